Context: an optimization exercise on an open-source flow, tuned for small area. The choices shown serve that exercise and are no tape-out recipe. Where RTL was checked, it was by simulation tests only, not by an equivalence proof against the original. The runs stand in the order in which they began. Some may have run side by side, so a run need not build on the results above it, and the first need not be the original design. Some runs may be left out. An edit can pass the tests and still lose a function that they never use. The RTL of runs 3 and 5 to 7 was laid out without a check of its function. Power and IR drop assume default switching activity.

==> flow/design.v <==
module VGA(clk, rst, VGA_HS, VGA_VS ,VGA_R, VGA_G, VGA_B,VGA_BLANK_N,VGA_CLOCK, player, result_in, result,  state);
	input 				clk, rst;
	input		[1:0]		state;  
	input 	[1:0]  	player;  
	input 	[1:0] 	result;  
	input 	[17:0] 	result_in;  
	output 				VGA_HS, VGA_VS;
	output 				VGA_BLANK_N, VGA_CLOCK;
	output reg [7:0] 	VGA_R, VGA_G, VGA_B;
	reg 					clk25M;
	reg 					VGA_HS, VGA_VS;
	reg		[10:0] 	counterHS;
	reg		[9:0] 	counterVS;
	reg 		[2:0] 	valid;
	reg 		[12:0] 	X, Y;
	reg 	[23:0]	color[0:5];
	parameter H_FRONT = 16;
	parameter H_SYNC  = 96;
	parameter H_BACK  = 48;
	parameter H_ACT   = 640;
	parameter H_BLANK = H_FRONT + H_SYNC + H_BACK;
	parameter H_TOTAL = H_FRONT + H_SYNC + H_BACK + H_ACT;
	parameter V_FRONT = 11;
	parameter V_SYNC  = 2;
	parameter V_BACK  = 32;
	parameter V_ACT   = 480;
	parameter V_BLANK = V_FRONT + V_SYNC + V_BACK;
	parameter V_TOTAL = V_FRONT + V_SYNC + V_BACK + V_ACT;
	assign VGA_BLANK_N = ~((counterHS<H_BLANK)||(counterVS<V_BLANK));
	assign VGA_CLOCK = ~clk25M;
	always@(posedge clk)
		if(!rst)
			clk25M <= 1'b0;
		else
			clk25M <= ~clk25M;
	wire pix_en = ~clk25M;
	always@(posedge clk)	begin
		if(!rst) begin
			counterHS <= 0;
			VGA_HS <= 1'b1;
			X <= 0;
		end
		else if(pix_en) begin
			if(counterHS == H_TOTAL) 
				counterHS <= 0;
			else 
				counterHS <= counterHS + 1'b1;
			if(counterHS == H_FRONT-1)
				VGA_HS <= 1'b0;
			if(counterHS == H_FRONT + H_SYNC -1)
				VGA_HS <= 1'b1;
			if(counterHS >= H_BLANK)
				X <= counterHS-H_BLANK;
			else
				X <= 0;	
		end
	end
	always@(posedge clk)
	begin
		if(!rst) begin
			counterVS <= 0;
			VGA_VS <= 1'b1;
			Y <= 0;
		end
		else if(pix_en) begin
			if(counterVS == V_TOTAL) 
				counterVS <= 0;
			else if(counterHS == H_TOTAL) 
				counterVS <= counterVS + 1'b1;
			if(counterVS == V_FRONT-1)
				VGA_VS <= 1'b0;
			if(counterVS == V_FRONT + V_SYNC -1)
				VGA_VS <= 1'b1;
			if(counterVS >= V_BLANK)
				Y <= counterVS-V_BLANK;
			else
				Y <= 0;
		end
	end
	always@(posedge clk) begin
		if (!rst) begin
			{VGA_R,VGA_G,VGA_B} <= 0 ;
		end else if(pix_en) begin
			if(state == 0)begin
				{VGA_R,VGA_G,VGA_B} <= 24'h64A682;  
				if( ((X - 270) * (X - 270)  + (Y - 240) * (Y - 240)) <= 1600)
					{VGA_R,VGA_G,VGA_B}<=  color[3]; 
				if( ((X - 270) * (X - 270)  + (Y - 240) * (Y - 240)) <= 400)
					{VGA_R,VGA_G,VGA_B}<=  24'h64A682;
				if( ((X < 413 && X > 323)  && (Y < 280 && Y > 200))	 && ( (X - Y >= 115) && (X - Y <= 145)  ) )
					{VGA_R,VGA_G,VGA_B} <=  color[3];
				if( ((X < 413 && X > 323)  && (Y < 280 && Y > 200))	 && ( (X + Y >= 595) && (X + Y <= 625)  ) )
					{VGA_R,VGA_G,VGA_B} <=  color[3];
			end
			else if(state == 1)begin
				if(( X <= 218 && X >= 208) || (X >= 421 && X <=431))
					{VGA_R,VGA_G,VGA_B} <= color[0];
				else if(( Y >= 155 && Y <= 165) || (Y <= 325 && Y >= 315))
					{VGA_R,VGA_G,VGA_B} <= color[0];
				else
					{VGA_R,VGA_G,VGA_B}<= color[3];
				if(result_in[1:0] == 2'b01)begin
					if( ((X - 107) * (X - 107)  + (Y - 80) * (Y - 80)) <= 1600)
						{VGA_R,VGA_G,VGA_B}<=  color[1];
					if( ((X - 107) * (X - 107)  + (Y - 80) * (Y - 80)) <= 900)
						{VGA_R,VGA_G,VGA_B}<=  color[3];
				end else if(result_in[1:0] == 2'b10)begin
					if( ((X < 150 && X > 60)  && (Y < 120 && Y > 40)) && ( ( (X - Y >= 22) && (X - Y <= 32)  )  || ( (X + Y >= 182) && (X + Y <= 192) )) )
						{VGA_R,VGA_G,VGA_B} <=  color[2];
				end
				if(result_in[3:2] == 2'b01)begin
					if( ((X - 320) * (X - 320)  + (Y - 80) * (Y - 80)) <= 1600)
						{VGA_R,VGA_G,VGA_B}<=  color[1];
					if( ((X - 320) * (X - 320)  + (Y - 80) * (Y - 80)) <= 900)
						{VGA_R,VGA_G,VGA_B}<=  color[3];
				end else if(result_in[3:2] == 2'b10)begin
					if( ((X < 363 && X > 273)  && (Y < 120 && Y > 40))	 && ( ((X - Y >= 235) && (X - Y <= 245) ) ||  ( (X + Y >= 395) && (X + Y <= 405)  ) ) )
						{VGA_R,VGA_G,VGA_B} <=  color[2];
				end
				if(result_in[5:4] == 2'b01)begin
					if( ((X - 533) * (X - 533)  + (Y - 80) * (Y - 80)) <= 1600)
						{VGA_R,VGA_G,VGA_B}<=  color[1];
					if( ((X - 533) * (X - 533)  + (Y - 80) * (Y - 80)) <= 900)
						{VGA_R,VGA_G,VGA_B}<=  color[3];
				end else if(result_in[5:4] == 2'b10)begin
					if( ((X < 576 && X > 486)  && (Y < 120 && Y > 40))	 && ( (X - Y >= 448) && (X - Y <= 458)  ) )
						{VGA_R,VGA_G,VGA_B} <=  color[2];
					if( ((X < 576 && X > 486)  && (Y < 120 && Y > 40))	 && ( (X + Y >= 608) && (X + Y <= 618)  ) )
						{VGA_R,VGA_G,VGA_B} <=  color[2];
				end
				if(result_in[7:6] == 2'b01)begin
					if( ((X - 107) * (X - 107)  + (Y - 240) * (Y - 240)) <= 1600)
						{VGA_R,VGA_G,VGA_B}<=  color[1];
					if( ((X - 107) * (X - 107)  + (Y - 240) * (Y - 240)) <= 900)
						{VGA_R,VGA_G,VGA_B}<=  color[3];
				end else if(result_in[7:6] == 2'b10)begin
					if( ((X < 150 && X > 60)  && (Y < 280 && Y > 200))	 && ( (X - Y >= -138) && (X - Y <= -128)  ) )
						{VGA_R,VGA_G,VGA_B} <=  color[2];
					if( ((X < 150 && X > 60)  && (Y < 280 && Y > 200))	 && ( (X + Y >= 342) && (X + Y <= 352)  ) )
						{VGA_R,VGA_G,VGA_B} <=  color[2];
				end
				if(result_in[9:8] == 2'b01)begin
					if( ((X - 320) * (X - 320)  + (Y - 240) * (Y - 240)) <= 1600)
						{VGA_R,VGA_G,VGA_B}<=  color[1];
					if( ((X - 320) * (X - 320)  + (Y - 240) * (Y - 240)) <= 900)
						{VGA_R,VGA_G,VGA_B}<=  color[3];
				end else if(result_in[9:8] == 2'b10)begin
					if( ((X < 363 && X > 273)  && (Y < 280 && Y > 200))	 && ( (X - Y >= 75) && (X - Y <= 85)  ) )
						{VGA_R,VGA_G,VGA_B} <=  color[2];
					if( ((X < 363 && X > 273)  && (Y < 280 && Y > 200))	 && ( (X + Y >= 555) && (X + Y <= 565)  ) )
						{VGA_R,VGA_G,VGA_B} <=  color[2];
				end
				if(result_in[11:10] == 2'b01)begin
					if( ((X - 533) * (X - 533)  + (Y - 240) * (Y - 240)) <= 1600)
						{VGA_R,VGA_G,VGA_B}<=  color[1];
					if( ((X - 533) * (X - 533)  + (Y - 240) * (Y - 240)) <= 900)
						{VGA_R,VGA_G,VGA_B}<=  color[3];
				end else if(result_in[11:10] == 2'b10)begin
					if( ((X < 576 && X > 486)  && (Y < 280 && Y > 200))	 && ( (X - Y >= 288) && (X - Y <= 298)  ) )
						{VGA_R,VGA_G,VGA_B} <=  color[2];
					if( ((X < 576 && X > 486)  && (Y < 280 && Y > 200))	 && ( (X + Y >= 768) && (X + Y <= 778)  ) )
						{VGA_R,VGA_G,VGA_B} <=  color[2];
				end
				if(result_in[13:12] == 2'b01)begin
					if( ((X - 107) * (X - 107)  + (Y - 400) * (Y - 400)) <= 1600)
						{VGA_R,VGA_G,VGA_B}<=  color[1];
					if( ((X - 107) * (X - 107)  + (Y - 400) * (Y - 400)) <= 900)
						{VGA_R,VGA_G,VGA_B}<=  color[3];
				end else if(result_in[13:12] == 2'b10)begin
					if( ((X < 150 && X > 60)  && (Y < 440 && Y > 360))	 && ( (X - Y >= -298) && (X - Y <= -288)  ) )
						{VGA_R,VGA_G,VGA_B} <=  color[2];
					if( ((X < 150 && X > 60)  && (Y < 440 && Y > 360))	 && ( (X + Y >= 502) && (X + Y <= 512)  ) )
						{VGA_R,VGA_G,VGA_B} <=  color[2];
				end
				if(result_in[15:14] == 2'b01)begin
					if( ((X - 320) * (X - 320)  + (Y - 400) * (Y - 400)) <= 1600)
						{VGA_R,VGA_G,VGA_B}<=  color[1];
					if( ((X - 320) * (X - 320)  + (Y - 400) * (Y - 400)) <= 900)
						{VGA_R,VGA_G,VGA_B}<=  color[3];
				end else if(result_in[15:14] == 2'b10)begin
					if( ((X < 363 && X > 273)  && (Y < 440 && Y > 360))	 && ( (X - Y >= -85) && (X - Y <= -75)  ) )
						{VGA_R,VGA_G,VGA_B} <=  color[2];
					if( ((X < 363 && X > 273)  && (Y < 440 && Y > 360))	 && ( (X + Y >= 715) && (X + Y <= 725)  ) )
						{VGA_R,VGA_G,VGA_B} <=  color[2];
				end
				if(result_in[17:16] == 2'b01)begin
					if( ((X - 533) * (X - 533)  + (Y - 400) * (Y - 400)) <= 1600)
						{VGA_R,VGA_G,VGA_B}<=  color[1];
					if( ((X - 533) * (X - 533)  + (Y - 400) * (Y - 400)) <= 900)
						{VGA_R,VGA_G,VGA_B}<=  color[3];
				end else if(result_in[17:16] == 2'b10)begin
					if( ((X < 576 && X > 486)  && (Y < 440 && Y > 360))	 && ( (X - Y >= 128) && (X - Y <= 138)  ) )
						{VGA_R,VGA_G,VGA_B} <=  color[2];
					if( ((X < 576 && X > 486)  && (Y < 440 && Y > 360))	 && ( (X + Y >= 928) && (X + Y <= 938)  ) )
						{VGA_R,VGA_G,VGA_B} <=  color[2];
				end
			end
			else if(state == 2)begin	
				if(result == 2'b01)
					{VGA_R,VGA_G,VGA_B}<= color[1];
				else if(result == 2'b10)
					{VGA_R,VGA_G,VGA_B}<= color[2];
				else if (result == 2'b00)
					{VGA_R,VGA_G,VGA_B}<= color[0];
			end		
		end
	end
	always@(posedge clk)begin
		if(!rst)begin
			color[0]<=24'h000000;
			color[1]<=24'h000000;
			color[2]<=24'h000000;
			color[3]<=24'h000000;
		end else begin
			color[0]<=24'hCACACA;	 
			color[1]<=24'h2E77AE;  	 
			color[2]<=24'hCA1F3D;	 
			color[3]<=24'hFFFFFF;	 
		end
	end
endmodule
==> flow/run.sh <==
#!/bin/bash
# synth_recipe.tcl (not shown) runs the flow's synth.tcl, then flattens the netlist and writes it again
# the make line also repeats each setting of config.mk as NAME=value (left out here)
make -C /OpenROAD-flow-scripts/flow DESIGN_CONFIG=/design/flow/config.mk WORK_HOME=/design/flow/orfs CLKGATE_MAP_FILE= SYNTH_SCRIPT=/design/flow/synth_recipe.tcl finish
==> flow/config.mk <==
export PLATFORM = sky130hd
export DESIGN_NAME = VGA
export DESIGN_NICKNAME = VGA
export VERILOG_FILES = /design/flow/design.v
export SDC_FILE = /design/flow/constraint.sdc
export NUM_CORES = 4
export LEC_CHECK = 0
export CAP_MARGIN = 20
export CORE_MARGIN = 2
export CORE_UTILIZATION = 40
export SLEW_MARGIN = 20
==> flow/constraint.sdc <==
create_clock -name core_clock -period 20.0 [get_ports {clk}]
set_input_delay 4.0000 -clock core_clock [delete_from_list [all_inputs] [get_ports {clk}]]
set_output_delay 4.0000 -clock core_clock [all_outputs]
set_load 0.01 [all_outputs]
==> results of run 1 <==
## synthesized netlist by cell type, types with 14 or more instances
cell       instances  area, sq um
o31a_1            15          131
nand2_1          572         2150
clkbuf_1         131          492
dfxtp_1           61         1220
a21boi_0          31          233
or3_1             55          344
mux2i_1           32          320
ha_1             710         8880
and2_1            75          469
or2_2             41          257
a311oi_1          14          123
nor3b_1           18          135
a21o_1           134         1010
xnor2_1          308         2700
o21ai_0          275         1380
clkinv_1          29          109
nor2_1           700         2630
buf_1             22         82.6
o21a_1            82          616
a211oi_1          53          398
nand4_1           53          332
o22ai_1           18          113
nand2b_1          96          601
nor2b_1           71          444
o211ai_1          39          293
a21oi_1          375         1880
or4_1             15          113
nor3_1           157          786
a2111oi_0         24          210
xor2_1            89          780
o2111ai_1         25          219
nand3_1          129          646
o21ai_1           18         90.1
and3_1            61          382
a211o_1           17          149
a31o_2            19          166
o31ai_1           26          195
inv_1           1591         5970
a31oi_1           54          338
o21bai_1          43          323
nor4_1            54          338
fa_1            1269        25400
## layout make-up
cell class	instances	area, sq um
fillers	16600	94400
inverters	1626	6100
clock inverters	7	80.1
multi-input cells	6038	58200
well taps	2189	2740
diodes	3	7.51
clock buffers	9	225
repair buffers	170	1400
flip-flops and latches	61	1220
## layer usage
layer	GRT usage	wire length [um]
met1	0.356	95200
met4	0.109	10900
met5	0	41
met2	0.424	99500
met3	0.0275	12900
## logic make-up (layout without fill, tap and decap cells)
kind of cell | Yosys count | in the layout | share of synthesized area
AO/OA/AOI/OAI | 1428 | 1428 | 0.143
XOR/XNOR | 400 | 400 | 0.0536
adder cells (fa/ha/maj) | 1982 | 1982 | 0.520
buffers and inverters | 1791 | 1812 | 0.102
flip-flops | 61 | 61 | 0.0185
multiplexers | 44 | 44 | 0.00690
other | 2 | 19 | 0.000114
AND/OR/NAND/NOR | 2168 | 2168 | 0.155
## stage by stage
step | worst slack, ns | cells
5_1_grt | 2.84 | 10100
6_report | 3.85 | 10100
2_1_floorplan | 6.42 | 7890
3_3_place_gp | 4.04 | 10100
3_5_place_dp | 3.91 | 10100
4_1_cts | 3.88 | 10100
## how the worst max path moves through the flow
| stage | from | to | slack, ns |
|---|---|---|---|
| final | Y[7]$_SDFFE_PN0N_ | VGA_R[5]$_SDFFE_PN0P_ | 3.85 |
| after global routing | Y[7]$_SDFFE_PN0N_ | VGA_R[5]$_SDFFE_PN0P_ | 2.84 |
| after CTS | Y[7]$_SDFFE_PN0N_ | VGA_R[5]$_SDFFE_PN0P_ | 3.88 |
| after detailed placement | Y[7]$_SDFFE_PN0N_ | VGA_R[5]$_SDFFE_PN0P_ | 3.91 |
| after global placement | Y[7]$_SDFFE_PN0N_ | VGA_R[5]$_SDFFE_PN0P_ | 4.04 |
| after floorplan | Y[4]$_SDFFE_PN0N_ | VGA_R[5]$_SDFFE_PN0P_ | 6.42 |
## cell usage in the layout (no fill, tap or decap), types with 55 or more instances in the layout
cell,n
and2_1,75
nand3_1,129
and3_1,61
nand2b_1,96
a21o_1,134
xor2_1,86
dfxtp_1,58
a21oi_1,373
fa_1,1269
inv_1,1591
xnor2_1,294
nor3_1,155
o21ai_0,275
nand2_1,572
nor2b_1,71
ha_1,708
o21a_1,82
buf_4,118
or3_1,55
nor2_1,698
## sequential cells by signal (all words and copies together) (netlist names), 3 cells and up
signal	count
VGA_B	3
VGA_G	6
VGA_R	4
X	12
Y	11
counterHS	11
counterVS	10
## worst max-delay path, delay by kind of cell, from the launching register on
kind / cells / cell delay (ns)
AND/OR/NAND/NOR: 9 / 2.09
flip-flops: 1 / 0.66
buffers and inverters: 8 / 1.02
XOR/XNOR: 6 / 2.08
adder cells (fa/ha/maj): 13 / 5.94
AO/OA/AOI/OAI: 17 / 4.18
==> summary.txt, run 1 <==
Synth cell types=between 100 and 150; Setup CP Type=reg2reg; max_cap viols=0; Post-CTS Setup Inserts=0; CP max-delay cell=dfxtp_1; Tot GR Track Use=0.261; Design Area, Final=70,000 sq um; Worst Tran Pin Value=around 1.3 ns; via density per instance=approximately 5.5; TritonCTS clock tree=yes; fin crit period=~16 ns; largest net degree at the start of global routing=48; Resize count post-CTS=0; asr flop ratio synth=0; H-tree Lvls=3; DRC violations left=0; I/O Buffers=51; setup TNS=0 ns; GPL Wtd Cong=between 0.9 and 1; core box area=164,000 sq um; Horiz. Die Dim=approximately 410 um; vias in the first global route=57,300; CTS root buffer=clkbuf_16; Post-Syn Instances=7,876; placed cell areas=between 60,000 and 70,000 sq um; Starting DRT DRC Count=~3,800; Worst Hold Class=reg2reg; Sink Count=61; Initial Util=0.401; share of layout cells above drive strength 1=0.0362; Layout Utilization=0.426; io pins=54; Die ar.=about 170,000 sq um; CTS Buffer Depth=2; hold path start=VGA_VS$_SDFFE_PN1P_; final-stage net count=approximately 10,000; worst skew pair latency=around 0.35 ns; Yosys warnings=2; mapped cell area=approximately 66,000 sq um; global-route wire length before repair=338,000 um; DP HPWL=188,000 um; outcome=complete, no violations; RSZ-0062 raised after global routing=false; clock transition at the registers of the reported paths=0.07 ns; Fin. Hold Viols=0; Slew Limit Fails=0; Main synth FF type=dfxtp_1; CP max FO=13; hold path cells=2; CP max stage delay=0.66 ns; Synth-to-Final Area Change=6.09%; sequential share of the synthesized area=0.0185; Die Y=between 400 and 500 um; Relative slew margins=0.118; fmax=between 60 and 70 MHz; flop2flop setup slack=~3.8 ns; R2R cell count=53; Synth Area per Inst=roughly 8.4 sq um; cts hold-fix bufs=0; Core Rows=between 100 and 150; WL final=between 200,000 and 250,000 um; EDFF count, synth=0; Startpoint Class=flip-flop; Synth Register Bits=approximately 60; Worst Path Required=approximately 20 ns; # setup viols final=0; FF-to-FF End=VGA_R[5]$_SDFFE_PN0P_; crit path DAT=around 16 ns; Setup Skew=about 0.012 ns; routed len/inst=21.6 um; vias=55,600; DRT antenna net count=0; DRT Pass-1 Iters=6; Crit. End Element=flip-flop; r2r startpoint=Y[7]$_SDFFE_PN0N_; cts bufs inserted=9; Top cell by count, worst path=fa_1; Worst Hold End=VGA_VS$_SDFFE_PN1P_; Hold Slack=around 0.54 ns; Tcrit/Tclk final=0.808; initial antenna violation count=11; gr ovfl total=0
Power of run 1 is left out: the tool's default activity adds up to more than one toggle a clock period on the data nets, which glitch-free logic cannot reach.
==> run 2, diff against run 1 <==
==> flow/design.v (replaced) <==
module VGA(clk, rst, VGA_HS, VGA_VS ,VGA_R, VGA_G, VGA_B,VGA_BLANK_N,VGA_CLOCK, player, result_in, result,  state);
	input 				clk, rst;
	input		[1:0]		state;
	input 	[1:0]  	player;
	input 	[1:0] 	result;
	input 	[17:0] 	result_in;
	output 				VGA_HS, VGA_VS;
	output 				VGA_BLANK_N, VGA_CLOCK;
	output  [7:0] 	VGA_R, VGA_G, VGA_B;
	localparam [2:0] C_Z = 3'd0, C_BG = 3'd1, C_GR = 3'd2, C_BL = 3'd3, C_RD = 3'd4, C_WH = 3'd5;
	reg			clk25M;
	reg	[9:0]	H;
	reg	[9:0]	V;
	reg			loaded;
	reg	[2:0]	code;
	function [5:0] n40;
		input [5:0] b;
		case (b)
			6'd0: n40 = 6'd41;
			6'd1: n40 = 6'd40;
			6'd2: n40 = 6'd40;
			6'd3: n40 = 6'd40;
			6'd4: n40 = 6'd40;
			6'd5: n40 = 6'd40;
			6'd6: n40 = 6'd40;
			6'd7: n40 = 6'd40;
			6'd8: n40 = 6'd40;
			6'd9: n40 = 6'd39;
			6'd10: n40 = 6'd39;
			6'd11: n40 = 6'd39;
			6'd12: n40 = 6'd39;
			6'd13: n40 = 6'd38;
			6'd14: n40 = 6'd38;
			6'd15: n40 = 6'd38;
			6'd16: n40 = 6'd37;
			6'd17: n40 = 6'd37;
			6'd18: n40 = 6'd36;
			6'd19: n40 = 6'd36;
			6'd20: n40 = 6'd35;
			6'd21: n40 = 6'd35;
			6'd22: n40 = 6'd34;
			6'd23: n40 = 6'd33;
			6'd24: n40 = 6'd33;
			6'd25: n40 = 6'd32;
			6'd26: n40 = 6'd31;
			6'd27: n40 = 6'd30;
			6'd28: n40 = 6'd29;
			6'd29: n40 = 6'd28;
			6'd30: n40 = 6'd27;
			6'd31: n40 = 6'd26;
			6'd32: n40 = 6'd25;
			6'd33: n40 = 6'd23;
			6'd34: n40 = 6'd22;
			6'd35: n40 = 6'd20;
			6'd36: n40 = 6'd18;
			6'd37: n40 = 6'd16;
			6'd38: n40 = 6'd13;
			6'd39: n40 = 6'd9;
			6'd40: n40 = 6'd1;
			default: n40 = 6'd0;
		endcase
	endfunction
	function [5:0] n30;
		input [5:0] b;
		case (b)
			6'd0: n30 = 6'd31;
			6'd1: n30 = 6'd30;
			6'd2: n30 = 6'd30;
			6'd3: n30 = 6'd30;
			6'd4: n30 = 6'd30;
			6'd5: n30 = 6'd30;
			6'd6: n30 = 6'd30;
			6'd7: n30 = 6'd30;
			6'd8: n30 = 6'd29;
			6'd9: n30 = 6'd29;
			6'd10: n30 = 6'd29;
			6'd11: n30 = 6'd28;
			6'd12: n30 = 6'd28;
			6'd13: n30 = 6'd28;
			6'd14: n30 = 6'd27;
			6'd15: n30 = 6'd26;
			6'd16: n30 = 6'd26;
			6'd17: n30 = 6'd25;
			6'd18: n30 = 6'd25;
			6'd19: n30 = 6'd24;
			6'd20: n30 = 6'd23;
			6'd21: n30 = 6'd22;
			6'd22: n30 = 6'd21;
			6'd23: n30 = 6'd20;
			6'd24: n30 = 6'd19;
			6'd25: n30 = 6'd17;
			6'd26: n30 = 6'd15;
			6'd27: n30 = 6'd14;
			6'd28: n30 = 6'd11;
			6'd29: n30 = 6'd8;
			6'd30: n30 = 6'd1;
			default: n30 = 6'd0;
		endcase
	endfunction
	function [5:0] n20;
		input [5:0] b;
		case (b)
			6'd0: n20 = 6'd21;
			6'd1: n20 = 6'd20;
			6'd2: n20 = 6'd20;
			6'd3: n20 = 6'd20;
			6'd4: n20 = 6'd20;
			6'd5: n20 = 6'd20;
			6'd6: n20 = 6'd20;
			6'd7: n20 = 6'd19;
			6'd8: n20 = 6'd19;
			6'd9: n20 = 6'd18;
			6'd10: n20 = 6'd18;
			6'd11: n20 = 6'd17;
			6'd12: n20 = 6'd17;
			6'd13: n20 = 6'd16;
			6'd14: n20 = 6'd15;
			6'd15: n20 = 6'd14;
			6'd16: n20 = 6'd13;
			6'd17: n20 = 6'd11;
			6'd18: n20 = 6'd9;
			6'd19: n20 = 6'd7;
			6'd20: n20 = 6'd1;
			default: n20 = 6'd0;
		endcase
	endfunction
	wire pix_en = ~clk25M;
	wire hend = (H == 10'd800);
	wire h0 = (H == 10'd0);
	always @(posedge clk) begin
		if (!rst) begin
			clk25M <= 1'b0;
			H <= 10'd0;
			V <= 10'd0;
			loaded <= 1'b0;
		end else begin
			clk25M <= ~clk25M;
			loaded <= 1'b1;
			if (pix_en) begin
				H <= hend ? 10'd0 : H + 10'd1;
				if (V == 10'd525) V <= 10'd0;
				else if (hend) V <= V + 10'd1;
			end
		end
	end
	assign VGA_CLOCK = ~clk25M;
	assign VGA_HS = ~(H >= 10'd16 && H <= 10'd111);
	assign VGA_VS = ~((!h0 && (V == 10'd10 || V == 10'd11)) || (h0 && (V == 10'd11 || V == 10'd12)));
	assign VGA_BLANK_N = (H >= 10'd160) && (V >= 10'd45);
	wire vline = (H >= 10'd369 && H <= 10'd379) || (H >= 10'd582 && H <= 10'd592);
	wire hline_n = (V >= 10'd200 && V <= 10'd210) || (V >= 10'd360 && V <= 10'd370);
	wire hline_0 = (V >= 10'd201 && V <= 10'd211) || (V >= 10'd361 && V <= 10'd371);
	wire hline = h0 ? hline_0 : hline_n;
	wire col0 = (H >= 10'd222 && H <= 10'd310);
	wire col1 = (H >= 10'd435 && H <= 10'd523);
	wire col2 = (H >= 10'd648 && H <= 10'd736);
	wire sring = (H >= 10'd391 && H <= 10'd471);
	wire scross = (H >= 10'd485 && H <= 10'd573);
	wire row0 = (V >= 10'd85 && V <= 10'd165);
	wire row1 = (V >= 10'd245 && V <= 10'd325);
	wire row2 = (V >= 10'd405 && V <= 10'd485);
	reg [9:0] hc;
	always @* begin
		if (state[0] == 1'b0) hc = sring ? 10'd431 : 10'd531;
		else hc = col0 ? 10'd268 : col1 ? 10'd481 : 10'd694;
	end
	wire [9:0] vc = row0 ? 10'd125 : row1 ? 10'd285 : 10'd445;
	wire [9:0] ud = H - hc;
	wire [9:0] vd = V - vc;
	wire [7:0] u = ud[7:0];
	wire [7:0] v = vd[7:0];
	wire [7:0] au = u[7] ? -u : u;
	wire [7:0] av = v[7] ? -v : v;
	wire [5:0] a = au[5:0];
	wire [5:0] b = av[5:0];
	wire in_o = (au[7:6] == 2'b00) && (a < n40(b));
	wire in_i30 = (a < n30(b));
	wire in_i20 = (a < n20(b));
	wire [6:0] d = {1'b0, a} - {1'b0, b};
	wire [6:0] ad = d[6] ? -d : d;
	wire vbox = (av <= 8'd39);
	wire ubox = u[7] ? (au <= 8'd46) : (au <= 8'd42);
	wire cr5 = vbox && ubox && (ad <= 7'd5);
	wire cr15 = vbox && ubox && (ad <= 7'd15);
	reg [1:0] cellv;
	always @* begin
		case ({row2, row1, row0, col2, col1, col0})
			6'b001001: cellv = result_in[1:0];
			6'b001010: cellv = result_in[3:2];
			6'b001100: cellv = result_in[5:4];
			6'b010001: cellv = result_in[7:6];
			6'b010010: cellv = result_in[9:8];
			6'b010100: cellv = result_in[11:10];
			6'b100001: cellv = result_in[13:12];
			6'b100010: cellv = result_in[15:14];
			6'b100100: cellv = result_in[17:16];
			default: cellv = 2'b00;
		endcase
	end
	reg [2:0] nxt;
	always @* begin
		nxt = code;
		if (state == 2'd0) begin
			nxt = C_BG;
			if (row1 && sring && in_o && !in_i20) nxt = loaded ? C_WH : C_Z;
			if (row1 && scross && cr15) nxt = loaded ? C_WH : C_Z;
		end else if (state == 2'd1) begin
			if (vline || hline) nxt = loaded ? C_GR : C_Z;
			else nxt = loaded ? C_WH : C_Z;
			if (cellv == 2'b01 && in_o && !in_i30) nxt = loaded ? C_BL : C_Z;
			if (cellv == 2'b10 && cr5) nxt = loaded ? C_RD : C_Z;
		end else if (state == 2'd2) begin
			if (result == 2'b01) nxt = loaded ? C_BL : C_Z;
			else if (result == 2'b10) nxt = loaded ? C_RD : C_Z;
			else if (result == 2'b00) nxt = loaded ? C_GR : C_Z;
		end
	end
	always @(posedge clk) begin
		if (!rst) code <= C_Z;
		else if (pix_en) code <= nxt;
	end
	reg [23:0] rgb;
	always @* begin
		case (code)
			C_BG: rgb = 24'h64A682;
			C_GR: rgb = 24'hCACACA;
			C_BL: rgb = 24'h2E77AE;
			C_RD: rgb = 24'hCA1F3D;
			C_WH: rgb = 24'hFFFFFF;
			default: rgb = 24'h000000;
		endcase
	end
	assign {VGA_R, VGA_G, VGA_B} = rgb;
endmodule
==> run 2 against run 1 <==
  * Still clean
  * Clock-buffer cell count decreased by 6
  * Routed wire length decreased by 94%
  * Global-route usage decreased by 5.0 points
  * Critical endpoint is now code[0]$_SDFFE_PN0P_
==> summary.txt, run 2 <==
outcome=complete, no violations; Tcrit/Tclk final=0.492; hold path cells=1; Synth Area per Inst=around 7.0 sq um; Yosys warnings=1; Resize count post-CTS=0; Synth cell types=between 80 and 90; RSZ-0062 raised after global routing=false; Setup Skew=0.00830 ns; asr flop ratio synth=0; GR Util met2=0.380; TritonCTS clock tree=yes; gr busiest metal=met2; GPL Wtd Cong=between 0.9 and 1; gr ovfl total=0; Starting DRT DRC Count=between 400 and 500; Pwr per Cell Area=about 38 nW/um^2; dpl cells=just over 800; H-tree Lvls=1; Main synth FF type=dfxtp_1; Die ar.=12,400 sq um; commonest non-fill, non-tap cell in the layout=nand2_1; Layout fillers=roughly 1,200; vias=between 4,000 and 5,000; met3 GRT Util=0.0208; Initial Util=0.407; Synth area leader=ha_1; Horiz. Die Dim=between 100 and 150 um; final-stage net count=751; cts bufs inserted=3; global-route wire length before repair=between 20,000 and 25,000 um; max_cap viols=0; initial antenna violation count=0; vias in the first global route=about 4,700; r2r startpoint=V[0]$_SDFFE_PN0P_; Sink Count=25; setup TNS=0 ns; DP HPWL=between 10,000 and 15,000 um; mapped cell area=between 4000 and 5000 sq um; Synth area leaders=ha_1 (14%), dfxtp_1 (11%), nand2_1 (6.2%); Startpoint Class=input port; DRT antenna net count=0; Worst Hold End=clk25M$_SDFF_PN0_; CP max FO=11; # setup viols final=0; R2R cell count=27; post-route non-filler standard cell count=around 810; antenna diode count=0; Setup CP Type=in2reg; Synth-to-Final Area Change=12.1%; Post-CTS Setup Inserts=0; Commonest cells post-synth=nand2_1 (76), nor2_1 (63), ha_1 (51); largest net degree at the start of global routing=17; via density per instance=roughly 6.1; DRT Pass-1 Iters=5; EDFF count, synth=0; Synth Register Bits=25; io pins=54; CTS Buffer Depth=2; Relative slew margins=0.436; core box area=11,300 sq um; share of layout cells above drive strength 1=0.0477; hold path start=clk25M$_SDFF_PN0_; routed len/inst=approximately 16 um; Slew Limit Fails=0; Core Rows=39; I/O Buffers=51; Fin. Hold Viols=0; FF-to-FF End=code[0]$_SDFFE_PN0P_; most common cell in the netlist=nand2_1; fin crit period=roughly 10 ns; flop2flop setup slack=12.43 ns; CTS root buffer=clkbuf_16; sequential share of the synthesized area=0.109; Worst Path Required=between 20 and 25 ns; Largest regs=H x10, V x10, code x3; Leak Pwr=between 1.5 and 2 nW; share of the synthesized area in the top cell type=0.139; Post-Syn Instances=approximately 660; Worst Tran Pin Value=~0.85 ns; fmax=102 MHz; DRC violations left=0; Die Y=~110 um; Tot GR Track Use=0.212; Crit. End Element=flip-flop; clock transition at the registers of the reported paths=0.07 ns; worst skew pair latency=~0.26 ns; Worst IR Drop VDD=between 0.03 and 0.04 mV; WL final=roughly 13,000 um; crit path DAT=9.97 ns; met1 Use GR=0.279; leading cell types in the layout, fill and taps excluded=nand2_1 (76), nor2_1 (63), ha_1 (51), clkdlybuf4s50_1 (51), o21ai_0 (44); cts hold-fix bufs=0; Worst Hold Class=reg2reg
run 2: cell types whose count changed after synthesis, sizes merged, moves of 287 or more:
cell | previous run | this run
a21oi | 379 | 39
fa | 1269 | 2
ha | 710 | 51
inv | 1597 | 34
nand2 | 572 | 77
nor2 | 701 | 64
xnor2 | 308 | 21
run 2: stage by stage:
step                      power (W)  hold WS [ns]  worst slack, ns  utilization  cell area (sq um)
after global routing       0.000211         0.555             9.63        0.456               5160
after floorplan            0.000120         0.476            11.46            -               4610
after global placement     0.000147         0.510             10.0        0.449               5080
after CTS                  0.000195         0.531            10.19        0.456               5160
final                      0.000195         0.528            10.17        0.456               5160
after detailed placement   0.000150         0.522             9.95        0.449               5080
run 2: how the worst max path moves through the flow:
stage | endpoint | start | slack [ns] | cells after the start
3_3_place_gp | code[0]$_SDFFE_PN0P_ | state[0] | 10.0 | 25
2_1_floorplan | code[0]$_SDFFE_PN0P_ | state[0] | 11.46 | 24
3_5_place_dp | code[0]$_SDFFE_PN0P_ | state[0] | 9.95 | 25
4_1_cts | code[0]$_SDFFE_PN0P_ | state[0] | 10.19 | 25
6_report | code[0]$_SDFFE_PN0P_ | state[0] | 10.17 | 25
5_1_grt | code[0]$_SDFFE_PN0P_ | state[0] | 9.63 | 25
run 2: logic make-up after synthesis:
| logic type | Yosys count | synth area share |
|---|---|---|
| AO/OA/AOI/OAI | 190 | 0.281 |
| buffers and inverters | 77 | 0.0785 |
| flip-flops | 25 | 0.109 |
| AND/OR/NAND/NOR | 262 | 0.287 |
| XOR/XNOR | 40 | 0.0777 |
| multiplexers | 8 | 0.0177 |
| adder cells (fa/ha/maj) | 54 | 0.149 |
run 2: critical path, cell delays in order:
cell             delay [ns]
clkdlybuf4s50_1        0.63
inv_1                  0.18
and2_1                 0.19
a21oi_1                0.12
ha_1                   0.32
a21o_1                 0.20
nand2_1                0.06
o211ai_1               0.14
o31ai_1                0.27
xor2_1                 0.68
mux2i_1                0.44
inv_1                  0.19
ha_1                   0.30
nor2b_1                0.12
o21a_1                 0.18
nor2_1                 0.11
xnor2_1                0.14
or4b_2                 0.68
a21oi_1                0.14
mux2i_1                0.12
nor4_1                 0.16
and3_1                 0.21
nand4_1                0.16
o2111ai_1              0.14
o21ai_1                0.08
run 2: cell type report:
cell class | count | area [sq um] | share of cell area
Multi-Input combinational cell | 554 | 3740 | 0.725
Clock buffer | 3 | 75.1 | 0.0145
Inverter | 35 | 136 | 0.0264
Sequential cell | 25 | 500 | 0.0969
Timing Repair Buffer | 53 | 526 | 0.102
Tap cell | 143 | 179 | 0.0346
Clock inverter | 1 | 5.00 | 0.000969
run 2: power by group:
group	switching [W]	internal, W	total, W
sequential	0.00000357	0.0000512	0.0000547
clock	0.0000186	0.0000270	0.0000456
combinational	0.0000516	0.0000427	0.0000943
total	0.0000738	0.000121	0.000195
run 2: routing by layer:
| layer | wire length [um] | vias up |
|---|---|---|
| met5 | 0 | - |
| met4 | 206 | 0 |
| met3 | 837 | 18 |
| met2 | 6410 | 197 |
| met1 | 5920 | 2327 |
| li1 | - | 2421 |
==> run 3, diff against run 2 <==
--- a/flow/design.v
+++ b/flow/design.v
@@ -9,8 +9,10 @@
 	output  [7:0] 	VGA_R, VGA_G, VGA_B;
 	localparam [2:0] C_Z = 3'd0, C_BG = 3'd1, C_GR = 3'd2, C_BL = 3'd3, C_RD = 3'd4, C_WH = 3'd5;
 	reg			clk25M;
-	reg	[9:0]	H;
-	reg	[9:0]	V;
+	reg	[1:0]	hs;		 
+	reg	[7:0]	ho;		 
+	reg	[1:0]	vs;		 
+	reg	[7:0]	vo;		 
 	reg			loaded;
 	reg	[2:0]	code;
 	function [5:0] n40;
@@ -125,75 +127,80 @@
 		endcase
 	endfunction
 	wire pix_en = ~clk25M;
-	wire hend = (H == 10'd800);
-	wire h0 = (H == 10'd0);
+	wire hend = (hs == 2'd0) ? (ho == 8'd195) : (hs == 2'd3) ? (ho == 8'd234) : (ho == 8'd240);
+	wire lend = (hs == 2'd3) && (ho == 8'd234);
+	wire vend = (vs == 2'd0) ? (vo == 8'd126) : (vo == 8'd224);
+	wire vwrap = (vs == 2'd3) && (vo == 8'd208);
+	wire h0 = (hs == 2'd0) && (ho == 8'd28);
 	always @(posedge clk) begin
 		if (!rst) begin
 			clk25M <= 1'b0;
-			H <= 10'd0;
-			V <= 10'd0;
+			hs <= 2'd0;
+			ho <= 8'd28;
+			vs <= 2'd0;
+			vo <= 8'd65;
 			loaded <= 1'b0;
 		end else begin
 			clk25M <= ~clk25M;
 			loaded <= 1'b1;
 			if (pix_en) begin
-				H <= hend ? 10'd0 : H + 10'd1;
-				if (V == 10'd525) V <= 10'd0;
-				else if (hend) V <= V + 10'd1;
+				if (hend) begin
+					hs <= hs + 2'd1;
+					ho <= 8'd28;
+				end else
+					ho <= ho + 8'd1;
+				if (vwrap) begin
+					vs <= 2'd0;
+					vo <= 8'd65;
+				end else if (lend) begin
+					if (vend) begin
+						vs <= vs + 2'd1;
+						vo <= 8'd65;
+					end else
+						vo <= vo + 8'd1;
+				end
 			end
 		end
 	end
 	assign VGA_CLOCK = ~clk25M;
-	assign VGA_HS = ~(H >= 10'd16 && H <= 10'd111);
-	assign VGA_VS = ~((!h0 && (V == 10'd10 || V == 10'd11)) || (h0 && (V == 10'd11 || V == 10'd12)));
-	assign VGA_BLANK_N = (H >= 10'd160) && (V >= 10'd45);
-	wire vline = (H >= 10'd369 && H <= 10'd379) || (H >= 10'd582 && H <= 10'd592);
-	wire hline_n = (V >= 10'd200 && V <= 10'd210) || (V >= 10'd360 && V <= 10'd370);
-	wire hline_0 = (V >= 10'd201 && V <= 10'd211) || (V >= 10'd361 && V <= 10'd371);
-	wire hline = h0 ? hline_0 : hline_n;
-	wire col0 = (H >= 10'd222 && H <= 10'd310);
-	wire col1 = (H >= 10'd435 && H <= 10'd523);
-	wire col2 = (H >= 10'd648 && H <= 10'd736);
-	wire sring = (H >= 10'd391 && H <= 10'd471);
-	wire scross = (H >= 10'd485 && H <= 10'd573);
-	wire row0 = (V >= 10'd85 && V <= 10'd165);
-	wire row1 = (V >= 10'd245 && V <= 10'd325);
-	wire row2 = (V >= 10'd405 && V <= 10'd485);
-	reg [9:0] hc;
-	always @* begin
-		if (state[0] == 1'b0) hc = sring ? 10'd431 : 10'd531;
-		else hc = col0 ? 10'd268 : col1 ? 10'd481 : 10'd694;
-	end
-	wire [9:0] vc = row0 ? 10'd125 : row1 ? 10'd285 : 10'd445;
-	wire [9:0] ud = H - hc;
-	wire [9:0] vd = V - vc;
-	wire [7:0] u = ud[7:0];
-	wire [7:0] v = vd[7:0];
-	wire [7:0] au = u[7] ? -u : u;
-	wire [7:0] av = v[7] ? -v : v;
-	wire [5:0] a = au[5:0];
-	wire [5:0] b = av[5:0];
-	wire in_o = (au[7:6] == 2'b00) && (a < n40(b));
-	wire in_i30 = (a < n30(b));
-	wire in_i20 = (a < n20(b));
-	wire [6:0] d = {1'b0, a} - {1'b0, b};
-	wire [6:0] ad = d[6] ? -d : d;
-	wire vbox = (av <= 8'd39);
-	wire ubox = u[7] ? (au <= 8'd46) : (au <= 8'd42);
-	wire cr5 = vbox && ubox && (ad <= 7'd5);
-	wire cr15 = vbox && ubox && (ad <= 7'd15);
+	assign VGA_HS = ~((hs == 2'd0) && ho >= 8'd44 && ho <= 8'd139);
+	assign VGA_VS = ~((vs == 2'd0) && (h0 ? (vo == 8'd76 || vo == 8'd77) : (vo == 8'd75 || vo == 8'd76)));
+	assign VGA_BLANK_N = (hs != 2'd0 || ho >= 8'd188) && (vs != 2'd0 || vo >= 8'd110);
+	wire hmid = (hs == 2'd1) || (hs == 2'd2);
+	wire vmid = (vs == 2'd1) || (vs == 2'd2);
+	wire vline = hmid && ho >= 8'd229 && ho <= 8'd239;
+	wire hline = vmid && (h0 ? (vo >= 8'd204 && vo <= 8'd214) : (vo >= 8'd203 && vo <= 8'd213));
+	wire colr = (hs != 2'd0) && ho >= 8'd82 && ho <= 8'd170;
+	wire rowr = (vs != 2'd0) && vo >= 8'd88 && vo <= 8'd168;
+	wire vbox = (vs != 2'd0) && vo >= 8'd89 && vo <= 8'd167;
+	wire sring = (hs == 2'd2) && (vs == 2'd2) && rowr && ho >= 8'd38 && ho <= 8'd118;
+	wire scross = (hs == 2'd2) && ho >= 8'd132 && ho <= 8'd220;
+	wire [7:0] un = 8'd128 - ho;
+	wire [7:0] vn = 8'd128 - vo;
+	wire [6:0] a = ho[7] ? ho[6:0] : un[6:0];
+	wire [6:0] b = vo[7] ? vo[6:0] : vn[6:0];
+	wire [6:0] g = a - 7'd50;
+	wire [6:0] gn = 7'd50 - a;
+	wire [5:0] h = g[6] ? gn[5:0] : g[5:0];
+	wire st0 = (state == 2'd0);
+	wire [5:0] m = st0 ? h : a[5:0];
+	wire r_out = m < n40(b[5:0]);
+	wire r_in = m < (st0 ? n20(b[5:0]) : n30(b[5:0]));
+	wire ring = r_out && !r_in;
+	wire [6:0] df = {1'b0, m} - {1'b0, b[5:0]};
+	wire crs = st0 ? ($signed(df) >= -7'sd15 && $signed(df) <= 7'sd15) : ($signed(df) >= -7'sd5 && $signed(df) <= 7'sd5);
 	reg [1:0] cellv;
 	always @* begin
-		case ({row2, row1, row0, col2, col1, col0})
-			6'b001001: cellv = result_in[1:0];
-			6'b001010: cellv = result_in[3:2];
-			6'b001100: cellv = result_in[5:4];
-			6'b010001: cellv = result_in[7:6];
-			6'b010010: cellv = result_in[9:8];
-			6'b010100: cellv = result_in[11:10];
-			6'b100001: cellv = result_in[13:12];
-			6'b100010: cellv = result_in[15:14];
-			6'b100100: cellv = result_in[17:16];
+		case ({vs, hs})
+			4'b0101: cellv = result_in[1:0];
+			4'b0110: cellv = result_in[3:2];
+			4'b0111: cellv = result_in[5:4];
+			4'b1001: cellv = result_in[7:6];
+			4'b1010: cellv = result_in[9:8];
+			4'b1011: cellv = result_in[11:10];
+			4'b1101: cellv = result_in[13:12];
+			4'b1110: cellv = result_in[15:14];
+			4'b1111: cellv = result_in[17:16];
 			default: cellv = 2'b00;
 		endcase
 	end
@@ -202,13 +209,13 @@
 		nxt = code;
 		if (state == 2'd0) begin
 			nxt = C_BG;
-			if (row1 && sring && in_o && !in_i20) nxt = loaded ? C_WH : C_Z;
-			if (row1 && scross && cr15) nxt = loaded ? C_WH : C_Z;
+			if (sring && ring) nxt = loaded ? C_WH : C_Z;
+			if ((vs == 2'd2) && scross && vbox && crs) nxt = loaded ? C_WH : C_Z;
 		end else if (state == 2'd1) begin
 			if (vline || hline) nxt = loaded ? C_GR : C_Z;
 			else nxt = loaded ? C_WH : C_Z;
-			if (cellv == 2'b01 && in_o && !in_i30) nxt = loaded ? C_BL : C_Z;
-			if (cellv == 2'b10 && cr5) nxt = loaded ? C_RD : C_Z;
+			if (cellv == 2'b01 && colr && rowr && ring) nxt = loaded ? C_BL : C_Z;
+			if (cellv == 2'b10 && colr && vbox && crs) nxt = loaded ? C_RD : C_Z;
 		end else if (state == 2'd2) begin
 			if (result == 2'b01) nxt = loaded ? C_BL : C_Z;
 			else if (result == 2'b10) nxt = loaded ? C_RD : C_Z;
==> flow/flow/run.sh (new file) <==
#!/bin/bash
# Layout flow: the standard synthesis, then the combinational cells of its netlist are
# re-optimised for area with ABC (flip-flops kept as they are, same cells and names), then
# the standard layout from floorplan on, with minimum-size port buffers.
set -euo pipefail
W=$(pwd)
R=$W/orfs/results/$FLOW_PLATFORM/VGA/base
LIB=$FLOW_HOME/platforms/$FLOW_PLATFORM/lib/sky130_fd_sc_hd__tt_025C_1v80.lib
YOSYS=$FLOW_HOME/../tools/install/yosys/bin/yosys
[ -x "$YOSYS" ] || YOSYS=yosys

bash standard.sh synth > $W/1_standard_synth.log 2>&1
cp $R/1_2_yosys.v $W/standard_synth.v

cat > $W/resynth.abc <<EOC
strash
&get -n
&deepsyn -T 60
&put
dch -f
map -a
topo
EOC
cat > $W/resynth.ys <<EOC
read_liberty -ignore_miss_func $LIB
read_verilog $W/standard_synth.v
hierarchy -top $FLOW_TOP
setattr -mod -set blackbox 1 sky130_fd_sc_hd__dfxtp_1
flatten
delete t:\\\$scopeinfo
opt_clean -purge
abc -script $W/resynth.abc -liberty $LIB -dont_use *probe* -dont_use *lpflow* -dont_use *clkbuf* -dont_use *dly* -dont_use *clkinv*
opt_clean -purge
hilomap -singleton -hicell sky130_fd_sc_hd__conb_1 HI -locell sky130_fd_sc_hd__conb_1 LO
stat -liberty $LIB
write_verilog -noattr -nohex -nodec $W/resynth.v
EOC
$YOSYS -l $W/2_resynth.log $W/resynth.ys > /dev/null 2>&1
cp $W/resynth.v $R/1_2_yosys.v
rm -f $R/1_synth.odb $R/1_synth.sdc

bash standard.sh "BUFFER_PORTS_ARGS=-buffer_cell sky130_fd_sc_hd__buf_1" finish > $W/3_standard_layout.log 2>&1
==> flow/standard.sh (new file) <==
#!/bin/bash
# synth_recipe.tcl (not shown) runs the flow's synth.tcl, then flattens the netlist and writes it again
# the make line also repeats each setting of config.mk as NAME=value (left out here)
make -C /OpenROAD-flow-scripts/flow DESIGN_CONFIG=/design/flow/config.mk WORK_HOME=/design/flow/orfs CLKGATE_MAP_FILE= SYNTH_SCRIPT=/design/flow/synth_recipe.tcl "${@:-finish}"
--- a/flow/config.mk
+++ b/flow/config.mk
@@ -5,7 +5,9 @@
 export SDC_FILE = /design/flow/constraint.sdc
 export NUM_CORES = 4
 export LEC_CHECK = 0
+export ABC_AREA = 1
 export CAP_MARGIN = 20
 export CORE_MARGIN = 2
 export CORE_UTILIZATION = 40
+export CTS_BUF_LIST = sky130_fd_sc_hd__clkbuf_4 sky130_fd_sc_hd__clkbuf_8
 export SLEW_MARGIN = 20
removed: flow/run.sh
==> run 3 against run 2 <==
  * Cell area fell by 42%
  * Maximum frequency rose by 26%
  * Combinational power fell by 56%
  * Critical path depth fell by 8
  * Clock-buffer cell count did not move
  * Clock power fell by 33%
  * Global-route usage rose by 0.82 points
  * Area after synthesis fell by 42%
  * Non-clock buffer count fell by 2
  * Register-to-register slack improved by 2.5 ns
  * Worst setup slack improved by 2.0 ns
  * Critical path type unchanged
  * Highest routed layer unchanged
==> summary.txt, run 3 <==
Post-Syn Instances=488; Crit. End Element=flip-flop; CTS root buffer=clkbuf_8; vias in the first global route=2,984; Yosys warnings=1; crit path DAT=roughly 8 ns; Slew Limit Fails=0; initial antenna violation count=0; met3 GRT Util=0.0173; DRT antenna net count=0; largest net degree at the start of global routing=15; Tot GR Track Use=0.220; Starting DRT DRC Count=around 200; Setup Skew=between 0.015 and 0.02 ns; Worst Hold Class=reg2reg; met1 Use GR=0.306; H-tree Lvls=1; Largest regs=ho x8, vo x8, code x3; WL final=7980 um; mapped cell area=between 2000 and 3000 sq um; placed cell areas=2970 sq um; global-route wire length before repair=13,600 um; DRT Pass-1 Iters=5; Relative slew margins=0.523; fin crit period=between 7 and 8 ns; core box area=between 6000 and 7000 sq um; GR Util met2=0.362; Die Y=between 80 and 90 um; gr busiest metal=met2; antenna diode count=0; RSZ-0062 raised after global routing=false; share of layout cells above drive strength 1=0.0147; Tcrit/Tclk final=0.391; final-stage net count=570; cts bufs inserted=3; Die ar.=about 7400 sq um; via density per instance=roughly 5.5; # setup viols final=0; gr ovfl total=0; Pwr per Cell Area=between 40 and 50 nW/um^2; commonest non-fill, non-tap cell in the layout=nor2_1; clock transition at the registers of the reported paths=0.10 ns; cts hold-fix bufs=0; TritonCTS clock tree=yes; GPL Wtd Cong=0.971; fmax=roughly 130 MHz; io pins=54; Horiz. Die Dim=around 86 um; Fin. Hold Viols=0; Synth-to-Final Area Change=12.5%; Resize count post-CTS=0; Worst Path Required=a little over 20 ns; routed len/inst=between 10 and 15 um; Startpoint Class=input port; vias=around 3,400; Initial Util=0.417; Synth Area per Inst=~5.5 sq um; CP max FO=10; I/O Buffers=between 50 and 60; Power Total=about 0.00013 W; Design Area, Final=about 3000 sq um; setup TNS=0 ns; Sink Count=25; leading cell types in the layout, fill and taps excluded=nor2_1 (98), nand2_1 (87), inv_1 (84); DRC violations left=0; Setup CP Type=in2reg; Post-CTS Setup Inserts=0; Layout Utilization=0.469; worst skew pair latency=0.28 ns; DP HPWL=between 6000 and 7000 um; CTS Buffer Depth=2; max_cap viols=0; outcome=complete, no violations; Worst IR Drop VDD=between 0.02 and 0.025 mV; Leak Pwr=around 1.4 nW; Core Rows=29; Worst Tran Pin Value=a little over 0.7 ns
run 3: path summary, 6_finish.rpt:
| path | to | cells past startpoint | slack [ns] | startpoint |
|---|---|---|---|---|
| setup / recovery | code[2]$_SDFFE_PN0P_ | 17 | 12.17 | state[0] |
| setup reg to reg | code[2]$_SDFFE_PN0P_ | 30 | 14.97 | ho[0]$_SDFFE_PN0N_ |
| hold reg to reg | clk25M$_SDFF_PN0_ | 1 | 0.45 | clk25M$_SDFF_PN0_ |
| hold / removal | clk25M$_SDFF_PN0_ | 1 | 0.45 | clk25M$_SDFF_PN0_ |
run 3: through the flow:
step	setup slack, ns	instances	hold WS (ns)
after global routing	11.87	620	0.481
after CTS	12.24	620	0.454
after detailed placement	11.96	616	0.432
after global placement	11.96	616	0.424
final	12.17	620	0.453
after floorplan	13.18	488	0.414
run 3: worst max-delay path: stages:
cell      delay [ns]
buf_1           0.12
nor2_1          0.53
inv_1           0.37
a21oi_1         0.19
o21ai_0         0.13
or2_2           0.30
nand2_1         0.07
xor2_1          0.37
xor2_1          0.25
nor2_1          0.08
a21oi_1         0.14
xor2_1          0.11
o41ai_1         0.60
nand2_1         0.09
o21ai_0         0.28
nand3_1         0.11
a221oi_1        0.25
run 3: cell type report:
class                           instances  area, sq um
Tap cell                               77         96.3
Inverter                               84          315
Clock buffer                            3         41.3
Multi-Input combinational cell        379         1860
Fill cell                             680         3410
Sequential cell                        25          500
Clock inverter                          1         5.00
Timing Repair Buffer                   51          191
run 3: per-layer routing:
| metal | share of wire | routed length, um | vias to the layer above |
|---|---|---|---|
| li1 | - | - | 1752 |
| met1 | 0.48 | 3820 | 1502 |
| met2 | 0.44 | 3480 | 155 |
| met3 | 0.063 | 506 | 19 |
| met4 | 0.021 | 166 | 0 |
| met5 | 0 | 0 | - |
run 3: where the power goes:
group | switching [W] | internal, W
Sequential | 0.00000169 | 0.0000512
Clock | 0.0000167 | 0.0000140
Combinational | 0.0000275 | 0.0000140
Total | 0.0000459 | 0.0000791
==> run 4, diff against run 3 <==
--- a/flow/design.v
+++ b/flow/design.v
@@ -15,115 +15,115 @@
 	reg	[7:0]	vo;		 
 	reg			loaded;
 	reg	[2:0]	code;
-	function [5:0] n40;
-		input [5:0] b;
-		case (b)
-			6'd0: n40 = 6'd41;
-			6'd1: n40 = 6'd40;
-			6'd2: n40 = 6'd40;
-			6'd3: n40 = 6'd40;
-			6'd4: n40 = 6'd40;
-			6'd5: n40 = 6'd40;
-			6'd6: n40 = 6'd40;
-			6'd7: n40 = 6'd40;
-			6'd8: n40 = 6'd40;
-			6'd9: n40 = 6'd39;
-			6'd10: n40 = 6'd39;
-			6'd11: n40 = 6'd39;
-			6'd12: n40 = 6'd39;
-			6'd13: n40 = 6'd38;
-			6'd14: n40 = 6'd38;
-			6'd15: n40 = 6'd38;
-			6'd16: n40 = 6'd37;
-			6'd17: n40 = 6'd37;
-			6'd18: n40 = 6'd36;
-			6'd19: n40 = 6'd36;
-			6'd20: n40 = 6'd35;
-			6'd21: n40 = 6'd35;
-			6'd22: n40 = 6'd34;
-			6'd23: n40 = 6'd33;
-			6'd24: n40 = 6'd33;
-			6'd25: n40 = 6'd32;
-			6'd26: n40 = 6'd31;
-			6'd27: n40 = 6'd30;
-			6'd28: n40 = 6'd29;
-			6'd29: n40 = 6'd28;
-			6'd30: n40 = 6'd27;
-			6'd31: n40 = 6'd26;
-			6'd32: n40 = 6'd25;
-			6'd33: n40 = 6'd23;
-			6'd34: n40 = 6'd22;
-			6'd35: n40 = 6'd20;
-			6'd36: n40 = 6'd18;
-			6'd37: n40 = 6'd16;
-			6'd38: n40 = 6'd13;
-			6'd39: n40 = 6'd9;
-			6'd40: n40 = 6'd1;
-			default: n40 = 6'd0;
+	function [5:0] t40;
+		input [5:0] p;
+		case (p)
+			6'd0: t40 = 6'd63;
+			6'd1: t40 = 6'd63;
+			6'd2: t40 = 6'd63;
+			6'd3: t40 = 6'd63;
+			6'd4: t40 = 6'd63;
+			6'd5: t40 = 6'd63;
+			6'd6: t40 = 6'd63;
+			6'd7: t40 = 6'd63;
+			6'd8: t40 = 6'd63;
+			6'd9: t40 = 6'd63;
+			6'd10: t40 = 6'd63;
+			6'd11: t40 = 6'd63;
+			6'd12: t40 = 6'd63;
+			6'd13: t40 = 6'd63;
+			6'd14: t40 = 6'd63;
+			6'd15: t40 = 6'd63;
+			6'd16: t40 = 6'd63;
+			6'd17: t40 = 6'd63;
+			6'd18: t40 = 6'd63;
+			6'd19: t40 = 6'd63;
+			6'd20: t40 = 6'd63;
+			6'd21: t40 = 6'd63;
+			6'd22: t40 = 6'd63;
+			6'd23: t40 = 6'd63;
+			6'd24: t40 = 6'd63;
+			6'd25: t40 = 6'd63;
+			6'd26: t40 = 6'd63;
+			6'd27: t40 = 6'd63;
+			6'd28: t40 = 6'd63;
+			6'd29: t40 = 6'd28;
+			6'd30: t40 = 6'd27;
+			6'd31: t40 = 6'd26;
+			6'd32: t40 = 6'd25;
+			6'd33: t40 = 6'd23;
+			6'd34: t40 = 6'd22;
+			6'd35: t40 = 6'd20;
+			6'd36: t40 = 6'd18;
+			6'd37: t40 = 6'd16;
+			6'd38: t40 = 6'd13;
+			6'd39: t40 = 6'd9;
+			6'd40: t40 = 6'd1;
+			default: t40 = 6'd0;
 		endcase
 	endfunction
-	function [5:0] n30;
-		input [5:0] b;
-		case (b)
-			6'd0: n30 = 6'd31;
-			6'd1: n30 = 6'd30;
-			6'd2: n30 = 6'd30;
-			6'd3: n30 = 6'd30;
-			6'd4: n30 = 6'd30;
-			6'd5: n30 = 6'd30;
-			6'd6: n30 = 6'd30;
-			6'd7: n30 = 6'd30;
-			6'd8: n30 = 6'd29;
-			6'd9: n30 = 6'd29;
-			6'd10: n30 = 6'd29;
-			6'd11: n30 = 6'd28;
-			6'd12: n30 = 6'd28;
-			6'd13: n30 = 6'd28;
-			6'd14: n30 = 6'd27;
-			6'd15: n30 = 6'd26;
-			6'd16: n30 = 6'd26;
-			6'd17: n30 = 6'd25;
-			6'd18: n30 = 6'd25;
-			6'd19: n30 = 6'd24;
-			6'd20: n30 = 6'd23;
-			6'd21: n30 = 6'd22;
-			6'd22: n30 = 6'd21;
-			6'd23: n30 = 6'd20;
-			6'd24: n30 = 6'd19;
-			6'd25: n30 = 6'd17;
-			6'd26: n30 = 6'd15;
-			6'd27: n30 = 6'd14;
-			6'd28: n30 = 6'd11;
-			6'd29: n30 = 6'd8;
-			6'd30: n30 = 6'd1;
-			default: n30 = 6'd0;
+	function [5:0] t30;
+		input [5:0] p;
+		case (p)
+			6'd0: t30 = 6'd63;
+			6'd1: t30 = 6'd63;
+			6'd2: t30 = 6'd63;
+			6'd3: t30 = 6'd63;
+			6'd4: t30 = 6'd63;
+			6'd5: t30 = 6'd63;
+			6'd6: t30 = 6'd63;
+			6'd7: t30 = 6'd63;
+			6'd8: t30 = 6'd63;
+			6'd9: t30 = 6'd63;
+			6'd10: t30 = 6'd63;
+			6'd11: t30 = 6'd63;
+			6'd12: t30 = 6'd63;
+			6'd13: t30 = 6'd63;
+			6'd14: t30 = 6'd63;
+			6'd15: t30 = 6'd63;
+			6'd16: t30 = 6'd63;
+			6'd17: t30 = 6'd63;
+			6'd18: t30 = 6'd63;
+			6'd19: t30 = 6'd63;
+			6'd20: t30 = 6'd63;
+			6'd21: t30 = 6'd63;
+			6'd22: t30 = 6'd21;
+			6'd23: t30 = 6'd20;
+			6'd24: t30 = 6'd19;
+			6'd25: t30 = 6'd17;
+			6'd26: t30 = 6'd15;
+			6'd27: t30 = 6'd14;
+			6'd28: t30 = 6'd11;
+			6'd29: t30 = 6'd8;
+			6'd30: t30 = 6'd1;
+			default: t30 = 6'd0;
 		endcase
 	endfunction
-	function [5:0] n20;
-		input [5:0] b;
-		case (b)
-			6'd0: n20 = 6'd21;
-			6'd1: n20 = 6'd20;
-			6'd2: n20 = 6'd20;
-			6'd3: n20 = 6'd20;
-			6'd4: n20 = 6'd20;
-			6'd5: n20 = 6'd20;
-			6'd6: n20 = 6'd20;
-			6'd7: n20 = 6'd19;
-			6'd8: n20 = 6'd19;
-			6'd9: n20 = 6'd18;
-			6'd10: n20 = 6'd18;
-			6'd11: n20 = 6'd17;
-			6'd12: n20 = 6'd17;
-			6'd13: n20 = 6'd16;
-			6'd14: n20 = 6'd15;
-			6'd15: n20 = 6'd14;
-			6'd16: n20 = 6'd13;
-			6'd17: n20 = 6'd11;
-			6'd18: n20 = 6'd9;
-			6'd19: n20 = 6'd7;
-			6'd20: n20 = 6'd1;
-			default: n20 = 6'd0;
+	function [5:0] t20;
+		input [5:0] p;
+		case (p)
+			6'd0: t20 = 6'd63;
+			6'd1: t20 = 6'd63;
+			6'd2: t20 = 6'd63;
+			6'd3: t20 = 6'd63;
+			6'd4: t20 = 6'd63;
+			6'd5: t20 = 6'd63;
+			6'd6: t20 = 6'd63;
+			6'd7: t20 = 6'd63;
+			6'd8: t20 = 6'd63;
+			6'd9: t20 = 6'd63;
+			6'd10: t20 = 6'd63;
+			6'd11: t20 = 6'd63;
+			6'd12: t20 = 6'd63;
+			6'd13: t20 = 6'd63;
+			6'd14: t20 = 6'd63;
+			6'd15: t20 = 6'd14;
+			6'd16: t20 = 6'd13;
+			6'd17: t20 = 6'd11;
+			6'd18: t20 = 6'd9;
+			6'd19: t20 = 6'd7;
+			6'd20: t20 = 6'd1;
+			default: t20 = 6'd0;
 		endcase
 	endfunction
 	wire pix_en = ~clk25M;
@@ -175,20 +175,21 @@
 	wire vbox = (vs != 2'd0) && vo >= 8'd89 && vo <= 8'd167;
 	wire sring = (hs == 2'd2) && (vs == 2'd2) && rowr && ho >= 8'd38 && ho <= 8'd118;
 	wire scross = (hs == 2'd2) && ho >= 8'd132 && ho <= 8'd220;
-	wire [7:0] un = 8'd128 - ho;
+	wire st0 = (state == 2'd0);
+	wire [7:0] hc = st0 ? (ho[7] ? 8'd178 : 8'd78) : 8'd128;
+	wire [7:0] du = ho - hc;
+	wire [7:0] dn = hc - ho;
+	wire [6:0] a = du[7] ? dn[6:0] : du[6:0];
 	wire [7:0] vn = 8'd128 - vo;
-	wire [6:0] a = ho[7] ? ho[6:0] : un[6:0];
 	wire [6:0] b = vo[7] ? vo[6:0] : vn[6:0];
-	wire [6:0] g = a - 7'd50;
-	wire [6:0] gn = 7'd50 - a;
-	wire [5:0] h = g[6] ? gn[5:0] : g[5:0];
-	wire st0 = (state == 2'd0);
-	wire [5:0] m = st0 ? h : a[5:0];
-	wire r_out = m < n40(b[5:0]);
-	wire r_in = m < (st0 ? n20(b[5:0]) : n30(b[5:0]));
+	wire [5:0] m = a[5:0];
+	wire [6:0] df = {1'b0, m} - {1'b0, b[5:0]};
+	wire [5:0] p = df[6] ? b[5:0] : m;
+	wire [5:0] q = df[6] ? m : b[5:0];
+	wire r_out = q < t40(p);
+	wire r_in = q < (st0 ? t20(p) : t30(p));
 	wire ring = r_out && !r_in;
-	wire [6:0] df = {1'b0, m} - {1'b0, b[5:0]};
-	wire crs = st0 ? ($signed(df) >= -7'sd15 && $signed(df) <= 7'sd15) : ($signed(df) >= -7'sd5 && $signed(df) <= 7'sd5);
+	wire crs = df[6] ? (df >= (st0 ? 7'd113 : 7'd123)) : (df <= (st0 ? 7'd15 : 7'd5));
 	reg [1:0] cellv;
 	always @* begin
 		case ({vs, hs})
--- a/flow/flow/run.sh
+++ b/flow/flow/run.sh
@@ -15,10 +15,10 @@
 cat > $W/resynth.abc <<EOC
 strash
 &get -n
-&deepsyn -T 60
+&deepsyn -T 30
 &put
 dch -f
-map -a
+amap
 topo
 EOC
 cat > $W/resynth.ys <<EOC
==> run 4 against run 3 <==
  * Still clean
  * Total power rose by 69%
  * Flip-flop and latch count unchanged
  * Worst hold slack better by 0.026 ns
  * Sequential share of layout area is 1.2 points higher
  * Worst setup slack got worse by 2.8 ns
  * Routed wire length is 4.6% lower
  * Highest routed layer unchanged
==> summary.txt, run 4 <==
outcome=complete, no violations; fin crit period=roughly 11 ns; Post-Syn Instances=approximately 430; clock transition at the registers of the reported paths=0.09 ns; Setup Skew=~0.0046 ns; DRC violations left=0; WL final=about 7600 um; Final WS setup=between 9 and 10 ns; CP max-delay cell=o32ai_1; Worst IR Drop VDD=just under 0.04 mV; R2R cell count=39; placed cell areas=roughly 2800 sq um; Horiz. Die Dim=82.6 um; # setup viols final=0; capture point of the worst path=code[0]$_SDFFE_PN0P_; global-route wire length before repair=11,600 um; Fin. Hold Viols=0; FF-to-FF End=code[0]$_SDFFE_PN0P_; CP delay by family, top=compound AO/OA/AOI/OAI gates; Tot GR Track Use=0.217; Leak Pwr=~1.1 nW; Startpoint Class=input port; Largest regs=ho x8, vo x8, code x3; final-stage net count=approximately 510; Core Rows=28; CP max FO=14; Top cell by count, worst path=nor2_1; Synth Area per Inst=5.80 sq um; DRT Pass-1 Iters=5; largest net degree at the start of global routing=15; fmax=~94 MHz; Layout Utilization=0.472; leading cell types in the layout, fill and taps excluded=nor2_1 (101), inv_1 (66), nand2_1 (55); flop2flop setup slack=between 10 and 15 ns; Die Y=a little over 80 um; Worst Hold Class=reg2reg; crit path DAT=roughly 11 ns; WP depth=37; vias in the first global route=2,614; setup TNS=0 ns; Relative slew margins=0.462; TritonCTS clock tree=yes; gr ovfl total=0; max_cap viols=0; r2r startpoint=ho[7]$_SDFFE_PN0N_; Sink Count=25; Slew Limit Fails=0; io pins=54; worst slack, placed=slightly above 9 ns; CP max stage delay=0.73 ns; DRT antenna net count=0; mapped cell area=about 2500 sq um; Synth-to-Final Area Change=13.8%; worst setup path startpoint=state[0]; Starting DRT DRC Count=~380; via density per instance=5.87; commonest non-fill, non-tap cell in the layout=nor2_1; initial antenna violation count=0; Setup CP Type=in2reg; CTS root buffer=clkbuf_8; Post-CTS Setup Inserts=0; Die ar.=6820 sq um; I/O Buffers=51; GPL Wtd Cong=just under 1; RSZ-0062 raised after global routing=false; Tcrit/Tclk final=0.530; Design Area, Final=between 2000 and 3000 sq um; vias=about 3,300; cts hold-fix bufs=0; worst skew pair latency=approximately 0.27 ns; share of layout cells above drive strength 1=0.0104; Yosys warnings=1; DP HPWL=6120 um; cts bufs inserted=3; Initial Util=0.415; routed len/inst=roughly 14 um; Resize count post-CTS=0; core box area=5960 sq um; sum of buffers and inverters on the critical path=4; CTS Buffer Depth=2; Pwr per Cell Area=~75 nW/um^2; Worst Path Required=just over 20 ns; Worst Tran Pin Value=a little over 0.8 ns; H-tree Lvls=1; antenna diode count=0; Crit. End Element=flip-flop
-- run 4: area by class of cell --
| cell class | instances | area, sq um |
|---|---|---|
| fill | 633 | 3140 |
| multi-input combinational | 335 | 1720 |
| inverter | 66 | 248 |
| tap | 75 | 93.8 |
| timing repair buffer | 52 | 199 |
| sequential | 25 | 500 |
| clock buffer | 4 | 48.8 |
-- run 4: how the worst min path moves through the flow --
stage | cells after the start | start | endpoint | slack (ns)
2_1_floorplan | 1 | clk25M$_SDFF_PN0_ | clk25M$_SDFF_PN0_ | 0.42
3_3_place_gp | 1 | vs[0]$_SDFFE_PN0P_ | vs[0]$_SDFFE_PN0P_ | 0.46
3_5_place_dp | 1 | vs[0]$_SDFFE_PN0P_ | vs[0]$_SDFFE_PN0P_ | 0.47
4_1_cts | 1 | vs[0]$_SDFFE_PN0P_ | vs[0]$_SDFFE_PN0P_ | 0.48
5_1_grt | 1 | vs[0]$_SDFFE_PN0P_ | vs[0]$_SDFFE_PN0P_ | 0.50
6_report | 1 | vs[0]$_SDFFE_PN0P_ | vs[0]$_SDFFE_PN0P_ | 0.48
-- run 4: where the power goes --
part	leakage, nW	internal (W)	switching, W
sequential	0.204	0.0000537	0.00000715
clock	0.0262	0.0000156	0.0000161
combinational	0.910	0.0000394	0.0000791
total	1.14	0.000109	0.000102
-- run 4: per-layer routing --
| metal | wire (um) | vias up | track usage |
|---|---|---|---|
| li1 | - | 1625 | - |
| met1 | 3530 | 1462 | 0.299 |
| met2 | 3240 | 168 | 0.350 |
| met3 | 713 | 12 | 0.0391 |
| met4 | 121 | 0 | 0.0541 |
| met5 | 0 | - | 0 |
-- run 4: metrics by stage --
stage                     cells  power [W]  hold WS, ns
after floorplan             426   0.000149        0.422
after CTS                   557   0.000210        0.483
after global placement      553   0.000175        0.463
after detailed placement    553   0.000177        0.471
after global routing        557   0.000231        0.497
final                       557   0.000211        0.479
==> run 5, diff against run 4 <==
--- a/flow/design.v
+++ b/flow/design.v
@@ -170,11 +170,6 @@
 	wire vmid = (vs == 2'd1) || (vs == 2'd2);
 	wire vline = hmid && ho >= 8'd229 && ho <= 8'd239;
 	wire hline = vmid && (h0 ? (vo >= 8'd204 && vo <= 8'd214) : (vo >= 8'd203 && vo <= 8'd213));
-	wire colr = (hs != 2'd0) && ho >= 8'd82 && ho <= 8'd170;
-	wire rowr = (vs != 2'd0) && vo >= 8'd88 && vo <= 8'd168;
-	wire vbox = (vs != 2'd0) && vo >= 8'd89 && vo <= 8'd167;
-	wire sring = (hs == 2'd2) && (vs == 2'd2) && rowr && ho >= 8'd38 && ho <= 8'd118;
-	wire scross = (hs == 2'd2) && ho >= 8'd132 && ho <= 8'd220;
 	wire st0 = (state == 2'd0);
 	wire [7:0] hc = st0 ? (ho[7] ? 8'd178 : 8'd78) : 8'd128;
 	wire [7:0] du = ho - hc;
@@ -189,6 +184,9 @@
 	wire r_out = q < t40(p);
 	wire r_in = q < (st0 ? t20(p) : t30(p));
 	wire ring = r_out && !r_in;
+	wire inr = !a[6] && !b[6];
+	wire ubox = du[7] ? (m <= 6'd46) : (m <= 6'd42);
+	wire vbox = (b[5:0] <= 6'd39);
 	wire crs = df[6] ? (df >= (st0 ? 7'd113 : 7'd123)) : (df <= (st0 ? 7'd15 : 7'd5));
 	reg [1:0] cellv;
 	always @* begin
@@ -210,13 +208,12 @@
 		nxt = code;
 		if (state == 2'd0) begin
 			nxt = C_BG;
-			if (sring && ring) nxt = loaded ? C_WH : C_Z;
-			if ((vs == 2'd2) && scross && vbox && crs) nxt = loaded ? C_WH : C_Z;
+			if ((hs == 2'd2) && (vs == 2'd2) && inr && (ho[7] ? (ubox && vbox && crs) : ring)) nxt = loaded ? C_WH : C_Z;
 		end else if (state == 2'd1) begin
 			if (vline || hline) nxt = loaded ? C_GR : C_Z;
 			else nxt = loaded ? C_WH : C_Z;
-			if (cellv == 2'b01 && colr && rowr && ring) nxt = loaded ? C_BL : C_Z;
-			if (cellv == 2'b10 && colr && vbox && crs) nxt = loaded ? C_RD : C_Z;
+			if (cellv == 2'b01 && inr && ring) nxt = loaded ? C_BL : C_Z;
+			if (cellv == 2'b10 && inr && ubox && vbox && crs) nxt = loaded ? C_RD : C_Z;
 		end else if (state == 2'd2) begin
 			if (result == 2'b01) nxt = loaded ? C_BL : C_Z;
 			else if (result == 2'b10) nxt = loaded ? C_RD : C_Z;
==> flow/flow/run.sh (replaced) <==
#!/bin/bash
# Layout flow: the standard synthesis; then the combinational cells of its netlist are
# re-optimised for area with ABC (several seeds, the smallest result kept), leaving the
# flip-flops as they are (same cells, same names); then the standard layout from
# floorplan on, with minimum-size port buffers.
set -euo pipefail
W=$(pwd)
R=$W/orfs/results/$FLOW_PLATFORM/VGA/base
LIB=$FLOW_HOME/platforms/$FLOW_PLATFORM/lib/sky130_fd_sc_hd__tt_025C_1v80.lib
YOSYS=$FLOW_HOME/../tools/install/yosys/bin/yosys
[ -x "$YOSYS" ] || YOSYS=yosys
NJ=${NUM_CORES:-4}

bash standard.sh synth > $W/1_standard_synth.log 2>&1
cp $R/1_2_yosys.v $W/standard_synth.v

mkdir -p $W/resynth
run_one() {
  local tag=$1 opt=$2 map=$3
  local d=$W/resynth/$tag
  mkdir -p $d
  printf 'strash\n&get -n\n&deepsyn %s\n&put\n%s\ntopo\n' "$opt" "$map" > $d/script.abc
  cat > $d/resynth.ys <<EOC
read_liberty -ignore_miss_func $LIB
read_verilog $W/standard_synth.v
hierarchy -top $FLOW_TOP
setattr -mod -set blackbox 1 sky130_fd_sc_hd__dfxtp_1
flatten
delete t:\\\$scopeinfo
opt_clean -purge
abc -script $d/script.abc -liberty $LIB -dont_use *probe* -dont_use *lpflow* -dont_use *clkbuf* -dont_use *dly* -dont_use *clkinv*
opt_clean -purge
hilomap -singleton -hicell sky130_fd_sc_hd__conb_1 HI -locell sky130_fd_sc_hd__conb_1 LO
tee -o $d/stat.txt stat -liberty $LIB
write_verilog -noattr -nohex -nodec $d/out.v
EOC
  timeout 900 $YOSYS -l $d/yosys.log $d/resynth.ys > /dev/null 2>&1 || true
}
i=0
for s in 0 7 13 21; do
  for map in "dch -f; amap" "dch -f; map -a; amap"; do
    run_one r$i "-S $s -T 15" "$map" &
    i=$((i+1))
    if (( i % NJ == 0 )); then wait; fi
  done
done
wait
best=""; bestA=""
for d in $W/resynth/r*; do
  [ -s $d/out.v ] || continue
  a=$(awk '/Chip area/ {print $NF}' $d/stat.txt | tail -1)
  [ -n "$a" ] || continue
  echo "$(basename $d) $a" >> $W/2_resynth_areas.txt
  if [ -z "$best" ] || awk -v a=$a -v b=$bestA 'BEGIN{exit !(a<b)}'; then best=$d; bestA=$a; fi
done
echo "kept $best ($bestA)" >> $W/2_resynth_areas.txt
cp $best/out.v $R/1_2_yosys.v
rm -f $R/1_synth.odb $R/1_synth.sdc

bash standard.sh "BUFFER_PORTS_ARGS=-buffer_cell sky130_fd_sc_hd__buf_1" finish > $W/3_standard_layout.log 2>&1
--- a/flow/config.mk
+++ b/flow/config.mk
@@ -9,5 +9,5 @@
 export CAP_MARGIN = 20
 export CORE_MARGIN = 2
 export CORE_UTILIZATION = 40
-export CTS_BUF_LIST = sky130_fd_sc_hd__clkbuf_4 sky130_fd_sc_hd__clkbuf_8
+export CTS_BUF_LIST = sky130_fd_sc_hd__clkbuf_8
 export SLEW_MARGIN = 20
==> run 5 against run 4 <==
  * Synthesized cell count decreased by 2.6%
  * Worst setup slack worse by 2.5 ns
  * Die area is 0.77% lower
  * Non-clock buffer count shrank 1
  * First-iteration DRC count is 43% lower
  * Register-to-register slack got worse by 1.3 ns
  * Still clean on timing, DRC and antenna
  * Critical endpoint is now code[2]$_SDFFE_PN0P_
  * Clock skew increased by 0.011 ns
  * Routed wire length shrank 1.8%
  * Combinational power down 47%
  * Largest cell class unchanged
  * Total power is 30% lower
==> summary.txt, run 5 <==
cts hold-fix bufs=0; R2R cell count=35; RSZ-0062 raised after global routing=false; Setup CP Type=in2reg; Die ar.=6770 sq um; outcome=complete, no violations; CTS Buffer Depth=2; Yosys warnings=1; largest net degree at the start of global routing=17; Leak Pwr=about 1.1 nW; Fin. Hold Viols=0; gr ovfl total=0; Largest regs=ho x8, vo x8, code x3; Crit. End Element=flip-flop; antenna diode count=0; DRT Pass-1 Iters=5; WL final=approximately 7500 um; routed len/inst=about 14 um; Synth-to-Final Area Change=13.7%; Slew Limit Fails=0; CP max FO=11; Final WS setup=just under 7 ns; final-stage net count=approximately 500; vias in the first global route=about 2,600; Sink Count=25; initial antenna violation count=0; Core Rows=28; max_cap viols=0; mapped cell area=2450 sq um; leading cell types in the layout, fill and taps excluded=nor2_1 (84), inv_1 (69), buf_1 (51); fmax=~76 MHz; r2r startpoint=ho[7]$_SDFFE_PN0N_; setup TNS=0 ns; CTS root buffer=clkbuf_8; clock transition at the registers of the reported paths=around 0.11 ns; crit path DAT=13.28 ns; Starting DRT DRC Count=217; Resize count post-CTS=0; I/O Buffers=51; Tcrit/Tclk final=0.655; Tot GR Track Use=0.222; # setup viols final=0; Die Y=around 80 um; FF-to-FF End=code[2]$_SDFFE_PN0P_; worst skew pair latency=about 0.28 ns; H-tree Lvls=1; worst slack, placed=between 6 and 7 ns; Synth Area per Inst=between 5 and 6 sq um; commonest non-fill, non-tap cell in the layout=nor2_1; global-route wire length before repair=11,800 um; Post-Syn Instances=a little over 400; Horiz. Die Dim=82.3 um; DRC violations left=0; hold path cells=1; DP HPWL=~6000 um; Worst Hold End=hs[0]$_SDFFE_PN0P_; Initial Util=0.414; Worst Tran Pin Value=approximately 1.0 ns; share of layout cells above drive strength 1=0.00851; Post-CTS Setup Inserts=0; io pins=54; via density per instance=~5.6; GPL Wtd Cong=0.862; TritonCTS clock tree=yes; vias=just over 3,000; core box area=5920 sq um; Hold Slack=0.545 ns; Setup Skew=0.0156 ns; hold path start=hs[0]$_SDFFE_PN0P_; CP max stage delay=~0.8 ns; Top cell by count, worst path=o21ai_0; CP max-delay cell=o21ai_0; Worst IR Drop VDD=~0.035 mV; fin crit period=between 10 and 15 ns; Worst Path Required=a little over 20 ns; Startpoint Class=input port; flop2flop setup slack=roughly 11 ns; Worst Hold Class=reg2reg; Pwr per Cell Area=roughly 53 nW/um^2; cts bufs inserted=3; Relative slew margins=0.318; DRT antenna net count=0
[run 5: area by class of cell]
class                   count  area (sq um)
multi-input cells         321          1690
well taps                  75          93.8
inverters                  69           259
clock inverters             1          8.76
repair buffers             51           191
clock buffers               3          41.3
flip-flops and latches     25           500
fillers                   630          3140
[run 5: how the worst max path moves through the flow]
stage	startpoint	depth (start not counted)	to	slack (ns)
floorplan	state[0]	36	code[2]$_SDFFE_PN0P_	9.24
global placement	state[0]	37	code[2]$_SDFFE_PN0P_	7.02
detailed placement	state[0]	37	code[2]$_SDFFE_PN0P_	6.80
CTS	state[0]	37	code[2]$_SDFFE_PN0P_	7.10
global route	state[0]	40	code[2]$_SDFFE_PN0P_	6.07
finish	state[0]	37	code[2]$_SDFFE_PN0P_	6.89
[run 5: critical path: cells and delay by family]
kind                   cells  cell delay (ns)
AOI/OAI and AO/OA         20             5.74
buffers and inverters      7             1.63
and+or+nand+nor           10             1.93
[run 5: routing by layer]
metal  GRT usage  wire (um)
met3      0.0283        257
met4      0.0433         59
met1       0.302       3540
met5           0          0
met2       0.375       3620
[run 5: power breakdown]
group	leakage [nW]	switching, W	internal (W)
Sequential	0.204	0.00000212	0.0000513
Combinational	0.826	0.0000420	0.0000205
Clock	0.0261	0.0000179	0.0000146
Total	1.06	0.0000621	0.0000865
[run 5: stage by stage]
step           area, sq um  utilization  cells  power (W)
2_1_floorplan         2450            -    415  0.0000997
3_3_place_gp          2740        0.462    541   0.000115
3_5_place_dp          2740        0.462    541   0.000115
4_1_cts               2790        0.470    545   0.000148
5_1_grt               2790        0.470    545   0.000159
6_report              2790        0.470    545   0.000149
==> run 6, diff against run 5 <==
--- a/flow/design.v
+++ b/flow/design.v
@@ -127,18 +127,18 @@
 		endcase
 	endfunction
 	wire pix_en = ~clk25M;
-	wire hend = (hs == 2'd0) ? (ho == 8'd195) : (hs == 2'd3) ? (ho == 8'd234) : (ho == 8'd240);
-	wire lend = (hs == 2'd3) && (ho == 8'd234);
-	wire vend = (vs == 2'd0) ? (vo == 8'd126) : (vo == 8'd224);
-	wire vwrap = (vs == 2'd3) && (vo == 8'd208);
-	wire h0 = (hs == 2'd0) && (ho == 8'd28);
+	wire hend = (hs == 2'd0) ? (&{ho[7], ho[5], ho[3:0]}) : (hs == 2'd3) ? (&{ho[7:5], ho[3], ho[1]}) : (&ho[7:4]);
+	wire lend = (hs == 2'd3) && (&{ho[7:5], ho[3], ho[1]});
+	wire vend = (vs == 2'd0) ? (&{vo[5], vo[3:2]}) : (&vo[7:5]);
+	wire vwrap = (vs == 2'd3) && (&{vo[7:6], vo[4]});
+	wire h0 = (hs == 2'd0) && (ho[7:5] == 3'd0) && (ho[3:0] == 4'd0);
 	always @(posedge clk) begin
 		if (!rst) begin
 			clk25M <= 1'b0;
 			hs <= 2'd0;
-			ho <= 8'd28;
+			ho <= 8'd16;
 			vs <= 2'd0;
-			vo <= 8'd65;
+			vo <= 8'd0;
 			loaded <= 1'b0;
 		end else begin
 			clk25M <= ~clk25M;
@@ -146,16 +146,16 @@
 			if (pix_en) begin
 				if (hend) begin
 					hs <= hs + 2'd1;
-					ho <= 8'd28;
+					ho <= (hs == 2'd3) ? 8'd16 : (hs == 2'd0) ? 8'd20 : 8'd28;
 				end else
 					ho <= ho + 8'd1;
 				if (vwrap) begin
 					vs <= 2'd0;
-					vo <= 8'd65;
+					vo <= 8'd0;
 				end else if (lend) begin
 					if (vend) begin
 						vs <= vs + 2'd1;
-						vo <= 8'd65;
+						vo <= (vs == 2'd0) ? 8'd48 : 8'd65;
 					end else
 						vo <= vo + 8'd1;
 				end
@@ -163,20 +163,20 @@
 		end
 	end
 	assign VGA_CLOCK = ~clk25M;
-	assign VGA_HS = ~((hs == 2'd0) && ho >= 8'd44 && ho <= 8'd139);
-	assign VGA_VS = ~((vs == 2'd0) && (h0 ? (vo == 8'd76 || vo == 8'd77) : (vo == 8'd75 || vo == 8'd76)));
-	assign VGA_BLANK_N = (hs != 2'd0 || ho >= 8'd188) && (vs != 2'd0 || vo >= 8'd110);
+	assign VGA_HS = ~((hs == 2'd0) && !ho[7] && (ho[6:5] != 2'd0));
+	assign VGA_VS = ~((vs == 2'd0) && (h0 ? (vo == 8'd11 || vo == 8'd12) : (vo == 8'd10 || vo == 8'd11)));
+	assign VGA_BLANK_N = (hs != 2'd0) && (vs != 2'd0);
 	wire hmid = (hs == 2'd1) || (hs == 2'd2);
 	wire vmid = (vs == 2'd1) || (vs == 2'd2);
-	wire vline = hmid && ho >= 8'd229 && ho <= 8'd239;
+	wire vline = hmid && ho >= 8'd229 && !(&ho[7:4]);
 	wire hline = vmid && (h0 ? (vo >= 8'd204 && vo <= 8'd214) : (vo >= 8'd203 && vo <= 8'd213));
 	wire st0 = (state == 2'd0);
 	wire [7:0] hc = st0 ? (ho[7] ? 8'd178 : 8'd78) : 8'd128;
 	wire [7:0] du = ho - hc;
-	wire [7:0] dn = hc - ho;
-	wire [6:0] a = du[7] ? dn[6:0] : du[6:0];
-	wire [7:0] vn = 8'd128 - vo;
-	wire [6:0] b = vo[7] ? vo[6:0] : vn[6:0];
+	wire [7:0] dx = du ^ {8{du[7]}};
+	wire [6:0] a = dx[6:0] + du[7];
+	wire [6:0] vx = vo[6:0] ^ {7{~vo[7]}};
+	wire [6:0] b = vx + !vo[7];
 	wire [5:0] m = a[5:0];
 	wire [6:0] df = {1'b0, m} - {1'b0, b[5:0]};
 	wire [5:0] p = df[6] ? b[5:0] : m;
==> run 6 against run 5 <==
  * Utilization decreased by 0.25 points
  * Final cell count increased by 0.73%
  * Die area fell by 2.1%
  * Routed wire length decreased by 7.0%
  * Combinational power grew 11%
  * Maximum frequency grew 19%
  * Critical path depth increased by 2
  * Critical path type unchanged
  * Critical endpoint is now code[0]$_SDFFE_PN0P_
==> summary.txt, run 6 <==
Synth-to-Final Area Change=14.3%; Die Y=around 81 um; crit path DAT=roughly 11 ns; Pwr per Cell Area=roughly 56 nW/um^2; met2 WL=about 3300 um; commonest non-fill, non-tap cell in the layout=nor2_1; RSZ-0062 raised after global routing=false; leading cell types in the layout, fill and taps excluded=nor2_1 (102), inv_1 (68), buf_1 (51); Resize count post-CTS=0; global-route wire length before repair=~11,000 um; fraction of power spent switching nets=0.421; Post-CTS Setup Inserts=0; Sink Count=25; vias in the first global route=between 2,000 and 3,000; WL final=approximately 6900 um; via density per instance=approximately 5.4; gr ovfl total=0; Worst Tran Pin Value=0.770 ns; initial antenna violation count=0; Yosys warnings=1; CTS Buffer Depth=2; GPL Wtd Cong=0.942; core box area=5850 sq um; cts bufs inserted=3; combinational share of power=0.450; TritonCTS clock tree=yes; Post-Route M1 WL=between 3000 and 4000 um; cts hold-fix bufs=0; Initial Util=0.409; Core Rows=28; Final WS setup=between 8 and 9 ns; Tot GR Track Use=0.213; largest net degree at the start of global routing=17; H-tree Lvls=1; CTS root buffer=clkbuf_8; io pins=54; Leak Pwr=around 1.0 nW; Worst IR Drop VDD=around 0.043 mV; Tcrit/Tclk final=0.553; sequential share of power=0.340; Synth Area per Inst=approximately 5.7 sq um; Slew Limit Fails=0; Setup Skew=roughly 0.0034 ns; worst slack, placed=around 9 ns; DRC violations left=0; outcome=complete, no violations; share of layout cells above drive strength 1=0.0105; max_cap viols=0; routed len/inst=about 13 um; sum of buffers and inverters on the critical path=5; Routed met3 length=between 150 and 200 um; antenna diode count=0; clock transition at the registers of the reported paths=approximately 0.10 ns; Setup CP Type=in2reg; P_int=approximately 0.000089 W; CP max stage delay=0.66 ns; setup TNS=0 ns; DRT Pass-1 Iters=5; mapped cell area=2390 sq um; clock power share=0.210; DP HPWL=~5700 um; CP max-delay cell=o22ai_1; Die ar.=about 6600 sq um; CP max FO=13; DRT antenna net count=0; flop2flop setup slack=12.45 ns; Fin. Hold Viols=0; Starting DRT DRC Count=~180; Largest regs=ho x8, vo x8, code x3; Crit. End Element=flip-flop; DR top layer=met4; Worst Path Required=between 20 and 25 ns; Top cell by count, worst path=nor2_1; Relative slew margins=0.473; Post-Syn Instances=between 400 and 500; CP delay by family, top=compound AO/OA/AOI/OAI gates; I/O Buffers=51; vias=2,985; # setup viols final=0; worst skew pair latency=0.28 ns; final-stage net count=between 500 and 600; fmax=90.4 MHz; Startpoint Class=input port; Horiz. Die Dim=a little over 80 um; Worst Hold Class=reg2reg; fin crit period=around 11 ns; total net switching power=0.0000648 W
-- run 6: final timing paths --
kind | startpoint | endpoint | cells after the start
worst min register to register | vs[1]$_SDFFE_PN0P_ | vs[1]$_SDFFE_PN0P_ | 1
worst max-delay path | state[1] | code[0]$_SDFFE_PN0P_ | 39
worst min-delay path | vs[1]$_SDFFE_PN0P_ | vs[1]$_SDFFE_PN0P_ | 1
worst max register to register | ho[7]$_SDFFE_PN0N_ | code[0]$_SDFFE_PN0P_ | 39
-- run 6: area by class of cell --
class	count	area [sq um]
well taps	75	93.8
fillers	637	3110
multi-input cells	325	1640
clock inverters	1	8.76
inverters	68	255
repair buffers	52	199
clock buffers	3	41.3
flip-flops and latches	25	500
-- run 6: power by group through the flow --
stage	clock, W	sequential [W]	combinational [W]
after global routing	0.0000350	0.0000525	0.0000791
after global placement	0	0.0000535	0.0000672
after CTS	0.0000333	0.0000523	0.0000686
after floorplan	0	0.0000531	0.0000517
final	0.0000323	0.0000523	0.0000692
after detailed placement	0	0.0000535	0.0000682
-- run 6: metal layers --
layer	global-route usage	vias up
met5	0	-
met4	0.0203	0
li1	-	1579
met3	0.0278	4
met1	0.295	1353
met2	0.365	49
-- run 6: through the flow --
step / area [sq um] / util / hold WS [ns] / power (W) / cells
after floorplan: 2390 / - / 0.455 / 0.000105 / 418
after global placement: 2690 / 0.459 / 0.472 / 0.000121 / 545
after detailed placement: 2690 / 0.459 / 0.486 / 0.000122 / 545
after CTS: 2740 / 0.468 / 0.511 / 0.000154 / 549
after global routing: 2740 / 0.468 / 0.537 / 0.000167 / 549
final: 2740 / 0.468 / 0.497 / 0.000154 / 549
-- run 6: worst register-to-register path: cells and delay by family (launching register included) --
kind	cells	cell delay, ns
AOI/OAI and AO/OA	17	3.46
buffers and inverters	3	0.58
DFF	1	0.54
and+or+nand+nor	19	2.85
==> run 7, diff against run 6 <==
--- a/flow/flow/run.sh
+++ b/flow/flow/run.sh
@@ -57,4 +57,4 @@
 cp $best/out.v $R/1_2_yosys.v
 rm -f $R/1_synth.odb $R/1_synth.sdc
 
-bash standard.sh "BUFFER_PORTS_ARGS=-buffer_cell sky130_fd_sc_hd__buf_1" finish > $W/3_standard_layout.log 2>&1
+bash standard.sh "BUFFER_PORTS_ARGS=-buffer_cell sky130_fd_sc_hd__buf_1" "CTS_ARGS=-repair_clock_nets -buf_list sky130_fd_sc_hd__clkbuf_8 -dont_use_dummy_load" finish > $W/3_standard_layout.log 2>&1
==> run 7 against run 6 <==
  * Still clean on timing, DRC and antenna
  * Routed wire length up 0.39%
  * Clock skew up 0.019 ns
  * Worst setup slack worse by 0.075 ns
  * Critical path type unchanged
==> summary.txt, run 7 <==
max_cap viols=0; clock transition at the registers of the reported paths=0.10 ns; vias in the first global route=2,535; Synth-to-Final Area Change=13.9%; worst skew pair latency=roughly 0.28 ns; Setup CP Type=in2reg; Worst Hold Class=reg2reg; share of layout cells above drive strength 1=0.00846; gr ovfl total=0; initial antenna violation count=0; leading cell types in the layout, fill and taps excluded=nor2_1 (102), inv_1 (68), buf_1 (51); Horiz. Die Dim=a little over 80 um; outcome=complete, no violations; Initial Util=0.409; Synth Area per Inst=~5.7 sq um; Worst Tran Pin Value=approximately 0.77 ns; worst setup path startpoint=state[1]; CTS root buffer=clkbuf_8; Die ar.=6620 sq um; io pins=54; fmax=89.8 MHz; Worst IR Drop VDD=around 0.042 mV; # setup viols final=0; mapped cell area=~2400 sq um; core box area=~6000 sq um; DRT Pass-1 Iters=7; cts bufs inserted=3; DP HPWL=5680 um; Starting DRT DRC Count=167; Relative slew margins=0.476; GPL Wtd Cong=between 0.9 and 1; Largest regs=ho x8, vo x8, code x3; hold path start=vs[1]$_SDFFE_PN0P_; Worst Path Required=around 20 ns; antenna diode count=0; DRT antenna net count=0; Setup Skew=between 0.02 and 0.025 ns; WL final=roughly 7000 um; H-tree Lvls=1; Post-Syn Instances=around 420; Yosys warnings=1; Core Rows=28; Tot GR Track Use=0.213; Die Y=~80 um; Power Total=0.000150 W; I/O Buffers=51; post-route non-filler standard cell count=between 500 and 600; Crit. End Element=flip-flop; dpl cells=~550; Leak Pwr=about 1.0 nW; Startpoint Class=input port; final-stage net count=roughly 500; Sink Count=25; CP max FO=13; crit path DAT=11.28 ns; Top cell by count, worst path=nor2_1; CP max-delay cell=o22ai_1; commonest non-fill, non-tap cell in the layout=nor2_1; r2r startpoint=ho[7]$_SDFFE_PN0N_; Resize count post-CTS=0; Fin. Hold Viols=0; Post-CTS Setup Inserts=0; fin crit period=around 11 ns; DRC violations left=0; TritonCTS clock tree=yes; largest net degree at the start of global routing=17; Tcrit/Tclk final=0.557; flop2flop setup slack=~12 ns; CTS Buffer Depth=2; routed len/inst=roughly 13 um; vias=just under 3,000; Pwr per Cell Area=about 55 nW/um^2; via density per instance=around 5.4; CP max stage delay=0.66 ns; cts hold-fix bufs=0; Slew Limit Fails=0; global-route wire length before repair=between 10,000 and 15,000 um; setup TNS=0 ns; RSZ-0062 raised after global routing=false
## run 7: final timing paths
kind | depth (start not counted) | to
setup / recovery | 39 | code[0]$_SDFFE_PN0P_
hold / removal | 1 | vs[1]$_SDFFE_PN0P_
setup reg to reg | 39 | code[0]$_SDFFE_PN0P_
hold reg to reg | 1 | vs[1]$_SDFFE_PN0P_
## run 7: worst max-delay path: cells and delay by family
| family | cells | cell delay, ns |
|---|---|---|
| AO/OA/AOI/OAI | 16 | 3.57 |
| buffers and inverters | 5 | 1.11 |
| AND/OR/NAND/NOR | 18 | 2.57 |
## run 7: report_power, final
group          leakage, nW  internal, W  switching [W]  total [W]
Sequential           0.203    0.0000510     0.00000128  0.0000523
Combinational        0.810    0.0000235      0.0000459  0.0000694
Clock               0.0216    0.0000135      0.0000153  0.0000288
Total                 1.03    0.0000879      0.0000625   0.000150
## run 7: layout make-up
type / instances / area [sq um]
sequential: 25 / 500
clock buffer: 3 / 41.3
fill: 637 / 3120
tap: 75 / 93.8
multi-input combinational: 325 / 1640
inverter: 68 / 255
timing repair buffer: 52 / 199
## run 7: metrics by stage
| stage | utilization | hold WS (ns) | cell area [sq um] | worst slack [ns] |
|---|---|---|---|---|
| floorplan | - | 0.455 | 2390 | 10.09 |
| global placement | 0.459 | 0.472 | 2690 | 8.76 |
| detailed placement | 0.459 | 0.486 | 2690 | 8.76 |
| CTS | 0.466 | 0.511 | 2730 | 9.01 |
| global route | 0.466 | 0.537 | 2730 | 7.86 |
| finish | 0.466 | 0.497 | 2730 | 8.86 |
## run 7: routing by layer
metal  part of all wire  wire, um  track usage  vias up
met2               0.48      3360        0.365       48
met5                  0         0            0        -
li1                   -         -            -     1578
met3              0.026       179       0.0278        2
met4             0.0010         7       0.0203        0
met1               0.49      3430        0.294     1348
==> run 8, diff against run 7 <==
--- a/flow/design.v
+++ b/flow/design.v
@@ -8,7 +8,7 @@
 	output 				VGA_BLANK_N, VGA_CLOCK;
 	output  [7:0] 	VGA_R, VGA_G, VGA_B;
 	localparam [2:0] C_Z = 3'd0, C_BG = 3'd1, C_GR = 3'd2, C_BL = 3'd3, C_RD = 3'd4, C_WH = 3'd5;
-	reg			clk25M;
+	reg			pclk;		 
 	reg	[1:0]	hs;		 
 	reg	[7:0]	ho;		 
 	reg	[1:0]	vs;		 
@@ -126,7 +126,7 @@
 			default: t20 = 6'd0;
 		endcase
 	endfunction
-	wire pix_en = ~clk25M;
+	wire pix_en = pclk;
 	wire hend = (hs == 2'd0) ? (&{ho[7], ho[5], ho[3:0]}) : (hs == 2'd3) ? (&{ho[7:5], ho[3], ho[1]}) : (&ho[7:4]);
 	wire lend = (hs == 2'd3) && (&{ho[7:5], ho[3], ho[1]});
 	wire vend = (vs == 2'd0) ? (&{vo[5], vo[3:2]}) : (&vo[7:5]);
@@ -134,14 +134,14 @@
 	wire h0 = (hs == 2'd0) && (ho[7:5] == 3'd0) && (ho[3:0] == 4'd0);
 	always @(posedge clk) begin
 		if (!rst) begin
-			clk25M <= 1'b0;
+			pclk <= 1'b1;
 			hs <= 2'd0;
 			ho <= 8'd16;
 			vs <= 2'd0;
 			vo <= 8'd0;
 			loaded <= 1'b0;
 		end else begin
-			clk25M <= ~clk25M;
+			pclk <= ~pclk;
 			loaded <= 1'b1;
 			if (pix_en) begin
 				if (hend) begin
@@ -162,7 +162,7 @@
 			end
 		end
 	end
-	assign VGA_CLOCK = ~clk25M;
+	assign VGA_CLOCK = pclk;
 	assign VGA_HS = ~((hs == 2'd0) && !ho[7] && (ho[6:5] != 2'd0));
 	assign VGA_VS = ~((vs == 2'd0) && (h0 ? (vo == 8'd11 || vo == 8'd12) : (vo == 8'd10 || vo == 8'd11)));
 	assign VGA_BLANK_N = (hs != 2'd0) && (vs != 2'd0);
==> flow/flow/run.sh (replaced) <==
#!/bin/bash
# Layout flow: the standard synthesis; then the combinational cells of its netlist are
# re-optimised for area with ABC (a few seeds in parallel, the smallest result kept), leaving the
# flip-flops as they are (same cells, same names); then the standard layout from floorplan
# on, with minimum-size port buffers and no dummy clock load.
set -euo pipefail
W=$(pwd)
R=$W/orfs/results/$FLOW_PLATFORM/VGA/base
LIB=$FLOW_HOME/platforms/$FLOW_PLATFORM/lib/sky130_fd_sc_hd__tt_025C_1v80.lib
YOSYS=$FLOW_HOME/../tools/install/yosys/bin/yosys
[ -x "$YOSYS" ] || YOSYS=yosys

bash standard.sh synth > $W/1_standard_synth.log 2>&1
cp $R/1_2_yosys.v $W/standard_synth.v

mkdir -p $W/resynth
run_one() {
  local tag=$1 opt=$2
  local d=$W/resynth/$tag
  mkdir -p $d
  printf 'strash\n&get -n\n&deepsyn %s\n&put\ndch -f\namap\ntopo\n' "$opt" > $d/script.abc
  cat > $d/resynth.ys <<EOC
read_liberty -ignore_miss_func $LIB
read_verilog $W/standard_synth.v
hierarchy -top $FLOW_TOP
setattr -mod -set blackbox 1 sky130_fd_sc_hd__dfxtp_1
flatten
delete t:\\\$scopeinfo
opt_clean -purge
abc -script $d/script.abc -liberty $LIB -dont_use *probe* -dont_use *lpflow* -dont_use *clkbuf* -dont_use *dly* -dont_use *clkinv*
opt_clean -purge
hilomap -singleton -hicell sky130_fd_sc_hd__conb_1 HI -locell sky130_fd_sc_hd__conb_1 LO
tee -o $d/stat.txt stat -liberty $LIB
write_verilog -noattr -nohex -nodec $d/out.v
EOC
  timeout 1200 $YOSYS -l $W/2_resynth_$tag.log $d/resynth.ys > /dev/null 2>&1 || true
}
run_one r0 "-I 4 -T 60 -S 0" &
run_one r1 "-I 4 -T 60 -S 7" &
run_one r2 "-I 4 -T 60 -S 13" &
run_one r3 "-I 4 -T 60 -S 21" &
wait
best=""; bestA=""
for d in $W/resynth/r*; do
  [ -s $d/out.v ] || continue
  a=$(awk '/Chip area/ {print $NF}' $d/stat.txt | tail -1)
  [ -n "$a" ] || continue
  echo "$(basename $d) $a" >> $W/2_resynth_areas.txt
  if [ -z "$best" ] || awk -v a=$a -v b=$bestA 'BEGIN{exit !(a<b)}'; then best=$d; bestA=$a; fi
done
echo "kept $best ($bestA)" >> $W/2_resynth_areas.txt
cp $best/out.v $R/1_2_yosys.v
rm -f $R/1_synth.odb $R/1_synth.sdc

bash standard.sh "BUFFER_PORTS_ARGS=-buffer_cell sky130_fd_sc_hd__buf_1" \
  "CTS_ARGS=-sink_clustering_enable -repair_clock_nets -buf_list sky130_fd_sc_hd__clkbuf_8 -dont_use_dummy_load" \
  finish > $W/3_standard_layout.log 2>&1
==> run 8 against run 7 <==
  * Routed wire length increased by 0.72%
  * Register-to-register slack got worse by 0.05 ns
  * Total power is 7.7% higher
  * Utilization up 1.0 points
  * First-iteration DRC count shrank 3.0%
  * Worst setup slack got worse by 0.093 ns
  * Clock-buffer cell count is the same
  * Synthesized cell count shrank 4.5%
==> summary.txt, run 8 <==
core box area=5570 sq um; final-stage net count=around 480; Post-CTS Setup Inserts=0; fin crit period=between 10 and 15 ns; Top cell by count, worst path=nor2_1; Sink Count=25; DP HPWL=about 5700 um; Tot GR Track Use=0.223; cts hold-fix bufs=0; # setup viols final=0; DRT Pass-1 Iters=6; DRT antenna net count=0; FF-to-FF End=code[0]$_SDFFE_PN0P_; placed cell areas=between 2000 and 3000 sq um; Setup Skew=between 0.009 and 0.01 ns; Largest regs=ho x8, vo x8, code x3; CP max FO=10; hold path cells=1; Relative slew margins=0.465; H-tree Lvls=1; crit path DAT=between 10 and 15 ns; Tcrit/Tclk final=0.561; Die Y=80.4 um; RSZ-0062 raised after global routing=false; vias=2,900; via density per instance=roughly 5.5; mapped cell area=roughly 2300 sq um; initial antenna violation count=0; sum of buffers and inverters on the critical path=7; Worst Hold Class=reg2reg; Starting DRT DRC Count=around 160; outcome=complete, no violations; Crit. End Element=flip-flop; routed len/inst=approximately 13 um; Synth-to-Final Area Change=13.8%; Synth Area per Inst=about 5.8 sq um; io pins=54; CP delay by family, top=compound AO/OA/AOI/OAI gates; Pwr per Cell Area=61.0 nW/um^2; Resize count post-CTS=0; WL final=7020 um; TritonCTS clock tree=yes; cts bufs inserted=3; Horiz. Die Dim=about 80 um; flop2flop setup slack=roughly 12 ns; DRC violations left=0; Post-Syn Instances=approximately 400; Design Area, Final=approximately 2700 sq um; leading cell types in the layout, fill and taps excluded=nor2_1 (100), inv_1 (69), buf_1 (51); CP max-delay cell=nor2_1; Worst Tran Pin Value=about 0.80 ns; Core Rows=27; CP max stage delay=between 0.4 and 0.5 ns; Leak Pwr=around 1.1 nW; Initial Util=0.419; gr ovfl total=0; hold path start=hs[0]$_SDFFE_PN0P_; capture point of the worst path=code[0]$_SDFFE_PN0P_; r2r startpoint=ho[2]$_SDFFE_PN0P_; Slew Limit Fails=0; Worst Path Required=roughly 20 ns; largest net degree at the start of global routing=15; Layout fillers=between 600 and 700; Fin. Hold Viols=0; I/O Buffers=between 50 and 60; antenna diode count=0; max_cap viols=0; WP depth=39; fmax=between 80 and 90 MHz; worst skew pair latency=0.27 ns; Yosys warnings=1; setup TNS=0 ns; commonest non-fill, non-tap cell in the layout=nor2_1; Worst IR Drop VDD=about 0.032 mV; Setup CP Type=in2reg; vias in the first global route=about 2,600; Startpoint Class=input port; worst setup path startpoint=state[0]; CTS root buffer=clkbuf_8; global-route wire length before repair=~12,000 um; Hold Slack=between 0.5 and 0.6 ns; GPL Wtd Cong=approximately 0.92; Die ar.=between 6000 and 7000 sq um; R2R cell count=40; share of layout cells above drive strength 1=0.00662; clock transition at the registers of the reported paths=~0.09 ns; CTS Buffer Depth=2
run 8: how the worst min path moves through the flow:
stage,to,slack [ns]
after detailed placement,code[1]$_SDFFE_PN0P_,0.50
final,hs[0]$_SDFFE_PN0P_,0.52
after global routing,code[1]$_SDFFE_PN0P_,0.54
after floorplan,code[0]$_SDFFE_PN0P_,0.46
after CTS,hs[0]$_SDFFE_PN0P_,0.52
after global placement,hs[0]$_SDFFE_PN0P_,0.49
run 8: area by class of cell:
type,count,area (sq um),share of cell area
flip-flops and latches,25,500,0.188
well taps,72,90.1,0.0339
clock buffers,3,41.3,0.0155
repair buffers,51,191,0.0721
inverters,69,259,0.0975
multi-input cells,305,1570,0.593
run 8: power breakdown:
part | switching (W) | total, W | leakage (nW) | internal, W
clock | 0.0000156 | 0.0000291 | 0.0216 | 0.0000135
sequential | 0.00000207 | 0.0000538 | 0.204 | 0.0000517
combinational | 0.0000533 | 0.0000792 | 0.832 | 0.0000258
total | 0.0000710 | 0.000162 | 1.06 | 0.0000910
run 8: per-stage QoR:
stage | instances | utilization | total power (W) | setup slack (ns)
floorplan | 399 | - | 0.000112 | 10.62
global placement | 522 | 0.469 | 0.000132 | 8.71
detailed placement | 522 | 0.469 | 0.000132 | 8.73
CTS | 525 | 0.477 | 0.000161 | 8.96
global route | 525 | 0.477 | 0.000174 | 7.99
finish | 525 | 0.477 | 0.000162 | 8.77
run 8: metal layers:
| layer | up-vias | track usage | share of wire |
|---|---|---|---|
| met3 | 8 | 0.0191 | 0.039 |
| li1 | 1505 | - | - |
| met2 | 78 | 0.384 | 0.46 |
| met1 | 1309 | 0.297 | 0.49 |
| met5 | - | 0 | 0 |
| met4 | 0 | 0.0627 | 0.014 |
==> run 9, diff against run 8 <==
--- a/flow/flow/run.sh
+++ b/flow/flow/run.sh
@@ -35,10 +35,10 @@
 EOC
   timeout 1200 $YOSYS -l $W/2_resynth_$tag.log $d/resynth.ys > /dev/null 2>&1 || true
 }
-run_one r0 "-I 4 -T 60 -S 0" &
-run_one r1 "-I 4 -T 60 -S 7" &
-run_one r2 "-I 4 -T 60 -S 13" &
-run_one r3 "-I 4 -T 60 -S 21" &
+run_one r0 "-T 10 -S 0" &
+run_one r1 "-T 10 -S 7" &
+run_one r2 "-T 10 -S 13" &
+run_one r3 "-T 10 -S 21" &
 wait
 best=""; bestA=""
 for d in $W/resynth/r*; do
@@ -53,5 +53,5 @@
 rm -f $R/1_synth.odb $R/1_synth.sdc
 
 bash standard.sh "BUFFER_PORTS_ARGS=-buffer_cell sky130_fd_sc_hd__buf_1" \
-  "CTS_ARGS=-sink_clustering_enable -repair_clock_nets -buf_list sky130_fd_sc_hd__clkbuf_8 -dont_use_dummy_load" \
+  "CTS_ARGS=-sink_clustering_enable -sink_clustering_size 30 -sink_clustering_max_diameter 500 -repair_clock_nets -buf_list sky130_fd_sc_hd__clkbuf_8 -dont_use_dummy_load" \
   finish > $W/3_standard_layout.log 2>&1
==> run 9 against run 8 <==
  * Still clean
  * Cell area is 2.0% higher
  * Via count hardly changed
  * Non-clock buffer count is 1 higher
  * Die area is 1.7% higher
  * Clock-buffer cell count stayed put
  * Maximum frequency is 1.3% lower
  * Combinational power is 31% lower
  * Routed wire length is 4.1% lower
  * Register-to-register slack better by 0.39 ns
  * Critical path depth is 2 lower
  * Utilization is 1.1 points lower
  * Critical path type unchanged
  * Critical endpoint is now code[2]$_SDFFE_PN0P_
==> summary.txt, run 9 <==
CP max FO=11; r2r startpoint=ho[7]$_SDFFE_PN0P_; GPL Wtd Cong=0.900; fmax=just under 90 MHz; Core Rows=28; cts hold-fix bufs=0; Tot GR Track Use=0.211; WP depth=37; flop2flop setup slack=12.74 ns; io pins=54; Fin. Hold Viols=0; gr ovfl total=0; # setup viols final=0; Post-Route M1 WL=approximately 3300 um; Starting DRT DRC Count=about 180; CP delay by family, top=compound AO/OA/AOI/OAI gates; Post-CTS Setup Inserts=0; Die Y=81.1 um; crit path DAT=around 12 ns; Setup CP Type=in2reg; leading cell types in the layout, fill and taps excluded=nor2_1 (81), inv_1 (66), buf_1 (51); DRC violations left=0; outcome=complete, no violations; Relative slew margins=0.544; DR top layer=met4; placed cell areas=2670 sq um; Resize count post-CTS=0; DRT antenna net count=0; Design Area, Final=between 2000 and 3000 sq um; Worst Hold Class=reg2reg; Crit. End Element=flip-flop; worst setup path startpoint=state[0]; core box area=~5800 sq um; Initial Util=0.409; vias in the first global route=2,471; setup TNS=0 ns; global-route wire length before repair=about 11,000 um; Horiz. Die Dim=between 80 and 90 um; CTS root buffer=clkbuf_8; clock transition at the registers of the reported paths=around 0.090 ns; vias=2,901; Leak Pwr=~1.0 nW; largest net degree at the start of global routing=15; via density per instance=5.38; met2 WL=~3100 um; Yosys warnings=1; Setup Skew=approximately 0.015 ns; TritonCTS clock tree=yes; Tcrit/Tclk final=0.569; post-route non-filler standard cell count=about 540; fin crit period=around 11 ns; Power Total=between 0.0001 and 0.00015 W; Startpoint Class=input port; CP max-delay cell=nor2_1; R2R cell count=37; routed len/inst=approximately 12 um; mapped cell area=2380 sq um; final-stage net count=roughly 490; commonest non-fill, non-tap cell in the layout=nor2_1; FF-to-FF End=code[2]$_SDFFE_PN0P_; RSZ-0062 raised after global routing=false; CTS Buffer Depth=2; WL final=between 6000 and 7000 um; Sink Count=25; Layout fillers=~660; sum of buffers and inverters on the critical path=8; Pwr per Cell Area=roughly 50 nW/um^2; share of layout cells above drive strength 1=0.00862; DP HPWL=~5600 um; Die ar.=approximately 6600 sq um; I/O Buffers=51; Post-Syn Instances=409; capture point of the worst path=code[2]$_SDFFE_PN0P_; dpl cells=536; Slew Limit Fails=0; Worst Tran Pin Value=a little under 0.7 ns; Worst IR Drop VDD=0.0279 mV; Routed met3 length=approximately 260 um; Worst Path Required=between 20 and 25 ns; cts bufs inserted=3; DRT Pass-1 Iters=5; H-tree Lvls=1; antenna diode count=0; Synth-to-Final Area Change=14.1%; Synth Area per Inst=just under 6 sq um; max_cap viols=0; CP max stage delay=0.58 ns; worst skew pair latency=about 0.27 ns; initial antenna violation count=0; Largest regs=ho x8, vo x8, code x3; Layout Utilization=0.466
-- run 9: changes by cell type in the layout (fill, tap and decap cells not counted), sizes merged, moves of 3 or more --
cell    delta
or2        +3
a221oi     -5
inv        -3
or3        +5
nand2     +10
nor2      -19
a22oi      +5
o22ai      +9
a21oi      +5
o221ai     -6
o32ai      -4
o21a       -5
o21ai     +12
-- run 9: layer usage --
layer | up-vias | global-route usage
li1 | 1551 | -
met5 | - | 0
met2 | 63 | 0.355
met3 | 5 | 0.0267
met1 | 1282 | 0.297
met4 | 0 | 0.0288
-- run 9: worst min path at each step --
stage / slack, ns / depth (start not counted) / end / startpoint
2_1_floorplan: 0.44 / 1 / vs[1]$_SDFFE_PN0P_ / vs[1]$_SDFFE_PN0P_
5_1_grt: 0.47 / 1 / pclk$_SDFF_PN1_ / pclk$_SDFF_PN1_
4_1_cts: 0.45 / 1 / pclk$_SDFF_PN1_ / pclk$_SDFF_PN1_
3_5_place_dp: 0.43 / 1 / pclk$_SDFF_PN1_ / pclk$_SDFF_PN1_
6_report: 0.46 / 1 / pclk$_SDFF_PN1_ / pclk$_SDFF_PN1_
3_3_place_gp: 0.44 / 1 / pclk$_SDFF_PN1_ / pclk$_SDFF_PN1_
-- run 9: area by class of cell --
cell class	count	area, sq um	area share
clock buffer	3	41.3	0.0152
inverter	66	248	0.0914
multi-input combinational	318	1630	0.601
sequential	25	500	0.185
tap	75	93.8	0.0346
timing repair buffer	52	199	0.0734
-- run 9: through the flow --
stage               worst slack (ns)  hold WS, ns
floorplan                       9.72        0.444
finish                          8.63        0.457
global route                    7.70        0.472
CTS                             8.72        0.451
global placement                8.40        0.437
detailed placement              8.45        0.433
-- run 9: worst reg2reg max path, delay by kind of cell (launching register included) --
| family | cells | cell delay [ns] |
|---|---|---|
| AO/OA/AOI/OAI | 15 | 3.36 |
| buffers and inverters | 7 | 0.96 |
| flip-flops | 1 | 0.47 |
| AND/OR/NAND/NOR | 15 | 2.41 |
-- run 9: report_power, final --
| group | leakage, nW | switching, W | internal [W] |
|---|---|---|---|
| registers | 0.203 | 0.00000116 | 0.0000509 |
| clock network | 0.0216 | 0.0000157 | 0.0000135 |
| logic | 0.776 | 0.0000349 | 0.0000198 |
==> run 10, diff against run 9 <==
--- a/flow/flow/run.sh
+++ b/flow/flow/run.sh
@@ -53,5 +53,5 @@
 rm -f $R/1_synth.odb $R/1_synth.sdc
 
 bash standard.sh "BUFFER_PORTS_ARGS=-buffer_cell sky130_fd_sc_hd__buf_1" \
-  "CTS_ARGS=-sink_clustering_enable -sink_clustering_size 30 -sink_clustering_max_diameter 500 -repair_clock_nets -buf_list sky130_fd_sc_hd__clkbuf_8 -dont_use_dummy_load" \
+  "CTS_ARGS=-repair_clock_nets -buf_list sky130_fd_sc_hd__clkbuf_16 -root_buf sky130_fd_sc_hd__clkbuf_16 -dont_use_dummy_load" \
   finish > $W/3_standard_layout.log 2>&1
==> run 10 against run 9 <==
  * Critical path depth is the same
  * Synthesized cell count unchanged
  * Non-clock buffer count stayed put
  * Flip-flop and latch count unchanged
  * Area after synthesis stayed put
  * Utilization up 0.58 points
  * Register-to-register slack lost 0.02 ns
  * Die area unchanged
  * Worst setup slack got worse by 0.010 ns
  * First-iteration DRC count is 14% higher
  * Critical endpoint unchanged
  * Largest power group unchanged
==> summary.txt, run 10 <==
outcome=complete, no violations; mapped cell area=between 2000 and 2500 sq um; Largest regs=ho x8, vo x8, code x3; global-route wire length before repair=about 11,000 um; GPL Wtd Cong=0.900; share of layout cells above drive strength 1=0.00862; CP max stage delay=between 0.5 and 0.6 ns; final-stage net count=about 490; Fin. Hold Viols=0; Tot GR Track Use=0.214; Starting DRT DRC Count=~200; TritonCTS clock tree=yes; # setup viols final=0; DRT antenna net count=0; flop2flop setup slack=12.72 ns; fin crit period=~11 ns; Initial Util=0.409; Synth-to-Final Area Change=15.5%; worst skew pair latency=~0.26 ns; CTS root buffer=clkbuf_16; Worst Tran Pin Value=approximately 0.66 ns; DRT Pass-1 Iters=5; Resize count post-CTS=0; CTS Buffer Depth=2; Worst Hold End=pclk$_SDFF_PN1_; Worst Path Required=20.17 ns; Synth Area per Inst=5.81 sq um; I/O Buffers=a little over 50; cts bufs inserted=3; Layout Utilization=0.472; Yosys warnings=1; Horiz. Die Dim=81.1 um; initial antenna violation count=0; R2R cell count=37; Crit. End Element=flip-flop; antenna diode count=0; Worst Hold Class=reg2reg; Relative slew margins=0.560; r2r startpoint=ho[7]$_SDFFE_PN0P_; io pins=54; DRC violations left=0; core box area=5820 sq um; Leak Pwr=~1 nW; leading cell types in the layout, fill and taps excluded=nor2_1 (81), inv_1 (66), buf_1 (51); Post-Syn Instances=409; crit path DAT=roughly 12 ns; Die Y=a little over 80 um; Sink Count=25; hold path cells=1; Pwr per Cell Area=between 50 and 60 nW/um^2; largest net degree at the start of global routing=15; Tcrit/Tclk final=0.569; Post-CTS Setup Inserts=0; gr ovfl total=0; clock transition at the registers of the reported paths=roughly 0.070 ns; Core Rows=28; fmax=~90 MHz; CP max FO=11; via density per instance=approximately 5.4; routed len/inst=between 10 and 15 um; setup TNS=0 ns; cts hold-fix bufs=0; vias in the first global route=~2,500; Layout fillers=655; CP delay by family, top=compound AO/OA/AOI/OAI gates; Setup CP Type=in2reg; DP HPWL=around 5600 um; RSZ-0062 raised after global routing=false; max_cap viols=0; Worst IR Drop VDD=approximately 0.026 mV; commonest non-fill, non-tap cell in the layout=nor2_1; CP max-delay cell=nor2_1; sum of buffers and inverters on the critical path=8; Die ar.=approximately 6600 sq um; Setup Skew=0.00835 ns; vias=2,911; H-tree Lvls=1; FF-to-FF End=code[2]$_SDFFE_PN0P_; Startpoint Class=input port; WL final=slightly below 7000 um; hold path start=pclk$_SDFF_PN1_; Slew Limit Fails=0
## run 10: layout make-up
type,count,area [sq um],share of cell area
clock buffers,3,75.1,0.0274
inverters,66,248,0.0903
multi-input cells,318,1630,0.593
flip-flops and latches,25,500,0.182
well taps,75,93.8,0.0342
repair buffers,52,199,0.0725
## run 10: power by group
part / internal [W] / switching, W
combinational: 0.0000198 / 0.0000348
sequential: 0.0000509 / 0.00000115
clock: 0.0000265 / 0.0000170
total: 0.0000972 / 0.0000530
## run 10: per-layer routing
layer  track usage  vias up  routed length (um)
met1         0.297     1301                3330
li1              -     1553                   -
met4        0.0288        0                  25
met2         0.362       55                3130
met5             0        -                   0
met3        0.0267        2                 259
## run 10: how the worst max path moves through the flow
stage	startpoint	end	slack (ns)	cells past startpoint
after floorplan	state[0]	code[2]$_SDFFE_PN0P_	9.72	37
after global placement	state[0]	code[2]$_SDFFE_PN0P_	8.40	37
after detailed placement	state[0]	code[0]$_SDFFE_PN0P_	8.45	38
after CTS	state[0]	code[2]$_SDFFE_PN0P_	8.70	37
after global routing	state[0]	code[2]$_SDFFE_PN0P_	7.68	37
final	state[0]	code[2]$_SDFFE_PN0P_	8.62	37
## run 10: stage by stage
step	setup slack, ns	instances	total power [W]	hold WS, ns	cell area, sq um
6_report	8.62	539	0.000150	0.452	2740
5_1_grt	7.68	539	0.000160	0.466	2740
4_1_cts	8.70	539	0.000150	0.446	2740
3_5_place_dp	8.45	536	0.000107	0.433	2670
3_3_place_gp	8.40	536	0.000107	0.437	2670
2_1_floorplan	9.72	409	0.0000936	0.444	2380
==> run 11, diff against run 10 <==
--- a/flow/design.v
+++ b/flow/design.v
@@ -129,8 +129,8 @@
 	wire pix_en = pclk;
 	wire hend = (hs == 2'd0) ? (&{ho[7], ho[5], ho[3:0]}) : (hs == 2'd3) ? (&{ho[7:5], ho[3], ho[1]}) : (&ho[7:4]);
 	wire lend = (hs == 2'd3) && (&{ho[7:5], ho[3], ho[1]});
-	wire vend = (vs == 2'd0) ? (&{vo[5], vo[3:2]}) : (&vo[7:5]);
-	wire vwrap = (vs == 2'd3) && (&{vo[7:6], vo[4]});
+	wire vend = (vs == 2'd0) ? (&vo[5:2]) : (&{vo[7], vo[4:0]});
+	wire vwrap = (vs == 2'd3) && (&{vo[7], vo[4]});
 	wire h0 = (hs == 2'd0) && (ho[7:5] == 3'd0) && (ho[3:0] == 4'd0);
 	always @(posedge clk) begin
 		if (!rst) begin
@@ -155,7 +155,7 @@
 				end else if (lend) begin
 					if (vend) begin
 						vs <= vs + 2'd1;
-						vo <= (vs == 2'd0) ? 8'd48 : 8'd65;
+						vo <= 8'd0;
 					end else
 						vo <= vo + 8'd1;
 				end
@@ -165,18 +165,19 @@
 	assign VGA_CLOCK = pclk;
 	assign VGA_HS = ~((hs == 2'd0) && !ho[7] && (ho[6:5] != 2'd0));
 	assign VGA_VS = ~((vs == 2'd0) && (h0 ? (vo == 8'd11 || vo == 8'd12) : (vo == 8'd10 || vo == 8'd11)));
-	assign VGA_BLANK_N = (hs != 2'd0) && (vs != 2'd0);
+	assign VGA_BLANK_N = (hs != 2'd0) && (vs != 2'd0 || vo >= 8'd45);
 	wire hmid = (hs == 2'd1) || (hs == 2'd2);
 	wire vmid = (vs == 2'd1) || (vs == 2'd2);
 	wire vline = hmid && ho >= 8'd229 && !(&ho[7:4]);
-	wire hline = vmid && (h0 ? (vo >= 8'd204 && vo <= 8'd214) : (vo >= 8'd203 && vo <= 8'd213));
+	wire hline = vmid && (h0 ? (vo >= 8'd140 && vo <= 8'd150) : (vo >= 8'd139 && vo <= 8'd149));
 	wire st0 = (state == 2'd0);
 	wire [7:0] hc = st0 ? (ho[7] ? 8'd178 : 8'd78) : 8'd128;
 	wire [7:0] du = ho - hc;
 	wire [7:0] dx = du ^ {8{du[7]}};
 	wire [6:0] a = dx[6:0] + du[7];
-	wire [6:0] vx = vo[6:0] ^ {7{~vo[7]}};
-	wire [6:0] b = vx + !vo[7];
+	wire vneg = (vo[7:6] == 2'b00);
+	wire [6:0] vx = {1'b0, vo[5:0] ^ {6{vneg}}} + vneg;
+	wire [6:0] b = {vx[6] | vo[7], vx[5:0]};
 	wire [5:0] m = a[5:0];
 	wire [6:0] df = {1'b0, m} - {1'b0, b[5:0]};
 	wire [5:0] p = df[6] ? b[5:0] : m;
--- a/flow/flow/run.sh
+++ b/flow/flow/run.sh
@@ -15,10 +15,10 @@
 
 mkdir -p $W/resynth
 run_one() {
-  local tag=$1 opt=$2
+  local tag=$1 pre=$2 opt=$3
   local d=$W/resynth/$tag
   mkdir -p $d
-  printf 'strash\n&get -n\n&deepsyn %s\n&put\ndch -f\namap\ntopo\n' "$opt" > $d/script.abc
+  printf 'strash\n%s\n&get -n\n&deepsyn %s\n&put\ndch -f\namap\ntopo\n' "$pre" "$opt" > $d/script.abc
   cat > $d/resynth.ys <<EOC
 read_liberty -ignore_miss_func $LIB
 read_verilog $W/standard_synth.v
@@ -35,10 +35,16 @@
 EOC
   timeout 1200 $YOSYS -l $W/2_resynth_$tag.log $d/resynth.ys > /dev/null 2>&1 || true
 }
-run_one r0 "-T 10 -S 0" &
-run_one r1 "-T 10 -S 7" &
-run_one r2 "-T 10 -S 13" &
-run_one r3 "-T 10 -S 21" &
+# two rounds of four ABC runs (different seeds and starting structures)
+run_one r0 "balance" "-I 4 -T 60 -S 0" &
+run_one r1 "balance" "-I 4 -T 60 -S 7" &
+run_one r2 "balance" "-I 4 -T 60 -S 13" &
+run_one r3 "balance" "-I 4 -T 60 -S 21" &
+wait
+run_one r4 "dc2" "-I 4 -T 60 -S 0" &
+run_one r5 "dc2" "-I 4 -T 60 -S 7" &
+run_one r6 "dc2" "-I 4 -T 60 -S 13" &
+run_one r7 "dc2" "-I 4 -T 60 -S 21" &
 wait
 best=""; bestA=""
 for d in $W/resynth/r*; do
@@ -53,5 +59,5 @@
 rm -f $R/1_synth.odb $R/1_synth.sdc
 
 bash standard.sh "BUFFER_PORTS_ARGS=-buffer_cell sky130_fd_sc_hd__buf_1" \
-  "CTS_ARGS=-repair_clock_nets -buf_list sky130_fd_sc_hd__clkbuf_16 -root_buf sky130_fd_sc_hd__clkbuf_16 -dont_use_dummy_load" \
+  "CTS_ARGS=-sink_clustering_enable -repair_clock_nets -buf_list sky130_fd_sc_hd__clkbuf_8 -dont_use_dummy_load" \
   finish > $W/3_standard_layout.log 2>&1
==> run 11 against run 10 <==
  * Still clean
  * Utilization up 0.38 points
  * Worst hold slack improved by 0.038 ns
  * Register-to-register slack lost 0.74 ns
  * Die area is 1.9% lower
  * Total power is 8.2% lower
  * Largest power group is now registers
==> summary.txt, run 11 <==
core box area=5570 sq um; gr ovfl total=0; CTS root buffer=clkbuf_8; Multi-input gate area=between 1500 and 2000 sq um; worst setup path startpoint=state[0]; Largest regs=ho x8, vo x8, code x3; crit path DAT=11.03 ns; routed len/inst=13.5 um; cts bufs inserted=3; WL final=7020 um; Initial Util=0.418; antenna diode count=0; leading cell types in the layout, fill and taps excluded=nor2_1 (99), inv_1 (61), buf_1 (51); Power Total=0.000138 W; largest net degree at the start of global routing=16; CTS Buffer Depth=2; H-tree Lvls=1; hold path cells=1; Post-Route M1 WL=approximately 3300 um; FF-to-FF End=code[0]$_SDFFE_PN0P_; worst skew pair latency=0.27 ns; DP HPWL=between 5000 and 6000 um; Setup CP Type=in2reg; DR top layer=met4; R2R cell count=37; Top cell by count, worst path=o21ai_0; Starting DRT DRC Count=225; DRT antenna net count=0; flop2flop setup slack=about 12 ns; GPL Wtd Cong=a little over 0.9; DRT Pass-1 Iters=5; mapped cell area=2330 sq um; setup TNS=0 ns; Worst Hold End=pclk$_SDFF_PN1_; initial antenna violation count=0; via density per instance=approximately 5.7; Relative slew margins=0.505; Resize count post-CTS=0; Worst IR Drop VDD=about 0.023 mV; Sink Count=25; Die Y=about 80 um; Tot GR Track Use=0.223; share of layout cells above drive strength 1=0.00668; Horiz. Die Dim=between 80 and 90 um; CP max stage delay=approximately 0.6 ns; Slew Limit Fails=0; Tcrit/Tclk final=0.544; Core Rows=27; fmax=roughly 92 MHz; final-stage net count=477; Yosys warnings=1; dpl cells=518; RSZ-0062 raised after global routing=false; Post-CTS Setup Inserts=0; Pwr per Cell Area=just over 50 nW/um^2; Layout fillers=601; met2 WL=roughly 3100 um; # setup viols final=0; outcome=complete, no violations; post-route non-filler standard cell count=521; Worst Tran Pin Value=0.742 ns; CP max-delay cell=a21oi_1; io pins=between 50 and 60; Setup Skew=around 0.024 ns; Worst Hold Class=reg2reg; DRC violations left=0; Synth Area per Inst=about 5.9 sq um; Crit. End Element=flip-flop; global-route wire length before repair=11,700 um; hold path start=pclk$_SDFF_PN1_; Post-Syn Instances=approximately 400; commonest non-fill, non-tap cell in the layout=nor2_1; Startpoint Class=input port; Die ar.=6450 sq um; Worst Path Required=between 20 and 25 ns; CP max FO=11; fin crit period=between 10 and 15 ns; Layout Utilization=0.476; Routed met3 length=approximately 530 um; max_cap viols=0; r2r startpoint=ho[7]$_SDFFE_PN0P_; vias in the first global route=around 2,600; Storage cell area=around 500 sq um; Fin. Hold Viols=0; TritonCTS clock tree=yes; I/O Buffers=between 50 and 60; clock transition at the registers of the reported paths=0.10 ns; Synth-to-Final Area Change=13.9%; vias=a little under 3,000; cts hold-fix bufs=0; Leak Pwr=between 1 and 1.5 nW
## run 11: power by group
group | switching, W | internal, W
registers | 0.00000329 | 0.0000517
clock network | 0.0000151 | 0.0000135
logic | 0.0000353 | 0.0000189
total | 0.0000536 | 0.0000841
## run 11: stage by stage
step                hold WS, ns  setup slack [ns]  cell area [sq um]
floorplan                 0.440             10.53               2330
global placement          0.458              9.11               2610
detailed placement        0.457              9.08               2610
CTS                       0.492              9.36               2650
global route              0.495              8.20               2650
finish                    0.491              9.12               2650
## run 11: area by class of cell
type | instances | area share
Timing Repair Buffer | 51 | 0.0722
Multi-Input combinational cell | 309 | 0.603
Tap cell | 72 | 0.0340
Inverter | 61 | 0.0864
Sequential cell | 25 | 0.189
Clock buffer | 3 | 0.0156
## run 11: worst max path at each step
stage,to,depth (start not counted)
3_3_place_gp,code[0]$_SDFFE_PN0P_,38
2_1_floorplan,code[2]$_SDFFE_PN0P_,35
5_1_grt,code[0]$_SDFFE_PN0P_,36
3_5_place_dp,code[0]$_SDFFE_PN0P_,38
4_1_cts,code[2]$_SDFFE_PN0P_,35
6_report,code[0]$_SDFFE_PN0P_,36
## run 11: per-layer routing
metal	track usage	vias up
li1	-	1522
met1	0.311	1325
met2	0.367	128
met3	0.0213	10
met4	0.0576	0
met5	0	-
## run 11: worst max-delay path, delay by kind of cell
kind	cells	cell delay, ns
AND/OR/NAND/NOR	9	1.25
AO/OA/AOI/OAI	20	4.69
buffers and inverters	7	1.08
==> run 12, diff against run 11 <==
--- a/flow/flow/run.sh
+++ b/flow/flow/run.sh
@@ -18,7 +18,7 @@
   local tag=$1 pre=$2 opt=$3
   local d=$W/resynth/$tag
   mkdir -p $d
-  printf 'strash\n%s\n&get -n\n&deepsyn %s\n&put\ndch -f\namap\ntopo\n' "$pre" "$opt" > $d/script.abc
+  printf 'strash\n%s\n&get -n\n&deepsyn %s\n&put\ndch -f\namap -F 100\ntopo\n' "$pre" "$opt" > $d/script.abc
   cat > $d/resynth.ys <<EOC
 read_liberty -ignore_miss_func $LIB
 read_verilog $W/standard_synth.v
==> run 12 against run 11 <==
  * Final cell count fell by 5.6%
  * Maximum frequency shrank 5.0%
  * Clock-buffer cell count did not move
  * Combinational power is 6.6% higher
  * Critical endpoint is now code[2]$_SDFFE_PN0P_
  * Largest cell class unchanged
==> summary.txt, run 12 <==
GPL Wtd Cong=0.999; GR Util met2=0.358; CTS root buffer=clkbuf_8; max_cap viols=0; initial antenna violation count=0; gr busiest metal=met2; Die ar.=6320 sq um; Fin. Hold Viols=0; outcome=complete, no violations; fmax=between 80 and 90 MHz; CP max stage delay=0.81 ns; met1 Use GR=0.315; DRT Pass-1 Iters=5; flop2flop setup slack=around 11 ns; CP max FO=10; CP max-delay cell=o21ai_0; H-tree Lvls=1; largest net degree at the start of global routing=15; WL final=about 7000 um; clock transition at the registers of the reported paths=around 0.090 ns; DP HPWL=5610 um; worst skew pair latency=0.27 ns; vias=around 3,000; Starting DRT DRC Count=roughly 250; R2R cell count=38; io pins=54; TritonCTS clock tree=yes; Resize count post-CTS=0; Worst Hold Class=reg2reg; mapped cell area=between 2000 and 2500 sq um; Die Y=79.5 um; Largest regs=ho x8, vo x8, code x3; DRC violations left=0; Final WS setup=8.55 ns; fin crit period=approximately 11 ns; worst slack, placed=8.56 ns; vias in the first global route=2,493; leading cell types in the layout, fill and taps excluded=nor2_1 (69), inv_1 (62), buf_1 (51); Yosys warnings=1; capture point of the worst path=code[2]$_SDFFE_PN0P_; crit path DAT=~12 ns; commonest non-fill, non-tap cell in the layout=nor2_1; RSZ-0062 raised after global routing=false; Worst IR Drop VDD=0.0298 mV; Initial Util=0.414; Pwr per Cell Area=between 50 and 60 nW/um^2; Top cell by count, worst path=nor2_1; Crit. End Element=flip-flop; Design Area, Final=~2600 sq um; CP delay by family, top=compound AO/OA/AOI/OAI gates; dpl cells=~490; # setup viols final=0; antenna diode count=0; global-route wire length before repair=between 10,000 and 15,000 um; routed len/inst=14.2 um; core box area=5510 sq um; WP depth=39; setup TNS=0 ns; cts bufs inserted=3; Core Rows=27; Leak Pwr=roughly 0.97 nW; Hold Slack=0.522 ns; DRT antenna net count=0; r2r startpoint=ho[7]$_SDFFE_PN0P_; via density per instance=a little under 6; Synth Area per Inst=6.23 sq um; gr ovfl total=0; CTS Buffer Depth=2; met3 GRT Util=0.0373; Setup CP Type=in2reg; Startpoint Class=input port; Tcrit/Tclk final=0.572; Layout fillers=600; Worst Path Required=between 20 and 25 ns; hold path cells=2; Post-CTS Setup Inserts=0; placed cell areas=approximately 2600 sq um; Tot GR Track Use=0.224; sum of buffers and inverters on the critical path=7; Relative slew margins=0.295; Post-Syn Instances=366; FF-to-FF End=code[2]$_SDFFE_PN0P_; post-route non-filler standard cell count=about 490; Sink Count=25; Setup Skew=between 0.015 and 0.02 ns; Horiz. Die Dim=between 70 and 80 um; final-stage net count=approximately 450; worst setup path startpoint=state[0]; Synth-to-Final Area Change=14.2%; Slew Limit Fails=0; cts hold-fix bufs=0; Worst Tran Pin Value=approximately 1.0 ns; I/O Buffers=51; share of layout cells above drive strength 1=0.00714
==> run 12: through the flow <==
step / utilization / power [W]
after floorplan: - / 0.0000967
after global placement: 0.465 / 0.000112
after detailed placement: 0.465 / 0.000112
after CTS: 0.473 / 0.000141
after global routing: 0.473 / 0.000152
final: 0.473 / 0.000141
==> run 12: cell type report <==
| class | instances | area (sq um) | share of cell area |
|---|---|---|---|
| tap | 72 | 90.1 | 0.0346 |
| inverter | 62 | 233 | 0.0894 |
| timing repair buffer | 51 | 191 | 0.0735 |
| sequential | 25 | 500 | 0.192 |
| clock buffer | 3 | 41.3 | 0.0159 |
| multi-input combinational | 279 | 1550 | 0.594 |
==> run 12: worst min-delay path, cell delays in order, from the launching register on <==
cell and delay (ns):
dfxtp_1 0.34, inv_1 0.08, a21oi_1 0.06
==> run 12: per-layer routing <==
metal,vias to the layer above,wire (um),share of wire
met2,97,3060,0.44
li1,1466,-,-
met1,1342,3350,0.48
met4,0,83,0.012
met3,11,468,0.067
met5,-,0,0
==> run 12: worst min-delay path by stage <==
stage / startpoint / to / slack [ns]
floorplan: vs[1]$_SDFFE_PN0P_ / vs[1]$_SDFFE_PN0P_ / 0.47
global placement: vo[1]$_SDFFE_PN0P_ / vo[1]$_SDFFE_PN0P_ / 0.51
detailed placement: vs[1]$_SDFFE_PN0P_ / vs[1]$_SDFFE_PN0P_ / 0.51
CTS: vs[1]$_SDFFE_PN0P_ / vs[1]$_SDFFE_PN0P_ / 0.52
global route: vo[1]$_SDFFE_PN0P_ / vo[1]$_SDFFE_PN0P_ / 0.56
finish: vs[1]$_SDFFE_PN0P_ / vs[1]$_SDFFE_PN0P_ / 0.52
==> run 12: where the power goes <==
group / total, W / switching (W) / internal (W)
Sequential: 0.0000547 / 0.00000292 / 0.0000517
Clock: 0.0000289 / 0.0000155 / 0.0000135
Combinational: 0.0000578 / 0.0000372 / 0.0000206
==> run 13, diff against run 12 <==
--- a/flow/design.v
+++ b/flow/design.v
@@ -209,17 +209,18 @@
 		nxt = code;
 		if (state == 2'd0) begin
 			nxt = C_BG;
-			if ((hs == 2'd2) && (vs == 2'd2) && inr && (ho[7] ? (ubox && vbox && crs) : ring)) nxt = loaded ? C_WH : C_Z;
+			if ((hs == 2'd2) && (vs == 2'd2) && inr && (ho[7] ? (ubox && vbox && crs) : ring)) nxt = C_WH;
 		end else if (state == 2'd1) begin
-			if (vline || hline) nxt = loaded ? C_GR : C_Z;
-			else nxt = loaded ? C_WH : C_Z;
-			if (cellv == 2'b01 && inr && ring) nxt = loaded ? C_BL : C_Z;
-			if (cellv == 2'b10 && inr && ubox && vbox && crs) nxt = loaded ? C_RD : C_Z;
+			if (vline || hline) nxt = C_GR;
+			else nxt = C_WH;
+			if (cellv == 2'b01 && inr && ring) nxt = C_BL;
+			if (cellv == 2'b10 && inr && ubox && vbox && crs) nxt = C_RD;
 		end else if (state == 2'd2) begin
-			if (result == 2'b01) nxt = loaded ? C_BL : C_Z;
-			else if (result == 2'b10) nxt = loaded ? C_RD : C_Z;
-			else if (result == 2'b00) nxt = loaded ? C_GR : C_Z;
+			if (result == 2'b01) nxt = C_BL;
+			else if (result == 2'b10) nxt = C_RD;
+			else if (result == 2'b00) nxt = C_GR;
 		end
+		if (!loaded) nxt = (state == 2'd0) ? C_BG : C_Z;
 	end
 	always @(posedge clk) begin
 		if (!rst) code <= C_Z;
==> run 13 against run 12 <==
  * Sequential share of layout area grew 0.065 points
  * Total power grew 2.7%
  * Flip-flop and latch count is the same
  * Highest routed layer unchanged
  * Clock skew shrank 0.014 ns
  * First-iteration DRC count shrank 4.4%
  * Non-clock buffer count is the same
==> summary.txt, run 13 <==
worst setup path startpoint=state[0]; cts bufs inserted=3; CTS root buffer=clkbuf_8; capture point of the worst path=code[2]$_SDFFE_PN0P_; Synth-to-Final Area Change=14.2%; initial antenna violation count=0; gr busiest metal=met2; largest net degree at the start of global routing=15; worst skew pair latency=between 0.2 and 0.3 ns; core box area=5510 sq um; Setup Skew=between 0.002 and 0.0025 ns; Post-Syn Instances=370; Slew Limit Fails=0; Final WS setup=~8.3 ns; FF-to-FF End=code[2]$_SDFFE_PN0P_; DRT Pass-1 Iters=5; DRT antenna net count=0; routed len/inst=around 14 um; Largest regs=ho x8, vo x8, code x3; clock transition at the registers of the reported paths=0.09 ns; Hold Slack=a little over 0.5 ns; setup TNS=0 ns; Yosys warnings=1; GR Util met2=0.362; vias=around 2,900; Layout fillers=600; fin crit period=11.73 ns; crit path DAT=approximately 12 ns; mapped cell area=about 2300 sq um; r2r startpoint=ho[3]$_SDFFE_PN0P_; placed cell areas=roughly 2600 sq um; CP max-delay cell=a31oi_1; Tcrit/Tclk final=0.586; RSZ-0062 raised after global routing=false; flop2flop setup slack=about 12 ns; Core Rows=27; DP HPWL=~5400 um; Relative slew margins=0.464; Setup CP Type=in2reg; CP max FO=14; Worst IR Drop VDD=~0.038 mV; vias in the first global route=between 2,000 and 2,500; via density per instance=a little under 6; Pwr per Cell Area=roughly 56 nW/um^2; Startpoint Class=input port; Starting DRT DRC Count=around 240; CP max stage delay=roughly 0.65 ns; GPL Wtd Cong=0.894; Horiz. Die Dim=~79 um; Die Y=79.4 um; commonest non-fill, non-tap cell in the layout=nor2_1; antenna diode count=0; R2R cell count=31; Die ar.=about 6300 sq um; CTS Buffer Depth=2; leading cell types in the layout, fill and taps excluded=nor2_1 (82), inv_1 (58), buf_1 (51); Worst Path Required=between 20 and 25 ns; Synth Area per Inst=just over 6 sq um; final-stage net count=about 450; cts hold-fix bufs=0; Power Total=roughly 0.00015 W; io pins=between 50 and 60; worst slack, placed=just over 8 ns; Crit. End Element=flip-flop; max_cap viols=0; Tot GR Track Use=0.215; gr ovfl total=0; met3 GRT Util=0.0215; fmax=85.3 MHz; # setup viols final=0; Leak Pwr=between 0.9 and 1 nW; I/O Buffers=51; share of layout cells above drive strength 1=0.00708; Resize count post-CTS=0; Initial Util=0.413; outcome=complete, no violations; Worst Hold Class=reg2reg; TritonCTS clock tree=yes; Design Area, Final=2590 sq um; met1 Use GR=0.302; Worst Tran Pin Value=between 0.8 and 0.9 ns; WL final=between 6000 and 7000 um; H-tree Lvls=1; global-route wire length before repair=between 10,000 and 15,000 um; Sink Count=25; DRC violations left=0; Post-CTS Setup Inserts=0; Fin. Hold Viols=0
==> run 13: changes by cell type in the layout (fill, tap and decap cells not counted), sizes merged, moves of 4 or more <==
cell	change
a211oi	+4
a21oi	-6
inv	-4
nand3	-5
nor2	+13
nor4	-5
o21ai	+10
o22ai	-4
==> run 13: routing by layer <==
metal  up-vias  share of wire
met4         0         0.0053
met5         -              0
li1       1470              -
met2       124           0.45
met3         6          0.076
met1      1267           0.47
==> run 13: through the flow <==
step            util  std cells
2_1_floorplan      -        370
3_3_place_gp   0.464        493
3_5_place_dp   0.464        493
4_1_cts        0.471        496
5_1_grt        0.471        496
6_report       0.471        496
==> run 13: worst min-delay path by stage <==
stage	start	endpoint	slack, ns	depth (start not counted)
finish	code[2]$_SDFFE_PN0P_	code[2]$_SDFFE_PN0P_	0.51	2
detailed placement	code[2]$_SDFFE_PN0P_	code[2]$_SDFFE_PN0P_	0.49	2
global placement	vo[6]$_SDFFE_PN0P_	vo[6]$_SDFFE_PN0P_	0.50	1
floorplan	vo[6]$_SDFFE_PN0P_	vo[6]$_SDFFE_PN0P_	0.46	1
CTS	code[2]$_SDFFE_PN0P_	code[2]$_SDFFE_PN0P_	0.51	2
global route	code[2]$_SDFFE_PN0P_	code[2]$_SDFFE_PN0P_	0.53	2
==> run 13: cell type report <==
| cell class | count | area [sq um] | share of cell area |
|---|---|---|---|
| tap | 72 | 90.1 | 0.0347 |
| sequential | 25 | 500 | 0.193 |
| timing repair buffer | 51 | 191 | 0.0738 |
| clock buffer | 3 | 41.3 | 0.0159 |
| inverter | 58 | 218 | 0.0839 |
| multi-input combinational | 287 | 1550 | 0.599 |
==> run 13: critical path: cells and delay by family <==
kind	cells	cell delay, ns
AOI/OAI and AO/OA	18	5.51
buffers and inverters	6	1.46
and+or+nand+nor	7	0.96
==> run 13: where the power goes <==
group          switching [W]   total, W  internal, W
Sequential        0.00000177  0.0000529    0.0000512
Clock              0.0000161  0.0000296    0.0000135
Combinational      0.0000403  0.0000627    0.0000224
Total              0.0000582   0.000145    0.0000871
==> run 14, diff against run 13 <==
--- a/flow/flow/run.sh
+++ b/flow/flow/run.sh
@@ -14,14 +14,16 @@
 cp $R/1_2_yosys.v $W/standard_synth.v
 
 mkdir -p $W/resynth
+# run_one TAG INPUT_NETLIST PRE DEEPSYN_OPTIONS: one ABC run on the combinational cells of
+# INPUT_NETLIST, written to resynth/TAG/out.v with its area in resynth/TAG/stat.txt
 run_one() {
-  local tag=$1 pre=$2 opt=$3
+  local tag=$1 in=$2 pre=$3 opt=$4
   local d=$W/resynth/$tag
   mkdir -p $d
   printf 'strash\n%s\n&get -n\n&deepsyn %s\n&put\ndch -f\namap -F 100\ntopo\n' "$pre" "$opt" > $d/script.abc
   cat > $d/resynth.ys <<EOC
 read_liberty -ignore_miss_func $LIB
-read_verilog $W/standard_synth.v
+read_verilog $in
 hierarchy -top $FLOW_TOP
 setattr -mod -set blackbox 1 sky130_fd_sc_hd__dfxtp_1
 flatten
@@ -35,25 +37,38 @@
 EOC
   timeout 1200 $YOSYS -l $W/2_resynth_$tag.log $d/resynth.ys > /dev/null 2>&1 || true
 }
-# two rounds of four ABC runs (different seeds and starting structures)
-run_one r0 "balance" "-I 4 -T 60 -S 0" &
-run_one r1 "balance" "-I 4 -T 60 -S 7" &
-run_one r2 "balance" "-I 4 -T 60 -S 13" &
-run_one r3 "balance" "-I 4 -T 60 -S 21" &
+# pick_best: the smallest result so far, in $best (folder) and $bestA (area)
+best=""; bestA=""
+pick_best() {
+  for d in $W/resynth/*; do
+    [ -s $d/out.v ] || continue
+    a=$(awk '/Chip area/ {print $NF}' $d/stat.txt | tail -1)
+    [ -n "$a" ] || continue
+    if [ -z "$best" ] || awk -v a=$a -v b=$bestA 'BEGIN{exit !(a<b)}'; then best=$d; bestA=$a; fi
+  done
+  echo "best so far $(basename $best) $bestA" >> $W/2_resynth_areas.txt
+}
+run_one a0 $W/standard_synth.v balance "-I 4 -T 60 -S 0" &
+run_one a1 $W/standard_synth.v balance "-I 4 -T 60 -S 7" &
+run_one a2 $W/standard_synth.v balance "-I 4 -T 60 -S 13" &
+run_one a3 $W/standard_synth.v balance "-I 4 -T 60 -S 21" &
 wait
-run_one r4 "dc2" "-I 4 -T 60 -S 0" &
-run_one r5 "dc2" "-I 4 -T 60 -S 7" &
-run_one r6 "dc2" "-I 4 -T 60 -S 13" &
-run_one r7 "dc2" "-I 4 -T 60 -S 21" &
+pick_best
+cp $best/out.v $W/round1_best.v
+run_one b0 $W/round1_best.v balance "-I 4 -T 60 -S 3" &
+run_one b1 $W/round1_best.v balance "-I 4 -T 60 -S 7" &
+run_one b2 $W/round1_best.v balance "-I 4 -T 60 -S 11" &
+run_one b3 $W/round1_best.v balance "-I 4 -T 60 -S 17" &
 wait
-best=""; bestA=""
-for d in $W/resynth/r*; do
-  [ -s $d/out.v ] || continue
-  a=$(awk '/Chip area/ {print $NF}' $d/stat.txt | tail -1)
-  [ -n "$a" ] || continue
-  echo "$(basename $d) $a" >> $W/2_resynth_areas.txt
-  if [ -z "$best" ] || awk -v a=$a -v b=$bestA 'BEGIN{exit !(a<b)}'; then best=$d; bestA=$a; fi
-done
+pick_best
+cp $best/out.v $W/round2_best.v
+run_one c0 $W/round2_best.v balance "-I 4 -T 60 -S 5" &
+run_one c1 $W/round2_best.v balance "-I 4 -T 60 -S 9" &
+run_one c2 $W/round2_best.v balance "-I 4 -T 60 -S 19" &
+run_one c3 $W/round2_best.v balance "-I 4 -T 60 -S 23" &
+wait
+pick_best
+for d in $W/resynth/*; do echo "$(basename $d) $(awk '/Chip area/ {print $NF}' $d/stat.txt | tail -1)" >> $W/2_resynth_areas.txt; done
 echo "kept $best ($bestA)" >> $W/2_resynth_areas.txt
 cp $best/out.v $R/1_2_yosys.v
 rm -f $R/1_synth.odb $R/1_synth.sdc
==> run 14 against run 13 <==
  * Utilization fell by 0.33 points
  * Largest cell class unchanged
  * Worst hold slack got worse by 0.0050 ns
  * Flip-flop and latch count did not move
  * Critical path depth rose by 2
  * Register-to-register slack improved by 0.94 ns
  * Still clean on timing, DRC and antenna
  * Synthesized cell count fell by 3.2%
==> summary.txt, run 14 <==
outcome=complete, no violations; combinational share of power=0.366; mapped cell area=about 2200 sq um; P_int=about 0.000081 W; Sink Count=25; Startpoint Class=input port; sum of buffers and inverters on the critical path=5; Tcrit/Tclk final=0.528; Starting DRT DRC Count=246; WP depth=33; routed len/inst=13.8 um; TritonCTS clock tree=yes; cts bufs inserted=3; clock power share=0.226; H-tree Lvls=1; antenna diode count=0; Horiz. Die Dim=~80 um; total net switching power=between 0.00004 and 0.00005 W; Design Area, Final=2540 sq um; Fin. Hold Viols=0; Relative slew margins=0.458; core box area=5440 sq um; CP max-delay cell=o21ai_0; Power Total=approximately 0.00013 W; fraction of power spent switching nets=0.378; DRT antenna net count=0; Resize count post-CTS=0; io pins=54; clock transition at the registers of the reported paths=around 0.080 ns; Largest regs=ho x8, vo x8, code x3; commonest non-fill, non-tap cell in the layout=inv_1; Slew Limit Fails=0; I/O Buffers=roughly 50; Worst Path Required=between 20 and 25 ns; crit path DAT=~11 ns; # setup viols final=0; Synth-to-Final Area Change=14.9%; final-stage net count=440; WL final=6660 um; CP max stage delay=approximately 0.65 ns; Post-CTS Setup Inserts=0; DRT Pass-1 Iters=6; CP delay by family, top=compound AO/OA/AOI/OAI gates; DRC violations left=0; share of layout cells above drive strength 1=0.00971; initial antenna violation count=0; fmax=between 90 and 100 MHz; GPL Wtd Cong=0.932; Leak Pwr=0.969 nW; Core Rows=27; placed cell areas=2500 sq um; Die ar.=between 6000 and 7000 sq um; Crit. End Element=flip-flop; Initial Util=0.407; fin crit period=between 10 and 15 ns; global-route wire length before repair=about 11,000 um; cts hold-fix bufs=0; R2R cell count=30; worst skew pair latency=~0.27 ns; Worst Tran Pin Value=slightly above 0.8 ns; CP max FO=14; Die Y=approximately 80 um; leading cell types in the layout, fill and taps excluded=inv_1 (64), nor2_1 (53), buf_1 (51); via density per instance=5.86; hold path cells=2; Pwr per Cell Area=51.4 nW/um^2; sequential share of power=0.408; CTS Buffer Depth=2; Synth Area per Inst=6.19 sq um; Post-Syn Instances=358; CTS root buffer=clkbuf_8; max_cap viols=0; RSZ-0062 raised after global routing=false; Setup Skew=0.00277 ns; Worst IR Drop VDD=approximately 0.027 mV; Tot GR Track Use=0.219; vias=roughly 2,800; Yosys warnings=1; largest net degree at the start of global routing=15; setup TNS=0 ns; Worst Hold Class=reg2reg; vias in the first global route=around 2,400; DP HPWL=around 5300 um; Setup CP Type=in2reg; gr ovfl total=0
[run 14: area by class of cell]
| class | instances | area [sq um] |
|---|---|---|
| repair buffers | 51 | 191 |
| inverters | 64 | 240 |
| flip-flops and latches | 25 | 500 |
| clock buffers | 3 | 41.3 |
| multi-input cells | 269 | 1480 |
| well taps | 72 | 90.1 |
| fillers | 607 | 2890 |
[run 14: worst reg2reg max path: cells and delay by family, from the launching register on]
kind / cells / cell delay, ns
AO/OA/AOI/OAI: 16 / 4.02
buffers and inverters: 4 / 0.73
AND/OR/NAND/NOR: 10 / 1.47
flip-flops: 1 / 0.52
[run 14: stage by stage]
step	hold WS (ns)	worst slack [ns]	cells	util
6_report	0.503	9.44	484	0.468
5_1_grt	0.534	8.37	484	0.468
4_1_cts	0.501	9.44	484	0.467
3_5_place_dp	0.489	9.20	481	0.459
3_3_place_gp	0.491	9.37	481	0.459
2_1_floorplan	0.458	11.04	358	-
[run 14: power groups by stage]
stage                     Sequential (W)  Combinational [W]  Clock [W]
after global placement         0.0000544          0.0000464          0
after global routing           0.0000536          0.0000543  0.0000325
after floorplan                0.0000539          0.0000341          0
final                          0.0000534          0.0000478  0.0000295
after CTS                      0.0000532          0.0000471  0.0000300
after detailed placement       0.0000544          0.0000469          0
[run 14: worst paths after layout]
kind                                          from  slack [ns]                   end
worst max-delay path                      state[0]        9.44  code[2]$_SDFFE_PN0P_
worst min-delay path                loaded$_DFF_P_        0.50  code[1]$_SDFFE_PN0P_
worst max register to register  ho[7]$_SDFFE_PN0P_       13.10  code[2]$_SDFFE_PN0P_
worst min register to register      loaded$_DFF_P_        0.50  code[1]$_SDFFE_PN0P_
[run 14: layer usage]
metal | global-route usage | vias to the layer above | part of all wire
li1 | - | 1439 | -
met1 | 0.302 | 1293 | 0.48
met2 | 0.350 | 86 | 0.44
met5 | 0 | - | 0
met4 | 0.0807 | 0 | 0.026
met3 | 0.0253 | 17 | 0.048
==> run 15, diff against run 14 <==
--- a/flow/flow/run.sh
+++ b/flow/flow/run.sh
@@ -68,6 +68,13 @@
 run_one c3 $W/round2_best.v balance "-I 4 -T 60 -S 23" &
 wait
 pick_best
+cp $best/out.v $W/round3_best.v
+run_one d0 $W/round3_best.v balance "-I 4 -T 60 -S 2" &
+run_one d1 $W/round3_best.v balance "-I 4 -T 60 -S 29" &
+run_one d2 $W/round3_best.v dc2 "-I 4 -T 60 -S 5" &
+run_one d3 $W/round3_best.v dc2 "-I 4 -T 60 -S 13" &
+wait
+pick_best
 for d in $W/resynth/*; do echo "$(basename $d) $(awk '/Chip area/ {print $NF}' $d/stat.txt | tail -1)" >> $W/2_resynth_areas.txt; done
 echo "kept $best ($bestA)" >> $W/2_resynth_areas.txt
 cp $best/out.v $R/1_2_yosys.v
==> run 15 against run 14 <==
  * Sequential share of layout area is 0.31 points lower
  * Critical path type unchanged
  * Cell area is 1.6% higher
  * Worst setup slack better by 0.18 ns
  * Synthesized cell count is 7.8% higher
  * Maximum frequency is 1.7% higher
==> summary.txt, run 15 <==
mapped cell area=~2300 sq um; CTS Buffer Depth=2; Power Total=around 0.00013 W; Pwr per Cell Area=roughly 50 nW/um^2; # setup viols final=0; commonest non-fill, non-tap cell in the layout=nor2_1; fmax=96.3 MHz; Layout Utilization=0.473; Startpoint Class=input port; worst skew pair latency=about 0.27 ns; Horiz. Die Dim=between 70 and 80 um; outcome=complete, no violations; Crit. End Element=flip-flop; DRT antenna net count=0; Sink Count=25; Relative slew margins=0.490; Worst IR Drop VDD=0.0305 mV; leading cell types in the layout, fill and taps excluded=nor2_1 (85), inv_1 (64), buf_1 (51); global-route wire length before repair=11,700 um; Worst Tran Pin Value=roughly 0.76 ns; Post-CTS Setup Inserts=0; Top cell by count, worst path=nor2_1; largest net degree at the start of global routing=16; Resize count post-CTS=0; vias=around 2,900; Setup CP Type=in2reg; cts hold-fix bufs=0; Synth-to-Final Area Change=14.3%; clock transition at the registers of the reported paths=roughly 0.090 ns; CP max stage delay=0.65 ns; CTS root buffer=clkbuf_8; Core Rows=27; Leak Pwr=roughly 0.96 nW; max_cap viols=0; routed len/inst=13.3 um; Post-Syn Instances=386; gr ovfl total=0; RSZ-0062 raised after global routing=false; Die ar.=roughly 6300 sq um; io pins=54; CP max FO=15; crit path DAT=approximately 11 ns; Setup Skew=roughly 0.011 ns; Worst Path Required=20.19 ns; Largest regs=ho x8, vo x8, code x3; Tot GR Track Use=0.223; I/O Buffers=between 50 and 60; TritonCTS clock tree=yes; via density per instance=5.63; DRC violations left=0; Synth Area per Inst=~6 sq um; Yosys warnings=1; GPL Wtd Cong=roughly 0.87; DRT Pass-1 Iters=5; fin crit period=10.39 ns; setup TNS=0 ns; antenna diode count=0; CP max-delay cell=o311ai_0; Initial Util=0.414; share of layout cells above drive strength 1=0.00682; vias in the first global route=around 2,600; Worst Hold Class=reg2reg; Hold Slack=roughly 0.54 ns; H-tree Lvls=1; Tcrit/Tclk final=0.519; final-stage net count=around 470; core box area=~5500 sq um; DP HPWL=roughly 5500 um; Fin. Hold Viols=0; Starting DRT DRC Count=154; Die Y=just under 80 um; Slew Limit Fails=0; initial antenna violation count=0; WL final=a little under 7000 um; cts bufs inserted=3
## run 15: area by class of cell
class	instances	area, sq um
Inverter	64	240
Tap cell	72	90.1
Timing Repair Buffer	51	191
Clock buffer	3	41.3
Sequential cell	25	500
Fill cell	615	2890
Multi-Input combinational cell	297	1520
## run 15: final timing paths
check	start	end	slack [ns]	depth (start not counted)
worst max register to register	ho[7]$_SDFFE_PN0P_	code[2]$_SDFFE_PN0P_	12.72	33
worst min-delay path	vo[7]$_SDFFE_PN0P_	vo[7]$_SDFFE_PN0P_	0.54	2
worst max-delay path	state[0]	code[2]$_SDFFE_PN0P_	9.61	29
worst min register to register	vo[7]$_SDFFE_PN0P_	vo[7]$_SDFFE_PN0P_	0.54	2
## run 15: worst max-delay path: cells and delay by family
family	cells	cell delay, ns
AOI/OAI and AO/OA	17	4.41
and+or+nand+nor	8	0.93
buffers and inverters	4	1.21
## run 15: per-stage QoR
stage	area [sq um]	setup slack [ns]	std cells
2_1_floorplan	2260	11.27	386
3_3_place_gp	2540	9.50	509
3_5_place_dp	2540	9.49	509
4_1_cts	2590	9.76	512
5_1_grt	2590	8.79	512
6_report	2590	9.61	512
## run 15: layer usage
layer | share of wire | up-vias | wire, um | global-route usage
met5 | 0 | - | 0 | 0
met2 | 0.46 | 95 | 3140 | 0.365
met1 | 0.47 | 1287 | 3190 | 0.300
met4 | 0.014 | 0 | 94 | 0.0569
li1 | - | 1491 | - | -
met3 | 0.059 | 10 | 405 | 0.0455
## run 15: power by group
group	total (W)	leakage [nW]	internal (W)	switching (W)
sequential	0.0000535	0.203	0.0000512	0.00000236
clock	0.0000291	0.0216	0.0000135	0.0000157
combinational	0.0000482	0.731	0.0000164	0.0000317

re-timing with driven ports:
The flow's constraints put no driver on any port. The routed layouts listed below were extracted and timed again, unchanged, in two steps.
Step 1, drivers: a clkbuf_16 drives clk and a buf_2 each remaining input, both assumed.
Step 2 also shifts input and output timing later by t, the mid clock arrival at the registers, as if the neighbouring blocks saw the same clock.
Three values: ideal ports, drivers, drivers and shift; two values: the first two.
run | t (ns) | slack for setup (ns) | hold WS [ns] | worst data-port slew with drivers (ns)
run 1 | 0.402 | 3.846 / 3.846 / 3.846 | 0.537 / 0.537 / 0.537 | 0.08
run 2 | 0.290 | 10.168 / 10.154 / 9.864 | 0.528 / 0.528 / 0.528 | 0.06
run 3 | 0.297 | 12.173 / 12.182 / 11.884 | 0.453 / 0.453 / 0.453 | 0.03
run 4 | 0.292 | 9.403 / 9.404 / 9.112 | 0.479 / 0.479 / 0.479 | 0.03
run 5 | 0.300 | 6.891 / 6.901 / 6.601 | 0.545 / 0.545 / 0.545 | 0.03
run 6 | 0.300 | 8.940 / 8.945 / 8.645 | 0.497 / 0.497 / 0.497 | 0.03
run 7 | 0.290 | 8.865 / 8.869 / 8.579 | 0.497 / 0.497 / 0.497 | 0.03
run 8 | 0.293 | 8.772 / 8.778 / 8.485 | 0.519 / 0.519 / 0.519 | 0.04
run 9 | 0.292 | 8.629 / 8.636 / 8.344 | 0.457 / 0.457 / 0.457 | 0.04
run 10 | 0.286 | 8.619 / 8.631 / 8.345 | 0.452 / 0.452 / 0.452 | 0.04
run 11 | 0.290 | 9.120 / 9.122 / 8.832 | 0.491 / 0.491 / 0.491 | 0.04
run 12 | 0.291 | 8.552 / 8.553 / 8.262 | 0.522 / 0.522 / 0.522 | 0.03
run 13 | 0.293 | 8.271 / 8.274 / 7.981 | 0.508 / 0.508 / 0.508 | 0.04
run 14 | 0.297 | 9.437 / 9.441 / 9.143 | 0.503 / 0.503 / 0.503 | 0.03
run 15 | 0.290 | 9.612 / 9.615 / 9.324 | 0.541 / 0.541 / 0.541 | 0.03
After both steps setup and hold are still met in every run listed. For run 2, which loses most, drivers alone change the setup slack by -0.014 ns; drivers and shift together by -0.304 ns.
